Background: an optimization exercise with open tools, aiming at small area, a short achievable clock period and few clock cycles per item. Do not read the settings as production practice. In this exercise RTL edits were held to simulation tests only and were not proved equivalent to the original. Runs are listed by start time; runs that overlapped did not see each other's results, and the first one shown may already differ from the original design. Some runs may be left out. An edit can pass the tests and still lose a function that they never use. Power and IR drop assume default switching activity.

==> flow/design.v <==
`timescale 1ns/1ns
module REGISTER(q, d, clk);
   parameter N = 1;
   output reg [N-1:0] q;
   input [N-1:0]      d;
   input 	     clk;
   always @(posedge clk)
    q <= d;
endmodule  
module REGISTER_CE(q, d, ce, clk);
   parameter N = 1;
   output reg [N-1:0] q;
   input [N-1:0]      d;
   input 	      ce, clk;
   always @(posedge clk)
     if (ce) q <= d;
endmodule  
module REGISTER_R(q, d, rst, clk);
   parameter N = 1;
   parameter INIT = {N{1'b0}};
   output reg [N-1:0] q;
   input [N-1:0]      d;
   input 	      rst, clk;
   always @(posedge clk)
     if (rst) q <= INIT;
     else q <= d;
endmodule  
module REGISTER_R_CE(q, d, rst, ce, clk);
   parameter N = 1;
   parameter INIT = {N{1'b0}};
   output reg [N-1:0] q;
   input [N-1:0]      d;
   input 	      rst, ce, clk;
   always @(posedge clk)
     if (rst) q <= INIT;
     else if (ce) q <= d;
endmodule  
module XILINX_ASYNC_RAM_DP(q0, d0, addr0, we0, q1, d1, addr1, we1, clk, rst);
    parameter DWIDTH = 8;                
    parameter AWIDTH = 8;                
    parameter DEPTH = 256;               
    parameter MEM_INIT_HEX_FILE = "";
    parameter MEM_INIT_BIN_FILE = "";
    input clk;
    input rst;
    input [DWIDTH-1:0] d0;                
    input [AWIDTH-1:0] addr0;             
    input 	           we0;
    output [DWIDTH-1:0] q0;
    input [DWIDTH-1:0] d1;                
    input [AWIDTH-1:0] addr1;             
    input 	           we1;
    output [DWIDTH-1:0] q1;
    reg [DWIDTH-1:0] mem [DEPTH-1:0];
    always @(posedge clk) begin
        if (we0)
            mem[addr0] <= d0;
    end
    always @(posedge clk) begin
        if (we1)
            mem[addr1] <= d1;
    end
    assign q0 = mem[addr0];
    assign q1 = mem[addr1];
endmodule  
module io_dmem_controller #(
    parameter AWIDTH        = 32,
    parameter DWIDTH        = 32,
    parameter MAX_BURST_LEN = 16384,  
    parameter IO_LATENCY    = 10      
) (
    input clk,
    input rst,
    input [AWIDTH-1:0]  req_read_addr,
    input               req_read_addr_valid,
    output              req_read_addr_ready,
    input [31:0]        req_read_len,  
    output [DWIDTH-1:0] resp_read_data,
    output              resp_read_data_valid,
    input               resp_read_data_ready,
    input [AWIDTH-1:0]  req_write_addr,
    input               req_write_addr_valid,
    output              req_write_addr_ready,
    input [31:0]        req_write_len,  
    input [DWIDTH-1:0]  req_write_data,
    input               req_write_data_valid,
    output              req_write_data_ready,
    output              resp_write_status,  
    output              resp_write_status_valid,
    input               resp_write_status_ready,
    input  [DWIDTH-1:0] dmem_douta,
    output [DWIDTH-1:0] dmem_dina,
    output [AWIDTH-1:0] dmem_addra,
    output [3:0]        dmem_wea,
    input  [DWIDTH-1:0] dmem_doutb,
    output [DWIDTH-1:0] dmem_dinb,
    output [AWIDTH-1:0] dmem_addrb,
    output [3:0]        dmem_web
);
    wire req_read_addr_fire     = req_read_addr_valid  & req_read_addr_ready;
    wire resp_read_data_fire    = resp_read_data_valid & resp_read_data_ready;
    wire req_write_addr_fire    = req_write_addr_valid & req_write_addr_ready;
    wire req_write_data_fire    = req_write_data_valid & req_write_data_ready;
    wire resp_write_status_fire = resp_write_status_valid & resp_write_status_ready;
    localparam STATE_READ_IDLE     = 2'b00;
    localparam STATE_READ_WAIT     = 2'b01;
    localparam STATE_READ_DMEM     = 2'b10;
    localparam STATE_WRITE_IDLE    = 2'b00;
    localparam STATE_WRITE_WAIT    = 2'b01;
    localparam STATE_WRITE_DMEM    = 2'b10;
    localparam STATE_WRITE_SUCCESS = 2'b11;
    wire [1:0] state_read_q;
    reg  [1:0] state_read_d;
    REGISTER_R #(.N(2), .INIT(STATE_READ_IDLE)) state_read_reg (
        .q(state_read_q),
        .d(state_read_d),
        .rst(rst),
        .clk(clk));
    wire [1:0] state_write_q;
    reg  [1:0] state_write_d;
    REGISTER_R #(.N(2), .INIT(STATE_WRITE_IDLE)) state_write_reg (
        .q(state_write_q),
        .d(state_write_d),
        .rst(rst),
        .clk(clk));
    wire [AWIDTH-1:0] req_read_addr_q;
    REGISTER_R_CE #(.N(AWIDTH), .INIT(0)) req_read_addr_reg (
        .q(req_read_addr_q),
        .d(req_read_addr),
        .ce(state_read_q == STATE_READ_IDLE && req_read_addr_fire),
        .rst(rst),
        .clk(clk)
    );
    wire [31:0] req_read_len_q;
    REGISTER_R_CE #(.N(32), .INIT(1)) req_read_len_reg (
        .q(req_read_len_q),
        .d(req_read_len),
        .ce(state_read_q == STATE_READ_IDLE && req_read_addr_fire),
        .rst(rst),
        .clk(clk)
    );
    wire [AWIDTH-1:0] req_write_addr_q;
    REGISTER_R_CE #(.N(AWIDTH), .INIT(0)) req_write_addr_reg (
        .q(req_write_addr_q),
        .d(req_write_addr),
        .ce(state_write_q == STATE_WRITE_IDLE && req_write_addr_fire),
        .rst(rst),
        .clk(clk)
    );
    wire [31:0] req_write_len_q;
    REGISTER_R_CE #(.N(32), .INIT(1)) req_write_len_reg (
        .q(req_write_len_q),
        .d(req_write_len),
        .ce(state_write_q == STATE_WRITE_IDLE && req_write_addr_fire),
        .rst(rst),
        .clk(clk)
    );
    wire [31:0] read_wait_cnt_q, read_wait_cnt_d;
    wire read_wait_cnt_ce, read_wait_cnt_rst;
    REGISTER_R_CE #(.N(32), .INIT(0)) read_wait_cnt_reg (
        .q(read_wait_cnt_q),
        .d(read_wait_cnt_d),
        .ce(read_wait_cnt_ce),
        .rst(read_wait_cnt_rst),
        .clk(clk)
    );
    wire [31:0] read_len_cnt_q, read_len_cnt_d;
    wire read_len_cnt_ce, read_len_cnt_rst;
    REGISTER_R_CE #(.N(32), .INIT(0)) read_len_cnt_reg (
        .q(read_len_cnt_q),
        .d(read_len_cnt_d),
        .ce(read_len_cnt_ce),
        .rst(read_len_cnt_rst),
        .clk(clk)
    );
    wire [31:0] write_wait_cnt_q, write_wait_cnt_d;
    wire write_wait_cnt_ce, write_wait_cnt_rst;
    REGISTER_R_CE #(.N(32), .INIT(0)) write_wait_cnt_reg (
        .q(write_wait_cnt_q),
        .d(write_wait_cnt_d),
        .ce(write_wait_cnt_ce),
        .rst(write_wait_cnt_rst),
        .clk(clk)
    );
    wire [31:0] write_len_cnt_q, write_len_cnt_d;
    wire write_len_cnt_ce, write_len_cnt_rst;
    REGISTER_R_CE #(.N(32), .INIT(0)) write_len_cnt_reg (
        .q(write_len_cnt_q),
        .d(write_len_cnt_d),
        .ce(write_len_cnt_ce),
        .rst(write_len_cnt_rst),
        .clk(clk)
    );
    wire read_delay_q;
    REGISTER_R_CE #(.N(1), .INIT(0)) read_delay_reg (
        .q(read_delay_q),
        .d(1'b1),
        .ce(read_delay_q == 0 & resp_read_data_valid == 1 & resp_read_data_ready == 0),
        .rst(resp_read_data_fire | rst),
        .clk(clk)
    );
    wire [DWIDTH-1:0] read_data_delay_q;
    REGISTER_CE #(.N(DWIDTH)) read_data_delay_reg (
        .q(read_data_delay_q),
        .d(dmem_douta),
        .ce(~(read_delay_q == 1 & resp_read_data_fire == 0)),
        .clk(clk)
    );
    wire [31:0] read_burst_len  = (req_read_len_q  == 0) ? 1 :
                                  (req_read_len_q  <  MAX_BURST_LEN) ? req_read_len_q  : MAX_BURST_LEN;
    wire [31:0] write_burst_len = (req_write_len_q == 0) ? 1 :
                                  (req_write_len_q <  MAX_BURST_LEN) ? req_write_len_q : MAX_BURST_LEN;
    wire read_idle  = (state_read_q  == STATE_READ_IDLE);
    wire read_wait  = (state_read_q  == STATE_READ_WAIT);
    wire read_dmem  = (state_read_q  == STATE_READ_DMEM);
    wire write_idle    = (state_write_q == STATE_WRITE_IDLE);
    wire write_wait    = (state_write_q == STATE_WRITE_WAIT);
    wire write_dmem    = (state_write_q == STATE_WRITE_DMEM);
    wire write_success = (state_write_q == STATE_WRITE_SUCCESS);
    assign read_wait_cnt_d      = read_wait_cnt_q + 1;
    assign read_wait_cnt_ce     = read_wait;
    assign read_wait_cnt_rst    = read_dmem | rst;
    assign read_len_cnt_d       = read_len_cnt_q + 1;
    assign read_len_cnt_ce      = (read_wait_cnt_q == IO_LATENCY - 1) |
                                  resp_read_data_fire;
    assign read_len_cnt_rst     = read_idle | rst;
    assign write_wait_cnt_d     = write_wait_cnt_q + 1;
    assign write_wait_cnt_ce    = write_wait;
    assign write_wait_cnt_rst   = write_dmem | rst;
    assign write_len_cnt_d      = write_len_cnt_q + 1;
    assign write_len_cnt_ce     = req_write_data_fire;
    assign write_len_cnt_rst    = write_idle | rst;
    assign req_read_addr_ready  = read_idle;
    assign resp_read_data_valid = read_dmem;
    assign resp_read_data       = read_delay_q ? read_data_delay_q : dmem_douta;
    assign dmem_addra           = req_read_addr_q + read_len_cnt_q;
    assign dmem_dina            = 0;
    assign dmem_wea             = 4'b0000;  
    assign req_write_addr_ready    = write_idle;
    assign req_write_data_ready    = write_dmem;
    assign resp_write_status_valid = write_success;
    assign resp_write_status       = write_success;  
    assign dmem_addrb              = req_write_addr_q + write_len_cnt_q;
    assign dmem_dinb               = req_write_data;
    assign dmem_web                = req_write_data_fire ? 4'b1111 : 4'b0000;
    always @(*) begin
        state_read_d = state_read_q;
        case (state_read_q)
            STATE_READ_IDLE: begin
                if (req_read_addr_fire)
                    state_read_d = STATE_READ_WAIT;
            end
            STATE_READ_WAIT: begin
                if (read_wait_cnt_q == IO_LATENCY - 1)
                    state_read_d = STATE_READ_DMEM;
            end
            STATE_READ_DMEM: begin
                if (read_len_cnt_q == read_burst_len)
                    state_read_d = STATE_READ_IDLE;
            end
        endcase
    end
    always @(*) begin
        state_write_d = state_write_q;
        case (state_write_q)
            STATE_WRITE_IDLE: begin
                if (req_write_addr_fire)
                    state_write_d = STATE_WRITE_WAIT;
            end
            STATE_WRITE_WAIT: begin
                if (write_wait_cnt_q == IO_LATENCY - 1)
                    state_write_d = STATE_WRITE_DMEM;
            end
            STATE_WRITE_DMEM: begin
                if (write_len_cnt_q == write_burst_len - 1 & req_write_data_fire)
                    state_write_d = STATE_WRITE_SUCCESS;
            end
            STATE_WRITE_SUCCESS: begin
                if (resp_write_status_fire)
                    state_write_d = STATE_WRITE_IDLE;
            end
        endcase
    end
endmodule
module conv2d_accel (
    input         clk,
    input         rst,
    input         start,
    output        idle,
    output        done,
    input  [31:0] fm_dim,
    input  [31:0] wt_offset,
    input  [31:0] ifm_offset,
    input  [31:0] ofm_offset,
    output [31:0] dmem_addra,
    input  [31:0] dmem_douta,
    output [31:0] dmem_addrb,
    output [31:0] dmem_dinb,
    output [3:0]  dmem_web
);
    wire [31:0] req_read_addr;
    wire        req_read_addr_valid, req_read_addr_ready;
    wire [31:0] req_read_len;
    wire [31:0] resp_read_data;
    wire        resp_read_data_valid, resp_read_data_ready;
    wire [31:0] req_write_addr;
    wire        req_write_addr_valid, req_write_addr_ready;
    wire [31:0] req_write_len;
    wire [31:0] req_write_data;
    wire        req_write_data_valid, req_write_data_ready;
    wire        resp_write_status, resp_write_status_valid, resp_write_status_ready;
    conv2D_opt #(.AWIDTH(32), .DWIDTH(32), .WT_DIM(3)) conv2D_opt (
        .clk(clk), .rst(rst),
        .start(start), .idle(idle), .done(done),
        .fm_dim(fm_dim), .wt_offset(wt_offset),
        .ifm_offset(ifm_offset), .ofm_offset(ofm_offset),
        .req_read_addr(req_read_addr),
        .req_read_addr_valid(req_read_addr_valid),
        .req_read_addr_ready(req_read_addr_ready),
        .req_read_len(req_read_len),
        .resp_read_data(resp_read_data),
        .resp_read_data_valid(resp_read_data_valid),
        .resp_read_data_ready(resp_read_data_ready),
        .req_write_addr(req_write_addr),
        .req_write_addr_valid(req_write_addr_valid),
        .req_write_addr_ready(req_write_addr_ready),
        .req_write_len(req_write_len),
        .req_write_data(req_write_data),
        .req_write_data_valid(req_write_data_valid),
        .req_write_data_ready(req_write_data_ready),
        .resp_write_status(resp_write_status),
        .resp_write_status_valid(resp_write_status_valid),
        .resp_write_status_ready(resp_write_status_ready)
    );
    io_dmem_controller #(.AWIDTH(32), .DWIDTH(32)) io_dmem_controller (
        .clk(clk), .rst(rst),
        .req_read_addr(req_read_addr),
        .req_read_addr_valid(req_read_addr_valid),
        .req_read_addr_ready(req_read_addr_ready),
        .req_read_len(req_read_len),
        .resp_read_data(resp_read_data),
        .resp_read_data_valid(resp_read_data_valid),
        .resp_read_data_ready(resp_read_data_ready),
        .req_write_addr(req_write_addr),
        .req_write_addr_valid(req_write_addr_valid),
        .req_write_addr_ready(req_write_addr_ready),
        .req_write_len(req_write_len),
        .req_write_data(req_write_data),
        .req_write_data_valid(req_write_data_valid),
        .req_write_data_ready(req_write_data_ready),
        .resp_write_status(resp_write_status),
        .resp_write_status_valid(resp_write_status_valid),
        .resp_write_status_ready(resp_write_status_ready),
        .dmem_douta(dmem_douta), .dmem_dina(), .dmem_addra(dmem_addra), .dmem_wea(),
        .dmem_doutb(32'b0), .dmem_dinb(dmem_dinb), .dmem_addrb(dmem_addrb), .dmem_web(dmem_web)
    );
endmodule

module fifo #(
    parameter WIDTH = 32,   
    parameter LOGDEPTH = 3  
) (
    input clk,
    input rst,
    input  enq_valid,
    input  [WIDTH-1:0] enq_data,
    output enq_ready,
    output deq_valid,
    output [WIDTH-1:0] deq_data,
    input deq_ready
);
    localparam DEPTH = (1 << LOGDEPTH);
    wire [LOGDEPTH-1:0] buffer_addr0, buffer_addr1;
    wire [WIDTH-1:0] buffer_d0, buffer_d1, buffer_q0, buffer_q1;
    wire buffer_we0, buffer_we1;
    XILINX_ASYNC_RAM_DP #(.AWIDTH(LOGDEPTH), .DWIDTH(WIDTH), .DEPTH(DEPTH)) buffer (
        .q0(buffer_q0), .d0(buffer_d0), .addr0(buffer_addr0), .we0(buffer_we0),
        .q1(buffer_q1), .d1(buffer_d1), .addr1(buffer_addr1), .we1(buffer_we1),
        .clk(clk), .rst(rst));
    assign buffer_we1 = 1'b0;
    assign buffer_d1  = 0;
    wire [LOGDEPTH:0] read_ptr_val, read_ptr_next;
    wire read_ptr_ce;
    wire [LOGDEPTH:0] write_ptr_val, write_ptr_next;
    wire write_ptr_ce;
    REGISTER_R_CE #(.N(LOGDEPTH + 1)) read_ptr_reg  (
        .q(read_ptr_val),
        .d(read_ptr_next),
        .ce(read_ptr_ce),
        .rst(rst), .clk(clk));
    REGISTER_R_CE #(.N(LOGDEPTH + 1)) write_ptr_reg (
        .q(write_ptr_val),
        .d(write_ptr_next),
        .ce(write_ptr_ce),
        .rst(rst), .clk(clk));
    wire enq_fire = enq_valid && enq_ready;
    wire deq_fire = deq_valid && deq_ready;
    assign buffer_d0            = enq_data;
    assign buffer_addr0         = write_ptr_val;
    assign buffer_we0           = enq_fire;
    assign enq_ready            = !((read_ptr_val[LOGDEPTH-1:0] == write_ptr_val[LOGDEPTH-1:0])
                                    && (read_ptr_val[LOGDEPTH] != write_ptr_val[LOGDEPTH]));
    assign buffer_addr1         = read_ptr_val;
    assign deq_data             = buffer_q1;
    assign deq_valid            = !(read_ptr_val == write_ptr_val);
    assign read_ptr_next    = read_ptr_val + 1;
    assign write_ptr_next   = write_ptr_val + 1;
    assign write_ptr_ce     = enq_fire;
    assign read_ptr_ce      = deq_fire; 
endmodule
module conv2D_pe #(
    parameter AWIDTH = 32,
    parameter DWIDTH = 32,
    parameter WT_DIM = 3
) (
    input clk,
    input rst,
    input [DWIDTH-1:0]      index_i,
    input [DWIDTH-1:0]      fm_dim,
    input [DWIDTH-1:0]      pe_weight_data_i,
    input                   pe_weight_data_valid,
    input [DWIDTH-1:0]      pe_fm_data_i,
    input                   pe_fm_data_valid,
    output [DWIDTH-1:0]     pe_data_o,
    output                  pe_data_valid
);
    localparam halo_cnt  = (WT_DIM - 1);
    localparam half_halo_cnt = halo_cnt >> 1;
    wire [31:0] x_cnt_edge = (fm_dim + halo_cnt - 1);
    wire [31:0] y_cnt_edge = (fm_dim + halo_cnt - 1);
    localparam WT_SIZE      = WT_DIM * WT_DIM;
    wire halo;
    wire [DWIDTH-1:0] index;
    REGISTER_R #(.N(DWIDTH)) index_reg (
        .q(index),
        .d(index_i),
        .clk(clk),
        .rst(rst));
    wire [31:0] m_cnt_d, m_cnt_q;
    wire m_cnt_ce, m_cnt_rst;
    REGISTER_R_CE #(.N(32), .INIT(0)) m_cnt_reg (
        .q(m_cnt_q),
        .d(m_cnt_d),
        .ce(m_cnt_ce),
        .rst(m_cnt_rst),
        .clk(clk)
    );
    wire [31:0] n_cnt_d, n_cnt_q;
    wire n_cnt_ce, n_cnt_rst;
    REGISTER_R_CE #(.N(32), .INIT(0)) n_cnt_reg (
        .q(n_cnt_q),
        .d(n_cnt_d),
        .ce(n_cnt_ce),
        .rst(n_cnt_rst),
        .clk(clk)
    );
    assign n_cnt_d      = n_cnt_q + 1;
    assign n_cnt_ce     = pe_weight_data_valid;
    assign n_cnt_rst    = (n_cnt_q == WT_DIM - 1 & pe_weight_data_valid) | rst; 
    assign m_cnt_d      = m_cnt_q + 1;
    assign m_cnt_ce     = (pe_weight_data_valid && n_cnt_q == WT_DIM - 1);
    assign m_cnt_rst    = (n_cnt_q == WT_DIM - 1 & m_cnt_q == WT_DIM -1 & pe_weight_data_valid) | rst;
    wire [DWIDTH-1:0] weight_reg_q[WT_DIM-1:0];
    wire [DWIDTH-1:0] weight_reg_d[WT_DIM-1:0];
    wire weight_reg_en[WT_DIM-1:0];
    genvar i;
    generate
        for (i = 0; i < WT_DIM; i = i + 1) begin:weight
            REGISTER_R_CE #(.N(DWIDTH), .INIT(32'b0)) weight_reg (
                .q(weight_reg_q[i]),
                .d(weight_reg_d[i]),
                .ce(weight_reg_en[i]),
                .clk(clk),
                .rst(rst));
        end
    endgenerate
    generate
        for (i = 0; i < WT_DIM; i = i + 1) begin
            assign weight_reg_d[i] = pe_weight_data_i;
            assign weight_reg_en[i] =  m_cnt_q == index_i
                                        & n_cnt_q == i & pe_weight_data_valid;
        end
    endgenerate
    wire [DWIDTH-1:0] x_cnt_reg_d, x_cnt_reg_q;
    wire x_cnt_reg_ce, x_cnt_reg_rst;
    REGISTER_R_CE #(.N(DWIDTH), .INIT(0)) x_cnt_reg (
        .q(x_cnt_reg_q),
        .d(x_cnt_reg_d),
        .ce(x_cnt_reg_ce),
        .rst(x_cnt_reg_rst),
        .clk(clk)
    );
    wire [DWIDTH-1:0] y_cnt_reg_d, y_cnt_reg_q;
    wire y_cnt_reg_ce, y_cnt_reg_rst;
    REGISTER_R_CE #(.N(DWIDTH), .INIT(0)) y_cnt_reg (
        .q(y_cnt_reg_q),
        .d(y_cnt_reg_d),
        .ce(y_cnt_reg_ce),
        .rst(y_cnt_reg_rst),
        .clk(clk)
    );
    wire weight_done_q, weight_done_d;
    wire weight_done_ce, weight_done_rst;
    REGISTER_R_CE #(.N(1), .INIT(0)) weight_done_reg (
        .q(weight_done_q),
        .d(weight_done_d),
        .ce(weight_done_ce),
        .rst(weight_done_rst),
        .clk(clk)
    );
    assign x_cnt_reg_d      = x_cnt_reg_q + 1;
    assign x_cnt_reg_ce     = weight_done_q & (pe_fm_data_valid | halo);
    assign x_cnt_reg_rst    = ((x_cnt_reg_q == x_cnt_edge) & (pe_fm_data_valid | halo)) | rst;
    assign y_cnt_reg_d      = y_cnt_reg_q + 1;
    assign y_cnt_reg_ce     = weight_done_q & (x_cnt_reg_q == x_cnt_edge)
                                            & (pe_fm_data_valid | halo);
    assign y_cnt_reg_rst    = (weight_done_q & (x_cnt_reg_q == x_cnt_edge)
                                            & (y_cnt_reg_q == y_cnt_edge)
                                            & (pe_fm_data_valid | halo)) | rst;
    assign halo         = (x_cnt_reg_q < half_halo_cnt) | (y_cnt_reg_q < half_halo_cnt)
                                                    | (x_cnt_reg_q > (x_cnt_edge - half_halo_cnt))
                                                    | (y_cnt_reg_q > (y_cnt_edge - half_halo_cnt));
    assign weight_done_d    = ~weight_done_q;
    assign weight_done_ce   = (m_cnt_q == WT_DIM - 1) & (n_cnt_q == WT_DIM - 1) & pe_weight_data_valid;
    assign weight_done_rst  = y_cnt_reg_rst;  
    wire [DWIDTH-1:0] inputs_reg_q[WT_DIM-1:0];
    wire [DWIDTH-1:0] inputs_reg_d[WT_DIM-1:0];
    wire inputs_reg_en[WT_DIM-1:0];
    wire inputs_reg_rst[WT_DIM-1:0];
    generate
        for (i = 0; i < WT_DIM; i = i + 1) begin:fm
            REGISTER_R_CE #(.N(DWIDTH), .INIT(32'b0)) input_reg (
                .q(inputs_reg_q[i]),
                .d(inputs_reg_d[i]),
                .ce(inputs_reg_en[i]),
                .clk(clk),
                .rst(inputs_reg_rst[i]));
        end
    endgenerate
    wire pe_out_fire_d, pe_out_fire_q;
    wire pe_out_fire_rst, pe_out_fire_en;
    REGISTER_R_CE #(.N(1), .INIT(0)) pe_out_fire (
        .q(pe_out_fire_q),
        .d(pe_out_fire_d),
        .ce(pe_out_fire_en),
        .rst(pe_out_fire_rst),
        .clk(clk)
    );
    assign pe_out_fire_d    = 1'b1;
    assign pe_out_fire_en   = weight_done_q & (y_cnt_reg_q >= index_i & x_cnt_reg_q >= WT_DIM - 1)
                                & (pe_fm_data_valid | halo);
    assign pe_out_fire_rst  = ~weight_done_q | rst | (y_cnt_reg_q < index_i | x_cnt_reg_q < WT_DIM - 1);
    generate
        for (i = 0; i < WT_DIM; i = i + 1) begin
            if (i == 0) begin
                assign inputs_reg_d[i]      = (halo == 1'b1) ? 32'b0 : pe_fm_data_i;
                assign inputs_reg_en[i]     = y_cnt_reg_q >= index_i & (pe_fm_data_valid | halo == 1'b1);
                assign inputs_reg_rst[i]    =  ~weight_done_q | rst; 
            end else begin
                assign inputs_reg_d[i]      = inputs_reg_q[i - 1];
                assign inputs_reg_en[i]     = weight_done_q;
                assign inputs_reg_rst[i]    = ((x_cnt_reg_q == WT_DIM + 1 & pe_fm_data_valid) & ~weight_done_q) | rst;
            end
        end
    endgenerate
    wire [DWIDTH-1:0] mult_result[WT_DIM-1:0];
    wire [DWIDTH-1:0] result_store[WT_DIM-1:0];
    generate
        for (i = 0; i < WT_DIM; i = i + 1) begin
            assign mult_result[i] = inputs_reg_q[i] * weight_reg_q[WT_DIM - 1 - i];
            REGISTER_R #(.N(32)) result_store_reg (
                .q(result_store[i]),
                .d(mult_result[i]),
                .clk(clk),
                .rst(rst)
            );
        end
    endgenerate
    integer j;
    reg [DWIDTH-1:0] sum_val;
    always @(*) begin
        sum_val = 32'b0;
        for (j = 0; j < WT_DIM; j = j + 1) begin
            sum_val = sum_val + result_store[j];
        end
    end
    wire pe_fire;
    REGISTER_R #(.N(1)) pe_fire_reg (
        .q(pe_fire),
        .d(pe_out_fire_q),
        .clk(clk),
        .rst(rst)
    );
    assign pe_data_o        = sum_val;
    assign pe_data_valid    = pe_fire; 
endmodule  
module conv2D_opt_compute #(
    parameter AWIDTH = 32,
    parameter DWIDTH = 32,
    parameter WT_DIM = 3,
    parameter IN_LOGDEPTH  = 4,
    parameter OUT_LOGDEPTH = 6,
    parameter PE_LOGDEPTH  = 5
) (
    input clk,
    input rst,
    input start,
    output idle,
    input  [31:0] fm_dim,
    input  [31:0] wt_offset,
    input  [31:0] ifm_offset,
    input  [31:0] ofm_offset,
    output [AWIDTH-1:0]  req_read_addr,
    output               req_read_addr_valid,
    input                req_read_addr_ready,
    output [31:0]        req_read_len,  
    input  [DWIDTH-1:0] rdata,
    input               rdata_valid,
    output              rdata_ready,
    output [AWIDTH-1:0]  req_write_addr,
    output               req_write_addr_valid,
    input                req_write_addr_ready,
    output [31:0]        req_write_len,  
    output [DWIDTH-1:0]  req_write_data,
    output               req_write_data_valid,
    input                req_write_data_ready,
    input                resp_write_status,
    input                resp_write_status_valid,
    output               resp_write_status_ready 
);
    assign resp_write_status_ready = 1'b1;
    localparam halo_cnt  = (WT_DIM - 1);
    localparam half_halo_cnt = halo_cnt >> 1;
    wire [31:0] x_cnt_edge = (fm_dim + halo_cnt - 1);
    wire [31:0] y_cnt_edge = (fm_dim + halo_cnt - 1);
    wire [DWIDTH-1:0] fifo_deq_read_data;
    wire fifo_deq_read_data_valid, fifo_deq_read_data_ready;
    wire fifo_rdata_fire;
    fifo #(.WIDTH(DWIDTH), .LOGDEPTH(IN_LOGDEPTH)) data_in_fifo(
        .clk(clk),
        .rst(rst),
        .enq_valid(rdata_valid),
        .enq_data(rdata),
        .enq_ready(rdata_ready),
        .deq_valid(fifo_deq_read_data_valid),
        .deq_data(fifo_deq_read_data),
        .deq_ready(fifo_deq_read_data_ready)
    );
    wire [DWIDTH-1:0] fifo_enq_write_data;
    wire fifo_enq_write_data_valid, fifo_enq_write_data_ready;
    fifo #(.WIDTH(DWIDTH), .LOGDEPTH(OUT_LOGDEPTH)) data_out_fifo(
        .clk(clk),
        .rst(rst),
        .enq_valid(fifo_enq_write_data_valid),
        .enq_data(fifo_enq_write_data),
        .enq_ready(fifo_enq_write_data_ready),
        .deq_valid(req_write_data_valid),
        .deq_data(req_write_data),
        .deq_ready(req_write_data_ready)
    );
    localparam STATE_IDLE       = 3'b000;
    localparam STATE_LOAD_WT    = 3'b001;
    localparam STATE_LOAD_FM    = 3'b010;
    localparam STATE_LAST_WRITE = 3'b011;
    localparam STATE_STORE_FM   = 3'b100;
    wire [2:0] state_q;
    reg  [2:0] state_d;
    REGISTER_R #(.N(3), .INIT(STATE_IDLE)) state_reg (
        .q(state_q),
        .d(state_d),
        .rst(rst),
        .clk(clk)
    );
    wire [31:0] m_cnt_d, m_cnt_q;
    wire m_cnt_ce, m_cnt_rst;
    REGISTER_R_CE #(.N(32), .INIT(0)) m_cnt_reg (
        .q(m_cnt_q),
        .d(m_cnt_d),
        .ce(m_cnt_ce),
        .rst(m_cnt_rst),
        .clk(clk)
    );
    wire [31:0] n_cnt_d, n_cnt_q;
    wire n_cnt_ce, n_cnt_rst;
    REGISTER_R_CE #(.N(32), .INIT(0)) n_cnt_reg (
        .q(n_cnt_q),
        .d(n_cnt_d),
        .ce(n_cnt_ce),
        .rst(n_cnt_rst),
        .clk(clk)
    );
    wire [31:0] x_cnt_d, x_cnt_q;
    wire x_cnt_ce, x_cnt_rst;
    REGISTER_R_CE #(.N(32), .INIT(0)) x_cnt_reg (
        .q(x_cnt_q),
        .d(x_cnt_d),
        .ce(x_cnt_ce),
        .rst(x_cnt_rst),
        .clk(clk)
    );
    wire [31:0] y_cnt_d, y_cnt_q;
    wire y_cnt_ce, y_cnt_rst;
    REGISTER_R_CE #(.N(32), .INIT(0)) y_cnt_reg (
        .q(y_cnt_q),
        .d(y_cnt_d),
        .ce(y_cnt_ce),
        .rst(y_cnt_rst),
        .clk(clk)
    );
    wire [31:0] write_counter_d;
    wire [31:0] write_counter_q;
    wire write_counter_ce, write_counter_rst;
    REGISTER_R_CE #(.N(32)) write_counter (
        .q(write_counter_q),
        .d(write_counter_d),
        .ce(write_counter_ce),
        .rst(write_counter_rst),
        .clk(clk)
    );
    wire rdata_addr_valid_reg_d, rdata_addr_valid_reg_q;
    wire rdata_addr_valid_reg_rst, rdata_addr_valid_reg_ce;
    REGISTER_R_CE #(.N(1)) rdata_addr_valid_reg (
        .q(rdata_addr_valid_reg_q),
        .d(rdata_addr_valid_reg_d),
        .ce(rdata_addr_valid_reg_ce),
        .rst(rdata_addr_valid_reg_rst),
        .clk(clk)
    );
    wire wdata_addr_valid_reg_d, wdata_addr_valid_reg_q;
    wire wdata_addr_valid_reg_rst, wdata_addr_valid_reg_ce;
    REGISTER_R_CE #(.N(1)) wdata_addr_valid_reg (
        .q(wdata_addr_valid_reg_q),
        .d(wdata_addr_valid_reg_d),
        .ce(wdata_addr_valid_reg_ce),
        .rst(wdata_addr_valid_reg_rst),
        .clk(clk)
    );
    wire [DWIDTH-1:0] pe_weight_data, pe_fm_data;
    wire pe_fm_data_valid;
    wire [DWIDTH-1:0] pe_data_outputs[WT_DIM-1:0];
    wire pe_data_valids[WT_DIM-1:0];
    wire pe_rst;
    wire pe_weight_data_valid;
    genvar i;
    generate
        for (i = 0; i < WT_DIM; i = i + 1) begin:PE
            conv2D_pe #(.AWIDTH(AWIDTH),
                        .DWIDTH(DWIDTH),
                        .WT_DIM(WT_DIM)) pe (
                            .clk(clk),
                            .rst(rst),
                            .index_i(i),
                            .fm_dim(fm_dim),
                            .pe_weight_data_i(pe_weight_data),
                            .pe_weight_data_valid(pe_weight_data_valid),
                            .pe_fm_data_i(pe_fm_data),
                            .pe_fm_data_valid(pe_fm_data_valid),
                            .pe_data_o(pe_data_outputs[i]),
                            .pe_data_valid(pe_data_valids[i]));
        end
    endgenerate
    wire pe_fifo_enq_ready[WT_DIM-1:0] ;
    wire pe_fifo_deq_ready[WT_DIM-1:0];
    wire pe_fifo_deq_valids[WT_DIM-1:0];
    wire [DWIDTH-1:0] pe_fifo_deq_datas[WT_DIM-1:0];
    generate
        for (i = 0; i < WT_DIM; i = i + 1) begin:FIFO
            fifo #(.WIDTH(32), .LOGDEPTH(PE_LOGDEPTH)) fifo (
                .clk(clk),
                .rst(rst),
                .enq_valid(pe_data_valids[i]),
                .enq_data(pe_data_outputs[i]),
                .enq_ready(pe_fifo_enq_ready[i]),
                .deq_valid(pe_fifo_deq_valids[i]),
                .deq_data(pe_fifo_deq_datas[i]),
                .deq_ready(pe_fifo_deq_ready[i]));
        end
    endgenerate
    wire halo;
    assign idle = (state_q == STATE_IDLE);
    always @(*) begin
        state_d = state_q;
        case (state_q)
            STATE_IDLE: begin
                if (start)
                    state_d = STATE_LOAD_WT;
            end
            STATE_LOAD_WT: begin
                if (n_cnt_q == WT_DIM - 1 & m_cnt_q == WT_DIM - 1 & fifo_rdata_fire)
                    state_d = STATE_LOAD_FM;
            end
            STATE_LOAD_FM: begin
                if (x_cnt_q == x_cnt_edge & y_cnt_q == y_cnt_edge & (fifo_rdata_fire | halo))
                    state_d = STATE_LAST_WRITE;
            end
            STATE_LAST_WRITE: begin
                if (write_counter_rst)
                    state_d = STATE_STORE_FM;
            end
            STATE_STORE_FM: begin
                if (~req_write_data_valid)
                    state_d = STATE_IDLE;
            end
        endcase
    end
    assign rdata_addr_valid_reg_d = 1;
    assign rdata_addr_valid_reg_ce = (state_d == STATE_LOAD_WT & state_q == STATE_IDLE)
                                    | (state_d == STATE_LOAD_FM & state_q == STATE_LOAD_WT);
    assign rdata_addr_valid_reg_rst = (rdata_addr_valid_reg_q & req_read_addr_ready) | rst;
    assign req_read_addr            = (state_q == STATE_LOAD_WT) ? wt_offset
                                        : (state_q == STATE_LOAD_FM) ? ifm_offset : 0;
    assign req_read_addr_valid      = rdata_addr_valid_reg_q;
    assign req_read_len             = (state_q == STATE_LOAD_WT) ? WT_DIM * WT_DIM
                                        : (state_q == STATE_LOAD_FM) ? fm_dim * fm_dim : 0;
    assign fifo_rdata_fire            = fifo_deq_read_data_ready & fifo_deq_read_data_valid;
    assign fifo_deq_read_data_ready = (state_q == STATE_LOAD_WT)
                                        | (state_q == STATE_LOAD_FM & ~halo);
    assign pe_weight_data_valid     = (state_q == STATE_LOAD_WT)
                                        & fifo_rdata_fire;
    assign pe_weight_data           = fifo_deq_read_data;
    assign m_cnt_d      = m_cnt_q + 1;
    assign m_cnt_ce     = (state_q == STATE_LOAD_WT) & fifo_rdata_fire & (n_cnt_q == WT_DIM - 1);
    assign m_cnt_rst    = ((m_cnt_q == WT_DIM - 1) & (n_cnt_q == WT_DIM - 1) & fifo_rdata_fire) | rst;
    assign n_cnt_d      = n_cnt_q + 1;
    assign n_cnt_ce     = (state_q == STATE_LOAD_WT) & fifo_rdata_fire;
    assign n_cnt_rst    = (n_cnt_q == WT_DIM - 1 & fifo_rdata_fire) | rst;
    assign pe_fm_data_valid         = ((state_q == STATE_LOAD_FM) | (state_q == STATE_LAST_WRITE))
                                        & fifo_rdata_fire;
    assign pe_fm_data               = fifo_deq_read_data;
    assign halo         = (x_cnt_q < half_halo_cnt) | (y_cnt_q < half_halo_cnt)
                                                    | (x_cnt_q > (x_cnt_edge - half_halo_cnt))
                                                    | (y_cnt_q > (y_cnt_edge - half_halo_cnt));
    assign x_cnt_d      = x_cnt_q + 1;
    assign x_cnt_ce     = (state_q == STATE_LOAD_FM) & (fifo_rdata_fire | halo);
    assign x_cnt_rst    = (state_q == STATE_LOAD_FM & x_cnt_q == x_cnt_edge & (fifo_rdata_fire | halo)) | rst;
    assign y_cnt_d      = y_cnt_q + 1;
    assign y_cnt_ce     = (state_q == STATE_LOAD_FM) & (x_cnt_q == x_cnt_edge) & (fifo_rdata_fire | halo);
    assign y_cnt_rst    = (state_q == STATE_LOAD_FM & x_cnt_q ==  x_cnt_edge & y_cnt_q == y_cnt_edge & (fifo_rdata_fire | halo)) | rst;
    reg pe_data_valid;
    reg [DWIDTH-1:0] pe_data_out;
    wire pe_data_fire;
    integer j;
    always @(*) begin
        pe_data_valid = 1'b1;
        for (j = 0; j < WT_DIM; j = j + 1) begin
            pe_data_valid = pe_data_valid & pe_fifo_deq_valids[j];
        end
    end
    generate
        for (i = 0; i < WT_DIM; i = i + 1) begin
            assign pe_fifo_deq_ready[i] = ((state_q == STATE_LOAD_FM)
                                       | (state_q == STATE_LAST_WRITE))
                                       & pe_data_valid
                                       & fifo_enq_write_data_ready;
        end
    endgenerate
    always @(*) begin
        pe_data_out = 32'b0;
        for (j = 0; j < WT_DIM; j = j + 1) begin
            pe_data_out = pe_data_out + pe_fifo_deq_datas[j];
        end
    end
    assign pe_data_fire                 = pe_data_valid
                                          & ((state_q == STATE_LOAD_FM) | (state_q == STATE_LAST_WRITE))
                                          & fifo_enq_write_data_ready;
    assign fifo_enq_write_data          = pe_data_out;
    assign fifo_enq_write_data_valid    = pe_data_valid;
    assign write_counter_d      = write_counter_q + 1;
    assign write_counter_ce     = pe_data_fire;
    assign write_counter_rst    = (write_counter_q == fm_dim * fm_dim) | rst;
    assign wdata_addr_valid_reg_d   = 1'b1;
    assign wdata_addr_valid_reg_ce  = (state_d == STATE_STORE_FM) & (state_q != STATE_STORE_FM);
    assign wdata_addr_valid_reg_rst = ((wdata_addr_valid_reg_q == 1'b1) & req_write_addr_ready) | rst;
    assign req_write_addr        = ofm_offset;
    assign req_write_addr_valid  = wdata_addr_valid_reg_q;
    assign req_write_len         = fm_dim * fm_dim; 
endmodule  
module conv2D_opt #(
    parameter AWIDTH  = 32,
    parameter DWIDTH  = 32,
    parameter WT_DIM  = 3
) (
    input clk,
    input rst,
    input start,
    output idle,
    output done,
    input  [31:0]       fm_dim,
    input  [31:0]       wt_offset,
    input  [31:0]       ifm_offset,
    input  [31:0]       ofm_offset,
    output [AWIDTH-1:0] req_read_addr,
    output              req_read_addr_valid,
    input               req_read_addr_ready,
    output [31:0]       req_read_len,  
    input [DWIDTH-1:0]  resp_read_data,
    input               resp_read_data_valid,
    output              resp_read_data_ready,
    output [AWIDTH-1:0] req_write_addr,
    output              req_write_addr_valid,
    input               req_write_addr_ready,
    output [31:0]       req_write_len,  
    output [DWIDTH-1:0] req_write_data,
    output              req_write_data_valid,
    input               req_write_data_ready,
    input                resp_write_status,
    input                resp_write_status_valid,
    output               resp_write_status_ready
);
    wire compute_idle;
    wire start_q;
    REGISTER_R_CE #(.N(1), .INIT(0)) start_reg (
        .q(start_q),
        .d(1'b1),
        .ce(start),
        .rst(rst | (done & ~start)),
        .clk(clk)
    );
    REGISTER_R_CE #(.N(1), .INIT(0)) done_reg (
        .q(done),
        .d(1'b1),
        .ce(start_q & compute_idle),
        .rst(rst | (done & start)),
        .clk(clk)
    );
    assign idle = compute_idle;
    conv2D_opt_compute #(.AWIDTH(AWIDTH),
                         .DWIDTH(DWIDTH),
                         .WT_DIM(WT_DIM)
    ) conv2D (
        .clk(clk),
        .rst(rst | done & ~start),
        .start(start),
        .idle(compute_idle),
        .fm_dim(fm_dim),
        .wt_offset(wt_offset),
        .ifm_offset(ifm_offset),
        .ofm_offset(ofm_offset),
        .req_read_addr(req_read_addr),
        .req_read_addr_valid(req_read_addr_valid),
        .req_read_addr_ready(req_read_addr_ready),
        .req_read_len(req_read_len),
        .rdata(resp_read_data),
        .rdata_valid(resp_read_data_valid),
        .rdata_ready(resp_read_data_ready),
        .req_write_addr(req_write_addr),
        .req_write_addr_valid(req_write_addr_valid),
        .req_write_addr_ready(req_write_addr_ready),
        .req_write_len(req_write_len),
        .req_write_data(req_write_data),
        .req_write_data_valid(req_write_data_valid),
        .req_write_data_ready(req_write_data_ready),
        .resp_write_status(resp_write_status),
        .resp_write_status_valid(resp_write_status_valid),
        .resp_write_status_ready(resp_write_status_ready)
    );
endmodule
==> flow/run.sh <==
#!/bin/bash
# synth_recipe.tcl (not shown) runs the flow's synth.tcl, then flattens the netlist and writes it again
# the make line also repeats each setting of config.mk as NAME=value (left out here)
make -C /OpenROAD-flow-scripts/flow DESIGN_CONFIG=/design/flow/config.mk WORK_HOME=/design/flow/orfs CLKGATE_MAP_FILE= SYNTH_SCRIPT=/design/flow/synth_recipe.tcl finish
==> flow/config.mk <==
export PLATFORM = sky130hd
export DESIGN_NAME = conv2d_accel
export DESIGN_NICKNAME = conv2d_accel
export VERILOG_FILES = /design/flow/design.v
export SDC_FILE = /design/flow/constraint.sdc
export NUM_CORES = 4
export LEC_CHECK = 0
export CAP_MARGIN = 20
export CORE_MARGIN = 2
export CORE_UTILIZATION = 35
export PLACE_DENSITY = 0.55
export SLEW_MARGIN = 20
==> flow/constraint.sdc <==
create_clock -name core_clock -period 11.0 [get_ports {clk}]
set_input_delay 2.2000 -clock core_clock [delete_from_list [all_inputs] [get_ports {clk}]]
set_output_delay 2.2000 -clock core_clock [all_outputs]
set_load 0.01 [all_outputs]
==> out/summary.txt, run 1 <==
=======================================================================================
Sequential cell area fraction in the yosys report                                 0.449
PostCTS Resize Cnt                                                                    0
Share of cell area taken by muxes after synthesis                                 0.103
Number of pins exceeding their max-slew limit in the final report                     0
Xor/xnor share of the synthesized area                                           0.0381
Clock slew seen by the registers of the worst setup and hold paths              0.06 ns
Number of global-route vias before repair                                          299k
Hpwl dp                                                                       929000 um
Cells after Synth                                                                 36.4k
CTS Root Buffer Type                                                       sky130_fd_sc_hd__clkbuf_16
Number of buffers added on ports                                                    264
Switch Pwr                                                                     0.0238 W
Mean post-synth cell area                                                    12.6 sq um
Number of violations reported at the end of detailed-routing iteration 0          24.3k
Std-Cell Core Area                                                         1310000 sq um
PwrDens                                                                     153 nW/um^2
Worst Hold Slack                                                               0.457 ns
Worst slew slack as a fraction of its limit                                       0.165
Placer's final routability congestion estimate                                    0.889
Class of the most critical setup path                                         in -> reg
Count of different cell masters after synthesis                                     101
Number of synthesized flops with an enable pin                                     5664
Number of antenna violations at the first check in global routing                    74
Max IR drop VDD                                                                 1.85 mV
Endpoint required time on the critical path                                    12.10 ns
Worst-Margin Slew                                                               1.25 ns
Clock buffer depth                                                                    5
Final WL                                                                     1380000 um
Worst endpoint data arrival time                                               11.19 ns
Critical path's most frequent cell                                         sky130_fd_sc_hd__fa_1
Sw Ratio                                                                          0.303
Synthesized flop and latch total                                                   7432
Adder-cell share of the synthesized area                                          0.230
Final critical-path share of the clock period                                     0.917
GR Overflow Total                                                                     0
Inserted Clock Buffers                                                              815
Leading cell types by total area after synthesis                           sky130_fd_sc_hd__edfxtp_1, sky130_fd_sc_hd__fa_1, sky130_fd_sc_hd__mux4_2, sky130_fd_sc_hd__dfxtp_1, sky130_fd_sc_hd__ha_1
First-pass iteration count of the detailed router                                     6
Fmax                                                                           99.1 MHz
Height of the die                                                               1150 um
Combinational Power Share                                                         0.267
Synth async-reset ratio                                                               0
Power Internal                                                                 0.0545 W
Initial cell density of the core                                                  0.350
Layout Nets                                                                       42.7k
Number of warnings printed during yosys synthesis                                    20
Dominant combinational cell family by area after synthesis                  adder cells
Class of the most critical hold timing path                                  reg -> reg
Die footprint                                                              1320000 sq um
Slowest library cell on the worst path                                     sky130_fd_sc_hd__fa_1
Share of Yosys cell area claimed by the top area cell type                        0.372
Final setup fails                                                                     0
Post-detailed-route count of antenna-violating nets                                   0
Vias after detailed routing                                                        285k
Critical-path maximum fanout                                                         13
Cell row count                                                                      420
Post-Syn Area                                                              458000 sq um
Slowest stage delay, CP                                                         0.61 ns
Vias per inst                                                                      5.20
Overall fraction of global-route tracks in use                                    0.207
Sort of element at the start of the critical path                             input pin
Library cell with the largest summed area after synthesis                  sky130_fd_sc_hd__edfxtp_1
First-pass GRT wire length                                                   2030000 um
Min Clock Period, post-route                                                   10.09 ns
Crit path capture type                                                        flip-flop
Sinks on Clock Net                                                                 7432
Clock tree from TritonCTS                                                         built
Cts hold-fix bufs                                                                     0
DRC violation count after routing                                                     0
Insertion delay to the later sink of the worst-skew pair                        1.30 ns
Max_cap viols                                                                         0
Die Span X                                                                      1150 um
Fraction of the mapped netlist area in simple logic gates                        0.0963
Synth Flop Type                                                            sky130_fd_sc_hd__edfxtp_1
Share of post-route cells with drive strength above 1                             0.124
H-Tree Level Count                                                                    6
Area grow syn2layout                                                              12.1%
Hold violation count in the final report                                              0
Clock network power share                                                         0.349
Setup bufs post-CTS                                                                   0
RSZ-0062 raised after global routing                                                 no
Leakage power total                                                              201 nW
Total Neg Setup Slack                                                              0 ns
Maximum number of pins on one net before global-route repair                        154
Clk_skew                                                                       0.231 ns
Synthesized-area fraction occupied by ao, oa, aoi and oai cells                  0.0245
Result of the run                                      no timing/DRC/antenna violations
# IOs                                                                               265
Routed WL per cell                                                              25.1 um
Sequential fraction of design power                                               0.384
=======================================================================================
==> cell usage after synthesis (254+ instances only) <==
master,n
sky130_fd_sc_hd__edfxtp_1,5664
sky130_fd_sc_hd__inv_1,5262
sky130_fd_sc_hd__nand2_1,4402
sky130_fd_sc_hd__fa_1,4166
sky130_fd_sc_hd__nor2_1,2139
sky130_fd_sc_hd__mux4_2,1787
sky130_fd_sc_hd__dfxtp_1,1768
sky130_fd_sc_hd__ha_1,1759
sky130_fd_sc_hd__clkbuf_1,1605
sky130_fd_sc_hd__and2_1,1325
sky130_fd_sc_hd__xnor2_1,1095
sky130_fd_sc_hd__xor2_1,869
sky130_fd_sc_hd__a21oi_1,574
sky130_fd_sc_hd__mux2i_1,540
sky130_fd_sc_hd__nand3_1,385
sky130_fd_sc_hd__o21ai_0,335
sky130_fd_sc_hd__nand4_1,289
sky130_fd_sc_hd__nor3_1,254
==> state kept, by name (all words and copies together) (netlist names), 96 cells and up, named ones only <==
register	cells
conv2D_opt.conv2D.data_in_fifo.buffer.mem	512
conv2D_opt.conv2D.PE.pe.y_cnt_reg.q	96
conv2D_opt.conv2D.PE.pe.n_cnt_reg.q	96
conv2D_opt.conv2D.PE.pe.genblk5.result_store_reg.q	288
conv2D_opt.conv2D.PE.pe.weight.weight_reg.q	288
conv2D_opt.conv2D.PE.pe.fm.input_reg.q	288
conv2D_opt.conv2D.PE.pe.x_cnt_reg.q	96
conv2D_opt.conv2D.FIFO.fifo.buffer.mem	3072
conv2D_opt.conv2D.data_out_fifo.buffer.mem	2048
conv2D_opt.conv2D.PE.pe.m_cnt_reg.q	96
==> worst max-delay path: cells and delay by family <==
kind / cells / cell delay (ns)
and+or+nand+nor: 8 / 1.65
AOI/OAI and AO/OA: 5 / 1.18
xor gates and xnor gates: 1 / 0.16
buffers and inverters: 9 / 1.39
adders and majority gates: 9 / 4.57
==> metrics by stage <==
step	utilization	total power (W)	cell area (sq um)	instances	setup WS, ns
6_report	0.393	0.0783	513000	54700	0.910
5_1_grt	0.393	0.0818	513000	54700	0.419
4_1_cts	0.392	0.0789	513000	54600	1.01
3_5_place_dp	0.372	0.0514	486000	53100	-0.253
3_3_place_gp	0.372	0.0514	486000	53100	-0.335
2_1_floorplan	-	0.0428	458000	36400	0.302
==> path summary, 6_finish.rpt <==
path                                                           startpoint                                                       to  slack (ns)  cells after the start
setup / recovery                                               fm_dim[17]    conv2D_opt.conv2D.wdata_addr_valid_reg.q$_SDFFE_PP0P_        0.91                     32
hold / removal    io_dmem_controller.req_write_len_reg.q[18]$_SDFFE_PP0P_  io_dmem_controller.req_write_len_reg.q[18]$_SDFFE_PP0P_        0.46                      2
setup reg to reg                                                flip-flop                                                flip-flop        1.69                     25
hold reg to reg   io_dmem_controller.req_write_len_reg.q[18]$_SDFFE_PP0P_  io_dmem_controller.req_write_len_reg.q[18]$_SDFFE_PP0P_        0.46                      2
==> final cells by class <==
class | count | area, sq um
Tap cell | 17300 | 21600
Clock inverter | 469 | 5000
Antenna cell | 64 | 160
Clock buffer | 1034 | 21700
Multi-Input combinational cell | 21800 | 228000
Inverter | 5271 | 19800
Sequential cell | 7432 | 206000
Fill cell | 123000 | 793000
Timing Repair Buffer | 1294 | 10900
==> placed cells by master, fill, tap and decap left out, types with 171 or more instances in the layout <==
| cell | n |
|---|---|
| sky130_fd_sc_hd__a21o_1 | 197 |
| sky130_fd_sc_hd__a21oi_1 | 565 |
| sky130_fd_sc_hd__and2_1 | 1323 |
| sky130_fd_sc_hd__and3_1 | 199 |
| sky130_fd_sc_hd__buf_4 | 989 |
| sky130_fd_sc_hd__clkbuf_1 | 173 |
| sky130_fd_sc_hd__clkbuf_16 | 816 |
| sky130_fd_sc_hd__clkdlybuf4s50_1 | 261 |
| sky130_fd_sc_hd__clkinv_1 | 171 |
| sky130_fd_sc_hd__dfxtp_1 | 1725 |
| sky130_fd_sc_hd__edfxtp_1 | 5664 |
| sky130_fd_sc_hd__fa_1 | 4165 |
| sky130_fd_sc_hd__ha_1 | 1757 |
| sky130_fd_sc_hd__inv_1 | 5261 |
| sky130_fd_sc_hd__mux2i_1 | 540 |
| sky130_fd_sc_hd__mux4_2 | 1787 |
| sky130_fd_sc_hd__nand2_1 | 4391 |
| sky130_fd_sc_hd__nand3_1 | 382 |
| sky130_fd_sc_hd__nand4_1 | 289 |
| sky130_fd_sc_hd__nor2_1 | 1956 |
| sky130_fd_sc_hd__nor2_4 | 178 |
| sky130_fd_sc_hd__nor3_1 | 244 |
| sky130_fd_sc_hd__nor4_1 | 185 |
| sky130_fd_sc_hd__o21ai_0 | 334 |
| sky130_fd_sc_hd__xnor2_1 | 1006 |
| sky130_fd_sc_hd__xor2_1 | 840 |
==> layer usage <==
| layer | vias up | global-route usage | wire (um) |
|---|---|---|---|
| met5 | - | 0 | 119 |
| met4 | 18 | 0.0679 | 49000 |
| met3 | 2135 | 0.0322 | 91700 |
| met2 | 10000 | 0.346 | 663000 |
| met1 | 150000 | 0.276 | 572000 |
| li1 | 122000 | - | - |
==> power by group through the flow <==
stage | registers (W) | clock network [W] | logic (W)
6_report | 0.0301 | 0.0273 | 0.0209
5_1_grt | 0.0300 | 0.0290 | 0.0228
4_1_cts | 0.0300 | 0.0279 | 0.0209
3_5_place_dp | 0.0306 | 0 | 0.0208
3_3_place_gp | 0.0306 | 0 | 0.0208
2_1_floorplan | 0.0306 | 0 | 0.0123
==> logic make-up after synthesis <==
| family | after synthesis |
|---|---|
| other cells | 2 |
| compound gates | 1753 |
| fa+ha+maj | 5925 |
| flops | 7432 |
| simple gates | 9725 |
| mux | 2458 |
| buf+inv | 7134 |
| xor+xnor | 1977 |
Testbench counts, summed over its fixed seeds: cycles 18,070, items 4,600.
==> run 2: changes to the inputs <==
==> flow/design.v (replaced) <==
`timescale 1ns/1ns
module REGISTER(q, d, clk);
   parameter N = 1;
   output reg [N-1:0] q;
   input [N-1:0]      d;
   input 	     clk;
   always @(posedge clk)
    q <= d;
endmodule  
module REGISTER_CE(q, d, ce, clk);
   parameter N = 1;
   output reg [N-1:0] q;
   input [N-1:0]      d;
   input 	      ce, clk;
   always @(posedge clk)
     if (ce) q <= d;
endmodule  
module REGISTER_R(q, d, rst, clk);
   parameter N = 1;
   parameter INIT = {N{1'b0}};
   output reg [N-1:0] q;
   input [N-1:0]      d;
   input 	      rst, clk;
   always @(posedge clk)
     if (rst) q <= INIT;
     else q <= d;
endmodule  
module REGISTER_R_CE(q, d, rst, ce, clk);
   parameter N = 1;
   parameter INIT = {N{1'b0}};
   output reg [N-1:0] q;
   input [N-1:0]      d;
   input 	      rst, ce, clk;
   always @(posedge clk)
     if (rst) q <= INIT;
     else if (ce) q <= d;
endmodule  
module XILINX_ASYNC_RAM_DP(q0, d0, addr0, we0, q1, d1, addr1, we1, clk, rst);
    parameter DWIDTH = 8;                
    parameter AWIDTH = 8;                
    parameter DEPTH = 256;               
    parameter MEM_INIT_HEX_FILE = "";
    parameter MEM_INIT_BIN_FILE = "";
    input clk;
    input rst;
    input [DWIDTH-1:0] d0;                
    input [AWIDTH-1:0] addr0;             
    input 	           we0;
    output [DWIDTH-1:0] q0;
    input [DWIDTH-1:0] d1;                
    input [AWIDTH-1:0] addr1;             
    input 	           we1;
    output [DWIDTH-1:0] q1;
    reg [DWIDTH-1:0] mem [DEPTH-1:0];
    always @(posedge clk) begin
        if (we0)
            mem[addr0] <= d0;
    end
    always @(posedge clk) begin
        if (we1)
            mem[addr1] <= d1;
    end
    assign q0 = mem[addr0];
    assign q1 = mem[addr1];
endmodule  
module io_dmem_controller #(
    parameter AWIDTH        = 32,
    parameter DWIDTH        = 32,
    parameter MAX_BURST_LEN = 16384,  
    parameter IO_LATENCY    = 10      
) (
    input clk,
    input rst,
    input [AWIDTH-1:0]  req_read_addr,
    input               req_read_addr_valid,
    output              req_read_addr_ready,
    input [31:0]        req_read_len,  
    output [DWIDTH-1:0] resp_read_data,
    output              resp_read_data_valid,
    input               resp_read_data_ready,
    input [AWIDTH-1:0]  req_write_addr,
    input               req_write_addr_valid,
    output              req_write_addr_ready,
    input [31:0]        req_write_len,  
    input [DWIDTH-1:0]  req_write_data,
    input               req_write_data_valid,
    output              req_write_data_ready,
    output              resp_write_status,  
    output              resp_write_status_valid,
    input               resp_write_status_ready,
    input  [DWIDTH-1:0] dmem_douta,
    output [DWIDTH-1:0] dmem_dina,
    output [AWIDTH-1:0] dmem_addra,
    output [3:0]        dmem_wea,
    input  [DWIDTH-1:0] dmem_doutb,
    output [DWIDTH-1:0] dmem_dinb,
    output [AWIDTH-1:0] dmem_addrb,
    output [3:0]        dmem_web
);
    wire req_read_addr_fire     = req_read_addr_valid  & req_read_addr_ready;
    wire resp_read_data_fire    = resp_read_data_valid & resp_read_data_ready;
    wire req_write_addr_fire    = req_write_addr_valid & req_write_addr_ready;
    wire req_write_data_fire    = req_write_data_valid & req_write_data_ready;
    wire resp_write_status_fire = resp_write_status_valid & resp_write_status_ready;
    localparam STATE_READ_IDLE     = 2'b00;
    localparam STATE_READ_WAIT     = 2'b01;
    localparam STATE_READ_DMEM     = 2'b10;
    localparam STATE_WRITE_IDLE    = 2'b00;
    localparam STATE_WRITE_WAIT    = 2'b01;
    localparam STATE_WRITE_DMEM    = 2'b10;
    localparam STATE_WRITE_SUCCESS = 2'b11;
    wire [1:0] state_read_q;
    reg  [1:0] state_read_d;
    REGISTER_R #(.N(2), .INIT(STATE_READ_IDLE)) state_read_reg (
        .q(state_read_q),
        .d(state_read_d),
        .rst(rst),
        .clk(clk));
    wire [1:0] state_write_q;
    reg  [1:0] state_write_d;
    REGISTER_R #(.N(2), .INIT(STATE_WRITE_IDLE)) state_write_reg (
        .q(state_write_q),
        .d(state_write_d),
        .rst(rst),
        .clk(clk));
    wire [AWIDTH-1:0] req_read_addr_q;
    REGISTER_R_CE #(.N(AWIDTH), .INIT(0)) req_read_addr_reg (
        .q(req_read_addr_q),
        .d(req_read_addr),
        .ce(state_read_q == STATE_READ_IDLE && req_read_addr_fire),
        .rst(rst),
        .clk(clk)
    );
    wire [31:0] req_read_len_q;
    REGISTER_R_CE #(.N(32), .INIT(1)) req_read_len_reg (
        .q(req_read_len_q),
        .d(req_read_len),
        .ce(state_read_q == STATE_READ_IDLE && req_read_addr_fire),
        .rst(rst),
        .clk(clk)
    );
    wire [AWIDTH-1:0] req_write_addr_q;
    REGISTER_R_CE #(.N(AWIDTH), .INIT(0)) req_write_addr_reg (
        .q(req_write_addr_q),
        .d(req_write_addr),
        .ce(state_write_q == STATE_WRITE_IDLE && req_write_addr_fire),
        .rst(rst),
        .clk(clk)
    );
    wire [31:0] req_write_len_q;
    REGISTER_R_CE #(.N(32), .INIT(1)) req_write_len_reg (
        .q(req_write_len_q),
        .d(req_write_len),
        .ce(state_write_q == STATE_WRITE_IDLE && req_write_addr_fire),
        .rst(rst),
        .clk(clk)
    );
    wire [31:0] read_wait_cnt_q, read_wait_cnt_d;
    wire read_wait_cnt_ce, read_wait_cnt_rst;
    REGISTER_R_CE #(.N(32), .INIT(0)) read_wait_cnt_reg (
        .q(read_wait_cnt_q),
        .d(read_wait_cnt_d),
        .ce(read_wait_cnt_ce),
        .rst(read_wait_cnt_rst),
        .clk(clk)
    );
    wire [31:0] read_len_cnt_q, read_len_cnt_d;
    wire read_len_cnt_ce, read_len_cnt_rst;
    REGISTER_R_CE #(.N(32), .INIT(0)) read_len_cnt_reg (
        .q(read_len_cnt_q),
        .d(read_len_cnt_d),
        .ce(read_len_cnt_ce),
        .rst(read_len_cnt_rst),
        .clk(clk)
    );
    wire [31:0] write_wait_cnt_q, write_wait_cnt_d;
    wire write_wait_cnt_ce, write_wait_cnt_rst;
    REGISTER_R_CE #(.N(32), .INIT(0)) write_wait_cnt_reg (
        .q(write_wait_cnt_q),
        .d(write_wait_cnt_d),
        .ce(write_wait_cnt_ce),
        .rst(write_wait_cnt_rst),
        .clk(clk)
    );
    wire [31:0] write_len_cnt_q, write_len_cnt_d;
    wire write_len_cnt_ce, write_len_cnt_rst;
    REGISTER_R_CE #(.N(32), .INIT(0)) write_len_cnt_reg (
        .q(write_len_cnt_q),
        .d(write_len_cnt_d),
        .ce(write_len_cnt_ce),
        .rst(write_len_cnt_rst),
        .clk(clk)
    );
    wire read_delay_q;
    REGISTER_R_CE #(.N(1), .INIT(0)) read_delay_reg (
        .q(read_delay_q),
        .d(1'b1),
        .ce(read_delay_q == 0 & resp_read_data_valid == 1 & resp_read_data_ready == 0),
        .rst(resp_read_data_fire | rst),
        .clk(clk)
    );
    wire [DWIDTH-1:0] read_data_delay_q;
    REGISTER_CE #(.N(DWIDTH)) read_data_delay_reg (
        .q(read_data_delay_q),
        .d(dmem_douta),
        .ce(~(read_delay_q == 1 & resp_read_data_fire == 0)),
        .clk(clk)
    );
    wire [31:0] read_burst_len  = (req_read_len_q  == 0) ? 1 :
                                  (req_read_len_q  <  MAX_BURST_LEN) ? req_read_len_q  : MAX_BURST_LEN;
    wire [31:0] write_burst_len = (req_write_len_q == 0) ? 1 :
                                  (req_write_len_q <  MAX_BURST_LEN) ? req_write_len_q : MAX_BURST_LEN;
    wire read_idle  = (state_read_q  == STATE_READ_IDLE);
    wire read_wait  = (state_read_q  == STATE_READ_WAIT);
    wire read_dmem  = (state_read_q  == STATE_READ_DMEM);
    wire write_idle    = (state_write_q == STATE_WRITE_IDLE);
    wire write_wait    = (state_write_q == STATE_WRITE_WAIT);
    wire write_dmem    = (state_write_q == STATE_WRITE_DMEM);
    wire write_success = (state_write_q == STATE_WRITE_SUCCESS);
    assign read_wait_cnt_d      = read_wait_cnt_q + 1;
    assign read_wait_cnt_ce     = read_wait;
    assign read_wait_cnt_rst    = read_dmem | rst;
    assign read_len_cnt_d       = read_len_cnt_q + 1;
    assign read_len_cnt_ce      = (read_wait_cnt_q == IO_LATENCY - 1) |
                                  resp_read_data_fire;
    assign read_len_cnt_rst     = read_idle | rst;
    assign write_wait_cnt_d     = write_wait_cnt_q + 1;
    assign write_wait_cnt_ce    = write_wait;
    assign write_wait_cnt_rst   = write_dmem | rst;
    assign write_len_cnt_d      = write_len_cnt_q + 1;
    assign write_len_cnt_ce     = req_write_data_fire;
    assign write_len_cnt_rst    = write_idle | rst;
    assign req_read_addr_ready  = read_idle;
    assign resp_read_data_valid = read_dmem;
    assign resp_read_data       = read_delay_q ? read_data_delay_q : dmem_douta;
    assign dmem_addra           = req_read_addr_q + read_len_cnt_q;
    assign dmem_dina            = 0;
    assign dmem_wea             = 4'b0000;  
    assign req_write_addr_ready    = write_idle;
    assign req_write_data_ready    = write_dmem;
    assign resp_write_status_valid = write_success;
    assign resp_write_status       = write_success;  
    assign dmem_addrb              = req_write_addr_q + write_len_cnt_q;
    assign dmem_dinb               = req_write_data;
    assign dmem_web                = req_write_data_fire ? 4'b1111 : 4'b0000;
    always @(*) begin
        state_read_d = state_read_q;
        case (state_read_q)
            STATE_READ_IDLE: begin
                if (req_read_addr_fire)
                    state_read_d = STATE_READ_WAIT;
            end
            STATE_READ_WAIT: begin
                if (read_wait_cnt_q == IO_LATENCY - 1)
                    state_read_d = STATE_READ_DMEM;
            end
            STATE_READ_DMEM: begin
                if (read_len_cnt_q == read_burst_len)
                    state_read_d = STATE_READ_IDLE;
            end
        endcase
    end
    always @(*) begin
        state_write_d = state_write_q;
        case (state_write_q)
            STATE_WRITE_IDLE: begin
                if (req_write_addr_fire)
                    state_write_d = STATE_WRITE_WAIT;
            end
            STATE_WRITE_WAIT: begin
                if (write_wait_cnt_q == IO_LATENCY - 1)
                    state_write_d = STATE_WRITE_DMEM;
            end
            STATE_WRITE_DMEM: begin
                if (write_len_cnt_q == write_burst_len - 1 & req_write_data_fire)
                    state_write_d = STATE_WRITE_SUCCESS;
            end
            STATE_WRITE_SUCCESS: begin
                if (resp_write_status_fire)
                    state_write_d = STATE_WRITE_IDLE;
            end
        endcase
    end
endmodule
module conv2d_accel (
    input         clk,
    input         rst,
    input         start,
    output        idle,
    output        done,
    input  [31:0] fm_dim,
    input  [31:0] wt_offset,
    input  [31:0] ifm_offset,
    input  [31:0] ofm_offset,
    output [31:0] dmem_addra,
    input  [31:0] dmem_douta,
    output [31:0] dmem_addrb,
    output [31:0] dmem_dinb,
    output [3:0]  dmem_web
);
    wire [31:0] req_read_addr;
    wire        req_read_addr_valid, req_read_addr_ready;
    wire [31:0] req_read_len;
    wire [31:0] resp_read_data;
    wire        resp_read_data_valid, resp_read_data_ready;
    wire [31:0] req_write_addr;
    wire        req_write_addr_valid, req_write_addr_ready;
    wire [31:0] req_write_len;
    wire [31:0] req_write_data;
    wire        req_write_data_valid, req_write_data_ready;
    wire        resp_write_status, resp_write_status_valid, resp_write_status_ready;
    conv2D_opt #(.AWIDTH(32), .DWIDTH(32), .WT_DIM(3)) conv2D_opt (
        .clk(clk), .rst(rst),
        .start(start), .idle(idle), .done(done),
        .fm_dim(fm_dim), .wt_offset(wt_offset),
        .ifm_offset(ifm_offset), .ofm_offset(ofm_offset),
        .req_read_addr(req_read_addr),
        .req_read_addr_valid(req_read_addr_valid),
        .req_read_addr_ready(req_read_addr_ready),
        .req_read_len(req_read_len),
        .resp_read_data(resp_read_data),
        .resp_read_data_valid(resp_read_data_valid),
        .resp_read_data_ready(resp_read_data_ready),
        .req_write_addr(req_write_addr),
        .req_write_addr_valid(req_write_addr_valid),
        .req_write_addr_ready(req_write_addr_ready),
        .req_write_len(req_write_len),
        .req_write_data(req_write_data),
        .req_write_data_valid(req_write_data_valid),
        .req_write_data_ready(req_write_data_ready),
        .resp_write_status(resp_write_status),
        .resp_write_status_valid(resp_write_status_valid),
        .resp_write_status_ready(resp_write_status_ready)
    );
    io_dmem_controller #(.AWIDTH(32), .DWIDTH(32)) io_dmem_controller (
        .clk(clk), .rst(rst),
        .req_read_addr(req_read_addr),
        .req_read_addr_valid(req_read_addr_valid),
        .req_read_addr_ready(req_read_addr_ready),
        .req_read_len(req_read_len),
        .resp_read_data(resp_read_data),
        .resp_read_data_valid(resp_read_data_valid),
        .resp_read_data_ready(resp_read_data_ready),
        .req_write_addr(req_write_addr),
        .req_write_addr_valid(req_write_addr_valid),
        .req_write_addr_ready(req_write_addr_ready),
        .req_write_len(req_write_len),
        .req_write_data(req_write_data),
        .req_write_data_valid(req_write_data_valid),
        .req_write_data_ready(req_write_data_ready),
        .resp_write_status(resp_write_status),
        .resp_write_status_valid(resp_write_status_valid),
        .resp_write_status_ready(resp_write_status_ready),
        .dmem_douta(dmem_douta), .dmem_dina(), .dmem_addra(dmem_addra), .dmem_wea(),
        .dmem_doutb(32'b0), .dmem_dinb(dmem_dinb), .dmem_addrb(dmem_addrb), .dmem_web(dmem_web)
    );
endmodule

module mac_stage (
    input  [31:0] w,
    input  [31:0] x,
    input  [31:0] x3,
    input  [31:0] zin,
    output [31:0] z
);
    wire [15:0] s1, s2, s3;
    assign s1[0] = ~w[1] &  w[0];
    assign s2[0] =  w[1] & ~w[0];
    assign s3[0] =  w[1] &  w[0];
    assign s1[1] = ~w[3] &  w[2];
    assign s2[1] =  w[3] & ~w[2];
    assign s3[1] =  w[3] &  w[2];
    assign s1[2] = ~w[5] &  w[4];
    assign s2[2] =  w[5] & ~w[4];
    assign s3[2] =  w[5] &  w[4];
    assign s1[3] = ~w[7] &  w[6];
    assign s2[3] =  w[7] & ~w[6];
    assign s3[3] =  w[7] &  w[6];
    assign s1[4] = ~w[9] &  w[8];
    assign s2[4] =  w[9] & ~w[8];
    assign s3[4] =  w[9] &  w[8];
    assign s1[5] = ~w[11] &  w[10];
    assign s2[5] =  w[11] & ~w[10];
    assign s3[5] =  w[11] &  w[10];
    assign s1[6] = ~w[13] &  w[12];
    assign s2[6] =  w[13] & ~w[12];
    assign s3[6] =  w[13] &  w[12];
    assign s1[7] = ~w[15] &  w[14];
    assign s2[7] =  w[15] & ~w[14];
    assign s3[7] =  w[15] &  w[14];
    assign s1[8] = ~w[17] &  w[16];
    assign s2[8] =  w[17] & ~w[16];
    assign s3[8] =  w[17] &  w[16];
    assign s1[9] = ~w[19] &  w[18];
    assign s2[9] =  w[19] & ~w[18];
    assign s3[9] =  w[19] &  w[18];
    assign s1[10] = ~w[21] &  w[20];
    assign s2[10] =  w[21] & ~w[20];
    assign s3[10] =  w[21] &  w[20];
    assign s1[11] = ~w[23] &  w[22];
    assign s2[11] =  w[23] & ~w[22];
    assign s3[11] =  w[23] &  w[22];
    assign s1[12] = ~w[25] &  w[24];
    assign s2[12] =  w[25] & ~w[24];
    assign s3[12] =  w[25] &  w[24];
    assign s1[13] = ~w[27] &  w[26];
    assign s2[13] =  w[27] & ~w[26];
    assign s3[13] =  w[27] &  w[26];
    assign s1[14] = ~w[29] &  w[28];
    assign s2[14] =  w[29] & ~w[28];
    assign s3[14] =  w[29] &  w[28];
    assign s1[15] = ~w[31] &  w[30];
    assign s2[15] =  w[31] & ~w[30];
    assign s3[15] =  w[31] &  w[30];
    wire p0_0 = (s1[0] & x[0]) | (s3[0] & x3[0]);
    wire p0_1 = (s1[0] & x[1]) | (s3[0] & x3[1]) | (s2[0] & x[0]);
    wire p0_2 = (s1[0] & x[2]) | (s3[0] & x3[2]) | (s2[0] & x[1]);
    wire p0_3 = (s1[0] & x[3]) | (s3[0] & x3[3]) | (s2[0] & x[2]);
    wire p0_4 = (s1[0] & x[4]) | (s3[0] & x3[4]) | (s2[0] & x[3]);
    wire p0_5 = (s1[0] & x[5]) | (s3[0] & x3[5]) | (s2[0] & x[4]);
    wire p0_6 = (s1[0] & x[6]) | (s3[0] & x3[6]) | (s2[0] & x[5]);
    wire p0_7 = (s1[0] & x[7]) | (s3[0] & x3[7]) | (s2[0] & x[6]);
    wire p0_8 = (s1[0] & x[8]) | (s3[0] & x3[8]) | (s2[0] & x[7]);
    wire p0_9 = (s1[0] & x[9]) | (s3[0] & x3[9]) | (s2[0] & x[8]);
    wire p0_10 = (s1[0] & x[10]) | (s3[0] & x3[10]) | (s2[0] & x[9]);
    wire p0_11 = (s1[0] & x[11]) | (s3[0] & x3[11]) | (s2[0] & x[10]);
    wire p0_12 = (s1[0] & x[12]) | (s3[0] & x3[12]) | (s2[0] & x[11]);
    wire p0_13 = (s1[0] & x[13]) | (s3[0] & x3[13]) | (s2[0] & x[12]);
    wire p0_14 = (s1[0] & x[14]) | (s3[0] & x3[14]) | (s2[0] & x[13]);
    wire p0_15 = (s1[0] & x[15]) | (s3[0] & x3[15]) | (s2[0] & x[14]);
    wire p0_16 = (s1[0] & x[16]) | (s3[0] & x3[16]) | (s2[0] & x[15]);
    wire p0_17 = (s1[0] & x[17]) | (s3[0] & x3[17]) | (s2[0] & x[16]);
    wire p0_18 = (s1[0] & x[18]) | (s3[0] & x3[18]) | (s2[0] & x[17]);
    wire p0_19 = (s1[0] & x[19]) | (s3[0] & x3[19]) | (s2[0] & x[18]);
    wire p0_20 = (s1[0] & x[20]) | (s3[0] & x3[20]) | (s2[0] & x[19]);
    wire p0_21 = (s1[0] & x[21]) | (s3[0] & x3[21]) | (s2[0] & x[20]);
    wire p0_22 = (s1[0] & x[22]) | (s3[0] & x3[22]) | (s2[0] & x[21]);
    wire p0_23 = (s1[0] & x[23]) | (s3[0] & x3[23]) | (s2[0] & x[22]);
    wire p0_24 = (s1[0] & x[24]) | (s3[0] & x3[24]) | (s2[0] & x[23]);
    wire p0_25 = (s1[0] & x[25]) | (s3[0] & x3[25]) | (s2[0] & x[24]);
    wire p0_26 = (s1[0] & x[26]) | (s3[0] & x3[26]) | (s2[0] & x[25]);
    wire p0_27 = (s1[0] & x[27]) | (s3[0] & x3[27]) | (s2[0] & x[26]);
    wire p0_28 = (s1[0] & x[28]) | (s3[0] & x3[28]) | (s2[0] & x[27]);
    wire p0_29 = (s1[0] & x[29]) | (s3[0] & x3[29]) | (s2[0] & x[28]);
    wire p0_30 = (s1[0] & x[30]) | (s3[0] & x3[30]) | (s2[0] & x[29]);
    wire p0_31 = (s1[0] & x[31]) | (s3[0] & x3[31]) | (s2[0] & x[30]);
    wire p1_2 = (s1[1] & x[0]) | (s3[1] & x3[0]);
    wire p1_3 = (s1[1] & x[1]) | (s3[1] & x3[1]) | (s2[1] & x[0]);
    wire p1_4 = (s1[1] & x[2]) | (s3[1] & x3[2]) | (s2[1] & x[1]);
    wire p1_5 = (s1[1] & x[3]) | (s3[1] & x3[3]) | (s2[1] & x[2]);
    wire p1_6 = (s1[1] & x[4]) | (s3[1] & x3[4]) | (s2[1] & x[3]);
    wire p1_7 = (s1[1] & x[5]) | (s3[1] & x3[5]) | (s2[1] & x[4]);
    wire p1_8 = (s1[1] & x[6]) | (s3[1] & x3[6]) | (s2[1] & x[5]);
    wire p1_9 = (s1[1] & x[7]) | (s3[1] & x3[7]) | (s2[1] & x[6]);
    wire p1_10 = (s1[1] & x[8]) | (s3[1] & x3[8]) | (s2[1] & x[7]);
    wire p1_11 = (s1[1] & x[9]) | (s3[1] & x3[9]) | (s2[1] & x[8]);
    wire p1_12 = (s1[1] & x[10]) | (s3[1] & x3[10]) | (s2[1] & x[9]);
    wire p1_13 = (s1[1] & x[11]) | (s3[1] & x3[11]) | (s2[1] & x[10]);
    wire p1_14 = (s1[1] & x[12]) | (s3[1] & x3[12]) | (s2[1] & x[11]);
    wire p1_15 = (s1[1] & x[13]) | (s3[1] & x3[13]) | (s2[1] & x[12]);
    wire p1_16 = (s1[1] & x[14]) | (s3[1] & x3[14]) | (s2[1] & x[13]);
    wire p1_17 = (s1[1] & x[15]) | (s3[1] & x3[15]) | (s2[1] & x[14]);
    wire p1_18 = (s1[1] & x[16]) | (s3[1] & x3[16]) | (s2[1] & x[15]);
    wire p1_19 = (s1[1] & x[17]) | (s3[1] & x3[17]) | (s2[1] & x[16]);
    wire p1_20 = (s1[1] & x[18]) | (s3[1] & x3[18]) | (s2[1] & x[17]);
    wire p1_21 = (s1[1] & x[19]) | (s3[1] & x3[19]) | (s2[1] & x[18]);
    wire p1_22 = (s1[1] & x[20]) | (s3[1] & x3[20]) | (s2[1] & x[19]);
    wire p1_23 = (s1[1] & x[21]) | (s3[1] & x3[21]) | (s2[1] & x[20]);
    wire p1_24 = (s1[1] & x[22]) | (s3[1] & x3[22]) | (s2[1] & x[21]);
    wire p1_25 = (s1[1] & x[23]) | (s3[1] & x3[23]) | (s2[1] & x[22]);
    wire p1_26 = (s1[1] & x[24]) | (s3[1] & x3[24]) | (s2[1] & x[23]);
    wire p1_27 = (s1[1] & x[25]) | (s3[1] & x3[25]) | (s2[1] & x[24]);
    wire p1_28 = (s1[1] & x[26]) | (s3[1] & x3[26]) | (s2[1] & x[25]);
    wire p1_29 = (s1[1] & x[27]) | (s3[1] & x3[27]) | (s2[1] & x[26]);
    wire p1_30 = (s1[1] & x[28]) | (s3[1] & x3[28]) | (s2[1] & x[27]);
    wire p1_31 = (s1[1] & x[29]) | (s3[1] & x3[29]) | (s2[1] & x[28]);
    wire p2_4 = (s1[2] & x[0]) | (s3[2] & x3[0]);
    wire p2_5 = (s1[2] & x[1]) | (s3[2] & x3[1]) | (s2[2] & x[0]);
    wire p2_6 = (s1[2] & x[2]) | (s3[2] & x3[2]) | (s2[2] & x[1]);
    wire p2_7 = (s1[2] & x[3]) | (s3[2] & x3[3]) | (s2[2] & x[2]);
    wire p2_8 = (s1[2] & x[4]) | (s3[2] & x3[4]) | (s2[2] & x[3]);
    wire p2_9 = (s1[2] & x[5]) | (s3[2] & x3[5]) | (s2[2] & x[4]);
    wire p2_10 = (s1[2] & x[6]) | (s3[2] & x3[6]) | (s2[2] & x[5]);
    wire p2_11 = (s1[2] & x[7]) | (s3[2] & x3[7]) | (s2[2] & x[6]);
    wire p2_12 = (s1[2] & x[8]) | (s3[2] & x3[8]) | (s2[2] & x[7]);
    wire p2_13 = (s1[2] & x[9]) | (s3[2] & x3[9]) | (s2[2] & x[8]);
    wire p2_14 = (s1[2] & x[10]) | (s3[2] & x3[10]) | (s2[2] & x[9]);
    wire p2_15 = (s1[2] & x[11]) | (s3[2] & x3[11]) | (s2[2] & x[10]);
    wire p2_16 = (s1[2] & x[12]) | (s3[2] & x3[12]) | (s2[2] & x[11]);
    wire p2_17 = (s1[2] & x[13]) | (s3[2] & x3[13]) | (s2[2] & x[12]);
    wire p2_18 = (s1[2] & x[14]) | (s3[2] & x3[14]) | (s2[2] & x[13]);
    wire p2_19 = (s1[2] & x[15]) | (s3[2] & x3[15]) | (s2[2] & x[14]);
    wire p2_20 = (s1[2] & x[16]) | (s3[2] & x3[16]) | (s2[2] & x[15]);
    wire p2_21 = (s1[2] & x[17]) | (s3[2] & x3[17]) | (s2[2] & x[16]);
    wire p2_22 = (s1[2] & x[18]) | (s3[2] & x3[18]) | (s2[2] & x[17]);
    wire p2_23 = (s1[2] & x[19]) | (s3[2] & x3[19]) | (s2[2] & x[18]);
    wire p2_24 = (s1[2] & x[20]) | (s3[2] & x3[20]) | (s2[2] & x[19]);
    wire p2_25 = (s1[2] & x[21]) | (s3[2] & x3[21]) | (s2[2] & x[20]);
    wire p2_26 = (s1[2] & x[22]) | (s3[2] & x3[22]) | (s2[2] & x[21]);
    wire p2_27 = (s1[2] & x[23]) | (s3[2] & x3[23]) | (s2[2] & x[22]);
    wire p2_28 = (s1[2] & x[24]) | (s3[2] & x3[24]) | (s2[2] & x[23]);
    wire p2_29 = (s1[2] & x[25]) | (s3[2] & x3[25]) | (s2[2] & x[24]);
    wire p2_30 = (s1[2] & x[26]) | (s3[2] & x3[26]) | (s2[2] & x[25]);
    wire p2_31 = (s1[2] & x[27]) | (s3[2] & x3[27]) | (s2[2] & x[26]);
    wire p3_6 = (s1[3] & x[0]) | (s3[3] & x3[0]);
    wire p3_7 = (s1[3] & x[1]) | (s3[3] & x3[1]) | (s2[3] & x[0]);
    wire p3_8 = (s1[3] & x[2]) | (s3[3] & x3[2]) | (s2[3] & x[1]);
    wire p3_9 = (s1[3] & x[3]) | (s3[3] & x3[3]) | (s2[3] & x[2]);
    wire p3_10 = (s1[3] & x[4]) | (s3[3] & x3[4]) | (s2[3] & x[3]);
    wire p3_11 = (s1[3] & x[5]) | (s3[3] & x3[5]) | (s2[3] & x[4]);
    wire p3_12 = (s1[3] & x[6]) | (s3[3] & x3[6]) | (s2[3] & x[5]);
    wire p3_13 = (s1[3] & x[7]) | (s3[3] & x3[7]) | (s2[3] & x[6]);
    wire p3_14 = (s1[3] & x[8]) | (s3[3] & x3[8]) | (s2[3] & x[7]);
    wire p3_15 = (s1[3] & x[9]) | (s3[3] & x3[9]) | (s2[3] & x[8]);
    wire p3_16 = (s1[3] & x[10]) | (s3[3] & x3[10]) | (s2[3] & x[9]);
    wire p3_17 = (s1[3] & x[11]) | (s3[3] & x3[11]) | (s2[3] & x[10]);
    wire p3_18 = (s1[3] & x[12]) | (s3[3] & x3[12]) | (s2[3] & x[11]);
    wire p3_19 = (s1[3] & x[13]) | (s3[3] & x3[13]) | (s2[3] & x[12]);
    wire p3_20 = (s1[3] & x[14]) | (s3[3] & x3[14]) | (s2[3] & x[13]);
    wire p3_21 = (s1[3] & x[15]) | (s3[3] & x3[15]) | (s2[3] & x[14]);
    wire p3_22 = (s1[3] & x[16]) | (s3[3] & x3[16]) | (s2[3] & x[15]);
    wire p3_23 = (s1[3] & x[17]) | (s3[3] & x3[17]) | (s2[3] & x[16]);
    wire p3_24 = (s1[3] & x[18]) | (s3[3] & x3[18]) | (s2[3] & x[17]);
    wire p3_25 = (s1[3] & x[19]) | (s3[3] & x3[19]) | (s2[3] & x[18]);
    wire p3_26 = (s1[3] & x[20]) | (s3[3] & x3[20]) | (s2[3] & x[19]);
    wire p3_27 = (s1[3] & x[21]) | (s3[3] & x3[21]) | (s2[3] & x[20]);
    wire p3_28 = (s1[3] & x[22]) | (s3[3] & x3[22]) | (s2[3] & x[21]);
    wire p3_29 = (s1[3] & x[23]) | (s3[3] & x3[23]) | (s2[3] & x[22]);
    wire p3_30 = (s1[3] & x[24]) | (s3[3] & x3[24]) | (s2[3] & x[23]);
    wire p3_31 = (s1[3] & x[25]) | (s3[3] & x3[25]) | (s2[3] & x[24]);
    wire p4_8 = (s1[4] & x[0]) | (s3[4] & x3[0]);
    wire p4_9 = (s1[4] & x[1]) | (s3[4] & x3[1]) | (s2[4] & x[0]);
    wire p4_10 = (s1[4] & x[2]) | (s3[4] & x3[2]) | (s2[4] & x[1]);
    wire p4_11 = (s1[4] & x[3]) | (s3[4] & x3[3]) | (s2[4] & x[2]);
    wire p4_12 = (s1[4] & x[4]) | (s3[4] & x3[4]) | (s2[4] & x[3]);
    wire p4_13 = (s1[4] & x[5]) | (s3[4] & x3[5]) | (s2[4] & x[4]);
    wire p4_14 = (s1[4] & x[6]) | (s3[4] & x3[6]) | (s2[4] & x[5]);
    wire p4_15 = (s1[4] & x[7]) | (s3[4] & x3[7]) | (s2[4] & x[6]);
    wire p4_16 = (s1[4] & x[8]) | (s3[4] & x3[8]) | (s2[4] & x[7]);
    wire p4_17 = (s1[4] & x[9]) | (s3[4] & x3[9]) | (s2[4] & x[8]);
    wire p4_18 = (s1[4] & x[10]) | (s3[4] & x3[10]) | (s2[4] & x[9]);
    wire p4_19 = (s1[4] & x[11]) | (s3[4] & x3[11]) | (s2[4] & x[10]);
    wire p4_20 = (s1[4] & x[12]) | (s3[4] & x3[12]) | (s2[4] & x[11]);
    wire p4_21 = (s1[4] & x[13]) | (s3[4] & x3[13]) | (s2[4] & x[12]);
    wire p4_22 = (s1[4] & x[14]) | (s3[4] & x3[14]) | (s2[4] & x[13]);
    wire p4_23 = (s1[4] & x[15]) | (s3[4] & x3[15]) | (s2[4] & x[14]);
    wire p4_24 = (s1[4] & x[16]) | (s3[4] & x3[16]) | (s2[4] & x[15]);
    wire p4_25 = (s1[4] & x[17]) | (s3[4] & x3[17]) | (s2[4] & x[16]);
    wire p4_26 = (s1[4] & x[18]) | (s3[4] & x3[18]) | (s2[4] & x[17]);
    wire p4_27 = (s1[4] & x[19]) | (s3[4] & x3[19]) | (s2[4] & x[18]);
    wire p4_28 = (s1[4] & x[20]) | (s3[4] & x3[20]) | (s2[4] & x[19]);
    wire p4_29 = (s1[4] & x[21]) | (s3[4] & x3[21]) | (s2[4] & x[20]);
    wire p4_30 = (s1[4] & x[22]) | (s3[4] & x3[22]) | (s2[4] & x[21]);
    wire p4_31 = (s1[4] & x[23]) | (s3[4] & x3[23]) | (s2[4] & x[22]);
    wire p5_10 = (s1[5] & x[0]) | (s3[5] & x3[0]);
    wire p5_11 = (s1[5] & x[1]) | (s3[5] & x3[1]) | (s2[5] & x[0]);
    wire p5_12 = (s1[5] & x[2]) | (s3[5] & x3[2]) | (s2[5] & x[1]);
    wire p5_13 = (s1[5] & x[3]) | (s3[5] & x3[3]) | (s2[5] & x[2]);
    wire p5_14 = (s1[5] & x[4]) | (s3[5] & x3[4]) | (s2[5] & x[3]);
    wire p5_15 = (s1[5] & x[5]) | (s3[5] & x3[5]) | (s2[5] & x[4]);
    wire p5_16 = (s1[5] & x[6]) | (s3[5] & x3[6]) | (s2[5] & x[5]);
    wire p5_17 = (s1[5] & x[7]) | (s3[5] & x3[7]) | (s2[5] & x[6]);
    wire p5_18 = (s1[5] & x[8]) | (s3[5] & x3[8]) | (s2[5] & x[7]);
    wire p5_19 = (s1[5] & x[9]) | (s3[5] & x3[9]) | (s2[5] & x[8]);
    wire p5_20 = (s1[5] & x[10]) | (s3[5] & x3[10]) | (s2[5] & x[9]);
    wire p5_21 = (s1[5] & x[11]) | (s3[5] & x3[11]) | (s2[5] & x[10]);
    wire p5_22 = (s1[5] & x[12]) | (s3[5] & x3[12]) | (s2[5] & x[11]);
    wire p5_23 = (s1[5] & x[13]) | (s3[5] & x3[13]) | (s2[5] & x[12]);
    wire p5_24 = (s1[5] & x[14]) | (s3[5] & x3[14]) | (s2[5] & x[13]);
    wire p5_25 = (s1[5] & x[15]) | (s3[5] & x3[15]) | (s2[5] & x[14]);
    wire p5_26 = (s1[5] & x[16]) | (s3[5] & x3[16]) | (s2[5] & x[15]);
    wire p5_27 = (s1[5] & x[17]) | (s3[5] & x3[17]) | (s2[5] & x[16]);
    wire p5_28 = (s1[5] & x[18]) | (s3[5] & x3[18]) | (s2[5] & x[17]);
    wire p5_29 = (s1[5] & x[19]) | (s3[5] & x3[19]) | (s2[5] & x[18]);
    wire p5_30 = (s1[5] & x[20]) | (s3[5] & x3[20]) | (s2[5] & x[19]);
    wire p5_31 = (s1[5] & x[21]) | (s3[5] & x3[21]) | (s2[5] & x[20]);
    wire p6_12 = (s1[6] & x[0]) | (s3[6] & x3[0]);
    wire p6_13 = (s1[6] & x[1]) | (s3[6] & x3[1]) | (s2[6] & x[0]);
    wire p6_14 = (s1[6] & x[2]) | (s3[6] & x3[2]) | (s2[6] & x[1]);
    wire p6_15 = (s1[6] & x[3]) | (s3[6] & x3[3]) | (s2[6] & x[2]);
    wire p6_16 = (s1[6] & x[4]) | (s3[6] & x3[4]) | (s2[6] & x[3]);
    wire p6_17 = (s1[6] & x[5]) | (s3[6] & x3[5]) | (s2[6] & x[4]);
    wire p6_18 = (s1[6] & x[6]) | (s3[6] & x3[6]) | (s2[6] & x[5]);
    wire p6_19 = (s1[6] & x[7]) | (s3[6] & x3[7]) | (s2[6] & x[6]);
    wire p6_20 = (s1[6] & x[8]) | (s3[6] & x3[8]) | (s2[6] & x[7]);
    wire p6_21 = (s1[6] & x[9]) | (s3[6] & x3[9]) | (s2[6] & x[8]);
    wire p6_22 = (s1[6] & x[10]) | (s3[6] & x3[10]) | (s2[6] & x[9]);
    wire p6_23 = (s1[6] & x[11]) | (s3[6] & x3[11]) | (s2[6] & x[10]);
    wire p6_24 = (s1[6] & x[12]) | (s3[6] & x3[12]) | (s2[6] & x[11]);
    wire p6_25 = (s1[6] & x[13]) | (s3[6] & x3[13]) | (s2[6] & x[12]);
    wire p6_26 = (s1[6] & x[14]) | (s3[6] & x3[14]) | (s2[6] & x[13]);
    wire p6_27 = (s1[6] & x[15]) | (s3[6] & x3[15]) | (s2[6] & x[14]);
    wire p6_28 = (s1[6] & x[16]) | (s3[6] & x3[16]) | (s2[6] & x[15]);
    wire p6_29 = (s1[6] & x[17]) | (s3[6] & x3[17]) | (s2[6] & x[16]);
    wire p6_30 = (s1[6] & x[18]) | (s3[6] & x3[18]) | (s2[6] & x[17]);
    wire p6_31 = (s1[6] & x[19]) | (s3[6] & x3[19]) | (s2[6] & x[18]);
    wire p7_14 = (s1[7] & x[0]) | (s3[7] & x3[0]);
    wire p7_15 = (s1[7] & x[1]) | (s3[7] & x3[1]) | (s2[7] & x[0]);
    wire p7_16 = (s1[7] & x[2]) | (s3[7] & x3[2]) | (s2[7] & x[1]);
    wire p7_17 = (s1[7] & x[3]) | (s3[7] & x3[3]) | (s2[7] & x[2]);
    wire p7_18 = (s1[7] & x[4]) | (s3[7] & x3[4]) | (s2[7] & x[3]);
    wire p7_19 = (s1[7] & x[5]) | (s3[7] & x3[5]) | (s2[7] & x[4]);
    wire p7_20 = (s1[7] & x[6]) | (s3[7] & x3[6]) | (s2[7] & x[5]);
    wire p7_21 = (s1[7] & x[7]) | (s3[7] & x3[7]) | (s2[7] & x[6]);
    wire p7_22 = (s1[7] & x[8]) | (s3[7] & x3[8]) | (s2[7] & x[7]);
    wire p7_23 = (s1[7] & x[9]) | (s3[7] & x3[9]) | (s2[7] & x[8]);
    wire p7_24 = (s1[7] & x[10]) | (s3[7] & x3[10]) | (s2[7] & x[9]);
    wire p7_25 = (s1[7] & x[11]) | (s3[7] & x3[11]) | (s2[7] & x[10]);
    wire p7_26 = (s1[7] & x[12]) | (s3[7] & x3[12]) | (s2[7] & x[11]);
    wire p7_27 = (s1[7] & x[13]) | (s3[7] & x3[13]) | (s2[7] & x[12]);
    wire p7_28 = (s1[7] & x[14]) | (s3[7] & x3[14]) | (s2[7] & x[13]);
    wire p7_29 = (s1[7] & x[15]) | (s3[7] & x3[15]) | (s2[7] & x[14]);
    wire p7_30 = (s1[7] & x[16]) | (s3[7] & x3[16]) | (s2[7] & x[15]);
    wire p7_31 = (s1[7] & x[17]) | (s3[7] & x3[17]) | (s2[7] & x[16]);
    wire p8_16 = (s1[8] & x[0]) | (s3[8] & x3[0]);
    wire p8_17 = (s1[8] & x[1]) | (s3[8] & x3[1]) | (s2[8] & x[0]);
    wire p8_18 = (s1[8] & x[2]) | (s3[8] & x3[2]) | (s2[8] & x[1]);
    wire p8_19 = (s1[8] & x[3]) | (s3[8] & x3[3]) | (s2[8] & x[2]);
    wire p8_20 = (s1[8] & x[4]) | (s3[8] & x3[4]) | (s2[8] & x[3]);
    wire p8_21 = (s1[8] & x[5]) | (s3[8] & x3[5]) | (s2[8] & x[4]);
    wire p8_22 = (s1[8] & x[6]) | (s3[8] & x3[6]) | (s2[8] & x[5]);
    wire p8_23 = (s1[8] & x[7]) | (s3[8] & x3[7]) | (s2[8] & x[6]);
    wire p8_24 = (s1[8] & x[8]) | (s3[8] & x3[8]) | (s2[8] & x[7]);
    wire p8_25 = (s1[8] & x[9]) | (s3[8] & x3[9]) | (s2[8] & x[8]);
    wire p8_26 = (s1[8] & x[10]) | (s3[8] & x3[10]) | (s2[8] & x[9]);
    wire p8_27 = (s1[8] & x[11]) | (s3[8] & x3[11]) | (s2[8] & x[10]);
    wire p8_28 = (s1[8] & x[12]) | (s3[8] & x3[12]) | (s2[8] & x[11]);
    wire p8_29 = (s1[8] & x[13]) | (s3[8] & x3[13]) | (s2[8] & x[12]);
    wire p8_30 = (s1[8] & x[14]) | (s3[8] & x3[14]) | (s2[8] & x[13]);
    wire p8_31 = (s1[8] & x[15]) | (s3[8] & x3[15]) | (s2[8] & x[14]);
    wire p9_18 = (s1[9] & x[0]) | (s3[9] & x3[0]);
    wire p9_19 = (s1[9] & x[1]) | (s3[9] & x3[1]) | (s2[9] & x[0]);
    wire p9_20 = (s1[9] & x[2]) | (s3[9] & x3[2]) | (s2[9] & x[1]);
    wire p9_21 = (s1[9] & x[3]) | (s3[9] & x3[3]) | (s2[9] & x[2]);
    wire p9_22 = (s1[9] & x[4]) | (s3[9] & x3[4]) | (s2[9] & x[3]);
    wire p9_23 = (s1[9] & x[5]) | (s3[9] & x3[5]) | (s2[9] & x[4]);
    wire p9_24 = (s1[9] & x[6]) | (s3[9] & x3[6]) | (s2[9] & x[5]);
    wire p9_25 = (s1[9] & x[7]) | (s3[9] & x3[7]) | (s2[9] & x[6]);
    wire p9_26 = (s1[9] & x[8]) | (s3[9] & x3[8]) | (s2[9] & x[7]);
    wire p9_27 = (s1[9] & x[9]) | (s3[9] & x3[9]) | (s2[9] & x[8]);
    wire p9_28 = (s1[9] & x[10]) | (s3[9] & x3[10]) | (s2[9] & x[9]);
    wire p9_29 = (s1[9] & x[11]) | (s3[9] & x3[11]) | (s2[9] & x[10]);
    wire p9_30 = (s1[9] & x[12]) | (s3[9] & x3[12]) | (s2[9] & x[11]);
    wire p9_31 = (s1[9] & x[13]) | (s3[9] & x3[13]) | (s2[9] & x[12]);
    wire p10_20 = (s1[10] & x[0]) | (s3[10] & x3[0]);
    wire p10_21 = (s1[10] & x[1]) | (s3[10] & x3[1]) | (s2[10] & x[0]);
    wire p10_22 = (s1[10] & x[2]) | (s3[10] & x3[2]) | (s2[10] & x[1]);
    wire p10_23 = (s1[10] & x[3]) | (s3[10] & x3[3]) | (s2[10] & x[2]);
    wire p10_24 = (s1[10] & x[4]) | (s3[10] & x3[4]) | (s2[10] & x[3]);
    wire p10_25 = (s1[10] & x[5]) | (s3[10] & x3[5]) | (s2[10] & x[4]);
    wire p10_26 = (s1[10] & x[6]) | (s3[10] & x3[6]) | (s2[10] & x[5]);
    wire p10_27 = (s1[10] & x[7]) | (s3[10] & x3[7]) | (s2[10] & x[6]);
    wire p10_28 = (s1[10] & x[8]) | (s3[10] & x3[8]) | (s2[10] & x[7]);
    wire p10_29 = (s1[10] & x[9]) | (s3[10] & x3[9]) | (s2[10] & x[8]);
    wire p10_30 = (s1[10] & x[10]) | (s3[10] & x3[10]) | (s2[10] & x[9]);
    wire p10_31 = (s1[10] & x[11]) | (s3[10] & x3[11]) | (s2[10] & x[10]);
    wire p11_22 = (s1[11] & x[0]) | (s3[11] & x3[0]);
    wire p11_23 = (s1[11] & x[1]) | (s3[11] & x3[1]) | (s2[11] & x[0]);
    wire p11_24 = (s1[11] & x[2]) | (s3[11] & x3[2]) | (s2[11] & x[1]);
    wire p11_25 = (s1[11] & x[3]) | (s3[11] & x3[3]) | (s2[11] & x[2]);
    wire p11_26 = (s1[11] & x[4]) | (s3[11] & x3[4]) | (s2[11] & x[3]);
    wire p11_27 = (s1[11] & x[5]) | (s3[11] & x3[5]) | (s2[11] & x[4]);
    wire p11_28 = (s1[11] & x[6]) | (s3[11] & x3[6]) | (s2[11] & x[5]);
    wire p11_29 = (s1[11] & x[7]) | (s3[11] & x3[7]) | (s2[11] & x[6]);
    wire p11_30 = (s1[11] & x[8]) | (s3[11] & x3[8]) | (s2[11] & x[7]);
    wire p11_31 = (s1[11] & x[9]) | (s3[11] & x3[9]) | (s2[11] & x[8]);
    wire p12_24 = (s1[12] & x[0]) | (s3[12] & x3[0]);
    wire p12_25 = (s1[12] & x[1]) | (s3[12] & x3[1]) | (s2[12] & x[0]);
    wire p12_26 = (s1[12] & x[2]) | (s3[12] & x3[2]) | (s2[12] & x[1]);
    wire p12_27 = (s1[12] & x[3]) | (s3[12] & x3[3]) | (s2[12] & x[2]);
    wire p12_28 = (s1[12] & x[4]) | (s3[12] & x3[4]) | (s2[12] & x[3]);
    wire p12_29 = (s1[12] & x[5]) | (s3[12] & x3[5]) | (s2[12] & x[4]);
    wire p12_30 = (s1[12] & x[6]) | (s3[12] & x3[6]) | (s2[12] & x[5]);
    wire p12_31 = (s1[12] & x[7]) | (s3[12] & x3[7]) | (s2[12] & x[6]);
    wire p13_26 = (s1[13] & x[0]) | (s3[13] & x3[0]);
    wire p13_27 = (s1[13] & x[1]) | (s3[13] & x3[1]) | (s2[13] & x[0]);
    wire p13_28 = (s1[13] & x[2]) | (s3[13] & x3[2]) | (s2[13] & x[1]);
    wire p13_29 = (s1[13] & x[3]) | (s3[13] & x3[3]) | (s2[13] & x[2]);
    wire p13_30 = (s1[13] & x[4]) | (s3[13] & x3[4]) | (s2[13] & x[3]);
    wire p13_31 = (s1[13] & x[5]) | (s3[13] & x3[5]) | (s2[13] & x[4]);
    wire p14_28 = (s1[14] & x[0]) | (s3[14] & x3[0]);
    wire p14_29 = (s1[14] & x[1]) | (s3[14] & x3[1]) | (s2[14] & x[0]);
    wire p14_30 = (s1[14] & x[2]) | (s3[14] & x3[2]) | (s2[14] & x[1]);
    wire p14_31 = (s1[14] & x[3]) | (s3[14] & x3[3]) | (s2[14] & x[2]);
    wire p15_30 = (s1[15] & x[0]) | (s3[15] & x3[0]);
    wire p15_31 = (s1[15] & x[1]) | (s3[15] & x3[1]) | (s2[15] & x[0]);
    wire hs1 = zin[24] ^ p0_24;
    wire hc2 = zin[24] & p0_24;
    wire fs3 = zin[25] ^ p0_25 ^ p1_25;
    wire fc4 = (zin[25] & p0_25) | (zin[25] & p1_25) | (p0_25 & p1_25);
    wire fs5 = zin[26] ^ p0_26 ^ p1_26;
    wire fc6 = (zin[26] & p0_26) | (zin[26] & p1_26) | (p0_26 & p1_26);
    wire hs7 = p2_26 ^ p3_26;
    wire hc8 = p2_26 & p3_26;
    wire fs9 = zin[27] ^ p0_27 ^ p1_27;
    wire fc10 = (zin[27] & p0_27) | (zin[27] & p1_27) | (p0_27 & p1_27);
    wire fs11 = p2_27 ^ p3_27 ^ p4_27;
    wire fc12 = (p2_27 & p3_27) | (p2_27 & p4_27) | (p3_27 & p4_27);
    wire fs13 = zin[28] ^ p0_28 ^ p1_28;
    wire fc14 = (zin[28] & p0_28) | (zin[28] & p1_28) | (p0_28 & p1_28);
    wire fs15 = p2_28 ^ p3_28 ^ p4_28;
    wire fc16 = (p2_28 & p3_28) | (p2_28 & p4_28) | (p3_28 & p4_28);
    wire hs17 = p5_28 ^ p6_28;
    wire hc18 = p5_28 & p6_28;
    wire fs19 = zin[29] ^ p0_29 ^ p1_29;
    wire fc20 = (zin[29] & p0_29) | (zin[29] & p1_29) | (p0_29 & p1_29);
    wire fs21 = p2_29 ^ p3_29 ^ p4_29;
    wire fc22 = (p2_29 & p3_29) | (p2_29 & p4_29) | (p3_29 & p4_29);
    wire fs23 = p5_29 ^ p6_29 ^ p7_29;
    wire fc24 = (p5_29 & p6_29) | (p5_29 & p7_29) | (p6_29 & p7_29);
    wire fs25 = zin[30] ^ p0_30 ^ p1_30;
    wire fc26 = (zin[30] & p0_30) | (zin[30] & p1_30) | (p0_30 & p1_30);
    wire fs27 = p2_30 ^ p3_30 ^ p4_30;
    wire fc28 = (p2_30 & p3_30) | (p2_30 & p4_30) | (p3_30 & p4_30);
    wire fs29 = p5_30 ^ p6_30 ^ p7_30;
    wire fc30 = (p5_30 & p6_30) | (p5_30 & p7_30) | (p6_30 & p7_30);
    wire hs31 = p8_30 ^ p9_30;
    wire hc32 = p8_30 & p9_30;
    wire fs33 = zin[31] ^ p0_31 ^ p1_31;
    wire fs35 = p2_31 ^ p3_31 ^ p4_31;
    wire fs37 = p5_31 ^ p6_31 ^ p7_31;
    wire fs39 = p8_31 ^ p9_31 ^ p10_31;
    wire hs41 = zin[16] ^ p0_16;
    wire hc42 = zin[16] & p0_16;
    wire fs43 = zin[17] ^ p0_17 ^ p1_17;
    wire fc44 = (zin[17] & p0_17) | (zin[17] & p1_17) | (p0_17 & p1_17);
    wire fs45 = zin[18] ^ p0_18 ^ p1_18;
    wire fc46 = (zin[18] & p0_18) | (zin[18] & p1_18) | (p0_18 & p1_18);
    wire hs47 = p2_18 ^ p3_18;
    wire hc48 = p2_18 & p3_18;
    wire fs49 = zin[19] ^ p0_19 ^ p1_19;
    wire fc50 = (zin[19] & p0_19) | (zin[19] & p1_19) | (p0_19 & p1_19);
    wire fs51 = p2_19 ^ p3_19 ^ p4_19;
    wire fc52 = (p2_19 & p3_19) | (p2_19 & p4_19) | (p3_19 & p4_19);
    wire fs53 = zin[20] ^ p0_20 ^ p1_20;
    wire fc54 = (zin[20] & p0_20) | (zin[20] & p1_20) | (p0_20 & p1_20);
    wire fs55 = p2_20 ^ p3_20 ^ p4_20;
    wire fc56 = (p2_20 & p3_20) | (p2_20 & p4_20) | (p3_20 & p4_20);
    wire hs57 = p5_20 ^ p6_20;
    wire hc58 = p5_20 & p6_20;
    wire fs59 = zin[21] ^ p0_21 ^ p1_21;
    wire fc60 = (zin[21] & p0_21) | (zin[21] & p1_21) | (p0_21 & p1_21);
    wire fs61 = p2_21 ^ p3_21 ^ p4_21;
    wire fc62 = (p2_21 & p3_21) | (p2_21 & p4_21) | (p3_21 & p4_21);
    wire fs63 = p5_21 ^ p6_21 ^ p7_21;
    wire fc64 = (p5_21 & p6_21) | (p5_21 & p7_21) | (p6_21 & p7_21);
    wire fs65 = zin[22] ^ p0_22 ^ p1_22;
    wire fc66 = (zin[22] & p0_22) | (zin[22] & p1_22) | (p0_22 & p1_22);
    wire fs67 = p2_22 ^ p3_22 ^ p4_22;
    wire fc68 = (p2_22 & p3_22) | (p2_22 & p4_22) | (p3_22 & p4_22);
    wire fs69 = p5_22 ^ p6_22 ^ p7_22;
    wire fc70 = (p5_22 & p6_22) | (p5_22 & p7_22) | (p6_22 & p7_22);
    wire hs71 = p8_22 ^ p9_22;
    wire hc72 = p8_22 & p9_22;
    wire fs73 = zin[23] ^ p0_23 ^ p1_23;
    wire fc74 = (zin[23] & p0_23) | (zin[23] & p1_23) | (p0_23 & p1_23);
    wire fs75 = p2_23 ^ p3_23 ^ p4_23;
    wire fc76 = (p2_23 & p3_23) | (p2_23 & p4_23) | (p3_23 & p4_23);
    wire fs77 = p5_23 ^ p6_23 ^ p7_23;
    wire fc78 = (p5_23 & p6_23) | (p5_23 & p7_23) | (p6_23 & p7_23);
    wire fs79 = p8_23 ^ p9_23 ^ p10_23;
    wire fc80 = (p8_23 & p9_23) | (p8_23 & p10_23) | (p9_23 & p10_23);
    wire fs81 = hs1 ^ p1_24 ^ p2_24;
    wire fc82 = (hs1 & p1_24) | (hs1 & p2_24) | (p1_24 & p2_24);
    wire fs83 = p3_24 ^ p4_24 ^ p5_24;
    wire fc84 = (p3_24 & p4_24) | (p3_24 & p5_24) | (p4_24 & p5_24);
    wire fs85 = p6_24 ^ p7_24 ^ p8_24;
    wire fc86 = (p6_24 & p7_24) | (p6_24 & p8_24) | (p7_24 & p8_24);
    wire fs87 = p9_24 ^ p10_24 ^ p11_24;
    wire fc88 = (p9_24 & p10_24) | (p9_24 & p11_24) | (p10_24 & p11_24);
    wire fs89 = fs3 ^ p2_25 ^ p3_25;
    wire fc90 = (fs3 & p2_25) | (fs3 & p3_25) | (p2_25 & p3_25);
    wire fs91 = p4_25 ^ p5_25 ^ p6_25;
    wire fc92 = (p4_25 & p5_25) | (p4_25 & p6_25) | (p5_25 & p6_25);
    wire fs93 = p7_25 ^ p8_25 ^ p9_25;
    wire fc94 = (p7_25 & p8_25) | (p7_25 & p9_25) | (p8_25 & p9_25);
    wire fs95 = p10_25 ^ p11_25 ^ p12_25;
    wire fc96 = (p10_25 & p11_25) | (p10_25 & p12_25) | (p11_25 & p12_25);
    wire fs97 = fs5 ^ hs7 ^ p4_26;
    wire fc98 = (fs5 & hs7) | (fs5 & p4_26) | (hs7 & p4_26);
    wire fs99 = p5_26 ^ p6_26 ^ p7_26;
    wire fc100 = (p5_26 & p6_26) | (p5_26 & p7_26) | (p6_26 & p7_26);
    wire fs101 = p8_26 ^ p9_26 ^ p10_26;
    wire fc102 = (p8_26 & p9_26) | (p8_26 & p10_26) | (p9_26 & p10_26);
    wire fs103 = p11_26 ^ p12_26 ^ p13_26;
    wire fc104 = (p11_26 & p12_26) | (p11_26 & p13_26) | (p12_26 & p13_26);
    wire fs105 = fs9 ^ fs11 ^ p5_27;
    wire fc106 = (fs9 & fs11) | (fs9 & p5_27) | (fs11 & p5_27);
    wire fs107 = p6_27 ^ p7_27 ^ p8_27;
    wire fc108 = (p6_27 & p7_27) | (p6_27 & p8_27) | (p7_27 & p8_27);
    wire fs109 = p9_27 ^ p10_27 ^ p11_27;
    wire fc110 = (p9_27 & p10_27) | (p9_27 & p11_27) | (p10_27 & p11_27);
    wire fs111 = p12_27 ^ p13_27 ^ fc6;
    wire fc112 = (p12_27 & p13_27) | (p12_27 & fc6) | (p13_27 & fc6);
    wire fs113 = fs13 ^ fs15 ^ hs17;
    wire fc114 = (fs13 & fs15) | (fs13 & hs17) | (fs15 & hs17);
    wire fs115 = p7_28 ^ p8_28 ^ p9_28;
    wire fc116 = (p7_28 & p8_28) | (p7_28 & p9_28) | (p8_28 & p9_28);
    wire fs117 = p10_28 ^ p11_28 ^ p12_28;
    wire fc118 = (p10_28 & p11_28) | (p10_28 & p12_28) | (p11_28 & p12_28);
    wire fs119 = p13_28 ^ p14_28 ^ fc10;
    wire fc120 = (p13_28 & p14_28) | (p13_28 & fc10) | (p14_28 & fc10);
    wire fs121 = fs19 ^ fs21 ^ fs23;
    wire fc122 = (fs19 & fs21) | (fs19 & fs23) | (fs21 & fs23);
    wire fs123 = p8_29 ^ p9_29 ^ p10_29;
    wire fc124 = (p8_29 & p9_29) | (p8_29 & p10_29) | (p9_29 & p10_29);
    wire fs125 = p11_29 ^ p12_29 ^ p13_29;
    wire fc126 = (p11_29 & p12_29) | (p11_29 & p13_29) | (p12_29 & p13_29);
    wire fs127 = p14_29 ^ fc14 ^ fc16;
    wire fc128 = (p14_29 & fc14) | (p14_29 & fc16) | (fc14 & fc16);
    wire fs129 = fs25 ^ fs27 ^ fs29;
    wire fc130 = (fs25 & fs27) | (fs25 & fs29) | (fs27 & fs29);
    wire fs131 = hs31 ^ p10_30 ^ p11_30;
    wire fc132 = (hs31 & p10_30) | (hs31 & p11_30) | (p10_30 & p11_30);
    wire fs133 = p12_30 ^ p13_30 ^ p14_30;
    wire fc134 = (p12_30 & p13_30) | (p12_30 & p14_30) | (p13_30 & p14_30);
    wire fs135 = p15_30 ^ fc20 ^ fc22;
    wire fc136 = (p15_30 & fc20) | (p15_30 & fc22) | (fc20 & fc22);
    wire fs137 = fs33 ^ fs35 ^ fs37;
    wire fs139 = fs39 ^ p11_31 ^ p12_31;
    wire fs141 = p13_31 ^ p14_31 ^ p15_31;
    wire fs143 = fc26 ^ fc28 ^ fc30;
    wire hs145 = zin[10] ^ p0_10;
    wire hc146 = zin[10] & p0_10;
    wire fs147 = zin[11] ^ p0_11 ^ p1_11;
    wire fc148 = (zin[11] & p0_11) | (zin[11] & p1_11) | (p0_11 & p1_11);
    wire fs149 = zin[12] ^ p0_12 ^ p1_12;
    wire fc150 = (zin[12] & p0_12) | (zin[12] & p1_12) | (p0_12 & p1_12);
    wire hs151 = p2_12 ^ p3_12;
    wire hc152 = p2_12 & p3_12;
    wire fs153 = zin[13] ^ p0_13 ^ p1_13;
    wire fc154 = (zin[13] & p0_13) | (zin[13] & p1_13) | (p0_13 & p1_13);
    wire fs155 = p2_13 ^ p3_13 ^ p4_13;
    wire fc156 = (p2_13 & p3_13) | (p2_13 & p4_13) | (p3_13 & p4_13);
    wire fs157 = zin[14] ^ p0_14 ^ p1_14;
    wire fc158 = (zin[14] & p0_14) | (zin[14] & p1_14) | (p0_14 & p1_14);
    wire fs159 = p2_14 ^ p3_14 ^ p4_14;
    wire fc160 = (p2_14 & p3_14) | (p2_14 & p4_14) | (p3_14 & p4_14);
    wire hs161 = p5_14 ^ p6_14;
    wire hc162 = p5_14 & p6_14;
    wire fs163 = zin[15] ^ p0_15 ^ p1_15;
    wire fc164 = (zin[15] & p0_15) | (zin[15] & p1_15) | (p0_15 & p1_15);
    wire fs165 = p2_15 ^ p3_15 ^ p4_15;
    wire fc166 = (p2_15 & p3_15) | (p2_15 & p4_15) | (p3_15 & p4_15);
    wire fs167 = p5_15 ^ p6_15 ^ p7_15;
    wire fc168 = (p5_15 & p6_15) | (p5_15 & p7_15) | (p6_15 & p7_15);
    wire fs169 = hs41 ^ p1_16 ^ p2_16;
    wire fc170 = (hs41 & p1_16) | (hs41 & p2_16) | (p1_16 & p2_16);
    wire fs171 = p3_16 ^ p4_16 ^ p5_16;
    wire fc172 = (p3_16 & p4_16) | (p3_16 & p5_16) | (p4_16 & p5_16);
    wire fs173 = p6_16 ^ p7_16 ^ p8_16;
    wire fc174 = (p6_16 & p7_16) | (p6_16 & p8_16) | (p7_16 & p8_16);
    wire fs175 = fs43 ^ p2_17 ^ p3_17;
    wire fc176 = (fs43 & p2_17) | (fs43 & p3_17) | (p2_17 & p3_17);
    wire fs177 = p4_17 ^ p5_17 ^ p6_17;
    wire fc178 = (p4_17 & p5_17) | (p4_17 & p6_17) | (p5_17 & p6_17);
    wire fs179 = p7_17 ^ p8_17 ^ hc42;
    wire fc180 = (p7_17 & p8_17) | (p7_17 & hc42) | (p8_17 & hc42);
    wire fs181 = fs45 ^ hs47 ^ p4_18;
    wire fc182 = (fs45 & hs47) | (fs45 & p4_18) | (hs47 & p4_18);
    wire fs183 = p5_18 ^ p6_18 ^ p7_18;
    wire fc184 = (p5_18 & p6_18) | (p5_18 & p7_18) | (p6_18 & p7_18);
    wire fs185 = p8_18 ^ p9_18 ^ fc44;
    wire fc186 = (p8_18 & p9_18) | (p8_18 & fc44) | (p9_18 & fc44);
    wire fs187 = fs49 ^ fs51 ^ p5_19;
    wire fc188 = (fs49 & fs51) | (fs49 & p5_19) | (fs51 & p5_19);
    wire fs189 = p6_19 ^ p7_19 ^ p8_19;
    wire fc190 = (p6_19 & p7_19) | (p6_19 & p8_19) | (p7_19 & p8_19);
    wire fs191 = p9_19 ^ fc46 ^ hc48;
    wire fc192 = (p9_19 & fc46) | (p9_19 & hc48) | (fc46 & hc48);
    wire fs193 = fs53 ^ fs55 ^ hs57;
    wire fc194 = (fs53 & fs55) | (fs53 & hs57) | (fs55 & hs57);
    wire fs195 = p7_20 ^ p8_20 ^ p9_20;
    wire fc196 = (p7_20 & p8_20) | (p7_20 & p9_20) | (p8_20 & p9_20);
    wire fs197 = p10_20 ^ fc50 ^ fc52;
    wire fc198 = (p10_20 & fc50) | (p10_20 & fc52) | (fc50 & fc52);
    wire fs199 = fs59 ^ fs61 ^ fs63;
    wire fc200 = (fs59 & fs61) | (fs59 & fs63) | (fs61 & fs63);
    wire fs201 = p8_21 ^ p9_21 ^ p10_21;
    wire fc202 = (p8_21 & p9_21) | (p8_21 & p10_21) | (p9_21 & p10_21);
    wire fs203 = fc54 ^ fc56 ^ hc58;
    wire fc204 = (fc54 & fc56) | (fc54 & hc58) | (fc56 & hc58);
    wire fs205 = fs65 ^ fs67 ^ fs69;
    wire fc206 = (fs65 & fs67) | (fs65 & fs69) | (fs67 & fs69);
    wire fs207 = hs71 ^ p10_22 ^ p11_22;
    wire fc208 = (hs71 & p10_22) | (hs71 & p11_22) | (p10_22 & p11_22);
    wire fs209 = fc60 ^ fc62 ^ fc64;
    wire fc210 = (fc60 & fc62) | (fc60 & fc64) | (fc62 & fc64);
    wire fs211 = fs73 ^ fs75 ^ fs77;
    wire fc212 = (fs73 & fs75) | (fs73 & fs77) | (fs75 & fs77);
    wire fs213 = fs79 ^ p11_23 ^ fc66;
    wire fc214 = (fs79 & p11_23) | (fs79 & fc66) | (p11_23 & fc66);
    wire fs215 = fc68 ^ fc70 ^ hc72;
    wire fc216 = (fc68 & fc70) | (fc68 & hc72) | (fc70 & hc72);
    wire fs217 = fs81 ^ fs83 ^ fs85;
    wire fc218 = (fs81 & fs83) | (fs81 & fs85) | (fs83 & fs85);
    wire fs219 = fs87 ^ p12_24 ^ fc74;
    wire fc220 = (fs87 & p12_24) | (fs87 & fc74) | (p12_24 & fc74);
    wire fs221 = fc76 ^ fc78 ^ fc80;
    wire fc222 = (fc76 & fc78) | (fc76 & fc80) | (fc78 & fc80);
    wire fs223 = fs89 ^ fs91 ^ fs93;
    wire fc224 = (fs89 & fs91) | (fs89 & fs93) | (fs91 & fs93);
    wire fs225 = fs95 ^ hc2 ^ fc82;
    wire fc226 = (fs95 & hc2) | (fs95 & fc82) | (hc2 & fc82);
    wire fs227 = fc84 ^ fc86 ^ fc88;
    wire fc228 = (fc84 & fc86) | (fc84 & fc88) | (fc86 & fc88);
    wire fs229 = fs97 ^ fs99 ^ fs101;
    wire fc230 = (fs97 & fs99) | (fs97 & fs101) | (fs99 & fs101);
    wire fs231 = fs103 ^ fc4 ^ fc90;
    wire fc232 = (fs103 & fc4) | (fs103 & fc90) | (fc4 & fc90);
    wire fs233 = fc92 ^ fc94 ^ fc96;
    wire fc234 = (fc92 & fc94) | (fc92 & fc96) | (fc94 & fc96);
    wire fs235 = fs105 ^ fs107 ^ fs109;
    wire fc236 = (fs105 & fs107) | (fs105 & fs109) | (fs107 & fs109);
    wire fs237 = fs111 ^ hc8 ^ fc98;
    wire fc238 = (fs111 & hc8) | (fs111 & fc98) | (hc8 & fc98);
    wire fs239 = fc100 ^ fc102 ^ fc104;
    wire fc240 = (fc100 & fc102) | (fc100 & fc104) | (fc102 & fc104);
    wire fs241 = fs113 ^ fs115 ^ fs117;
    wire fc242 = (fs113 & fs115) | (fs113 & fs117) | (fs115 & fs117);
    wire fs243 = fs119 ^ fc12 ^ fc106;
    wire fc244 = (fs119 & fc12) | (fs119 & fc106) | (fc12 & fc106);
    wire fs245 = fc108 ^ fc110 ^ fc112;
    wire fc246 = (fc108 & fc110) | (fc108 & fc112) | (fc110 & fc112);
    wire fs247 = fs121 ^ fs123 ^ fs125;
    wire fc248 = (fs121 & fs123) | (fs121 & fs125) | (fs123 & fs125);
    wire fs249 = fs127 ^ hc18 ^ fc114;
    wire fc250 = (fs127 & hc18) | (fs127 & fc114) | (hc18 & fc114);
    wire fs251 = fc116 ^ fc118 ^ fc120;
    wire fc252 = (fc116 & fc118) | (fc116 & fc120) | (fc118 & fc120);
    wire fs253 = fs129 ^ fs131 ^ fs133;
    wire fc254 = (fs129 & fs131) | (fs129 & fs133) | (fs131 & fs133);
    wire fs255 = fs135 ^ fc24 ^ fc122;
    wire fc256 = (fs135 & fc24) | (fs135 & fc122) | (fc24 & fc122);
    wire fs257 = fc124 ^ fc126 ^ fc128;
    wire fc258 = (fc124 & fc126) | (fc124 & fc128) | (fc126 & fc128);
    wire fs259 = fs137 ^ fs139 ^ fs141;
    wire fs261 = fs143 ^ hc32 ^ fc130;
    wire fs263 = fc132 ^ fc134 ^ fc136;
    wire hs265 = zin[6] ^ p0_6;
    wire hc266 = zin[6] & p0_6;
    wire fs267 = zin[7] ^ p0_7 ^ p1_7;
    wire fc268 = (zin[7] & p0_7) | (zin[7] & p1_7) | (p0_7 & p1_7);
    wire fs269 = zin[8] ^ p0_8 ^ p1_8;
    wire fc270 = (zin[8] & p0_8) | (zin[8] & p1_8) | (p0_8 & p1_8);
    wire hs271 = p2_8 ^ p3_8;
    wire hc272 = p2_8 & p3_8;
    wire fs273 = zin[9] ^ p0_9 ^ p1_9;
    wire fc274 = (zin[9] & p0_9) | (zin[9] & p1_9) | (p0_9 & p1_9);
    wire fs275 = p2_9 ^ p3_9 ^ p4_9;
    wire fc276 = (p2_9 & p3_9) | (p2_9 & p4_9) | (p3_9 & p4_9);
    wire fs277 = hs145 ^ p1_10 ^ p2_10;
    wire fc278 = (hs145 & p1_10) | (hs145 & p2_10) | (p1_10 & p2_10);
    wire fs279 = p3_10 ^ p4_10 ^ p5_10;
    wire fc280 = (p3_10 & p4_10) | (p3_10 & p5_10) | (p4_10 & p5_10);
    wire fs281 = fs147 ^ p2_11 ^ p3_11;
    wire fc282 = (fs147 & p2_11) | (fs147 & p3_11) | (p2_11 & p3_11);
    wire fs283 = p4_11 ^ p5_11 ^ hc146;
    wire fc284 = (p4_11 & p5_11) | (p4_11 & hc146) | (p5_11 & hc146);
    wire fs285 = fs149 ^ hs151 ^ p4_12;
    wire fc286 = (fs149 & hs151) | (fs149 & p4_12) | (hs151 & p4_12);
    wire fs287 = p5_12 ^ p6_12 ^ fc148;
    wire fc288 = (p5_12 & p6_12) | (p5_12 & fc148) | (p6_12 & fc148);
    wire fs289 = fs153 ^ fs155 ^ p5_13;
    wire fc290 = (fs153 & fs155) | (fs153 & p5_13) | (fs155 & p5_13);
    wire fs291 = p6_13 ^ fc150 ^ hc152;
    wire fc292 = (p6_13 & fc150) | (p6_13 & hc152) | (fc150 & hc152);
    wire fs293 = fs157 ^ fs159 ^ hs161;
    wire fc294 = (fs157 & fs159) | (fs157 & hs161) | (fs159 & hs161);
    wire fs295 = p7_14 ^ fc154 ^ fc156;
    wire fc296 = (p7_14 & fc154) | (p7_14 & fc156) | (fc154 & fc156);
    wire fs297 = fs163 ^ fs165 ^ fs167;
    wire fc298 = (fs163 & fs165) | (fs163 & fs167) | (fs165 & fs167);
    wire fs299 = fc158 ^ fc160 ^ hc162;
    wire fc300 = (fc158 & fc160) | (fc158 & hc162) | (fc160 & hc162);
    wire fs301 = fs169 ^ fs171 ^ fs173;
    wire fc302 = (fs169 & fs171) | (fs169 & fs173) | (fs171 & fs173);
    wire fs303 = fc164 ^ fc166 ^ fc168;
    wire fc304 = (fc164 & fc166) | (fc164 & fc168) | (fc166 & fc168);
    wire fs305 = fs175 ^ fs177 ^ fs179;
    wire fc306 = (fs175 & fs177) | (fs175 & fs179) | (fs177 & fs179);
    wire fs307 = fc170 ^ fc172 ^ fc174;
    wire fc308 = (fc170 & fc172) | (fc170 & fc174) | (fc172 & fc174);
    wire fs309 = fs181 ^ fs183 ^ fs185;
    wire fc310 = (fs181 & fs183) | (fs181 & fs185) | (fs183 & fs185);
    wire fs311 = fc176 ^ fc178 ^ fc180;
    wire fc312 = (fc176 & fc178) | (fc176 & fc180) | (fc178 & fc180);
    wire fs313 = fs187 ^ fs189 ^ fs191;
    wire fc314 = (fs187 & fs189) | (fs187 & fs191) | (fs189 & fs191);
    wire fs315 = fc182 ^ fc184 ^ fc186;
    wire fc316 = (fc182 & fc184) | (fc182 & fc186) | (fc184 & fc186);
    wire fs317 = fs193 ^ fs195 ^ fs197;
    wire fc318 = (fs193 & fs195) | (fs193 & fs197) | (fs195 & fs197);
    wire fs319 = fc188 ^ fc190 ^ fc192;
    wire fc320 = (fc188 & fc190) | (fc188 & fc192) | (fc190 & fc192);
    wire fs321 = fs199 ^ fs201 ^ fs203;
    wire fc322 = (fs199 & fs201) | (fs199 & fs203) | (fs201 & fs203);
    wire fs323 = fc194 ^ fc196 ^ fc198;
    wire fc324 = (fc194 & fc196) | (fc194 & fc198) | (fc196 & fc198);
    wire fs325 = fs205 ^ fs207 ^ fs209;
    wire fc326 = (fs205 & fs207) | (fs205 & fs209) | (fs207 & fs209);
    wire fs327 = fc200 ^ fc202 ^ fc204;
    wire fc328 = (fc200 & fc202) | (fc200 & fc204) | (fc202 & fc204);
    wire fs329 = fs211 ^ fs213 ^ fs215;
    wire fc330 = (fs211 & fs213) | (fs211 & fs215) | (fs213 & fs215);
    wire fs331 = fc206 ^ fc208 ^ fc210;
    wire fc332 = (fc206 & fc208) | (fc206 & fc210) | (fc208 & fc210);
    wire fs333 = fs217 ^ fs219 ^ fs221;
    wire fc334 = (fs217 & fs219) | (fs217 & fs221) | (fs219 & fs221);
    wire fs335 = fc212 ^ fc214 ^ fc216;
    wire fc336 = (fc212 & fc214) | (fc212 & fc216) | (fc214 & fc216);
    wire fs337 = fs223 ^ fs225 ^ fs227;
    wire fc338 = (fs223 & fs225) | (fs223 & fs227) | (fs225 & fs227);
    wire fs339 = fc218 ^ fc220 ^ fc222;
    wire fc340 = (fc218 & fc220) | (fc218 & fc222) | (fc220 & fc222);
    wire fs341 = fs229 ^ fs231 ^ fs233;
    wire fc342 = (fs229 & fs231) | (fs229 & fs233) | (fs231 & fs233);
    wire fs343 = fc224 ^ fc226 ^ fc228;
    wire fc344 = (fc224 & fc226) | (fc224 & fc228) | (fc226 & fc228);
    wire fs345 = fs235 ^ fs237 ^ fs239;
    wire fc346 = (fs235 & fs237) | (fs235 & fs239) | (fs237 & fs239);
    wire fs347 = fc230 ^ fc232 ^ fc234;
    wire fc348 = (fc230 & fc232) | (fc230 & fc234) | (fc232 & fc234);
    wire fs349 = fs241 ^ fs243 ^ fs245;
    wire fc350 = (fs241 & fs243) | (fs241 & fs245) | (fs243 & fs245);
    wire fs351 = fc236 ^ fc238 ^ fc240;
    wire fc352 = (fc236 & fc238) | (fc236 & fc240) | (fc238 & fc240);
    wire fs353 = fs247 ^ fs249 ^ fs251;
    wire fc354 = (fs247 & fs249) | (fs247 & fs251) | (fs249 & fs251);
    wire fs355 = fc242 ^ fc244 ^ fc246;
    wire fc356 = (fc242 & fc244) | (fc242 & fc246) | (fc244 & fc246);
    wire fs357 = fs253 ^ fs255 ^ fs257;
    wire fc358 = (fs253 & fs255) | (fs253 & fs257) | (fs255 & fs257);
    wire fs359 = fc248 ^ fc250 ^ fc252;
    wire fc360 = (fc248 & fc250) | (fc248 & fc252) | (fc250 & fc252);
    wire fs361 = fs259 ^ fs261 ^ fs263;
    wire fs363 = fc254 ^ fc256 ^ fc258;
    wire hs365 = zin[4] ^ p0_4;
    wire hc366 = zin[4] & p0_4;
    wire fs367 = zin[5] ^ p0_5 ^ p1_5;
    wire fc368 = (zin[5] & p0_5) | (zin[5] & p1_5) | (p0_5 & p1_5);
    wire fs369 = hs265 ^ p1_6 ^ p2_6;
    wire fc370 = (hs265 & p1_6) | (hs265 & p2_6) | (p1_6 & p2_6);
    wire fs371 = fs267 ^ p2_7 ^ p3_7;
    wire fc372 = (fs267 & p2_7) | (fs267 & p3_7) | (p2_7 & p3_7);
    wire fs373 = fs269 ^ hs271 ^ p4_8;
    wire fc374 = (fs269 & hs271) | (fs269 & p4_8) | (hs271 & p4_8);
    wire fs375 = fs273 ^ fs275 ^ fc270;
    wire fc376 = (fs273 & fs275) | (fs273 & fc270) | (fs275 & fc270);
    wire fs377 = fs277 ^ fs279 ^ fc274;
    wire fc378 = (fs277 & fs279) | (fs277 & fc274) | (fs279 & fc274);
    wire fs379 = fs281 ^ fs283 ^ fc278;
    wire fc380 = (fs281 & fs283) | (fs281 & fc278) | (fs283 & fc278);
    wire fs381 = fs285 ^ fs287 ^ fc282;
    wire fc382 = (fs285 & fs287) | (fs285 & fc282) | (fs287 & fc282);
    wire fs383 = fs289 ^ fs291 ^ fc286;
    wire fc384 = (fs289 & fs291) | (fs289 & fc286) | (fs291 & fc286);
    wire fs385 = fs293 ^ fs295 ^ fc290;
    wire fc386 = (fs293 & fs295) | (fs293 & fc290) | (fs295 & fc290);
    wire fs387 = fs297 ^ fs299 ^ fc294;
    wire fc388 = (fs297 & fs299) | (fs297 & fc294) | (fs299 & fc294);
    wire fs389 = fs301 ^ fs303 ^ fc298;
    wire fc390 = (fs301 & fs303) | (fs301 & fc298) | (fs303 & fc298);
    wire fs391 = fs305 ^ fs307 ^ fc302;
    wire fc392 = (fs305 & fs307) | (fs305 & fc302) | (fs307 & fc302);
    wire fs393 = fs309 ^ fs311 ^ fc306;
    wire fc394 = (fs309 & fs311) | (fs309 & fc306) | (fs311 & fc306);
    wire fs395 = fs313 ^ fs315 ^ fc310;
    wire fc396 = (fs313 & fs315) | (fs313 & fc310) | (fs315 & fc310);
    wire fs397 = fs317 ^ fs319 ^ fc314;
    wire fc398 = (fs317 & fs319) | (fs317 & fc314) | (fs319 & fc314);
    wire fs399 = fs321 ^ fs323 ^ fc318;
    wire fc400 = (fs321 & fs323) | (fs321 & fc318) | (fs323 & fc318);
    wire fs401 = fs325 ^ fs327 ^ fc322;
    wire fc402 = (fs325 & fs327) | (fs325 & fc322) | (fs327 & fc322);
    wire fs403 = fs329 ^ fs331 ^ fc326;
    wire fc404 = (fs329 & fs331) | (fs329 & fc326) | (fs331 & fc326);
    wire fs405 = fs333 ^ fs335 ^ fc330;
    wire fc406 = (fs333 & fs335) | (fs333 & fc330) | (fs335 & fc330);
    wire fs407 = fs337 ^ fs339 ^ fc334;
    wire fc408 = (fs337 & fs339) | (fs337 & fc334) | (fs339 & fc334);
    wire fs409 = fs341 ^ fs343 ^ fc338;
    wire fc410 = (fs341 & fs343) | (fs341 & fc338) | (fs343 & fc338);
    wire fs411 = fs345 ^ fs347 ^ fc342;
    wire fc412 = (fs345 & fs347) | (fs345 & fc342) | (fs347 & fc342);
    wire fs413 = fs349 ^ fs351 ^ fc346;
    wire fc414 = (fs349 & fs351) | (fs349 & fc346) | (fs351 & fc346);
    wire fs415 = fs353 ^ fs355 ^ fc350;
    wire fc416 = (fs353 & fs355) | (fs353 & fc350) | (fs355 & fc350);
    wire fs417 = fs357 ^ fs359 ^ fc354;
    wire fc418 = (fs357 & fs359) | (fs357 & fc354) | (fs359 & fc354);
    wire fs419 = fs361 ^ fs363 ^ fc358;
    wire hs421 = zin[2] ^ p0_2;
    wire hc422 = zin[2] & p0_2;
    wire fs423 = zin[3] ^ p0_3 ^ p1_3;
    wire fc424 = (zin[3] & p0_3) | (zin[3] & p1_3) | (p0_3 & p1_3);
    wire fs425 = hs365 ^ p1_4 ^ p2_4;
    wire fc426 = (hs365 & p1_4) | (hs365 & p2_4) | (p1_4 & p2_4);
    wire fs427 = fs367 ^ p2_5 ^ hc366;
    wire fc428 = (fs367 & p2_5) | (fs367 & hc366) | (p2_5 & hc366);
    wire fs429 = fs369 ^ p3_6 ^ fc368;
    wire fc430 = (fs369 & p3_6) | (fs369 & fc368) | (p3_6 & fc368);
    wire fs431 = fs371 ^ hc266 ^ fc370;
    wire fc432 = (fs371 & hc266) | (fs371 & fc370) | (hc266 & fc370);
    wire fs433 = fs373 ^ fc268 ^ fc372;
    wire fc434 = (fs373 & fc268) | (fs373 & fc372) | (fc268 & fc372);
    wire fs435 = fs375 ^ hc272 ^ fc374;
    wire fc436 = (fs375 & hc272) | (fs375 & fc374) | (hc272 & fc374);
    wire fs437 = fs377 ^ fc276 ^ fc376;
    wire fc438 = (fs377 & fc276) | (fs377 & fc376) | (fc276 & fc376);
    wire fs439 = fs379 ^ fc280 ^ fc378;
    wire fc440 = (fs379 & fc280) | (fs379 & fc378) | (fc280 & fc378);
    wire fs441 = fs381 ^ fc284 ^ fc380;
    wire fc442 = (fs381 & fc284) | (fs381 & fc380) | (fc284 & fc380);
    wire fs443 = fs383 ^ fc288 ^ fc382;
    wire fc444 = (fs383 & fc288) | (fs383 & fc382) | (fc288 & fc382);
    wire fs445 = fs385 ^ fc292 ^ fc384;
    wire fc446 = (fs385 & fc292) | (fs385 & fc384) | (fc292 & fc384);
    wire fs447 = fs387 ^ fc296 ^ fc386;
    wire fc448 = (fs387 & fc296) | (fs387 & fc386) | (fc296 & fc386);
    wire fs449 = fs389 ^ fc300 ^ fc388;
    wire fc450 = (fs389 & fc300) | (fs389 & fc388) | (fc300 & fc388);
    wire fs451 = fs391 ^ fc304 ^ fc390;
    wire fc452 = (fs391 & fc304) | (fs391 & fc390) | (fc304 & fc390);
    wire fs453 = fs393 ^ fc308 ^ fc392;
    wire fc454 = (fs393 & fc308) | (fs393 & fc392) | (fc308 & fc392);
    wire fs455 = fs395 ^ fc312 ^ fc394;
    wire fc456 = (fs395 & fc312) | (fs395 & fc394) | (fc312 & fc394);
    wire fs457 = fs397 ^ fc316 ^ fc396;
    wire fc458 = (fs397 & fc316) | (fs397 & fc396) | (fc316 & fc396);
    wire fs459 = fs399 ^ fc320 ^ fc398;
    wire fc460 = (fs399 & fc320) | (fs399 & fc398) | (fc320 & fc398);
    wire fs461 = fs401 ^ fc324 ^ fc400;
    wire fc462 = (fs401 & fc324) | (fs401 & fc400) | (fc324 & fc400);
    wire fs463 = fs403 ^ fc328 ^ fc402;
    wire fc464 = (fs403 & fc328) | (fs403 & fc402) | (fc328 & fc402);
    wire fs465 = fs405 ^ fc332 ^ fc404;
    wire fc466 = (fs405 & fc332) | (fs405 & fc404) | (fc332 & fc404);
    wire fs467 = fs407 ^ fc336 ^ fc406;
    wire fc468 = (fs407 & fc336) | (fs407 & fc406) | (fc336 & fc406);
    wire fs469 = fs409 ^ fc340 ^ fc408;
    wire fc470 = (fs409 & fc340) | (fs409 & fc408) | (fc340 & fc408);
    wire fs471 = fs411 ^ fc344 ^ fc410;
    wire fc472 = (fs411 & fc344) | (fs411 & fc410) | (fc344 & fc410);
    wire fs473 = fs413 ^ fc348 ^ fc412;
    wire fc474 = (fs413 & fc348) | (fs413 & fc412) | (fc348 & fc412);
    wire fs475 = fs415 ^ fc352 ^ fc414;
    wire fc476 = (fs415 & fc352) | (fs415 & fc414) | (fc352 & fc414);
    wire fs477 = fs417 ^ fc356 ^ fc416;
    wire fc478 = (fs417 & fc356) | (fs417 & fc416) | (fc356 & fc416);
    wire fs479 = fs419 ^ fc360 ^ fc418;
    wire [31:0] ra = {fs479, fs477, fs475, fs473, fs471, fs469, fs467, fs465, fs463, fs461, fs459, fs457, fs455, fs453, fs451, fs449, fs447, fs445, fs443, fs441, fs439, fs437, fs435, fs433, fs431, fs429, fs427, fs425, fs423, hs421, zin[1], zin[0]};
    wire [31:0] rb = {fc478, fc476, fc474, fc472, fc470, fc468, fc466, fc464, fc462, fc460, fc458, fc456, fc454, fc452, fc450, fc448, fc446, fc444, fc442, fc440, fc438, fc436, fc434, fc432, fc430, fc428, fc426, fc424, hc422, p1_2, p0_1, p0_0};
    assign z = ra + rb;
endmodule
module conv2D_opt #(
    parameter AWIDTH  = 32,
    parameter DWIDTH  = 32,
    parameter WT_DIM  = 3
) (
    input clk,
    input rst,
    input start,
    output idle,
    output done,
    input  [31:0]       fm_dim,
    input  [31:0]       wt_offset,
    input  [31:0]       ifm_offset,
    input  [31:0]       ofm_offset,
    output [AWIDTH-1:0] req_read_addr,
    output              req_read_addr_valid,
    input               req_read_addr_ready,
    output [31:0]       req_read_len,  
    input [DWIDTH-1:0]  resp_read_data,
    input               resp_read_data_valid,
    output              resp_read_data_ready,
    output [AWIDTH-1:0] req_write_addr,
    output              req_write_addr_valid,
    input               req_write_addr_ready,
    output [31:0]       req_write_len,  
    output [DWIDTH-1:0] req_write_data,
    output              req_write_data_valid,
    input               req_write_data_ready,
    input                resp_write_status,
    input                resp_write_status_valid,
    output               resp_write_status_ready
);
    wire [3:0] d  = fm_dim[3:0];
    wire [6:0] dd = d * d;
    wire       narrow = (d < 4'd3);
    wire [3:0] dv = narrow ? 4'd3 : d;         
    reg busy, done_q;
    reg rq_wt, rq_ifm, rq_wr;
    reg [3:0] wcnt;                            
    reg ifm_on;                                
    reg [6:0] k;                               
    reg [2:0] ic;                              
    reg m0_q, m2_q;                            
    reg ov;                                    
    reg [2:0] oy, ox;                          
    wire st = start & ~busy;
    wire rd_wt = st | rq_wt;
    assign req_read_addr_valid = rd_wt | rq_ifm;
    assign req_read_addr       = rd_wt ? wt_offset : ifm_offset;
    assign req_read_len        = rd_wt ? 32'd9 : {25'd0, dd};
    assign req_write_addr_valid = st | rq_wr;
    assign req_write_addr       = ofm_offset;
    assign req_write_len        = {25'd0, dd};
    assign resp_write_status_ready = 1'b1;
    wire bubble = (d == 4'd2) & ifm_on & (k == 7'd1);
    assign resp_read_data_ready = ~bubble;
    wire wbeat = resp_read_data_valid & (wcnt != 4'd0);
    wire pbeat = resp_read_data_valid & ~bubble & busy & (wcnt == 4'd0);
    reg [31:0] w [0:8];
    integer i;
    always @(posedge clk) begin
        if (wbeat) begin
            for (i = 0; i < 8; i = i + 1) w[i] <= w[i+1];
            w[8] <= resp_read_data;
        end
    end
    reg [31:0] x_q, x3_q;
    always @(posedge clk) begin
        x_q  <= pbeat ? resp_read_data : 32'd0;
        x3_q <= pbeat ? resp_read_data + {resp_read_data[30:0], 1'b0} : 32'd0;
    end
    wire last = ov & (oy == d - 1) & (ox == d - 1);
    wire [2:0] ic_n = ~ifm_on ? 3'd0 : (ic == dv - 1) ? 3'd0 : ic + 3'd1;
    always @(posedge clk) begin
        if (rst) begin
            busy <= 1'b0; done_q <= 1'b0;
            rq_wt <= 1'b0; rq_ifm <= 1'b0; rq_wr <= 1'b0;
            wcnt <= 4'd0; ifm_on <= 1'b0; k <= 7'd0; ic <= 3'd0;
            m0_q <= 1'b0; m2_q <= 1'b0;
            ov <= 1'b0; oy <= 3'd0; ox <= 3'd0;
        end else begin
            if (st) begin
                busy <= 1'b1; done_q <= 1'b0;
            end else if (last) begin
                busy <= 1'b0; done_q <= 1'b1;
            end
            rq_wt  <= rd_wt & ~req_read_addr_ready;
            rq_ifm <= (rd_wt & req_read_addr_ready) | (rq_ifm & ~req_read_addr_ready);
            rq_wr  <= (st | rq_wr) & ~req_write_addr_ready;
            if (st) wcnt <= 4'd9;
            else if (wbeat) wcnt <= wcnt - 4'd1;
            ifm_on <= (ifm_on | pbeat) & ~last;
            k  <= ifm_on ? k + 7'd1 : 7'd0;
            ic <= ic_n;
            m0_q <= (ic_n == dv - 1);
            m2_q <= (ic_n == 3'd0);
            if (last) begin
                ov <= 1'b0;
            end else if (ifm_on & (k == {3'd0, dv} + 7'd1)) begin
                ov <= 1'b1; oy <= 3'd0; ox <= 3'd0;
            end else if (ov) begin
                ox <= (ox == dv - 1) ? 3'd0 : ox + 3'd1;
                if (ox == dv - 1) oy <= oy + 3'd1;
            end
        end
    end
    assign idle = ~busy;
    assign done = done_q;
    wire [31:0] wm [0:8];
    genvar g;
    generate
        for (g = 0; g < 9; g = g + 1) begin : wmask
            if (g % 3 == 0)      assign wm[g] = m0_q ? 32'd0 : w[g];
            else if (g % 3 == 2) assign wm[g] = m2_q ? 32'd0 : w[g];
            else                 assign wm[g] = w[g];
        end
    endgenerate
    reg  [31:0] c0, c1, c2, b0, b1, b2, a0, a1, a2;
    reg  [31:0] l1 [1:5];
    reg  [31:0] l2 [1:5];
    wire [31:0] c0_n, c1_n, c2_n, b0_n, b1_n, b2_n, a0_n, a1_n, a2_n;
    reg  [31:0] e1, e2;
    always @(*) begin
        case (dv[2:0])
            3'd4:    begin e1 = l1[1]; e2 = l2[1]; end
            3'd5:    begin e1 = l1[2]; e2 = l2[2]; end
            3'd6:    begin e1 = l1[3]; e2 = l2[3]; end
            3'd7:    begin e1 = l1[4]; e2 = l2[4]; end
            3'd0:    begin e1 = l1[5]; e2 = l2[5]; end
            default: begin e1 = c2;    e2 = b2;    end
        endcase
    end
    mac_stage s00 (.w(wm[0]), .x(x_q), .x3(x3_q), .zin(32'd0), .z(c0_n));
    mac_stage s01 (.w(wm[1]), .x(x_q), .x3(x3_q), .zin(c0),    .z(c1_n));
    mac_stage s02 (.w(wm[2]), .x(x_q), .x3(x3_q), .zin(c1),    .z(c2_n));
    mac_stage s10 (.w(wm[3]), .x(x_q), .x3(x3_q), .zin(e1),    .z(b0_n));
    mac_stage s11 (.w(wm[4]), .x(x_q), .x3(x3_q), .zin(b0),    .z(b1_n));
    mac_stage s12 (.w(wm[5]), .x(x_q), .x3(x3_q), .zin(b1),    .z(b2_n));
    mac_stage s20 (.w(wm[6]), .x(x_q), .x3(x3_q), .zin(e2),    .z(a0_n));
    mac_stage s21 (.w(wm[7]), .x(x_q), .x3(x3_q), .zin(a0),    .z(a1_n));
    mac_stage s22 (.w(wm[8]), .x(x_q), .x3(x3_q), .zin(a1),    .z(a2_n));
    always @(posedge clk) begin
        c0 <= c0_n; c1 <= c1_n; c2 <= c2_n;
        b0 <= b0_n; b1 <= b1_n; b2 <= b2_n;
        a0 <= a0_n; a1 <= a1_n; a2 <= a2_n;
        l1[1] <= c2; l1[2] <= l1[1]; l1[3] <= l1[2]; l1[4] <= l1[3]; l1[5] <= l1[4];
        l2[1] <= b2; l2[2] <= l2[1]; l2[3] <= l2[2]; l2[4] <= l2[3]; l2[5] <= l2[4];
    end
    assign req_write_data       = a2;
    assign req_write_data_valid = ov & (ox < d);
endmodule
==> run 2 against run 1 <==
Critical path type unchanged. Highest routed layer unchanged. Synthesized cell count fell by 52%. Utilization fell by 1.2 points. Global-route usage rose by 7.5 points.
==> out/summary.txt, run 2 <==
=======================================================================================
First-pass GRT wire length                                                    977000 um   -52%
Final WL                                                                      672000 um   -51%
Mean post-synth cell area                                                    9.29 sq um   -26%
Vias after detailed routing                                                        138k   -52%
Adder-cell share of the synthesized area                                          0.276   +0.0459
Vias per inst                                                                      6.06   +16%
Die footprint                                                              466000 sq um   -65%
Flip-flop count of the largest register after layout                                288   -91%
Number of pins exceeding their max-slew limit in the final report                     0   unchanged
Endpoint required time on the critical path                                    11.75 ns   -0.35 ns
Maximum number of pins on one net before global-route repair                        181   +18%
Setup bufs post-CTS                                                                   0   unchanged
Commonest cells post-synth                                                 sky130_fd_sc_hd__mux2_2, sky130_fd_sc_hd__fa_1, sky130_fd_sc_hd__inv_1
H-Tree Level Count                                                                    4   -2
Library cell with the largest summed area after synthesis                  sky130_fd_sc_hd__fa_1
Number of warnings printed during yosys synthesis                                    13   -35%
Synth Flop Type                                                            sky130_fd_sc_hd__dfxtp_1
Area grow syn2layout                                                              8.44%
Fraction of the mapped netlist area in simple logic gates                        0.0974   +0.00105
PwrDens                                                                     118 nW/um^2   -23%
Overall power of the completed layout                                          0.0206 W   -74%
Cells after Synth                                                                 17.3k   -52%
Crit path capture type                                                        flip-flop
Most numerous cell in the Yosys netlist                                    sky130_fd_sc_hd__mux2_2
Max IR drop VDD                                                                0.144 mV   -92%
Share of post-route cells with drive strength above 1                             0.228   +0.104
# IOs                                                                               265   unchanged
Dominant combinational cell family by area after synthesis                  adder cells
Die Span X                                                                       682 um   -41%
Smallest setup slack after layout                                               1.72 ns   +0.813 ns
First-pass iteration count of the detailed router                                     8   +2
DRC violation count after routing                                                     0   unchanged
Critical-path maximum fanout                                                         64   +51
Height of the die                                                                682 um   -41%
Minimum setup slack after placement                                            0.945 ns   +1.20 ns
Final setup fails                                                                     0   unchanged
Synthesized-area fraction occupied by ao, oa, aoi and oai cells                   0.163   +0.138
Clock buffer depth                                                                    4   -1
Top library cells by usage in the layout, fill and taps aside              sky130_fd_sc_hd__mux2_2, sky130_fd_sc_hd__fa_1, sky130_fd_sc_hd__inv_1, sky130_fd_sc_hd__a22oi_1, sky130_fd_sc_hd__nor2_1
Number of antenna violations at the first check in global routing                    45   -39%
Class of the most critical hold timing path                                  reg -> reg
Layout Nets                                                                       19.0k   -55%
Std-Cell Core Area                                                         459000 sq um   -65%
Class of the most critical setup path                                         in -> reg
Max_cap viols                                                                         0   unchanged
Hold violation count in the final report                                              0   unchanged
Share of Yosys cell area claimed by the top area cell type                        0.233   -0.139
Initial cell density of the core                                                  0.351   about the same
Routed WL per cell                                                              29.5 um   +17%
Largest regs                                                               conv2D_opt.w (288), conv2D_opt.l1 (160), conv2D_opt.l2 (160)
Worst slew slack as a fraction of its limit                                       0.203   +0.0380
Hpwl dp                                                                       429000 um   -54%
Inserted Clock Buffers                                                              154   -81%
CTS Root Buffer Type                                                       sky130_fd_sc_hd__clkbuf_16
RSZ-0062 raised after global routing                                                 no
Worst-Margin Slew                                                               1.20 ns   -0.0524 ns
Min Clock Period, post-route                                                    9.28 ns   -0.813 ns
Xor/xnor share of the synthesized area                                           0.0403   +0.00215
Clock slew seen by the registers of the worst setup and hold paths              0.07 ns   about the same
Finished Core Util                                                                0.380   -0.0123
Count of different cell masters after synthesis                                     107   +5.9%
PostCTS Resize Cnt                                                                    0   unchanged
Number of buffers added on ports                                                    236   -11%
GR Overflow Total                                                                     0   unchanged
Post-Syn Area                                                              161000 sq um   -65%
Placer's final routability congestion estimate                                    0.934   +5.1%
Most common cell after layout, fill and taps aside                         sky130_fd_sc_hd__mux2_2
Sequential cell area fraction in the yosys report                                 0.173   -0.276
Leakage power total                                                             74.7 nW   -63%
Number of global-route vias before repair                                          138k   -54%
Clk_skew                                                                      0.0806 ns   -0.150 ns
Most flop-heavy register                                                   conv2D_opt.w
Clock tree from TritonCTS                                                         built
Leading cell types by total area after synthesis                           sky130_fd_sc_hd__fa_1, sky130_fd_sc_hd__mux2_2, sky130_fd_sc_hd__dfxtp_1, sky130_fd_sc_hd__a22oi_1, sky130_fd_sc_hd__edfxtp_1
Fmax                                                                            108 MHz   +8.8%
Total Neg Setup Slack                                                              0 ns   unchanged
Overall fraction of global-route tracks in use                                    0.282   +0.0752
Synth async-reset ratio                                                               0   unchanged
Cts hold-fix bufs                                                                     0   unchanged
Number of violations reported at the end of detailed-routing iteration 0          16.3k   -33%
Synthesized flop and latch total                                                   1229   -83%
Filler Cells Inserted                                                             46.3k   -62%
Final critical-path share of the clock period                                     0.843   -0.0739
Insertion delay to the later sink of the worst-skew pair                        0.94 ns   -0.36 ns
Share of cell area taken by muxes after synthesis                                 0.168   +0.0645
Sort of element at the start of the critical path                             input pin
Number of synthesized flops with an enable pin                                      320   -94%
Post-detailed-route count of antenna-violating nets                                   0   unchanged
Result of the run                                      no timing/DRC/antenna violations
Worst endpoint data arrival time                                               10.03 ns   -1.16 ns
Sinks on Clock Net                                                                 1229   -83%
Cell row count                                                                      249   -41%
=======================================================================================
-- run 2: cell count changes in the layout (fill, tap and decap cells not counted), sizes merged, moves of 579 or more --
cell and change:
nor2 -731, and2 -1215, dfxtp -859, clkbuf -829
xnor2 -579, xor2 -652, mux2 +2201, ha -1200
a22oi +1643, edfxtp -5344, mux4 -1787, inv -3529
fa -2293, nand2 -3765
-- run 2: worst max-delay path: stages --
cell                              delay (ns)
sky130_fd_sc_hd__clkdlybuf4s50_1        0.42
sky130_fd_sc_hd__ha_1                   0.28
sky130_fd_sc_hd__or3_1                  0.47
sky130_fd_sc_hd__o21ai_0                0.24
sky130_fd_sc_hd__ha_4                   0.22
sky130_fd_sc_hd__buf_12                 0.29
sky130_fd_sc_hd__nand2_1                0.10
sky130_fd_sc_hd__o21ai_0                0.10
sky130_fd_sc_hd__a221oi_1               0.08
sky130_fd_sc_hd__a21oi_1                0.49
sky130_fd_sc_hd__ha_1                   0.35
sky130_fd_sc_hd__fa_1                   0.54
sky130_fd_sc_hd__inv_1                  0.05
sky130_fd_sc_hd__fa_1                   0.53
sky130_fd_sc_hd__inv_1                  0.06
sky130_fd_sc_hd__fa_1                   0.53
sky130_fd_sc_hd__inv_1                  0.05
sky130_fd_sc_hd__fa_1                   0.53
sky130_fd_sc_hd__inv_1                  0.04
sky130_fd_sc_hd__ha_1                   0.37
sky130_fd_sc_hd__nand4_1                0.15
sky130_fd_sc_hd__o21a_1                 0.23
sky130_fd_sc_hd__a311oi_1               0.68
sky130_fd_sc_hd__a221oi_2               0.19
sky130_fd_sc_hd__o21bai_1               0.27
sky130_fd_sc_hd__a21o_1                 0.16
sky130_fd_sc_hd__a21oi_1                0.07
sky130_fd_sc_hd__xnor2_1                0.14
-- run 2: path summary, 6_finish.rpt --
kind | from | to | slack [ns] | depth (start not counted)
min reg2reg | conv2D_opt.l1[3][28]$_DFF_P_ | conv2D_opt.l1[4][28]$_DFF_P_ | 0.30 | 0
max | fm_dim[0] | conv2D_opt.a0[29]$_DFF_P_ | 1.72 | 28
min | conv2D_opt.l1[3][28]$_DFF_P_ | conv2D_opt.l1[4][28]$_DFF_P_ | 0.30 | 0
max reg2reg | conv2D_opt.w[5][2]$_DFFE_PP_ | conv2D_opt.b2[31]$_DFF_P_ | 3.07 | 20
-- run 2: per-stage QoR --
stage                     area, sq um  std cells  hold slack [ns]
after global placement         169000      22400            0.332
after detailed placement       169000      22400            0.336
final                          175000      22800            0.297
after CTS                      175000      22700            0.295
after floorplan                161000      17300            0.326
after global routing           175000      22700            0.309
-- run 2: report_power, final --
group	internal [W]	switching, W	leakage, nW
Sequential	0.00571	0.000877	10.4
Combinational	0.00321	0.00536	61.7
Clock	0.00312	0.00231	2.58
-- run 2: final cells by class --
type	count	area, sq um	area share
clock buffer	205	4430	0.0254
sequential	1229	28000	0.160
inverter	1754	6580	0.0377
tap	6149	7690	0.0440
clock inverter	74	822	0.00471
multi-input combinational	12500	120000	0.688
timing repair buffer	758	6950	0.0398
antenna	32	80.1	0.000458
-- run 2: cell families after synthesis --
group / Yosys count
XOR/XNOR: 741
adder cells (fa/ha/maj): 2432
flip-flops: 1229
buffers and inverters: 3559
other: 1
AO/OA/AOI/OAI: 3627
AND/OR/NAND/NOR: 3344
multiplexers: 2404
-- run 2: routing by layer --
metal | global-route usage | routed length [um] | vias to the layer above
li1 | - | - | 57500
met1 | 0.364 | 262000 | 69000
met2 | 0.426 | 288000 | 8909
met3 | 0.0705 | 74300 | 2355
met4 | 0.166 | 46900 | 22
met5 | 0 | 168 | -
Testbench counts for the RTL of run 2, summed over its fixed seeds: cycles 9,822, items 4,600.

[separate check: timing with driven ports]
How much do the figures lean on ideal ports? The routed layouts below were timed once more, with nothing changed but the port constraints.
Step 1: set_driving_cell puts a clkbuf_16 on clk and a buf_2 on each other input, an assumption about the parent block.
Step 2 also shifts input and output timing later by t, the mid clock arrival at the registers, as if the neighbouring blocks saw the same clock.
a / b / c = no drivers / after step 1 / after step 2; a / b = the first two.
| run | shift t [ns] | setup slack, ns | pins driven straight from the clock port |
|---|---|---|---|
| run 1 | 1.345 | 0.910 / 1.051 / -0.294 | 1 |
| run 2 | 1.012 | 1.723 / 1.793 / 0.780 | 1 |
Met with ideal ports but missed after step 2: setup timing in run 1. For run 1, which loses most, drivers alone change the setup slack by +0.141 ns; drivers and shift together by -1.204 ns.
